What follows belongs to an exercise in optimizing a design on an open flow for small area; a production flow would make more cautious choices. At most, simulation tests tie the RTL to the original design; equivalence was not proved. The runs stand in the order in which they began. Some may have run side by side, so a run need not build on the results above it, and the first need not be the original design. Some runs may be left out. An edit can pass the tests and still lose a function that they never use. The RTL of runs 11 and 12 was laid out without a check of its function. No activity file was given, so power comes from the tool's default toggle rates.

File: run.sh
#!/bin/bash
# synth_recipe.tcl (not shown) runs the flow's synth.tcl, then flattens the netlist and writes it again
# the make line also repeats each setting of config.mk as NAME=value (left out here)
make -C /OpenROAD-flow-scripts/flow DESIGN_CONFIG=/design/flow/config.mk WORK_HOME=/design/flow/orfs CLKGATE_MAP_FILE= SYNTH_SCRIPT=/design/flow/synth_recipe.tcl finish
File: config.mk
export PLATFORM = sky130hd
export DESIGN_NAME = safety_monitor
export DESIGN_NICKNAME = safety_monitor
export VERILOG_FILES = /design/flow/design.v
export SDC_FILE = /design/flow/constraint.sdc
export NUM_CORES = 4
export LEC_CHECK = 0
export CAP_MARGIN = 20
export CORE_MARGIN = 2
export CORE_UTILIZATION = 40
export PLACE_DENSITY = 0.6
export SLEW_MARGIN = 20
File: constraint.sdc
create_clock -name core_clock -period 5.0 [get_ports {clk}]
set_input_delay 1.0000 -clock core_clock [delete_from_list [all_inputs] [get_ports {clk}]]
set_output_delay 1.0000 -clock core_clock [all_outputs]
set_load 0.01 [all_outputs]
File: design.v
module reset_generator #(
    parameter [31:0] RESET_DELAY = 32'h00000010
)(
    input  rstn,
    input  clk,
    output reset_n
);
   reg  in_d1;
   reg  in_d2;
   reg  in_d3;
   reg  out_n;
   reg [5:0] div;
   wire clk_d2_en  = (div[0] == 1'b0);
   wire clk_d64_en = (div == 6'b011111);
   reg reset_delay;
   reg [31:0] count;
   assign reset_n = out_n & reset_delay;
   always @(posedge clk or negedge rstn) begin
      if(!rstn) begin
         div <= 6'd0;
      end else begin
         div <= div + 6'd1;
      end
   end
   always @(posedge clk or negedge rstn) begin
      if(!rstn) begin
         in_d1 <= 1'b0;
         in_d2 <= 1'b0;
         in_d3 <= 1'b0;
      end else if (clk_d2_en) begin
         in_d1 <= rstn;        
         in_d2 <= in_d1;        
         in_d3 <= in_d2;        
      end
   end
   always @(posedge clk or negedge rstn) begin
      if(!rstn) begin
         out_n <= 1'b0;
      end else if (clk_d2_en && in_d2 == in_d3) begin
         out_n <= in_d3;
      end
   end
   always @(posedge clk or negedge rstn) begin
      if(!rstn) begin
         count <= 0;
         reset_delay <= 0;
      end else if (clk_d64_en) begin
		         if (!reset_delay) begin
					 if (count > RESET_DELAY) begin
						 count <= 0;
						 reset_delay <= 1;
					 end else count <= count + 1;
				 end
      end
   end
endmodule
module reset_laser #(
    parameter [31:0] LASER_DELAY = 32'h00002000
)(
    input  rstn,
    input  clk,
    output reg laser_ready
);
   reg [31:0] count;
   always @(posedge clk or negedge rstn) begin
      if(!rstn) begin
         count <= 0;
         laser_ready <= 0;
      end else begin
		         if (!laser_ready) begin
					 if (count > LASER_DELAY) begin
						 count <= 0;
						 laser_ready <= 1;
					 end else count <= count + 1;
				 end
      end
   end
endmodule
module synchronizer( 
    input  rstn,
    input  srstn,
    input  clk,
    input  din,
    output reg dount
);
reg din_d;
always @(posedge clk or negedge rstn) begin
      if(!rstn) begin
         din_d <= 0;
         dount <= 0;
      end else if (!srstn) begin
         din_d <= 0;
         dount <= 0;
      end else begin
		           din_d <= din;
		           dount <= din_d;
			   end
   end
endmodule
module logic_check( 
    input           rstn,
    input           clk,
    input           clear_fail,
    input           laser_pulse_in,
    input           laser_ready,
    input [31:0]    pulse_width_lower_limit,
    input [31:0]    pulse_width_upper_limit,
    input [31:0]    rate_lower_limit,
    output reg      pulse_lower_limit_fail,
    output reg      pulse_upper_limit_fail,
    output reg      rate_lower_limit_fail,
    output reg      edge_detect_1st,
    output reg      edge_detect_2nd,
    output          width_limit_window,
    output reg      pulse_check,
    output reg      period_check,
    output reg      pulse_limit_check
);
parameter   IDLE         = 0,
            WIDTH_CHECK  = 1,
            RATE_CHECK   = 2, 
      CHECK_LOWER_WINDOW = 3, 
      CHECK_UPPER_WINDOW = 4, 
            DONE         = 5;
reg [3:0]  state,window_state,edge_detect_state;
reg        laser_pulse_d1,laser_pulse_d2,laser_pulse_d3,laser_pulse_d4,laser_pulse_d5;
reg [31:0] count,window_count;
reg pulse_width_limit_window;
reg [3:0] edge_count;
reg [31:0] pulse_width_lower_limit_d,pulse_width_upper_limit_d;
reg [15:0] clk_count;
wire pulse_en;
reg laser_pulse;
reg clear_fail_d1,clear_fail_d2,clear_fail_d3,clear_fail_d4,clear_fail_all;
assign width_limit_window = pulse_width_limit_window;
assign pulse_en = (clk_count[2:0] == 3'd3);
always @(posedge clk or negedge rstn) begin
      if (!rstn) begin
           clk_count <= 0;
      end else begin
                  clk_count <= clk_count + 1;
               end
end
always @(posedge clk or negedge rstn) begin
      if (!rstn) begin
           clear_fail_d1 <= 0;
           clear_fail_d2 <= 0;
           clear_fail_d3 <= 0;
           clear_fail_d4 <= 0;
      end else begin
                  clear_fail_d1 <= clear_fail;
                  clear_fail_d2 <= clear_fail_d1;
                  clear_fail_d3 <= clear_fail_d2;
				  clear_fail_d4 <= clear_fail_d3 | clear_fail_d2 | clear_fail_d1 | clear_fail;
               end
end
always @(posedge clk,negedge rstn)
begin
    if (!rstn) begin
        laser_pulse <= 0;     
    end else if (pulse_en) begin
                laser_pulse <= laser_pulse_in & laser_ready;
              end
end
always @(posedge clk,negedge rstn)
begin
    if (!rstn) begin
        laser_pulse_d1 <= 0;     
        edge_detect_1st <= 0;    
        edge_detect_2nd <= 0;   
        edge_count <= 0;   
        edge_detect_state <= IDLE;
    end else if (pulse_en) begin
                laser_pulse_d1 <= laser_pulse;
                case(edge_detect_state)
                     IDLE : begin
						         edge_detect_2nd <= 0;
								 if (!laser_pulse_d1 & laser_pulse) begin
									 edge_detect_1st <= 1; 
									 edge_detect_state <= DONE;
								 end
                            end
                     DONE : begin
						         edge_detect_1st <= 0; 
                                 if (laser_pulse_d1 & !laser_pulse) begin
									 edge_detect_2nd <= 1;
									 edge_detect_state <= IDLE;
								 end
                            end
                endcase
            end
end
always @(posedge clk,negedge rstn)
begin
    if (!rstn) begin
        count <= 0;  
        pulse_lower_limit_fail <= 0;
        pulse_upper_limit_fail <= 0;
        rate_lower_limit_fail <= 0;
        pulse_check <= 0;
        period_check <= 0;
		pulse_limit_check <= 0;
		clear_fail_all <= 0;
        state <= IDLE;
    end else if (pulse_en) begin
                clear_fail_all <= clear_fail_d4;		
                case(state)
                     IDLE : begin
                                if (edge_detect_1st) begin
                                     count <= count + 2;
                                     state <= WIDTH_CHECK;
							    end else count <= 0;
                            end
               WIDTH_CHECK: begin
				   				pulse_check <= 1;
				                period_check <= 0;
				                count <= count + 1;
                                if (count > 32'h2f5) pulse_limit_check <= 1;     
                                if (!laser_pulse_d1) begin
									pulse_limit_check <= 0; 
                                    if (count > pulse_width_upper_limit) begin     
                                        pulse_upper_limit_fail <= 1;
                                        state <= DONE;
                                    end else begin
												if (count < pulse_width_lower_limit) begin     
													pulse_lower_limit_fail <= 1;
													state <= DONE;
												end else state <= RATE_CHECK;
											 end
                                end  
                            end
               RATE_CHECK: begin
				                pulse_check <= 0;
				                period_check <= 1;
								pulse_limit_check <= 0;
								if (count == 32'h013123) pulse_limit_check <= 1;     
                                if (laser_pulse_d1) begin
									pulse_limit_check <= 0; 
                                    if (count < rate_lower_limit) begin              
                                        rate_lower_limit_fail <= 1;
                                        state <= DONE;
                                    end else begin
									             count <= 1;
									             state <= WIDTH_CHECK;
										     end
                                end else begin
											if (count > rate_lower_limit) begin
												count <= 0;
												state <= IDLE;
											end else count <= count + 1;
										 end
                            end
                     DONE : begin
                                if (pulse_lower_limit_fail | pulse_upper_limit_fail | rate_lower_limit_fail) begin
                                    if (clear_fail_all) begin
                                        count <= 0;
                                        pulse_lower_limit_fail <= 0;
                                        pulse_upper_limit_fail <= 0;
                                        rate_lower_limit_fail <= 0;
                                        state <= IDLE;
                                    end
                                end 
                            end
                endcase
            end
end
always @(posedge clk,negedge rstn)
begin
    if (!rstn) begin
        window_count <= 0;
        pulse_width_lower_limit_d <= 0;
        pulse_width_upper_limit_d <= 0;
        pulse_width_limit_window <= 0;
        window_state <= IDLE;
    end else if (pulse_en) begin
		        pulse_width_lower_limit_d <= pulse_width_lower_limit;
		        pulse_width_upper_limit_d <= pulse_width_upper_limit;
                case(window_state)
                     IDLE : begin
                                if (edge_detect_1st) begin
                                    window_count <= window_count + 1;
                                    window_state <= CHECK_LOWER_WINDOW;
                                end
                            end
        CHECK_LOWER_WINDOW: begin
                                window_count <= window_count + 1;
                                if (window_count == pulse_width_lower_limit_d) begin
									pulse_width_limit_window <= 1;
                                    window_state <= CHECK_UPPER_WINDOW;
                                end 
                            end
        CHECK_UPPER_WINDOW: begin
                                if (window_count == pulse_width_upper_limit_d) begin
                                    window_count <= 0;
                                    pulse_width_limit_window <= 0;
                                    window_state <= IDLE;
                                end else begin
                                              window_count <= window_count + 1;
                                         end
                            end
                endcase
            end
end
endmodule
module limit_check( 
    input        rstn,
    input        clk,
    input        clear_fail,
    input        laser_pulse,
    input        laser_ready,
    input [31:0] pulse_width_lower_limit,
    input [31:0] pulse_width_upper_limit,
    input [31:0] rate_lower_limit,	
    output       pulse_lower_limit_fail,
    output       pulse_upper_limit_fail,
    output       rate_lower_limit_fail,
    output       width_limit_window,
	output       edge_detect_1st,
    output       edge_detect_2nd,
	output       pulse_check,
    output       period_check,
    output       pulse_limit_check
);
logic_check logic_check( 
    .rstn                     (rstn),
    .clk                      (clk),
    .clear_fail               (clear_fail),
    .laser_pulse_in           (laser_pulse),
    .laser_ready              (laser_ready),
    .pulse_width_lower_limit  (pulse_width_lower_limit),
    .pulse_width_upper_limit  (pulse_width_upper_limit),
    .rate_lower_limit         (rate_lower_limit),
    .pulse_lower_limit_fail   (pulse_lower_limit_fail),
    .pulse_upper_limit_fail   (pulse_upper_limit_fail),
    .rate_lower_limit_fail    (rate_lower_limit_fail),
    .width_limit_window       (width_limit_window),
    .edge_detect_1st          (edge_detect_1st),
    .edge_detect_2nd          (edge_detect_2nd),
    .pulse_check              (pulse_check),
    .period_check             (period_check),
    .pulse_limit_check        (pulse_limit_check)
);
endmodule
module adc_control( 
    input              rstn,
    input              srstn,
    input              clk,
    input              laser_pulse,
    input              clear_peak_power,
    input              adc_sdo,
    output             adc_sck,
    output reg         adc_convert,
	output reg         adc_data_valid,
    output reg [15:0] adc_data_value,
    output reg [15:0] peak_power_value,
    output reg [15:0] cw_power_value,
    output reg         start_timer,
	output             laser_pulse_delay
) ;
parameter   CONVERT_DELAY = 16'd3000;
parameter   SAMPLE = 16'd10;
parameter   INIT        = 4'd0,
            IDLE        = 4'd1,
            CONVERT     = 4'd2, 
            SCK_HIGH    = 4'd3, 
            SCK_LOW     = 4'd4, 
            CAPTURE     = 4'd5,
            SEND_HIBYTE = 4'd6,
            WAIT        = 4'd7,
            SEND_LOBYTE = 4'd8,
            REPEAT      = 4'd9,
            DONE        = 4'd10,
            PWRUP       = 4'd11;
reg [3:0] state,capture_state;
reg [7:0] convert_count;
reg [7:0] count;
reg [11:0] voltage_data;
reg [11:0] current_data;
reg [15:0] adc_voltage_data_temp,adc_voltage_data_temp_d;
reg [3:0] sck_count;
reg [3:0] index;
reg [7:0] cycle_count;
reg [15:0] wait_timer,sample_count;
reg [15:0] adc_data_value_old;
reg [15:0] adc_data_value_final;
reg [15:0] power_up_count;
reg data_ready;
reg adc_sck_temp;
reg adc_data_valid_temp,adc_data_valid_temp_d;
reg laser_pulse_d1,laser_pulse_d2,laser_pulse_d3,laser_pulse_d4,laser_pulse_d5;
assign adc_sck = adc_sck_temp & data_ready;
assign laser_pulse_delay = laser_pulse_d2;
always @(posedge clk,negedge rstn)
begin
    if (!rstn) begin
        adc_convert <= 0;     
        convert_count <= 0; 
        sample_count <= 0;		
        data_ready <= 0;     
        adc_sck_temp <= 0;     
        sck_count <= 0;     
        cycle_count <= 0;     
        wait_timer <= 0;     
        start_timer <= 0;     
        laser_pulse_d1 <= 0;     
        laser_pulse_d2 <= 0;     
        laser_pulse_d3 <= 0;     
        laser_pulse_d4 <= 0;     
        laser_pulse_d5 <= 0;     
        power_up_count <= 0;     
        state <= PWRUP;     
    end else if (!srstn) begin
        adc_convert <= 0;     
        convert_count <= 0; 
        sample_count <= 0;		
        data_ready <= 0;     
        adc_sck_temp <= 0;     
        sck_count <= 0;     
        cycle_count <= 0;     
        wait_timer <= 0;     
        start_timer <= 0;     
        laser_pulse_d1 <= 0;     
        laser_pulse_d2 <= 0;     
        laser_pulse_d3 <= 0;     
        laser_pulse_d4 <= 0;     
        laser_pulse_d5 <= 0;     
        power_up_count <= 0;     
        state <= PWRUP;     
    end else begin
		      laser_pulse_d1 <= laser_pulse;
		      laser_pulse_d2 <= laser_pulse_d1;
		      laser_pulse_d3 <= laser_pulse_d2;
		      laser_pulse_d4 <= laser_pulse_d3;
		      laser_pulse_d5 <= laser_pulse_d4;
                    case (state)
                          PWRUP : begin
									if (power_up_count > 16'hfff0) begin
										power_up_count <= 0;
									    state <= INIT;
								    end else power_up_count <= power_up_count + 1;
                                 end
                          INIT : begin
                                    data_ready <= 0;
									if (!laser_pulse_d5 && laser_pulse) begin
										wait_timer <= 0;
										start_timer <= 1;
									    state <= IDLE;
								    end
                                 end
                          IDLE : begin
									if (wait_timer > CONVERT_DELAY) begin
											wait_timer <= 0;
											start_timer <= 0; 
											adc_convert <= 0;
											state <= CONVERT;
									end else begin
											        wait_timer <= wait_timer + 1;
												    adc_convert <= 1;
											 end
                                 end
                       CONVERT : begin
                                    if (convert_count > 20) begin
                                        adc_convert <= 0;
                                        convert_count <= 0;
                                        data_ready <= 1;
                                        state <= SCK_HIGH;
                                    end else convert_count <= convert_count + 1;                                       
                                 end
                      SCK_HIGH : begin
                                    adc_sck_temp <= 1;
                                    state <= SCK_LOW;
                                 end
                       SCK_LOW : begin
                                    adc_sck_temp <= 0;
                                    if (sck_count > 12) data_ready <= 0;
                                    if (sck_count > 13) adc_convert <= 1;
                                    if (sck_count > 14) begin
                                        sck_count <= 0;
									    state <= REPEAT;
                                    end else begin
                                                sck_count <= sck_count + 1;
                                                state <= SCK_HIGH;
                                             end
                                 end
                        REPEAT : begin
									if (sample_count > SAMPLE) begin
										sample_count <= 0;
										state <= DONE;
									end else begin
										        sample_count <= sample_count + 1;
											    state <= CONVERT;
										 end
                                 end
                          DONE : begin
									if (laser_pulse_d2 && !laser_pulse_d1) state <= INIT;
                                 end
                    endcase
        end
end
always @(posedge clk,negedge rstn)
begin
    if (!rstn) begin
        index <= 13;     
        count <= 0;     
        adc_data_valid_temp <= 0; 
        adc_voltage_data_temp <= 0;    
        voltage_data <= 0;     
        capture_state <= IDLE;
    end else if (!srstn) begin
        index <= 13;     
        count <= 0;     
        adc_data_valid_temp <= 0; 
        adc_voltage_data_temp <= 0;    
        voltage_data <= 0;     
        capture_state <= IDLE;
    end else if (adc_sck_temp) begin
                case(capture_state)
                        IDLE : begin
                                    adc_data_valid_temp <= 0;
                                    adc_voltage_data_temp <= 0;
                                    if (data_ready) capture_state <= CAPTURE;
                               end
                     CAPTURE : begin  
                                    if (index < 12) voltage_data[index] <= adc_sdo;    
                                    if (count > 12) begin
                                        index <= 13;
                                        count <= 0;
                                        capture_state <= DONE;
                                    end else begin
                                                index <= index - 1;
                                                count <= count + 1;
                                             end
                              end
                       DONE : begin  
                                    adc_data_valid_temp <= 1;
                                    adc_voltage_data_temp <= {4'h0,voltage_data};
                                    capture_state <= IDLE;
                              end
                endcase
            end
end
always @(posedge clk,negedge rstn)
begin
    if (!rstn) begin
        peak_power_value <= 0;
		cw_power_value <= 0;
        adc_data_valid_temp_d <= 0;     
        adc_voltage_data_temp_d <= 0;     
        adc_data_value_final <= 16'h0;     
        adc_data_value_old <= 16'h0;     
        adc_data_value <= 16'h0;     
        adc_data_valid <= 0;     
    end else if (!srstn) begin
        peak_power_value <= 0;
		cw_power_value <= 0;
        adc_data_valid_temp_d <= 0;     
        adc_voltage_data_temp_d <= 0;     
        adc_data_value_final <= 16'h0;     
        adc_data_value_old <= 16'h0;     
        adc_data_value <= 16'h0;     
        adc_data_valid <= 0;     
    end else begin
				 adc_data_valid_temp_d <= adc_data_valid_temp;
				 adc_voltage_data_temp_d <= adc_voltage_data_temp;
				 if (clear_peak_power) peak_power_value <= 0;
				 if (laser_pulse) peak_power_value <= adc_data_value_final;
				 if (!adc_data_valid_temp_d & adc_data_valid_temp) begin
				     adc_data_valid <= 1;
					 adc_data_value <= adc_voltage_data_temp;
					 adc_data_value_old <= adc_voltage_data_temp;
					 adc_data_value_final <= (adc_voltage_data_temp + adc_data_value_old)/2;
				 end else begin
								adc_data_value <= 0;
								adc_data_valid <= 0;
						  end
             end
end
endmodule
module power_peak_check( 
    input         rstn,
    input         srstn,
    input         clk,
    input         laser_pulse,
    input         clear_power_fail,
    input          adc_data_valid,
    input [15:0]  adc_data_value,
    input [15:0]  adc_data_old_value,
    input [15:0]  peak_power_value,
    input [15:0]  cw_power_value,
    input [15:0]  cw_current_limit,
    input [15:0]  drive_current_limit,
    output reg    cw_current_limit_fail,
    output reg    power_peak_current_limit_fail
);
parameter   IDLE  = 0,
            CHECK = 1, 
            DONE  = 2;
reg [3:0] state;
reg [15:0] adc_data_d1;
reg [15:0] peak_power_value_d1,peak_power_value_d2;
reg [15:0] cw_power_value_d1,cw_power_value_d2;
reg [15:0] cw_current_limit_d1,cw_current_limit_d2;
reg [15:0] drive_current_limit_d1,drive_current_limit_d2;
reg adc_data_valid_d1;
reg laser_pulse_d1;
always @(posedge clk,negedge rstn)
begin
    if (!rstn) begin
        drive_current_limit_d1 <= 0;     
        drive_current_limit_d2 <= 0;     
        cw_current_limit_d1 <= 0;     
        cw_current_limit_d2 <= 0;     
        cw_power_value_d1 <= 0;     
        cw_power_value_d2 <= 0;     
        peak_power_value_d1 <= 0;     
        peak_power_value_d2 <= 0;     
        adc_data_valid_d1 <= 0;     
        adc_data_d1 <= 0;     
        laser_pulse_d1 <= 0;     
        cw_current_limit_fail <= 0;     
        power_peak_current_limit_fail <= 0;     
	    state <= IDLE;
    end else if (!srstn) begin
        drive_current_limit_d1 <= 0;     
        drive_current_limit_d2 <= 0;     
        cw_current_limit_d1 <= 0;     
        cw_current_limit_d2 <= 0;     
        cw_power_value_d1 <= 0;     
        cw_power_value_d2 <= 0;     
        peak_power_value_d1 <= 0;     
        peak_power_value_d2 <= 0;     
        adc_data_valid_d1 <= 0;     
        adc_data_d1 <= 0;     
        laser_pulse_d1 <= 0;     
        cw_current_limit_fail <= 0;     
        power_peak_current_limit_fail <= 0;     
	    state <= IDLE;
    end else begin
                laser_pulse_d1 <= laser_pulse;
                drive_current_limit_d1 <= drive_current_limit;
                drive_current_limit_d2 <= drive_current_limit_d1;
                cw_current_limit_d1 <= cw_current_limit;
                cw_current_limit_d2 <= cw_current_limit_d1;
                peak_power_value_d1 <= peak_power_value;
                peak_power_value_d2 <= peak_power_value_d1;
                cw_power_value_d1 <= cw_power_value;
                cw_power_value_d2 <= cw_power_value_d1;
                adc_data_valid_d1 <= adc_data_valid;
                adc_data_d1 <= adc_data_old_value;
				case (state)
						IDLE : begin
									if (!laser_pulse_d1 & laser_pulse) state <= CHECK;
							   end
				   	   CHECK : begin
									if (peak_power_value > drive_current_limit_d1) begin
										state <= DONE;
										power_peak_current_limit_fail <= 1;
									end
							   end
						DONE : begin
									if (clear_power_fail) begin
										state <= IDLE;
										cw_current_limit_fail <= 0;
										power_peak_current_limit_fail <= 0;
									end
							   end
				endcase
            end
end
endmodule
module power_peak_check_top( 
    input            rstn,
    input            srstn,
    input            clk,
    input            laser_pulse,
    input            clear_power_fail,
    input            clear_peak_power,
    input            adc_sdo,
    output           adc_sck,
    output           adc_convert,
    input [15:0]    cw_current_limit,
    input [15:0]    drive_current_limit,
    output           adc_data_valid,
    output [15:0]   adc_data_value,
    output [15:0]   peak_power_value,
    output [15:0]   cw_power_value,
    output           cw_current_limit_fail,
    output           power_peak_current_limit_fail,
    output           start_timer,
	output           laser_pulse_delay
);
adc_control adc_control( 
    .rstn      			(rstn),
    .srstn      			(srstn),
    .clk       			(clk),
    .laser_pulse 		(laser_pulse),
    .clear_peak_power 	(clear_peak_power),
    .adc_sdo 			(adc_sdo),
    .adc_sck 			(adc_sck),
    .adc_convert 		(adc_convert),
    .adc_data_valid 	(adc_data_valid),
    .adc_data_value 	(adc_data_value),
    .peak_power_value   (peak_power_value), 
    .cw_power_value     (cw_power_value),
    .start_timer        (start_timer),
    .laser_pulse_delay  (laser_pulse_delay)
);
power_peak_check power_peak_check( 
    .rstn      						(rstn),
    .srstn      						(srstn),
    .clk       						(clk),
    .laser_pulse 		            (laser_pulse),
    .clear_power_fail 	            (clear_power_fail),
    .adc_data_valid 				(adc_data_valid),
    .adc_data_value 				(adc_data_value),
    .adc_data_old_value 			(16'h0),
    .peak_power_value              (peak_power_value), 
    .cw_power_value                (cw_power_value), 
    .cw_current_limit 		        (cw_current_limit),
    .cw_current_limit_fail     	    (cw_current_limit_fail),
    .drive_current_limit 		    (drive_current_limit),
    .power_peak_current_limit_fail 	(power_peak_current_limit_fail)
);
endmodule
module safety_monitor (
    input         clk,
    input         rstn,                          
    input         laser_pulse,                   
    input         adc_sdo,                       
    input  [31:0] pulse_width_lower_limit,       
    input  [31:0] pulse_width_upper_limit,
    input  [31:0] rate_lower_limit,
    input  [15:0] drive_current_limit,
    input  [2:0]  dynamic_control,               
    output        ta_shutdown,
    output        pulse_lower_limit_fail,
    output        pulse_upper_limit_fail,
    output        rate_lower_limit_fail,
    output        power_peak_current_limit_fail,
    output        adc_sck,
    output        adc_convert,
    output        start_timer,
    output        adc_data_valid,
    output [15:0] adc_data_value,
    output [15:0] peak_power_value
);
wire reset_n;
wire laser_ready;
wire buf_laser_pulse;
wire clear_fail       = dynamic_control[0];
wire clear_power_fail = dynamic_control[1] | dynamic_control[0];
wire clear_peak_power = dynamic_control[2];
assign ta_shutdown = pulse_lower_limit_fail | pulse_upper_limit_fail | rate_lower_limit_fail | power_peak_current_limit_fail;
reset_generator reset_generator (
    .rstn      (rstn),
    .clk       (clk),
    .reset_n   (reset_n)
);
reset_laser reset_laser (
    .rstn          (rstn),
    .clk           (clk),
    .laser_ready   (laser_ready)
);
synchronizer synchronizer (
    .rstn      (rstn),
    .srstn     (reset_n),
    .clk       (clk),
    .din       (laser_pulse),
    .dount     (buf_laser_pulse)
);
limit_check limit_check (
    .rstn                               (rstn),
    .clk                                (clk),
    .clear_fail                         (clear_fail),
    .laser_pulse                        (buf_laser_pulse),
    .laser_ready                        (laser_ready),
    .pulse_width_lower_limit            (pulse_width_lower_limit),
    .pulse_width_upper_limit            (pulse_width_upper_limit),
    .rate_lower_limit                   (rate_lower_limit),
    .pulse_lower_limit_fail             (pulse_lower_limit_fail),
    .pulse_upper_limit_fail             (pulse_upper_limit_fail),
    .rate_lower_limit_fail              (rate_lower_limit_fail),
    .width_limit_window                 (),
    .edge_detect_1st                    (),
    .edge_detect_2nd                    (),
    .pulse_check                        (),
    .period_check                       (),
    .pulse_limit_check                  ()
);
power_peak_check_top power_peak_check_top (
    .rstn                           (rstn),
    .srstn                          (reset_n),
    .clk                            (clk),
    .laser_pulse                    (buf_laser_pulse),
    .clear_power_fail               (clear_power_fail),
    .clear_peak_power               (clear_peak_power),
    .adc_sdo                        (adc_sdo),
    .adc_sck                        (adc_sck),
    .adc_convert                    (adc_convert),
    .adc_data_valid                 (adc_data_valid),
    .adc_data_value                 (adc_data_value),
    .peak_power_value               (peak_power_value),
    .cw_power_value                 (),
    .cw_current_limit               (16'h0),
    .cw_current_limit_fail          (),
    .drive_current_limit            (drive_current_limit),
    .power_peak_current_limit_fail  (power_peak_current_limit_fail),
    .start_timer                    (start_timer),
    .laser_pulse_delay              ()
);
endmodule
==> flow_summary_export.csv, run 1 <==
group,metric,value,unit
outcome,status,"finished clean",
synthesis,synthAdderAreaFrac,10.6,%
placement,gp_congestion,0.915,
synthesis,yosysWarningCount,6,
sta,slew_headroom,31.2,%
sta,finalCritPeriodShare,72.0,%
finish,fillers,4024,
sta,max_freq,0.278,GHz
detailed_routing,wl,45100,um
sta,grt_setup_unrepaired,"false",
sta,setup_violations,0,
worst_setup_path,crit-reg2reg-launch,"limit_check.logic_check.count[0]",
clock_tree,insertion_delay,0.55,ns
clock_tree,clkSinkCount,310,
detailed_routing,dr.pass1.iters,6,
worst_setup_path,reg2reg_slack,1.69,ns
sta,hold_viol,0,
worst_setup_path,critPathArrivalTime,4.00,ns
placement,portBuffers,151,
grt,grt_pass1_wl,73000,um
detailed_routing,wl_per_cell,17.2,um
power,clockPowerShare,50.8,%
synthesis,synthXorXnorAreaFrac,1.35,%
synthesis,synth_area,17500,um^2
die,die-height,213,um
worst_setup_path,crit_path_end_kind,"flip-flop",
worst_setup_path,worst-path-max-fanout,11,
sta,drv_slew,0,
power,sequentialPowerShare,45.0,%
die,core-area,43200,um^2
clock_tree,post-cts-setup-buffers,0,
clock_tree,htreeDepth,2,
detailed_routing,drtAntennaViolNets,0,
detailed_routing,via_count,14200,
synthesis,synthMuxAreaShare,0.436,%
finish,num-nets-final,2282,
finish,layout_commonest_cell,"dfrtp_1",
detailed_routing,drc,0,
worst_setup_path,r2r_end,"limit_check.logic_check.count[23]",
power,leakage,9.90,nW
grt,grt_overflow,0,
sta,worst_pin_slew,1.03,ns
placement,dp_hpwl,32700,um
worst_hold_path,min_to,"limit_check.logic_check.clear_fail_d2",
die,rows,76,
clock_tree,clk_pin_slew,0.06,ns
clock_tree,cts-hold-fix-buffers,0,
synthesis,synth_top_family_by_area,"simple AND/OR/NAND/NOR gates",
finish,drive_gt1_share,6.27,%
worst_hold_path,hold_path.startpoint,"limit_check.logic_check.clear_fail_d1",
finish,diodes,0,
power,vdd_ir_drop_max,0.230,mV
finish,fin_area,20800,um^2
synthesis,synth_edf_count,0,
sta,timing.final.crit_period,3.60,ns
grt,grt_use_total,20.1,%
detailed_routing,viasPerCell,5.41,
die,start_util,40.5,%
flow_run,maxCapViolCount,0,
clock_tree,cts_tree,"built",
die,die_x,213,um
finish,layout_common_cells,"dfrtp_1, inv_1, nor2_1",
grt,grt_pass1_vias,13900,
finish,syn_to_final_growth,19.0,%
synthesis,synthSimpleGateAreaFrac,18.9,%
die,die_area,45400,um^2
clock_tree,numCtsBuffers,37,
synthesis,synth_compound_area_share,18.5,%
clock_tree,cts_buffer_depth,3,
worst_hold_path,hold_depth,0,
worst_setup_path,worst-setup-path-type,"input pin to flip-flop",
synthesis,ys_ff_latch,310,
worst_setup_path,critPathLaunchType,"input pin",
synthesis,postSynthAreaPerCell,9.34,um^2
grt,antenna_found_initial,1,
synthesis,synth_ff_type,"dfrtp_1",
worst_hold_path,hold_path_class,"flip-flop to flip-flop",
power,internal-power,4.39,mW
die,ios,160,
worst_setup_path,worstRegToRegCells,10,
synthesis,ys_types,96,
power,power_switching,1.20,mW
sta,tns,0,ns
detailed_routing,drt_iter0_drc,773,
clock_tree,ctsResizeCount,0,
power,combPwrFrac,4.2,%
worst_setup_path,worst_ep_required_time,5.40,ns
power,sw_frac_of_total,21.4,%
sta,skew,0.0159,ns
clock_tree,cts.root.buffer_cell,"clkbuf_16",
synthesis,async_flop_share,100,%
grt,grt_max_degree,96,
power,power.density,268,nW/um^2
synthesis,synth_cells,1874,
placement,detailed_place.area,19500,um^2
synthesis,ys_seq_area_share,44.4,%
==> cell families after synthesis <==
| group | Yosys count |
|---|---|
| and+or+nand+nor | 641 |
| AOI/OAI and AO/OA | 501 |
| DFF | 310 |
| buffers and inverters | 239 |
| adders and majority gates | 148 |
| xor gates and xnor gates | 27 |
| muxes | 7 |
| other | 1 |
==> per-layer routing <==
layer / vias up / track usage [%] / part of all wire, % / routed length (um)
met5: - / 0 / 0.042 / 19
met1: 6882 / 26.4 / 45 / 20300
met4: 2 / 8.19 / 3.6 / 1640
met2: 307 / 33.1 / 47 / 21000
met3: 85 / 3.13 / 4.7 / 2110
li1: 6951 / - / - / -
==> registers in the layout, summed over array words and instances, names as in the netlist, 12 cells and up, named ones only <==
name,cells
power_peak_check_top.adc_control.adc_data_value_old,12
reset_laser.count,32
power_peak_check_top.adc_control.peak_power_value,12
power_peak_check_top.adc_control.adc_voltage_data_temp,12
power_peak_check_top.adc_control.adc_data_value,12
power_peak_check_top.adc_control.adc_data_value_final,12
power_peak_check_top.power_peak_check.drive_current_limit_d1,16
limit_check.logic_check.count,32
power_peak_check_top.adc_control.voltage_data,12
power_peak_check_top.adc_control.power_up_count,16
power_peak_check_top.adc_control.sample_count,16
reset_generator.count,32
power_peak_check_top.adc_control.wait_timer,16
==> through the flow <==
| step | hold slack, ns | setup WS [ns] | power [mW] | util (%) | std cells |
|---|---|---|---|---|---|
| after floorplan | 0.346 | 1.85 | 2.63 | - | 1881 |
| after global placement | 0.353 | 0.920 | 2.79 | 45.3 | 2561 |
| after detailed placement | 0.373 | 0.857 | 2.80 | 45.3 | 2561 |
| after CTS | 0.386 | 1.44 | 5.66 | 48.2 | 2628 |
| after global routing | 0.397 | 1.22 | 5.79 | 48.2 | 2628 |
| final | 0.380 | 1.40 | 5.59 | 48.2 | 2628 |
==> area by class of cell <==
| class | instances | area, um^2 | share of cell area, % |
|---|---|---|---|
| Clock buffer | 51 | 1070 | 5.14 |
| Clock inverter | 16 | 218 | 1.05 |
| Inverter | 168 | 631 | 3.03 |
| Multi-Input combinational cell | 1332 | 8760 | 42.0 |
| Sequential cell | 310 | 7770 | 37.3 |
| Tap cell | 585 | 732 | 3.51 |
| Timing Repair Buffer | 166 | 1650 | 7.94 |
==> synth_stat cells (4+ instances only) <==
| master | n | area, um^2 |
|---|---|---|
| nand4_1 | 41 | 257 |
| nand3_1 | 62 | 310 |
| ha_1 | 147 | 1840 |
| nand2_1 | 121 | 454 |
| a22oi_1 | 12 | 90.1 |
| dfrtp_1 | 303 | 7580 |
| nand2b_1 | 20 | 125 |
| buf_4 | 11 | 82.6 |
| clkbuf_8 | 5 | 68.8 |
| a31oi_1 | 33 | 206 |
| nor3_2 | 4 | 40.0 |
| nor3_1 | 32 | 160 |
| xnor2_1 | 12 | 105 |
| o211ai_1 | 8 | 60.1 |
| o221ai_1 | 4 | 35.0 |
| nand3b_1 | 5 | 37.5 |
| nor4_1 | 27 | 169 |
| o21ai_1 | 13 | 65.1 |
| xor2_1 | 15 | 131 |
| nor2b_1 | 21 | 131 |
| o31ai_1 | 13 | 97.6 |
| inv_1 | 167 | 627 |
| a22o_1 | 27 | 236 |
| clkbuf_1 | 46 | 173 |
| and3_1 | 69 | 432 |
| a21o_1 | 33 | 248 |
| a21oi_1 | 131 | 656 |
| o21ai_0 | 140 | 701 |
| a211oi_1 | 8 | 60.1 |
| dfstp_2 | 7 | 184 |
| a311oi_2 | 4 | 60.1 |
| or4_1 | 4 | 30.0 |
| mux2_2 | 5 | 56.3 |
| and4_1 | 6 | 52.6 |
| and2_1 | 50 | 313 |
| o22ai_1 | 9 | 56.3 |
| a41oi_1 | 7 | 61.3 |
| o41ai_1 | 4 | 35.0 |
| nor2_1 | 156 | 586 |
| o21a_1 | 10 | 75.1 |
==> worst max path at each step <==
stage	to	from	slack (ns)
after global routing	limit_check.logic_check.count[9]	rate_lower_limit[27]	1.22
final	limit_check.logic_check.count[23]	rate_lower_limit[27]	1.40
after floorplan	limit_check.logic_check.count[6]	rate_lower_limit[30]	1.85
after detailed placement	limit_check.logic_check.count[23]	rate_lower_limit[27]	0.86
after CTS	limit_check.logic_check.count[19]	rate_lower_limit[27]	1.44
after global placement	limit_check.logic_check.count[23]	rate_lower_limit[25]	0.92
==> worst max-delay path, cell delays in order <==
cell and delay [ns]:
clkdlybuf4s50_1 0.46, inv_1 0.04, ha_1 0.30, nand4_1 0.22, nor4_1 0.59, nand2b_1 0.11, a31o_2 0.25, a31oi_4 0.16
nand2_1 0.18, nor2_2 0.57, nor3b_2 0.10
==> power by group through the flow <==
stage	Combinational [mW]	Clock (mW)	Sequential (mW)
after floorplan	0.0668	0	2.56
after detailed placement	0.237	0	2.56
after CTS	0.239	2.91	2.51
after global routing	0.264	3.02	2.51
final	0.233	2.84	2.52
after global placement	0.233	0	2.56
==> run 2, diff against run 1 <==
==> design.v (replaced) <==
module safety_monitor (
    input         clk,
    input         rstn,                          
    input         laser_pulse,                   
    input         adc_sdo,                       
    input  [31:0] pulse_width_lower_limit,
    input  [31:0] pulse_width_upper_limit,
    input  [31:0] rate_lower_limit,
    input  [15:0] drive_current_limit,
    input  [2:0]  dynamic_control,               
    output        ta_shutdown,
    output        pulse_lower_limit_fail,
    output        pulse_upper_limit_fail,
    output        rate_lower_limit_fail,
    output        power_peak_current_limit_fail,
    output        adc_sck,
    output        adc_convert,
    output        start_timer,
    output        adc_data_valid,
    output [15:0] adc_data_value,
    output [15:0] peak_power_value
);
reg  [2:0] tc;
wire       tick = (tc == 3'd3);
always @(posedge clk or negedge rstn) begin
    if (!rstn) tc <= 3'd0;
    else       tc <= tc + 3'd1;
end
reg din_d, lp0, lp1, lp2, lp3, lp4, lp5;
always @(posedge clk or negedge rstn) begin
    if (!rstn) begin
        din_d <= 1'b0;
        lp0   <= 1'b0;
        lp1   <= 1'b0;
        lp2   <= 1'b0;
        lp3   <= 1'b0;
        lp4   <= 1'b0;
        lp5   <= 1'b0;
    end else begin
        din_d <= laser_pulse;
        lp0   <= din_d;
        lp1   <= lp0;
        lp2   <= lp1;
        lp3   <= lp2;
        lp4   <= lp3;
        lp5   <= lp4;
    end
end
localparam [2:0] S_PWRUP = 3'd0,
                 S_INIT  = 3'd1,
                 S_IDLE  = 3'd2,
                 S_CONV  = 3'd3,
                 S_SCK   = 3'd4,
                 S_REP   = 3'd5,
                 S_DONE  = 3'd6;
reg  [2:0]  state;
reg  [13:0] p;
reg  [3:0]  sample_count;
reg         convert_r;
reg         valid_r;
reg  [11:0] sr;            
reg  [11:0] old;           
reg  [11:0] final_v;       
reg  [11:0] peak;
wire pwrup       = (state == S_PWRUP);
wire laser_ready = !(pwrup && p[13:10] == 4'd0);
wire sck_low     = (state == S_SCK) && p[0];
always @(posedge clk or negedge rstn) begin
    if (!rstn) begin
        state        <= S_PWRUP;
        p            <= 14'd0;
        sample_count <= 4'd0;
        convert_r    <= 1'b0;
        valid_r      <= 1'b0;
    end else begin
        valid_r <= 1'b0;
        case (state)
            S_PWRUP: begin
                if (p == 14'd8330 && tc == 3'd1) begin
                    p     <= 14'd0;
                    state <= S_INIT;
                end else if (tc == 3'd7) p <= p + 14'd1;
            end
            S_INIT: begin
                if (!lp5 && lp0) state <= S_IDLE;
            end
            S_IDLE: begin
                if (p == 14'd3001) begin
                    p         <= 14'd0;
                    convert_r <= 1'b0;
                    state     <= S_CONV;
                end else begin
                    p         <= p + 14'd1;
                    convert_r <= 1'b1;
                end
            end
            S_CONV: begin
                if (p[4:0] == 5'd21) begin
                    p         <= 14'd0;
                    convert_r <= 1'b0;
                    state     <= S_SCK;
                end else p <= p + 14'd1;
            end
            S_SCK: begin
                if (p[4:0] == 5'd29) convert_r <= 1'b1;
                if (p[4:0] == 5'd31) begin
                    p     <= 14'd0;
                    state <= S_REP;
                end else p <= p + 14'd1;
            end
            S_REP: begin
                valid_r <= 1'b1;
                if (sample_count == 4'd11) begin
                    sample_count <= 4'd0;
                    state        <= S_DONE;
                end else begin
                    sample_count <= sample_count + 4'd1;
                    state        <= S_CONV;
                end
            end
            S_DONE: begin
                if (lp2 && !lp1) state <= S_INIT;
            end
            default: state <= S_PWRUP;
        endcase
    end
end
always @(posedge clk) begin
    if (sck_low && p[4:1] != 4'd15) sr <= {sr[10:0], adc_sdo};
end
always @(posedge clk or negedge rstn) begin
    if (!rstn) begin
        old     <= 12'd0;
        final_v <= 12'd0;
    end else if (state == S_REP) begin
        old     <= sr;
        final_v <= ({1'b0, sr} + {1'b0, old}) >> 1;
    end
end
wire [11:0] peak_next = lp0 ? final_v : (dynamic_control[2] ? 12'd0 : peak);
always @(posedge clk or negedge rstn) begin
    if (!rstn) peak <= 12'd0;
    else       peak <= peak_next;
end
assign adc_sck          = sck_low && (p[4:1] <= 4'd13);
assign adc_convert      = convert_r;
assign start_timer      = (state == S_IDLE);
assign adc_data_valid   = valid_r;
assign adc_data_value   = {4'd0, old & {12{valid_r}}};
assign peak_power_value = {4'd0, peak};
reg pchk, pfail, gt_r;
always @(posedge clk or negedge rstn) begin
    if (!rstn) begin
        pchk  <= 1'b0;
        pfail <= 1'b0;
        gt_r  <= 1'b0;
    end else begin
        gt_r <= ({4'd0, peak_next} > drive_current_limit);
        if (pfail) begin
            if (dynamic_control[1] | dynamic_control[0]) pfail <= 1'b0;
        end else if (pchk) begin
            if (gt_r) begin
                pfail <= 1'b1;
                pchk  <= 1'b0;
            end
        end else if (!lp1 && lp0) pchk <= 1'b1;
    end
end
assign power_peak_current_limit_fail = pfail;
reg        acc, cfa;
reg        lpt, lpt_d, e1;
reg [1:0]  mode;
reg        f_lo, f_up, f_rate;
localparam [1:0] M_IDLE = 2'd0, M_WIDTH = 2'd1, M_RATE = 2'd2;
wire any_fail = f_lo | f_up | f_rate;
reg [31:0] cn;
reg        rot_carry, rot_clr;
wire       cnt_load  = (mode == M_IDLE) || (mode == M_RATE && lpt_d);
wire       clr_eff   = tick ? cnt_load : rot_clr;
wire [1:0] add_eff   = tick ? ((mode == M_IDLE) ? 2'd2 : 2'd1) : {1'b0, rot_carry};
wire [4:0] slice_sum = {1'b0, (clr_eff ? 4'd0 : ~cn[3:0])} + {3'd0, add_eff};
always @(posedge clk) begin
    cn        <= {~slice_sum[3:0], cn[31:4]};
    rot_carry <= slice_sum[4];
    rot_clr   <= clr_eff;
end
function automatic le_chain(input [31:0] an, input [31:0] b, input cin);
    integer i;
    reg c;
    begin
        c = cin;
        for (i = 0; i < 32; i = i + 1)
            c = (an[i] & b[i]) | (an[i] & c) | (b[i] & c);
        le_chain = c;
    end
endfunction
wire count_gt_up = !le_chain(cn, pulse_width_upper_limit, 1'b1);
wire count_lt_lo =  le_chain(cn, pulse_width_lower_limit, 1'b0);
wire rate_c      =  le_chain(cn, rate_lower_limit, !lpt_d);   
always @(posedge clk or negedge rstn) begin
    if (!rstn) begin
        lpt    <= 1'b0;
        lpt_d  <= 1'b0;
        e1     <= 1'b0;
        mode   <= M_IDLE;
        f_lo   <= 1'b0;
        f_up   <= 1'b0;
        f_rate <= 1'b0;
    end else if (tick) begin
        lpt   <= lp0 & laser_ready;
        lpt_d <= lpt;
        e1    <= !lpt_d & lpt;
        if (any_fail) begin
            if (cfa) begin
                f_lo   <= 1'b0;
                f_up   <= 1'b0;
                f_rate <= 1'b0;
                mode   <= M_IDLE;
            end
        end else begin
            case (mode)
                M_IDLE: if (e1) mode <= M_WIDTH;
                M_WIDTH: begin
                    if (!lpt_d) begin
                        if (count_gt_up)      f_up <= 1'b1;
                        else if (count_lt_lo) f_lo <= 1'b1;
                        else                  mode <= M_RATE;
                    end
                end
                default: begin
                    if (lpt_d) begin
                        if (rate_c) f_rate <= 1'b1;
                        else        mode   <= M_WIDTH;
                    end else if (!rate_c) mode <= M_IDLE;
                end
            endcase
        end
    end
end
always @(posedge clk) begin
    acc <= dynamic_control[0] | (acc & (tc != 3'd7));
    if (tick) cfa <= acc;
end
assign pulse_lower_limit_fail = f_lo;
assign pulse_upper_limit_fail = f_up;
assign rate_lower_limit_fail  = f_rate;
assign ta_shutdown = f_lo | f_up | f_rate | pfail;
endmodule
==> flow/run.sh (new file) <==
#!/bin/bash
# The standard ORFS layout (standard.sh), with smaller port buffers, a clock
# tree of small buffers without dummy loads, and power recovery (downsizing)
# after global routing. ORFS keeps each step's log under orfs/logs/; the
# make output goes to flow.log.
set -euo pipefail
bash standard.sh \
  "BUFFER_PORTS_ARGS=-buffer_cell sky130_fd_sc_hd__buf_1" \
  "CTS_ARGS=-sink_clustering_enable -repair_clock_nets -dont_use_dummy_load -buf_list sky130_fd_sc_hd__clkbuf_8 -root_buf sky130_fd_sc_hd__clkbuf_8 -sink_clustering_size 30 -sink_clustering_max_diameter 60" \
  RECOVER_POWER=100 \
  finish > flow.log 2>&1
==> standard.sh (new file) <==
#!/bin/bash
# synth_recipe.tcl (not shown) runs the flow's synth.tcl, then flattens the netlist and writes it again
# the make line also repeats each setting of config.mk as NAME=value (left out here)
make -C /OpenROAD-flow-scripts/flow DESIGN_CONFIG=/design/flow/config.mk WORK_HOME=/design/flow/orfs CLKGATE_MAP_FILE= SYNTH_SCRIPT=/design/flow/synth_recipe.tcl "${@:-finish}"
removed: run.sh
==> run 2 against run 1 <==
  * Die area down 59%
  * Sequential share of layout area up 1.4 points
  * Clock power fell by 78%
  * Non-clock buffer count fell by 12
  * Via count shrank 56%
  * Count of clock-buffer cells in the layout shrank 34
  * Largest power group is now registers
  * The layout now fails its checks (max-capacitance violations, max-slew violations)
  * Fmax grew 14%
  * Worst setup slack gained 0.44 ns
==> flow_summary_export.csv, run 2 <==
group,metric,value,unit
die,rows,48,
clock_tree,clkSinkCount,128,
synthesis,synth_area_leaders,"dfrtp_1, dfxtp_1, ha_1",
synthesis,synthXorXnorAreaFrac,1.74,%
outcome,status,"failed layout checks",
clock_tree,cts-hold-fix-buffers,0,
finish,drive_gt1_share,3.81,%
die,core-area,17200,um^2
synthesis,postSynthAreaPerCell,9.09,um^2
power,leakage,3.36,nW
synthesis,synth_ff_type,"dfrtp_1",
finish,largest_register_ffs,32,
die,ios,160,
worst_setup_path,worst-path-max-fanout,15,
worst_setup_path,r2r_end,"p[13]",
finish,layout_common_cells,"buf_1, nand2_1, dfrtp_1",
synthesis,synthSimpleGateAreaFrac,19.1,%
worst_setup_path,worstRegToRegCells,10,
worst_setup_path,reg2reg_slack,1.84,ns
worst_setup_path,crit_path_end_kind,"flip-flop",
finish,fillers,1719,
clock_tree,post-cts-setup-buffers,0,
synthesis,synthMuxAreaShare,0.604,%
grt,grt_pass1_wl,28500,um
power,p_total,1.80,mW
synthesis,async_flop_share,62.5,%
detailed_routing,wl,18000,um
synthesis,synth_top_area_share,28.4,%
detailed_routing,viasPerCell,5.47,
sta,skew,0.0262,ns
sta,grt_setup_unrepaired,"false",
clock_tree,ctsResizeCount,0,
synthesis,ys_types,79,
synthesis,ys_ff_latch,128,
worst_hold_path,hold_path_class,"flip-flop to flip-flop",
detailed_routing,dr.pass1.iters,5,
clock_tree,cts.root.buffer_cell,"clkbuf_8",
sta,slew_headroom,-81.9,%
synthesis,yosysTopAreaCell,"dfrtp_1",
grt,grt_max_degree,51,
flow_run,maxCapViolCount,2,
detailed_routing,drtAntennaViolNets,0,
sta,finalCritPeriodShare,63.2,%
die,die_x,137,um
placement,dp_hpwl,13700,um
outcome,so.violations,"max-capacitance violations, max-slew violations",
power,vdd_ir_drop_max,0.179,mV
placement,detailed_place.area,7770,um^2
synthesis,synth_commonest_cells,"nand2_1, dfrtp_1, o21ai_0, nor2_1",
detailed_routing,wl_per_cell,15.8,um
worst_hold_path,min_to,"lp5",
grt,grt_use_total,19.4,%
sta,tns,0,ns
sta,max_freq,0.316,GHz
die,start_util,40.9,%
finish,num-nets-final,1076,
finish,diodes,0,
sta,worst_pin_slew,2.73,ns
synthesis,synth_compound_area_share,22.2,%
worst_hold_path,hold_depth,0,
placement,portBuffers,151,
finish,regMostFlops,"cn",
detailed_routing,via_count,6258,
detailed_routing,drc,0,
finish,fin_area,7990,um^2
sta,drv_slew,67,
sta,whs,0.350,ns
worst_setup_path,crit-reg2reg-launch,"p[0]",
synthesis,synth_area,7040,um^2
clock_tree,clk_pin_slew,0.07,ns
clock_tree,cts_tree,"built",
worst_hold_path,hold_path.startpoint,"lp4",
finish,multi_input_area,3660,um^2
clock_tree,htreeDepth,4,
die,die-height,137,um
power,power.density,225,nW/um^2
synthesis,synth_most_common_cell,"nand2_1",
synthesis,synth_edf_count,13,
worst_setup_path,critPathLaunchType,"flip-flop",
synthesis,yosysWarningCount,1,
sta,hold_viol,0,
finish,regArea,3090,um^2
clock_tree,insertion_delay,0.43,ns
die,die_area,18700,um^2
sta,setup_violations,0,
synthesis,synth_cells,775,
worst_setup_path,critPathArrivalTime,3.45,ns
grt,grt_pass1_vias,5803,
synthesis,synthAdderAreaFrac,8.07,%
finish,syn_to_final_growth,13.5,%
worst_setup_path,worst_ep_required_time,5.29,ns
synthesis,synth_top_family_by_area,"compound AO/OA/AOI/OAI gates",
worst_setup_path,worst-setup-path-type,"flip-flop to flip-flop",
grt,antenna_found_initial,0,
synthesis,ys_seq_area_share,43.9,%
clock_tree,cts_buffer_depth,2,
finish,top_regs,"cn: 32 flops, p: 14 flops",
finish,layout_commonest_cell,"buf_1",
sta,timing.final.crit_period,3.16,ns
detailed_routing,drt_iter0_drc,390,
grt,grt_overflow,0,
placement,gp_congestion,0.883,
clock_tree,numCtsBuffers,17,
==> run 2: cell count changes in the layout (fill, tap and decap cells not counted), moves of 42 or more <==
cell,change
a21oi_1,-99
and3_1,-60
buf_1,+150
clkdlybuf4s50_1,-150
dfrtp_1,-223
ha_1,-113
inv_1,-132
nand3_1,-42
nor2_1,-99
o21ai_0,-80
==> run 2: critical path, stage by stage, from the launching register on <==
cell     delay, ns
dfrtp_1       0.45
inv_1         0.07
ha_1          0.20
nor4b_1       0.14
nand4_1       0.16
a31oi_1       0.11
o21ai_0       1.19
nor3_1        0.28
nand4_1       0.21
xor2_1        0.16
nor2_1        0.05
==> run 2: cells by family after synthesis <==
kind of cell,Yosys count
simple gates,277
compound gates,235
flops,128
buf+inv,70
fa+ha+maj,46
xor+xnor,14
mux,4
other cells,1
==> run 2: stage by stage <==
stage / setup WS [ns] / util, % / cells
after floorplan: 2.31 / - / 782
after global placement: 1.91 / 45.1 / 1127
after detailed placement: 1.89 / 45.1 / 1127
after CTS: 2.22 / 46.5 / 1144
after global routing: 1.36 / 46.4 / 1144
final: 1.84 / 46.4 / 1144
==> run 2: per-layer routing <==
metal / global-route usage, % / vias up / wire length, um
met4: 5.32 / 0 / 225
met5: 0 / - / 0
met3: 4.33 / 21 / 880
li1: - / 3118 / -
met2: 30.6 / 166 / 8360
met1: 26.8 / 2953 / 8580
==> run 2: power by group <==
| group | total, mW | leakage [nW] | switching [mW] | internal, mW |
|---|---|---|---|---|
| Clock | 0.637 | 0.122 | 0.339 | 0.298 |
| Combinational | 0.110 | 1.76 | 0.0667 | 0.0430 |
| Sequential | 1.05 | 1.48 | 0.00374 | 1.05 |
| Total | 1.80 | 3.36 | 0.410 | 1.39 |
==> run 2: cell type report <==
cell class	instances	area share, %
flip-flops and latches	128	38.7
well taps	225	3.52
inverters	36	1.69
repair buffers	154	7.33
multi-input cells	584	45.8
clock buffers	17	2.93
==> run 2: how the worst max path moves through the flow <==
stage                              from     endpoint  slack, ns  depth (start not counted)
finish                             p[0]        p[13]       1.84                         10
global route                       rstn       old[8]       1.36                          2
CTS                                f_up  ta_shutdown       2.22                          3
detailed placement  rate_lower_limit[8]      mode[0]       1.89                          9
global placement    rate_lower_limit[8]      mode[0]       1.91                          9
floorplan           rate_lower_limit[8]      mode[0]       2.31                          8
==> run 3, diff against run 2 <==
==> flow/run.sh (replaced) <==
#!/bin/bash
# The standard ORFS layout (standard.sh), with smaller port buffers and a
# clock tree of small buffers without dummy loads. ORFS keeps each step's
# log under orfs/logs/; the make output goes to flow.log.
set -euo pipefail
bash standard.sh \
  "BUFFER_PORTS_ARGS=-buffer_cell sky130_fd_sc_hd__buf_1" \
  "CTS_ARGS=-sink_clustering_enable -repair_clock_nets -dont_use_dummy_load -buf_list sky130_fd_sc_hd__clkbuf_8 -root_buf sky130_fd_sc_hd__clkbuf_8 -sink_clustering_size 30 -sink_clustering_max_diameter 60" \
  finish > flow.log 2>&1
==> run 3 against run 2 <==
  * First-iteration DRC count rose by 3.3%
  * Hold slack barely moved
  * Flip-flop and latch count did not move
  * Count of clock-buffer cells in the layout did not move
  * Now clean on timing, DRC and antenna
  * Area after synthesis did not move
  * Power barely moved
  * Worst setup slack improved by 0.42 ns
  * Global-route usage did not move
  * Non-clock buffer count did not move
  * Combinational power barely moved
==> flow_summary_export.csv, run 3 <==
group,metric,value,unit
outcome,status,"finished clean",
synthesis,synth_ff_type,"dfrtp_1",
grt,grt_use_total,19.4,%
sta,max_freq,0.365,GHz
worst_setup_path,r2r_end,"gt_r",
placement,portBuffers,151,
detailed_routing,drtAntennaViolNets,0,
worst_hold_path,hold_path_class,"flip-flop to flip-flop",
power,leakage,3.38,nW
placement,gp_congestion,0.883,
placement,detailed_place.area,7770,um^2
worst_setup_path,worst-path-max-fanout,18,
grt,grt_overflow,0,
sta,worst_slack,2.26,ns
grt,top_usage_layer,"met2",
synthesis,yosysWarningCount,1,
worst_setup_path,worstRegToRegCells,10,
synthesis,synth_area,7040,um^2
worst_setup_path,reg2reg_slack,2.26,ns
detailed_routing,via_count,6225,
clock_tree,cts-hold-fix-buffers,0,
grt,grt_pass1_vias,5803,
sta,worst_pin_slew,0.945,ns
flow_run,maxCapViolCount,0,
clock_tree,insertion_delay,0.43,ns
worst_hold_path,hold_depth,0,
finish,fillers,1714,
finish,drive_gt1_share,4.46,%
worst_setup_path,critPathArrivalTime,3.06,ns
power,p_total,1.80,mW
clock_tree,post-cts-setup-buffers,0,
synthesis,ys_types,79,
sta,slew_headroom,36.6,%
detailed_routing,wl_per_cell,15.7,um
finish,fin_area,8010,um^2
sta,grt_setup_unrepaired,"false",
worst_setup_path,crit_path_end_kind,"flip-flop",
synthesis,synth_edf_count,13,
die,rows,48,
synthesis,async_flop_share,62.5,%
worst_hold_path,hold_path.startpoint,"lp4",
synthesis,synth_compound_area_share,22.2,%
finish,top_regs,"cn: 32 flops, p: 14 flops",
detailed_routing,viasPerCell,5.44,
grt,met2_usage,30.6,%
grt,grt_pass1_wl,28500,um
synthesis,synthMuxAreaShare,0.604,%
finish,layout_commonest_cell,"buf_1",
synthesis,postSynthAreaPerCell,9.09,um^2
synthesis,synth_top_family_by_area,"compound AO/OA/AOI/OAI gates",
sta,whs,0.350,ns
sta,drv_slew,0,
grt,grt_use_met3,4.33,%
sta,skew,0.0246,ns
finish,syn_to_final_growth,13.7,%
sta,timing.final.crit_period,2.74,ns
placement,dp_hpwl,13700,um
die,die-height,137,um
clock_tree,cts.root.buffer_cell,"clkbuf_8",
placement,dp_slack,1.89,ns
grt,grt_max_degree,51,
synthesis,synth_most_common_cell,"nand2_1",
grt,antenna_found_initial,0,
finish,regMostFlops,"cn",
synthesis,synth_top_area_share,28.4,%
worst_setup_path,worst-setup-path-type,"flip-flop to flip-flop",
finish,layout_common_cells,"buf_1, nand2_1, dfrtp_1",
synthesis,synth_cells,775,
worst_setup_path,worst_ep_required_time,5.32,ns
synthesis,synthAdderAreaFrac,8.07,%
finish,diodes,0,
detailed_routing,drt_iter0_drc,403,
clock_tree,ctsResizeCount,0,
finish,num-nets-final,1076,
die,ios,160,
synthesis,ys_seq_area_share,43.9,%
power,power.density,225,nW/um^2
clock_tree,cts_tree,"built",
worst_hold_path,min_to,"lp5",
detailed_routing,wl,18000,um
die,start_util,40.9,%
die,die_area,18700,um^2
die,core-area,17200,um^2
power,vdd_ir_drop_max,0.177,mV
worst_setup_path,critPathLaunchType,"flip-flop",
sta,setup_violations,0,
synthesis,synth_commonest_cells,"nand2_1, dfrtp_1, o21ai_0, nor2_1",
grt,grt_util_met1,26.8,%
synthesis,synthXorXnorAreaFrac,1.74,%
detailed_routing,drc,0,
sta,tns,0,ns
sta,finalCritPeriodShare,54.8,%
synthesis,ys_ff_latch,128,
die,die_x,137,um
worst_setup_path,crit-reg2reg-launch,"lp0",
clock_tree,htreeDepth,4,
clock_tree,clk_pin_slew,0.07,ns
synthesis,synthSimpleGateAreaFrac,19.1,%
detailed_routing,dr.pass1.iters,5,
sta,hold_viol,0,
clock_tree,numCtsBuffers,17,
clock_tree,cts_buffer_depth,2,
synthesis,synth_area_leaders,"dfrtp_1, dfxtp_1, ha_1",
finish,largest_register_ffs,32,
clock_tree,clkSinkCount,128,
synthesis,yosysTopAreaCell,"dfrtp_1",
==> run 3: how the worst max path moves through the flow <==
stage / from / end
after global placement: rate_lower_limit[8] / mode[0]
after global routing: lp0 / gt_r
final: lp0 / gt_r
after detailed placement: rate_lower_limit[8] / mode[0]
after floorplan: rate_lower_limit[8] / mode[0]
after CTS: f_up / ta_shutdown
==> run 3: layer usage <==
metal / vias up / wire length [um]
met3: 12 / 867
met1: 2946 / 8550
met4: 0 / 175
met5: - / 0
met2: 148 / 8420
li1: 3119 / -
==> run 3: final cells by class <==
type / instances / area (um^2) / area share, %
Multi-Input combinational cell: 584 / 3670 / 45.9
Sequential cell: 128 / 3090 / 38.6
Timing Repair Buffer: 154 / 593 / 7.41
Tap cell: 225 / 282 / 3.52
Clock buffer: 17 / 234 / 2.92
Inverter: 36 / 135 / 1.69
==> run 3: stage by stage <==
stage               utilization (%)  instances
floorplan                         -        782
global placement               45.1       1127
global route                   46.5       1144
CTS                            46.5       1144
detailed placement             45.1       1127
finish                         46.5       1144
==> run 3: report_power, final <==
group | switching [mW] | leakage, nW | total, mW | internal, mW
registers | 0.00372 | 1.48 | 1.05 | 1.05
logic | 0.0665 | 1.78 | 0.110 | 0.0435
clock network | 0.339 | 0.122 | 0.637 | 0.298
total | 0.409 | 3.38 | 1.80 | 1.39
==> run 3: cell families after synthesis <==
group,count (synthesis)
simple gates,277
compound gates,235
flops,128
buf+inv,70
fa+ha+maj,46
xor+xnor,14
mux,4
other cells,1
==> run 3: worst max-delay path, stage by stage (launching register included) <==
cell      delay (ns)
dfrtp_1         0.62
nor2_1          0.70
a22o_1          0.25
ha_1            0.24
o21ai_0         0.08
nand2b_1        0.07
a21oi_1         0.13
o21ai_0         0.10
nand4_1         0.10
a31oi_1         0.09
o31a_1          0.24
==> run 4, diff against run 3 <==
==> flow/run.sh (replaced) <==
#!/bin/bash
# Layout flow: the standard ORFS flow (standard.sh) with
#  - the standard synthesis, whose combinational logic is then re-mapped by
#    ABC for area (flip-flops untouched, see reopt.ys.in),
#  - buf_1 port buffers,
#  - a clock tree of clkbuf_8 without dummy loads.
# Each tool's output goes to its own log here; ORFS also keeps per-step logs
# under orfs/logs/.
set -euo pipefail
LIB=$FLOW_HOME/platforms/sky130hd/lib/sky130_fd_sc_hd__tt_025C_1v80.lib
R=orfs/results/sky130hd/safety_monitor/base
ARGS=(
  "BUFFER_PORTS_ARGS=-buffer_cell sky130_fd_sc_hd__buf_1"
  "CTS_ARGS=-sink_clustering_enable -repair_clock_nets -dont_use_dummy_load -buf_list sky130_fd_sc_hd__clkbuf_8 -root_buf sky130_fd_sc_hd__clkbuf_8 -sink_clustering_size 30 -sink_clustering_max_diameter 60"
)
bash standard.sh "${ARGS[@]}" synth > synth.log 2>&1
cp $R/1_2_yosys.v 1_2_yosys.standard.v
python3 flow/libcomb.py $LIB comb_models.v > libcomb.log 2>&1
sed -e "s#@LIB@#$LIB#g" -e "s#@IN@#1_2_yosys.standard.v#" -e "s#@OUT@#$R/1_2_yosys.v#" \
    -e "s#@TOP@#$FLOW_TOP#" flow/reopt.ys.in > reopt.ys
yosys -c reopt.ys > reopt.log 2>&1 || yosys -s reopt.ys > reopt.log 2>&1
rm -f $R/1_synth.odb $R/1_synth.sdc
bash standard.sh "${ARGS[@]}" finish > flow.log 2>&1
==> flow/area.abc (new file) <==
strash
&get -n
&st
&deepsyn -T 20
&dch -f
&nf -a -R 1000
&put
==> flow/libcomb.py (new file) <==
#!/usr/bin/env python3
# Write Verilog models of the combinational cells of a liberty file (one
# output pin with a "function"), for yosys to flatten and re-map.
import re, sys
txt = open(sys.argv[1]).read()
out = open(sys.argv[2], 'w')
def conv(f):
    f = f.strip().strip('"')
    f = f.replace('!', '~').replace('*', '&').replace('+', '|')
    # implicit AND by whitespace between operands: "A B" -> "A & B"
    f = re.sub(r'([A-Za-z0-9_\)])\s+(?=[A-Za-z0-9_\(~])', r'\1 & ', f)
    return f
n = 0
for m in re.finditer(r'\n\s*cell\s*\(\s*"?([\w]+)"?\s*\)\s*\{', txt):
    name = m.group(1)
    start = m.end()
    # find end of the cell group by brace matching
    depth = 1; i = start
    while depth:
        c = txt[i]
        if c == '{': depth += 1
        elif c == '}': depth -= 1
        i += 1
    body = txt[start:i]
    if re.search(r'\b(ff|latch|statetable)\s*\(', body): continue
    pins = []
    for pm in re.finditer(r'\n\s*pin\s*\(\s*"?(\w+)"?\s*\)\s*\{', body):
        ps = pm.end(); d = 1; j = ps
        while d:
            c = body[j]
            if c == '{': d += 1
            elif c == '}': d -= 1
            j += 1
        pb = body[ps:j]
        dm = re.search(r'direction\s*:\s*"?(\w+)"?', pb)
        fm = re.search(r'\n\s*function\s*:\s*"([^"]*)"', pb)
        pins.append((pm.group(1), dm.group(1) if dm else None, fm.group(1) if fm else None))
    outs = [p for p in pins if p[1] == 'output']
    ins = [p for p in pins if p[1] == 'input']
    if not outs or any(o[2] is None for o in outs) or not ins: continue
    out.write('module %s(%s);\n' % (name, ', '.join([p[0] for p in ins] + [o[0] for o in outs])))
    for p in ins: out.write('  input %s;\n' % p[0])
    for o in outs: out.write('  output %s;\n  assign %s = %s;\n' % (o[0], o[0], conv(o[2])))
    out.write('endmodule\n')
    n += 1
sys.stderr.write('%d combinational cells\n' % n)
==> flow/reopt.ys.in (new file) <==
# Re-map the combinational logic of the standard synthesis for area. The
# flip-flop instances are left as they are (liberty cells read as black
# boxes); the combinational cells are read as their liberty functions.
read_liberty -lib @LIB@
read_verilog -overwrite comb_models.v
read_verilog @IN@
hierarchy -top @TOP@
flatten
opt -purge
techmap
opt -fast
abc -liberty @LIB@ -dont_use *probe* -dont_use *lpflow* -script flow/area.abc
opt_clean -purge
hilomap -singleton -hicell sky130_fd_sc_hd__conb_1 HI -locell sky130_fd_sc_hd__conb_1 LO
splitnets
opt_clean -purge
tee -o reopt_stat.txt stat -liberty @LIB@
write_verilog -noattr -noexpr -nohex -nodec @OUT@
==> run 4 against run 3 <==
  * Still clean
  * Flip-flop and latch count unchanged
  * Combinational power down 22%
  * First-iteration DRC count down 12%
  * Design area down 14%
  * Count of clock-buffer cells in the layout unchanged
  * Clock skew down 0.0060 ns
  * Critical path depth up 22
  * Fmax down 41%
  * Largest cell class is now registers
==> flow_summary_export.csv, run 4 <==
group,metric,value,unit
placement,dp_slack,-0.314,ns
synthesis,synth_area,5760,um^2
sta,worst_slack,0.373,ns
die,die_area,15400,um^2
detailed_routing,wl,15500,um
clock_tree,insertion_delay,0.44,ns
sta,drv_slew,0,
sta,slew_headroom,34.5,%
detailed_routing,dr.pass1.iters,5,
sta,skew,0.0186,ns
grt,antenna_found_initial,0,
finish,syn_to_final_growth,19.8,%
worst_setup_path,worst_ep_required_time,5.37,ns
grt,grt_max_degree,81,
sta,worst_pin_slew,0.979,ns
power,vdd_ir_drop_max,0.242,mV
finish,top_regs,"cn: 32 flops, p: 14 flops",
finish,layout_commonest_cell,"buf_1",
finish,drive_gt1_share,3.92,%
synthesis,postSynthAreaPerCell,9.46,um^2
grt,grt_pass1_vias,5121,
clock_tree,cts_tree,"built",
grt,grt_pass1_wl,24100,um
worst_setup_path,reg2reg_slack,0.55,ns
clock_tree,clk_pin_slew,0.06,ns
die,core-area,14000,um^2
synthesis,yosysWarningCount,1,
power,leakage,2.73,nW
detailed_routing,viasPerCell,5.61,
die,die_x,124,um
placement,dp_hpwl,11200,um
clock_tree,clkSinkCount,128,
synthesis,synth_cells,609,
sta,finalCritPeriodShare,92.5,%
worst_hold_path,hold_path_class,"flip-flop to flip-flop",
power,p_total,1.77,mW
flow_run,maxCapViolCount,0,
grt,grt_use_total,20.2,%
clock_tree,cts-hold-fix-buffers,0,
grt,grt_overflow,0,
clock_tree,htreeDepth,4,
finish,regMostFlops,"cn",
outcome,status,"finished clean",
worst_setup_path,cpMostUsedCell,"a21oi_1",
clock_tree,cts.root.buffer_cell,"clkbuf_8",
die,rows,43,
worst_setup_path,critPathLaunchType,"input pin",
sta,hold_viol,0,
placement,gp_congestion,0.839,
worst_setup_path,worst_path_max_delay_cell,"maj3_2",
finish,num-nets-final,911,
worst_setup_path,crit_path_end_kind,"flip-flop",
die,start_util,41.2,%
clock_tree,cts_buffer_depth,2,
sta,max_freq,0.216,GHz
worst_setup_path,worst-setup-path-type,"input pin to flip-flop",
detailed_routing,via_count,5438,
finish,largest_register_ffs,32,
placement,portBuffers,151,
clock_tree,numCtsBuffers,17,
detailed_routing,drt_iter0_drc,355,
worst_setup_path,worst-path-max-fanout,4,
detailed_routing,wl_per_cell,16.0,um
worst_setup_path,critPathArrivalTime,5.00,ns
die,die-height,124,um
detailed_routing,drc,0,
worst_setup_path,critPathMaxStageDelay,0.35,ns
finish,layout_common_cells,"buf_1, nor2_1, dfrtp_1",
finish,diodes,0,
die,ios,160,
sta,setup_violations,0,
power,power.density,256,nW/um^2
sta,timing.final.crit_period,4.63,ns
detailed_routing,drtAntennaViolNets,0,
[run 4: where the power goes]
group	leakage [nW]	switching, mW	internal, mW
combinational	1.13	0.0528	0.0329
clock	0.122	0.331	0.298
sequential	1.48	0.00380	1.05
total	2.73	0.387	1.38
[run 4: final timing paths]
kind,cells after the start,to,startpoint
max reg2reg,31,mode[0],cn[1]
min,0,lp0,din_d
max in group asynchronous,1,sample_count[3],rstn
min in group asynchronous,1,final_v[2],rstn
min reg2reg,0,lp0,din_d
max,32,mode[0],pulse_width_upper_limit[2]
[run 4: repair_timing]
item / in CTS / in global routing
resized for setup: 0 / 18
setup buffers: 0 / 1
setup endpoints to repair: 0 / 5
[run 4: layer usage]
| layer | vias to the layer above | part of all wire, % | global-route usage, % |
|---|---|---|---|
| li1 | 2633 | - | - |
| met1 | 2579 | 43 | 24.5 |
| met2 | 201 | 46 | 33.5 |
| met3 | 25 | 9.3 | 6.73 |
| met4 | 0 | 1.8 | 7.58 |
| met5 | - | 0 | 0 |
[run 4: metrics by stage]
| step | hold WS [ns] | instances | utilization, % | TNS (ns) | cell area [um^2] |
|---|---|---|---|---|---|
| after floorplan | 0.331 | 616 | - | 0 | 5790 |
| after global placement | 0.333 | 952 | 47.3 | -0.195 | 6620 |
| after detailed placement | 0.336 | 952 | 47.3 | -0.658 | 6620 |
| after CTS | 0.352 | 969 | 49.0 | 0 | 6860 |
| after global routing | 0.354 | 970 | 49.3 | -0.00859 | 6900 |
| final | 0.350 | 970 | 49.3 | 0 | 6900 |
[run 4: critical path, delay by kind of cell]
kind                       cells  cell delay [ns]
AOI/OAI and AO/OA             27             3.37
adders and majority gates      1             0.35
buffers and inverters          1             0.09
and+or+nand+nor                3             0.20
[run 4: final cells by class]
| cell class | instances | area [um^2] |
|---|---|---|
| fill | 1372 | 7090 |
| sequential | 128 | 3090 |
| multi-input combinational | 468 | 2660 |
| tap | 180 | 225 |
| clock buffer | 17 | 234 |
| timing repair buffer | 157 | 619 |
| inverter | 20 | 75.1 |
==> run 5, diff against run 4 <==
--- a/flow/run.sh
+++ b/flow/run.sh
@@ -18,6 +18,6 @@
 python3 flow/libcomb.py $LIB comb_models.v > libcomb.log 2>&1
 sed -e "s#@LIB@#$LIB#g" -e "s#@IN@#1_2_yosys.standard.v#" -e "s#@OUT@#$R/1_2_yosys.v#" \
     -e "s#@TOP@#$FLOW_TOP#" flow/reopt.ys.in > reopt.ys
-yosys -c reopt.ys > reopt.log 2>&1 || yosys -s reopt.ys > reopt.log 2>&1
+yosys -s reopt.ys > reopt.log 2>&1
 rm -f $R/1_synth.odb $R/1_synth.sdc
 bash standard.sh "${ARGS[@]}" finish > flow.log 2>&1
==> run 5 against run 4 <==
  * Critical endpoint unchanged
  * First-iteration DRC count unchanged
  * Fmax unchanged
  * Die area unchanged
  * Still clean
  * Clock power about the same
  * Largest cell class unchanged
==> flow_summary_export.csv, run 5 <==
group,metric,value,unit
outcome,status,"finished clean",
finish,top_regs,"cn: 32 flops, p: 14 flops",
die,die-height,124,um
detailed_routing,wl_per_cell,16.0,um
clock_tree,cts-hold-fix-buffers,0,
finish,diodes,0,
detailed_routing,dr.pass1.iters,5,
worst_setup_path,worst-path-max-fanout,4,
clock_tree,cts.root.buffer_cell,"clkbuf_8",
worst_setup_path,worst_ep_required_time,5.37,ns
finish,regMostFlops,"cn",
sta,drv_slew,0,
sta,slew_headroom,34.5,%
power,leakage,2.73,nW
placement,portBuffers,151,
detailed_routing,drt_iter0_drc,355,
die,die_area,15400,um^2
synthesis,synth_cells,609,
detailed_routing,wl,15500,um
grt,grt_pass1_vias,5121,
worst_setup_path,worst-setup-path-type,"input pin to flip-flop",
finish,syn_to_final_growth,19.8,%
detailed_routing,drc,0,
clock_tree,cts_tree,"built",
grt,grt_use_total,20.2,%
sta,max_freq,0.216,GHz
sta,finalCritPeriodShare,92.5,%
grt,grt_max_degree,81,
sta,setup_violations,0,
finish,num-nets-final,911,
placement,dp_hpwl,11200,um
finish,largest_register_ffs,32,
worst_setup_path,critPathArrivalTime,5.00,ns
finish,fin_util,49.3,%
finish,drive_gt1_share,3.92,%
clock_tree,clkSinkCount,128,
detailed_routing,viasPerCell,5.61,
clock_tree,clk_pin_slew,0.06,ns
clock_tree,htreeDepth,4,
sta,skew,0.0186,ns
synthesis,synth_area,5760,um^2
die,core-area,14000,um^2
finish,layout_commonest_cell,"buf_1",
synthesis,postSynthAreaPerCell,9.46,um^2
grt,antenna_found_initial,0,
finish,layout_common_cells,"buf_1, nor2_1, dfrtp_1",
worst_setup_path,critPathLaunchType,"input pin",
clock_tree,cts_buffer_depth,2,
sta,hold_viol,0,
worst_setup_path,critPathMaxStageDelay,0.35,ns
clock_tree,numCtsBuffers,17,
sta,whs,0.350,ns
worst_setup_path,worst_path_max_delay_cell,"maj3_2",
finish,fillers,1372,
die,rows,43,
synthesis,yosysWarningCount,1,
power,p_total,1.77,mW
sta,worst_pin_slew,0.979,ns
detailed_routing,drtAntennaViolNets,0,
die,start_util,41.2,%
clock_tree,insertion_delay,0.44,ns
placement,gp_congestion,0.839,
sta,timing.final.crit_period,4.63,ns
grt,grt_pass1_wl,24100,um
worst_hold_path,hold_path_class,"flip-flop to flip-flop",
flow_run,maxCapViolCount,0,
worst_setup_path,crit_path_end_kind,"flip-flop",
power,vdd_ir_drop_max,0.242,mV
detailed_routing,via_count,5438,
die,ios,160,
worst_setup_path,cpMostUsedCell,"a21oi_1",
grt,grt_overflow,0,
power,power.density,256,nW/um^2
die,die_x,124,um
## run 5: what timing repair did
item / 4_1_cts / 5_1_grt
resized for setup: 0 / 18
setup buffers: 0 / 1
endpoints found under the setup margin: 0 / 5
## run 5: where the power goes
part	internal, mW	total (mW)	switching, mW	leakage (nW)
Combinational	0.0329	0.0857	0.0528	1.13
Clock	0.298	0.629	0.331	0.122
Sequential	1.05	1.05	0.00380	1.48
## run 5: layer usage
| layer | global-route usage, % | share of wire, % |
|---|---|---|
| met3 | 6.73 | 9.3 |
| met2 | 33.5 | 46 |
| met5 | 0 | 0 |
| met1 | 24.5 | 43 |
| met4 | 7.58 | 1.8 |
## run 5: layout make-up
type / instances / area [um^2] / area share [%]
timing repair buffer: 157 / 619 / 8.97
tap: 180 / 225 / 3.26
inverter: 20 / 75.1 / 1.09
sequential: 128 / 3090 / 44.8
multi-input combinational: 468 / 2660 / 38.5
clock buffer: 17 / 234 / 3.39
## run 5: path summary, 6_finish.rpt
kind / start / end / slack (ns) / depth (start not counted)
setup / recovery: pulse_width_upper_limit[2] / mode[0] / 0.37 / 32
hold / removal: din_d / lp0 / 0.35 / 0
setup reg to reg: cn[1] / mode[0] / 0.55 / 31
hold reg to reg: din_d / lp0 / 0.35 / 0
max in group asynchronous: rstn / sample_count[3] / 3.90 / 1
min in group asynchronous: rstn / final_v[2] / 0.59 / 1
## run 5: critical path, delay by kind of cell
family,cells,cell delay [ns]
AOI/OAI and AO/OA,27,3.37
adders and majority gates,1,0.35
and+or+nand+nor,3,0.20
buffers and inverters,1,0.09
## run 5: through the flow
| step | TNS, ns | std cells | cell area (um^2) | setup slack (ns) |
|---|---|---|---|---|
| 2_1_floorplan | 0 | 616 | 5790 | 0.548 |
| 3_3_place_gp | -0.195 | 952 | 6620 | -0.171 |
| 3_5_place_dp | -0.658 | 952 | 6620 | -0.314 |
| 4_1_cts | 0 | 969 | 6860 | 0.158 |
| 5_1_grt | -0.00859 | 970 | 6900 | -0.00859 |
| 6_report | 0 | 970 | 6900 | 0.373 |
==> run 6, diff against run 5 <==
--- a/design.v
+++ b/design.v
@@ -27,24 +27,14 @@
     else       tc <= tc + 3'd1;
 end
 reg din_d, lp0, lp1, lp2, lp3, lp4, lp5;
-always @(posedge clk or negedge rstn) begin
-    if (!rstn) begin
-        din_d <= 1'b0;
-        lp0   <= 1'b0;
-        lp1   <= 1'b0;
-        lp2   <= 1'b0;
-        lp3   <= 1'b0;
-        lp4   <= 1'b0;
-        lp5   <= 1'b0;
-    end else begin
-        din_d <= laser_pulse;
-        lp0   <= din_d;
-        lp1   <= lp0;
-        lp2   <= lp1;
-        lp3   <= lp2;
-        lp4   <= lp3;
-        lp5   <= lp4;
-    end
+always @(posedge clk) begin
+    din_d <= laser_pulse;
+    lp0   <= din_d;
+    lp1   <= lp0;
+    lp2   <= lp1;
+    lp3   <= lp2;
+    lp4   <= lp3;
+    lp5   <= lp4;
 end
 localparam [2:0] S_PWRUP = 3'd0,
                  S_INIT  = 3'd1,
@@ -54,8 +44,7 @@
                  S_REP   = 3'd5,
                  S_DONE  = 3'd6;
 reg  [2:0]  state;
-reg  [13:0] p;
-reg  [3:0]  sample_count;
+reg  [13:0] p;             
 reg         convert_r;
 reg         valid_r;
 reg  [11:0] sr;            
@@ -69,7 +58,6 @@
     if (!rstn) begin
         state        <= S_PWRUP;
         p            <= 14'd0;
-        sample_count <= 4'd0;
         convert_r    <= 1'b0;
         valid_r      <= 1'b0;
     end else begin
@@ -96,26 +84,24 @@
             end
             S_CONV: begin
                 if (p[4:0] == 5'd21) begin
-                    p         <= 14'd0;
+                    p[4:0]    <= 5'd0;
                     convert_r <= 1'b0;
                     state     <= S_SCK;
-                end else p <= p + 14'd1;
+                end else p[4:0] <= p[4:0] + 5'd1;
             end
             S_SCK: begin
                 if (p[4:0] == 5'd29) convert_r <= 1'b1;
-                if (p[4:0] == 5'd31) begin
-                    p     <= 14'd0;
-                    state <= S_REP;
-                end else p <= p + 14'd1;
+                p[4:0] <= p[4:0] + 5'd1;
+                if (p[4:0] == 5'd31) state <= S_REP;
             end
             S_REP: begin
                 valid_r <= 1'b1;
-                if (sample_count == 4'd11) begin
-                    sample_count <= 4'd0;
-                    state        <= S_DONE;
+                if (p[8:5] == 4'd11) begin
+                    p     <= 14'd0;
+                    state <= S_DONE;
                 end else begin
-                    sample_count <= sample_count + 4'd1;
-                    state        <= S_CONV;
+                    p[8:5] <= p[8:5] + 4'd1;
+                    state  <= S_CONV;
                 end
             end
             S_DONE: begin
@@ -168,16 +154,19 @@
 end
 assign power_peak_current_limit_fail = pfail;
 reg        acc, cfa;
-reg        lpt, lpt_d, e1;
+reg        lpt, lpt_d;
 reg [1:0]  mode;
 reg        f_lo, f_up, f_rate;
-localparam [1:0] M_IDLE = 2'd0, M_WIDTH = 2'd1, M_RATE = 2'd2;
+localparam [1:0] M_IDLE = 2'd0, M_WIDTH = 2'd1, M_RATE = 2'd2, M_ARMED = 2'd3;
 wire any_fail = f_lo | f_up | f_rate;
+wire rise     = !lpt_d & lpt;
+wire idle     = (mode == M_IDLE) || (mode == M_ARMED);
+wire [1:0] idle_next = rise ? M_ARMED : M_IDLE;
 reg [31:0] cn;
 reg        rot_carry, rot_clr;
-wire       cnt_load  = (mode == M_IDLE) || (mode == M_RATE && lpt_d);
+wire       cnt_load  = idle || (mode == M_RATE && lpt_d);
 wire       clr_eff   = tick ? cnt_load : rot_clr;
-wire [1:0] add_eff   = tick ? ((mode == M_IDLE) ? 2'd2 : 2'd1) : {1'b0, rot_carry};
+wire [1:0] add_eff   = tick ? (idle ? 2'd2 : 2'd1) : {1'b0, rot_carry};
 wire [4:0] slice_sum = {1'b0, (clr_eff ? 4'd0 : ~cn[3:0])} + {3'd0, add_eff};
 always @(posedge clk) begin
     cn        <= {~slice_sum[3:0], cn[31:4]};
@@ -201,7 +190,6 @@
     if (!rstn) begin
         lpt    <= 1'b0;
         lpt_d  <= 1'b0;
-        e1     <= 1'b0;
         mode   <= M_IDLE;
         f_lo   <= 1'b0;
         f_up   <= 1'b0;
@@ -209,17 +197,17 @@
     end else if (tick) begin
         lpt   <= lp0 & laser_ready;
         lpt_d <= lpt;
-        e1    <= !lpt_d & lpt;
         if (any_fail) begin
             if (cfa) begin
                 f_lo   <= 1'b0;
                 f_up   <= 1'b0;
                 f_rate <= 1'b0;
-                mode   <= M_IDLE;
+                mode   <= idle_next;
             end
         end else begin
             case (mode)
-                M_IDLE: if (e1) mode <= M_WIDTH;
+                M_IDLE:  mode <= idle_next;
+                M_ARMED: mode <= M_WIDTH;
                 M_WIDTH: begin
                     if (!lpt_d) begin
                         if (count_gt_up)      f_up <= 1'b1;
@@ -227,11 +215,11 @@
                         else                  mode <= M_RATE;
                     end
                 end
-                default: begin
+                M_RATE: begin
                     if (lpt_d) begin
                         if (rate_c) f_rate <= 1'b1;
                         else        mode   <= M_WIDTH;
-                    end else if (!rate_c) mode <= M_IDLE;
+                    end else if (!rate_c) mode <= idle_next;
                 end
             endcase
         end
--- a/flow/run.sh
+++ b/flow/run.sh
@@ -11,7 +11,7 @@
 R=orfs/results/sky130hd/safety_monitor/base
 ARGS=(
   "BUFFER_PORTS_ARGS=-buffer_cell sky130_fd_sc_hd__buf_1"
-  "CTS_ARGS=-sink_clustering_enable -repair_clock_nets -dont_use_dummy_load -buf_list sky130_fd_sc_hd__clkbuf_8 -root_buf sky130_fd_sc_hd__clkbuf_8 -sink_clustering_size 30 -sink_clustering_max_diameter 60"
+  "CTS_ARGS=-sink_clustering_enable -repair_clock_nets -dont_use_dummy_load -buf_list sky130_fd_sc_hd__clkbuf_8 -root_buf sky130_fd_sc_hd__clkbuf_8 -sink_clustering_size 40 -sink_clustering_max_diameter 200"
 )
 bash standard.sh "${ARGS[@]}" synth > synth.log 2>&1
 cp $R/1_2_yosys.v 1_2_yosys.standard.v
==> run 6 against run 5 <==
  * Still clean
  * Worst setup slack got worse by 0.16 ns
  * Power shrank 2.9%
  * Critical path depth decreased by 4
  * Largest power group unchanged
  * Highest routed layer unchanged
==> flow_summary_export.csv, run 6 <==
group,metric,value,unit
detailed_routing,wl_per_cell,16.2,um
power,combPwrFrac,5.0,%
worst_setup_path,critical_path_buf_inv_count,1,
power,p_total,1.71,mW
sta,whs,0.326,ns
worst_setup_path,worst-setup-path-type,"input pin to flip-flop",
placement,dp_slack,-0.282,ns
detailed_routing,viasPerCell,5.63,
clock_tree,cts_buffer_depth,2,
synthesis,synth_cells,596,
clock_tree,cts_tree,"built",
clock_tree,clkSinkCount,123,
worst_setup_path,critPathArrivalTime,5.09,ns
sta,worst_slack,0.208,ns
power,vdd_ir_drop_max,0.139,mV
clock_tree,cts.root.buffer_cell,"clkbuf_8",
sta,hold_viol,0,
sta,finalCritPeriodShare,95.8,%
finish,num-nets-final,899,
worst_hold_path,hold_depth,0,
grt,grt_pass1_wl,24300,um
power,leakage,2.64,nW
worst_setup_path,worstRegToRegCells,27,
grt,grt_pass1_vias,5043,
clock_tree,numCtsBuffers,17,
placement,gp_congestion,0.842,
worst_hold_path,hold_path_class,"flip-flop to flip-flop",
placement,dp_hpwl,11400,um
sta,slew_headroom,41.8,%
die,core-area,13800,um^2
detailed_routing,drc,0,
worst_setup_path,worst-path-max-fanout,2,
finish,layout_commonest_cell,"buf_1",
worst_setup_path,worst_path_max_delay_cell,"maj3_1",
finish,diodes,0,
worst_setup_path,reg2reg_slack,0.47,ns
die,die_area,15000,um^2
worst_setup_path,crit-reg2reg-launch,"cn[1]",
grt,grt_use_total,21.0,%
detailed_routing,drt-met1-wl,7050,um
worst_setup_path,critPathMaxStageDelay,0.41,ns
detailed_routing,dr.pass1.iters,6,
finish,drive_gt1_share,4.50,%
sta,max_freq,0.209,GHz
sta,skew,0.0228,ns
flow_run,maxCapViolCount,0,
finish,top_regs,"cn: 32 flops, p: 14 flops",
outcome,status,"finished clean",
detailed_routing,via_count,5397,
sta,timing.final.crit_period,4.79,ns
clock_tree,cts-hold-fix-buffers,0,
worst_hold_path,min_to,"lp0",
detailed_routing,wl,15500,um
sta,tns,0,ns
sta,setup_violations,0,
finish,syn_to_final_growth,20.9,%
power,sw_frac_of_total,22.0,%
sta,drv_slew,0,
placement,detailed_place.area,6480,um^2
placement,portBuffers,151,
die,ios,160,
clock_tree,clk_pin_slew,0.06,ns
finish,largest_register_ffs,32,
die,die-height,122,um
power,sequentialPowerShare,58.9,%
grt,antenna_found_initial,0,
finish,final_cell_count_no_fill,958,
detailed_routing,dr_wl_met3,1200,um
die,rows,43,
detailed_routing,met2_length,7130,um
detailed_routing,drtAntennaViolNets,0,
detailed_routing,top_layer,"met4",
grt,grt_overflow,0,
worst_setup_path,critPathTopFamily,"compound AO/OA/AOI/OAI gates",
clock_tree,htreeDepth,4,
worst_setup_path,worst_ep_required_time,5.30,ns
power,clockPowerShare,36.1,%
power,internal-power,1.34,mW
worst_setup_path,critPathLaunchType,"input pin",
placement,placed_cells,940,
finish,regMostFlops,"cn",
sta,worst_pin_slew,0.872,ns
clock_tree,insertion_delay,0.43,ns
synthesis,yosysWarningCount,1,
finish,fin_util,49.2,%
die,die_x,122,um
power,power.density,253,nW/um^2
worst_hold_path,hold_path.startpoint,"din_d",
worst_setup_path,r2r_end,"mode[1]",
worst_setup_path,crit_path_end_kind,"flip-flop",
grt,grt_max_degree,39,
power,power_switching,0.378,mW
synthesis,postSynthAreaPerCell,9.41,um^2
finish,layout_common_cells,"buf_1, nor2_1, dfrtp_1",
sta,grt_setup_unrepaired,"true",
detailed_routing,drt_iter0_drc,322,
finish,fin_area,6780,um^2
die,start_util,40.7,%
synthesis,synth_area,5610,um^2
-- run 6: power by group through the flow --
| stage | sequential (mW) | combinational (mW) | clock, mW |
|---|---|---|---|
| floorplan | 1.03 | 0.0182 | 0 |
| global placement | 1.03 | 0.0796 | 0 |
| detailed placement | 1.03 | 0.0820 | 0 |
| CTS | 1.01 | 0.0825 | 0.644 |
| global route | 1.01 | 0.0949 | 0.687 |
| finish | 1.01 | 0.0850 | 0.619 |
-- run 6: cell type report --
| type | instances | area (um^2) |
|---|---|---|
| Clock buffer | 17 | 234 |
| Sequential cell | 123 | 2930 |
| Tap cell | 180 | 225 |
| Timing Repair Buffer | 158 | 621 |
| Multi-Input combinational cell | 461 | 2690 |
| Inverter | 19 | 71.3 |
| Fill cell | 1365 | 7000 |
-- run 6: how the worst max path moves through the flow --
stage,from,endpoint,cells past startpoint
after floorplan,rate_lower_limit[0],mode[0],32
after global placement,rate_lower_limit[0],mode[0],33
after detailed placement,rate_lower_limit[0],mode[0],33
after CTS,rate_lower_limit[0],mode[0],33
after global routing,rate_lower_limit[0],mode[1],33
final,pulse_width_upper_limit[1],mode[1],28
-- run 6: worst reg2reg max path: cells and delay by family (launching register included) --
kind	cells	cell delay, ns
flops	1	0.38
compound gates	22	3.22
fa+ha+maj	1	0.41
simple gates	4	0.43
-- run 6: routing by layer --
| metal | vias up | GRT usage (%) |
|---|---|---|
| li1 | 2606 | - |
| met1 | 2560 | 27.2 |
| met2 | 218 | 34.0 |
| met3 | 13 | 5.48 |
| met4 | 0 | 7.26 |
| met5 | - | 0 |
-- run 6: repair_timing --
action | 4_1_cts | 5_1_grt
hold endpoints to repair | 0 | 0
setup buffers | 0 | 1
gates resized for setup | 0 | 23
endpoints found under the setup margin | 0 | 4
==> run 7, diff against run 6 <==
--- a/flow/run.sh
+++ b/flow/run.sh
@@ -11,7 +11,7 @@
 R=orfs/results/sky130hd/safety_monitor/base
 ARGS=(
   "BUFFER_PORTS_ARGS=-buffer_cell sky130_fd_sc_hd__buf_1"
-  "CTS_ARGS=-sink_clustering_enable -repair_clock_nets -dont_use_dummy_load -buf_list sky130_fd_sc_hd__clkbuf_8 -root_buf sky130_fd_sc_hd__clkbuf_8 -sink_clustering_size 40 -sink_clustering_max_diameter 200"
+  "CTS_ARGS=-sink_clustering_enable -repair_clock_nets -dont_use_dummy_load -buf_list sky130_fd_sc_hd__clkbuf_4 -root_buf sky130_fd_sc_hd__clkbuf_4 -sink_clustering_size 40 -sink_clustering_max_diameter 200"
 )
 bash standard.sh "${ARGS[@]}" synth > synth.log 2>&1
 cp $R/1_2_yosys.v 1_2_yosys.standard.v
==> run 7 against run 6 <==
  * Fmax increased by 4.5%
  * Wire length decreased by 3.6%
  * Critical endpoint is now mode[0]
  * Die area increased by 0.61%
  * Area after synthesis increased by 0.62%
  * Via count about the same
  * Global-route usage decreased by 1.2 points
  * Count of clock-buffer cells in the layout unchanged
  * Critical path type unchanged
==> flow_summary_export.csv, run 7 <==
group,metric,value,unit
sta,worst_pin_slew,0.922,ns
worst_setup_path,worst-setup-path-type,"input pin to flip-flop",
sta,worst_slack,0.415,ns
finish,largest_register_ffs,32,
clock_tree,cts.root.buffer_cell,"clkbuf_4",
detailed_routing,viasPerCell,5.70,
clock_tree,insertion_delay,0.52,ns
detailed_routing,drt_iter0_drc,469,
clock_tree,htreeDepth,4,
finish,layout_common_cells,"buf_1, nor2_1, dfrtp_1",
clock_tree,cts_tree,"built",
outcome,status,"finished clean",
detailed_routing,dr.pass1.iters,5,
detailed_routing,drtAntennaViolNets,0,
worst_setup_path,reg2reg_slack,0.56,ns
placement,dp_hpwl,10900,um
die,ios,160,
placement,portBuffers,151,
worst_setup_path,worstRegToRegCells,24,
power,vdd_ir_drop_max,0.112,mV
synthesis,postSynthAreaPerCell,9.61,um^2
worst_setup_path,cpMostUsedCell,"a221oi_1",
worst_hold_path,min_to,"lp0",
worst_setup_path,worst-path-max-fanout,3,
worst_setup_path,r2r_end,"mode[0]",
detailed_routing,via_count,5401,
worst_setup_path,critical_path_buf_inv_count,1,
placement,dp_slack,-0.0418,ns
die,die-height,123,um
grt,antenna_found_initial,2,
die,die_area,15100,um^2
sta,hold_viol,0,
worst_setup_path,crit_path_end_kind,"flip-flop",
finish,drive_gt1_share,3.00,%
sta,finalCritPeriodShare,91.7,%
finish,regMostFlops,"cn",
grt,grt_pass1_wl,23200,um
finish,fillers,1372,
clock_tree,cts_buffer_depth,2,
grt,grt_use_total,19.7,%
sta,setup_violations,0,
synthesis,yosysWarningCount,1,
sta,drv_slew,0,
power,leakage,2.59,nW
worst_hold_path,hold_depth,0,
clock_tree,cts-hold-fix-buffers,0,
worst_setup_path,critPathArrivalTime,4.98,ns
synthesis,synth_cells,587,
clock_tree,numCtsBuffers,17,
die,start_util,40.8,%
grt,grt_pass1_vias,4986,
worst_setup_path,crit-reg2reg-launch,"cn[1]",
grt,grt_max_degree,55,
finish,top_regs,"cn: 32 flops, p: 14 flops",
finish,syn_to_final_growth,17.5,%
sta,max_freq,0.218,GHz
finish,final_cell_count_no_fill,947,
sta,skew,0.0319,ns
finish,num-nets-final,887,
worst_setup_path,worst_ep_required_time,5.40,ns
grt,grt_overflow,0,
die,rows,43,
power,power.density,233,nW/um^2
detailed_routing,wl,15000,um
sta,grt_setup_unrepaired,"false",
sta,timing.final.crit_period,4.58,ns
clock_tree,clkSinkCount,123,
synthesis,synth_area,5640,um^2
worst_setup_path,critPathTopFamily,"compound AO/OA/AOI/OAI gates",
worst_setup_path,critPathLaunchType,"input pin",
worst_hold_path,hold_path.startpoint,"din_d",
worst_setup_path,critPathMaxStageDelay,0.37,ns
worst_hold_path,hold_path_class,"flip-flop to flip-flop",
finish,layout_commonest_cell,"buf_1",
placement,gp_congestion,0.836,
placement,placed_cells,929,
worst_setup_path,worst_path_max_delay_cell,"a222oi_1",
detailed_routing,drc,0,
sta,slew_headroom,38.4,%
flow_run,maxCapViolCount,0,
sta,tns,0,ns
clock_tree,clk_pin_slew,0.09,ns
die,core-area,13800,um^2
detailed_routing,wl_per_cell,15.8,um
die,die_x,123,um
==> run 7: cell types whose count changed in the layout (fill, tap and decap cells not counted), sizes merged, moves of 3 or more <==
cell and change:
a211o +3, a21oi -5, a41oi +3, buf -3, nand2 -7, nand3 +4, nand4 -3, nor2 -6
nor3 +4, o21a +3, o21ai -8
==> run 7: metrics by stage <==
step | utilization (%) | total power [mW] | instance area [um^2] | hold slack (ns)
floorplan | - | 1.05 | 5670 | 0.310
global placement | 46.9 | 1.11 | 6490 | 0.311
detailed placement | 46.9 | 1.11 | 6490 | 0.312
CTS | 47.9 | 1.57 | 6620 | 0.333
global route | 47.9 | 1.62 | 6620 | 0.337
finish | 47.9 | 1.55 | 6630 | 0.332
==> run 7: what timing repair did <==
action / CTS / global route
resized for setup: 0 / 2
endpoints found under the setup margin: 0 / 2
buffers inserted: 0 / 0
==> run 7: worst max-delay path by stage <==
| stage | from | to | slack, ns | depth (start not counted) |
|---|---|---|---|---|
| after floorplan | pulse_width_lower_limit[1] | mode[0] | 0.56 | 24 |
| after global routing | pulse_width_lower_limit[1] | mode[0] | 0.01 | 25 |
| final | pulse_width_lower_limit[1] | mode[0] | 0.42 | 25 |
| after global placement | pulse_width_lower_limit[1] | mode[0] | -0.01 | 25 |
| after detailed placement | pulse_width_lower_limit[1] | mode[0] | -0.04 | 25 |
| after CTS | pulse_width_lower_limit[1] | mode[0] | 0.53 | 25 |
==> run 7: power by group <==
| part | internal, mW | switching [mW] |
|---|---|---|
| clock | 0.155 | 0.301 |
| sequential | 1.01 | 0.00349 |
| combinational | 0.0325 | 0.0490 |
| total | 1.19 | 0.354 |
==> run 7: cell type report <==
cell class | instances | area [um^2] | share of cell area, %
well taps | 180 | 225 | 3.40
clock buffers | 17 | 128 | 1.93
repair buffers | 155 | 598 | 9.03
inverters | 17 | 63.8 | 0.963
diodes | 1 | 2.50 | 0.0378
multi-input cells | 454 | 2680 | 40.4
flip-flops and latches | 123 | 2930 | 44.3
==> run 7: routing by layer <==
metal	GRT usage (%)	wire length, um	vias up
met5	0	16	-
met4	7.76	285	2
met3	5.99	1310	30
met2	31.9	6890	234
met1	24.6	6490	2545
li1	-	-	2590
==> run 8, diff against run 7 <==
--- a/flow/run.sh
+++ b/flow/run.sh
@@ -3,7 +3,7 @@
 #  - the standard synthesis, whose combinational logic is then re-mapped by
 #    ABC for area (flip-flops untouched, see reopt.ys.in),
 #  - buf_1 port buffers,
-#  - a clock tree of clkbuf_8 without dummy loads.
+#  - a clock tree of clkbuf_4 without dummy loads.
 # Each tool's output goes to its own log here; ORFS also keeps per-step logs
 # under orfs/logs/.
 set -euo pipefail
==> run 8 against run 7 <==
  * Still clean
  * Clock power about the same
  * Sequential share of layout area is 0.24 points lower
  * Via count grew 0.61%
  * Largest cell class unchanged
==> flow_summary_export.csv, run 8 <==
group,metric,value,unit
detailed_routing,via_count,5434,
finish,regMostFlops,"cn",
synthesis,postSynthAreaPerCell,9.41,um^2
worst_hold_path,min_to,"lp0",
flow_run,maxCapViolCount,0,
power,power.density,233,nW/um^2
placement,portBuffers,151,
worst_setup_path,reg2reg_slack,0.47,ns
die,start_util,40.7,%
finish,regArea,2930,um^2
worst_setup_path,crit-reg2reg-launch,"cn[0]",
placement,dp_slack,-0.282,ns
clock_tree,insertion_delay,0.54,ns
sta,finalCritPeriodShare,94.2,%
power,vdd_ir_drop_max,0.143,mV
die,core-area,13800,um^2
grt,antenna_found_initial,1,
detailed_routing,drc,0,
grt,grt_pass1_wl,24300,um
worst_setup_path,cpMostUsedCell,"o21ai_0",
finish,top_regs,"cn: 32 flops, p: 14 flops",
clock_tree,numCtsBuffers,17,
clock_tree,cts.root.buffer_cell,"clkbuf_4",
worst_setup_path,cp-startpoint,"pulse_width_upper_limit[1]",
clock_tree,cts-hold-fix-buffers,0,
clock_tree,clkSinkCount,123,
detailed_routing,dr.pass1.iters,4,
worst_setup_path,critPathLaunchType,"input pin",
detailed_routing,drt_iter0_drc,341,
finish,drive_gt1_share,4.37,%
placement,placed_cells,940,
synthesis,synth_area,5610,um^2
worst_setup_path,r2r_end,"mode[1]",
finish,syn_to_final_growth,18.9,%
outcome,status,"finished clean",
power,leakage,2.60,nW
sta,max_freq,0.212,GHz
synthesis,synth_cells,596,
die,ios,160,
finish,largest_register_ffs,32,
finish,layout_commonest_cell,"buf_1",
finish,fillers,1377,
detailed_routing,wl_per_cell,16.3,um
worst_setup_path,critPathMaxStageDelay,0.41,ns
sta,hold_viol,0,
power,p_total,1.55,mW
worst_setup_path,critPathArrivalTime,5.10,ns
grt,grt_use_total,21.0,%
synthesis,yosysWarningCount,1,
grt,grt_overflow,0,
worst_setup_path,worst_ep_required_time,5.39,ns
finish,multi_input_area,2680,um^2
sta,worst_pin_slew,0.872,ns
sta,skew,0.0437,ns
grt,grt_max_degree,39,
worst_setup_path,worst-path-max-fanout,2,
sta,timing.final.crit_period,4.71,ns
worst_setup_path,worst_path_max_delay_cell,"maj3_1",
finish,final_cell_count_no_fill,959,
finish,num-nets-final,899,
die,die_area,15000,um^2
worst_hold_path,hold_path.startpoint,"din_d",
clock_tree,cts_buffer_depth,2,
sta,whs,0.334,ns
detailed_routing,wl,15600,um
sta,drv_slew,0,
sta,worst_slack,0.290,ns
sta,setup_violations,0,
detailed_routing,viasPerCell,5.67,
die,die-height,122,um
clock_tree,clk_pin_slew,0.09,ns
detailed_routing,drtAntennaViolNets,0,
worst_setup_path,crit_path_end_kind,"flip-flop",
grt,grt_pass1_vias,5030,
worst_hold_path,hold_path_class,"flip-flop to flip-flop",
placement,dp_hpwl,11400,um
clock_tree,htreeDepth,4,
worst_setup_path,worst-setup-path-type,"input pin to flip-flop",
clock_tree,cts_tree,"built",
placement,gp_congestion,0.842,
sta,slew_headroom,41.9,%
die,rows,43,
worst_setup_path,worstRegToRegCells,32,
finish,layout_common_cells,"buf_1, nor2_1, dfrtp_1",
die,die_x,122,um
worst_hold_path,hold_depth,0,
run 8: where the power goes:
group          leakage [nW]  internal [mW]  switching (mW)
combinational          1.13         0.0321          0.0529
clock                0.0782          0.155           0.304
sequential             1.39           1.01         0.00348
total                  2.60           1.19           0.361
run 8: cell type report:
cell class                 count  area share [%]
inverter                      19            1.07
timing repair buffer         158            9.31
clock buffer                  17            1.91
sequential                   123            44.0
multi-input combinational    461            40.3
antenna                        1          0.0375
tap                          180            3.38
run 8: worst max-delay path, delay by kind of cell:
family / cells / cell delay [ns]
adders and majority gates: 1 / 0.41
and+or+nand+nor: 4 / 0.43
buffers and inverters: 1 / 0.10
AOI/OAI and AO/OA: 22 / 3.17
run 8: through the flow:
step	cell area, um^2	utilization [%]	setup TNS, ns
floorplan	5630	-	0
global placement	6480	47.0	-0.465
detailed placement	6480	47.0	-0.630
CTS	6600	47.9	0
global route	6670	48.4	-0.0386
finish	6670	48.4	0
run 8: how the worst max path moves through the flow:
stage,cells after the start,endpoint
floorplan,32,mode[0]
global placement,33,mode[0]
detailed placement,33,mode[0]
CTS,33,mode[0]
global route,33,mode[1]
finish,28,mode[1]
run 8: routing by layer:
| metal | global-route usage [%] | vias to the layer above | part of all wire (%) |
|---|---|---|---|
| li1 | - | 2612 | - |
| met1 | 27.1 | 2596 | 45 |
| met2 | 33.9 | 213 | 46 |
| met3 | 5.62 | 13 | 7.6 |
| met4 | 7.47 | 0 | 1.2 |
| met5 | 0 | - | 0 |
run 8: repair_timing:
action | in CTS | in global routing
gates resized for setup | 0 | 18
buffers inserted | 0 | 1
setup endpoints to repair | 0 | 4
==> run 9, diff against run 8 <==
--- a/design.v
+++ b/design.v
@@ -28,8 +28,6 @@
 end
 reg din_d, lp0, lp1, lp2, lp3, lp4, lp5;
 always @(posedge clk) begin
-    din_d <= laser_pulse;
-    lp0   <= din_d;
     lp1   <= lp0;
     lp2   <= lp1;
     lp3   <= lp2;
@@ -54,6 +52,16 @@
 wire pwrup       = (state == S_PWRUP);
 wire laser_ready = !(pwrup && p[13:10] == 4'd0);
 wire sck_low     = (state == S_SCK) && p[0];
+wire early_startup = pwrup && (p[13:2] == 12'd0);
+always @(posedge clk or negedge rstn) begin
+    if (!rstn) begin
+        din_d <= 1'b0;
+        lp0   <= 1'b0;
+    end else begin
+        din_d <= laser_pulse & !early_startup;
+        lp0   <= din_d;
+    end
+end
 always @(posedge clk or negedge rstn) begin
     if (!rstn) begin
         state        <= S_PWRUP;
@@ -112,13 +120,10 @@
     end
 end
 always @(posedge clk) begin
-    if (sck_low && p[4:1] != 4'd15) sr <= {sr[10:0], adc_sdo};
-end
-always @(posedge clk or negedge rstn) begin
-    if (!rstn) begin
-        old     <= 12'd0;
-        final_v <= 12'd0;
-    end else if (state == S_REP) begin
+    if (pwrup || (sck_low && p[4:1] != 4'd15)) sr <= {sr[10:0], adc_sdo & !pwrup};
+end
+always @(posedge clk) begin
+    if (pwrup || state == S_REP) begin
         old     <= sr;
         final_v <= ({1'b0, sr} + {1'b0, old}) >> 1;
     end
@@ -135,13 +140,12 @@
 assign adc_data_value   = {4'd0, old & {12{valid_r}}};
 assign peak_power_value = {4'd0, peak};
 reg pchk, pfail, gt_r;
+always @(posedge clk) gt_r <= ({4'd0, peak_next} > drive_current_limit);
 always @(posedge clk or negedge rstn) begin
     if (!rstn) begin
         pchk  <= 1'b0;
         pfail <= 1'b0;
-        gt_r  <= 1'b0;
     end else begin
-        gt_r <= ({4'd0, peak_next} > drive_current_limit);
         if (pfail) begin
             if (dynamic_control[1] | dynamic_control[0]) pfail <= 1'b0;
         end else if (pchk) begin
==> run 9 against run 8 <==
  * Register-to-register slack got worse by 0.09 ns
  * Critical path type unchanged
  * Combinational power increased by 2%
  * Critical endpoint is now mode[0]
  * Worst setup slack got worse by 0.086 ns
  * Power increased by 0.90%
  * Largest cell class unchanged
  * Clock skew increased by 0.0051 ns
  * Flip-flop and latch count unchanged
  * Cell count decreased by 4.6%
  * Die area decreased by 1.3%
  * Wire length decreased by 3.5%
  * Still clean
==> flow_summary_export.csv, run 9 <==
group,metric,value,unit
clock_tree,clk_pin_slew,0.10,ns
finish,syn_to_final_growth,19.9,%
finish,regArea,3060,um^2
worst_setup_path,crit_path_end_kind,"flip-flop",
detailed_routing,drt_iter0_drc,288,
finish,fin_area,6640,um^2
power,power_switching,0.348,mW
power,leakage,2.56,nW
power,sequentialPowerShare,65.7,%
detailed_routing,drtAntennaViolNets,0,
finish,drive_gt1_share,6.38,%
sta,max_freq,0.209,GHz
worst_setup_path,worst_ep_required_time,5.43,ns
placement,detailed_place.area,6420,um^2
worst_setup_path,cpMostUsedCell,"o21ai_1",
die,die_x,122,um
finish,largest_register_ffs,32,
synthesis,synth_area,5530,um^2
finish,layout_commonest_cell,"buf_1",
worst_setup_path,critPathLaunchType,"input pin",
grt,grt_max_degree,46,
grt,grt_use_total,20.2,%
finish,fillers,1312,
clock_tree,numCtsBuffers,17,
sta,slew_headroom,42.3,%
sta,whs,0.338,ns
die,die-height,122,um
worst_setup_path,critPathMaxStageDelay,0.28,ns
sta,worst_slack,0.205,ns
power,power.density,236,nW/um^2
detailed_routing,viasPerCell,5.58,
clock_tree,htreeDepth,4,
finish,layout_common_cells,"buf_1, nand2_1, dfrtp_1",
power,p_total,1.57,mW
synthesis,synth_cells,553,
clock_tree,cts_buffer_depth,2,
sta,hold_viol,0,
die,ios,160,
detailed_routing,drc,0,
synthesis,postSynthAreaPerCell,10.0,um^2
detailed_routing,dr.pass1.iters,6,
sta,timing.final.crit_period,4.80,ns
clock_tree,clkSinkCount,123,
sta,grt_setup_unrepaired,"true",
power,vdd_ir_drop_max,0.163,mV
power,sw_frac_of_total,22.2,%
worst_hold_path,hold_path_class,"flip-flop to flip-flop",
worst_setup_path,worst_path_max_delay_cell,"a221o_1",
worst_setup_path,critPathArrivalTime,5.22,ns
power,clockPowerShare,28.8,%
detailed_routing,wl_per_cell,16.4,um
placement,dp_hpwl,11200,um
finish,top_regs,"cn: 32 flops, p: 14 flops",
sta,setup_violations,0,
grt,grt_pass1_vias,4805,
detailed_routing,wl,15000,um
flow_run,maxCapViolCount,0,
placement,gp_congestion,0.854,
detailed_routing,via_count,5104,
finish,num-nets-final,858,
sta,tns,0,ns
finish,multi_input_area,2510,um^2
sta,drv_slew,0,
placement,portBuffers,151,
grt,grt_overflow,0,
outcome,status,"finished clean",
finish,regMostFlops,"cn",
clock_tree,insertion_delay,0.52,ns
synthesis,yosysWarningCount,1,
power,internal-power,1.22,mW
die,rows,42,
sta,finalCritPeriodShare,95.9,%
placement,dp_slack,-0.611,ns
sta,worst_pin_slew,0.844,ns
worst_setup_path,worst-path-max-fanout,3,
clock_tree,cts_tree,"built",
die,core-area,13400,um^2
die,start_util,41.3,%
die,die_area,14800,um^2
sta,skew,0.0488,ns
grt,grt_pass1_wl,23200,um
power,combPwrFrac,5.5,%
clock_tree,cts.root.buffer_cell,"clkbuf_4",
grt,antenna_found_initial,1,
worst_setup_path,worst-setup-path-type,"input pin to flip-flop",
run 9: metal layers:
metal  track usage, %  wire length [um]
met4             6.11               212
met3             5.99              1150
met2             35.0              7300
met1             24.4              6370
met5                0                 0
run 9: critical path: cells and delay by family:
family / cells / cell delay, ns
buffers and inverters: 1 / 0.10
AND/OR/NAND/NOR: 3 / 0.21
AO/OA/AOI/OAI: 32 / 3.92
run 9: power groups by stage:
stage | clock network, mW | logic [mW] | registers (mW)
5_1_grt | 0.516 | 0.0956 | 1.03
4_1_cts | 0.475 | 0.0825 | 1.03
3_3_place_gp | 0 | 0.0792 | 1.05
6_report | 0.451 | 0.0864 | 1.03
3_5_place_dp | 0 | 0.0821 | 1.05
2_1_floorplan | 0 | 0.0196 | 1.05
run 9: repair_timing:
item                                    in CTS  in global routing
resized for setup                            1                 38
pin swaps                                    0                 17
endpoints found under the setup margin       2                  4
buffers inserted                             0                  0
hold buffers                                 0                  0
run 9: final timing paths:
| path | from | to | slack, ns | cells after the start |
|---|---|---|---|---|
| max in group asynchronous | rstn | peak[11] | 3.99 | 2 |
| max | rate_lower_limit[0] | mode[0] | 0.20 | 36 |
| min reg2reg | lp3 | lp4 | 0.34 | 0 |
| max reg2reg | cn[2] | mode[0] | 0.38 | 33 |
| min | lp3 | lp4 | 0.34 | 0 |
| min in group asynchronous | rstn | peak[2] | 0.56 | 2 |
run 9: area by class of cell:
type,instances,area share (%)
inverter,17,0.962
tap,176,3.32
multi-input combinational,420,37.8
antenna,2,0.0754
sequential,123,46.1
clock buffer,17,1.92
timing repair buffer,160,9.75
run 9: stage by stage:
stage,util (%),cells
6_report,49.5,915
5_1_grt,49.5,913
4_1_cts,48.8,913
3_5_place_dp,47.9,896
3_3_place_gp,47.9,896
2_1_floorplan,-,560
==> run 10, diff against run 9 <==
--- a/design.v
+++ b/design.v
@@ -119,13 +119,27 @@
         endcase
     end
 end
+function automatic [11:0] avg12(input [11:0] x, input [11:0] y);
+    integer i;
+    reg c;
+    reg [12:0] sum;
+    begin
+        c = 1'b0;
+        for (i = 0; i < 12; i = i + 1) begin
+            sum[i] = x[i] ^ y[i] ^ c;
+            c = (x[i] & y[i]) | (x[i] & c) | (y[i] & c);
+        end
+        sum[12] = c;
+        avg12 = sum[12:1];
+    end
+endfunction
 always @(posedge clk) begin
     if (pwrup || (sck_low && p[4:1] != 4'd15)) sr <= {sr[10:0], adc_sdo & !pwrup};
 end
 always @(posedge clk) begin
     if (pwrup || state == S_REP) begin
         old     <= sr;
-        final_v <= ({1'b0, sr} + {1'b0, old}) >> 1;
+        final_v <= avg12(sr, old);
     end
 end
 wire [11:0] peak_next = lp0 ? final_v : (dynamic_control[2] ? 12'd0 : peak);
==> flow/run.sh (replaced) <==
#!/bin/bash
# Layout flow: the standard ORFS flow (standard.sh) with
#  - the standard synthesis, whose combinational logic is then re-mapped by
#    ABC for area (flip-flops untouched, see reopt.ys.in); four ABC scripts
#    (flow/area*.abc) are tried and the smallest netlist that meets timing
#    after layout is kept,
#  - buf_1 port buffers,
#  - a clock tree of clkbuf_4 without dummy loads.
# Each tool's output goes to its own log here; ORFS also keeps per-step logs
# under orfs/logs/.
set -euo pipefail
LIB=$FLOW_HOME/platforms/sky130hd/lib/sky130_fd_sc_hd__tt_025C_1v80.lib
R=orfs/results/sky130hd/safety_monitor/base
ARGS=(
  "SETUP_SLACK_MARGIN=0.15"
  "BUFFER_PORTS_ARGS=-buffer_cell sky130_fd_sc_hd__buf_1"
  "CTS_ARGS=-sink_clustering_enable -repair_clock_nets -dont_use_dummy_load -buf_list sky130_fd_sc_hd__clkbuf_4 -root_buf sky130_fd_sc_hd__clkbuf_4 -sink_clustering_size 40 -sink_clustering_max_diameter 200"
)
bash standard.sh "${ARGS[@]}" synth > synth.log 2>&1
cp $R/1_2_yosys.v 1_2_yosys.standard.v
python3 flow/libcomb.py $LIB comb_models.v > libcomb.log 2>&1
for k in 1 2 3 4; do
  sed -e "s#@LIB@#$LIB#g" -e "s#@IN@#1_2_yosys.standard.v#" -e "s#@OUT@#reopt_$k.v#" \
      -e "s#@TOP@#$FLOW_TOP#" -e "s#@ABC@#flow/area$k.abc#" -e "s#@STAT@#reopt_stat_$k.txt#" \
      flow/reopt.ys.in > reopt_$k.ys
  yosys -s reopt_$k.ys > reopt_$k.log 2>&1 &
done
wait
# candidates, smallest first; if the layout of one misses timing, the next
# one is laid out
cands=$(for k in 1 2 3 4; do echo "$(grep 'Chip area' reopt_stat_$k.txt | awk '{print $NF}') $k"; done | sort -g | awk '{print $2}')
n=0
for k in $cands; do
  n=$((n + 1))
  echo "laying out reopt_$k.v" >> reopt_choice.log
  cp reopt_$k.v $R/1_2_yosys.v
  rm -f $R/1_synth.* $R/2_* $R/3_* $R/4_* $R/5_* $R/6_*
  bash standard.sh "${ARGS[@]}" finish > flow_$n.log 2>&1
  ws=$(python3 -c "import json; print(json.load(open('orfs/logs/sky130hd/safety_monitor/base/6_report.json'))['finish__timing__setup__ws'])")
  echo "reopt_$k.v: setup slack $ws" >> reopt_choice.log
  if python3 -c "import sys; sys.exit(0 if float('$ws') >= 0.15 else 1)"; then break; fi
  if [ $n -ge 3 ]; then break; fi
done
==> flow/area1.abc (new file) <==
strash
&get -n
&st
&syn3
&dch -f
&nf -a -R 1000
&put
==> flow/area2.abc (new file) <==
strash
&get -n
&st
&deepsyn -T 30 -S 1
&dch -f
&nf -a -R 1000
&put
==> flow/area3.abc (new file) <==
strash
&get -n
&st
&deepsyn -T 30 -S 2
&dch -f
&nf -a -R 1000
&put
==> flow/area4.abc (new file) <==
strash
&get -n
&st
&deepsyn -T 30 -S 3
&dch -f
&nf -a -R 1000
&put
--- a/flow/reopt.ys.in
+++ b/flow/reopt.ys.in
@@ -9,10 +9,10 @@
 opt -purge
 techmap
 opt -fast
-abc -liberty @LIB@ -dont_use *probe* -dont_use *lpflow* -script flow/area.abc
+abc -liberty @LIB@ -dont_use *probe* -dont_use *lpflow* -script @ABC@
 opt_clean -purge
 hilomap -singleton -hicell sky130_fd_sc_hd__conb_1 HI -locell sky130_fd_sc_hd__conb_1 LO
 splitnets
 opt_clean -purge
-tee -o reopt_stat.txt stat -liberty @LIB@
+tee -o @STAT@ stat -liberty @LIB@
 write_verilog -noattr -noexpr -nohex -nodec @OUT@
removed: flow/area.abc
==> run 10 against run 9 <==
  * Clock power is 2% lower
  * Sequential share of layout area is 0.76 points higher
  * Global-route usage is 1.3 points lower
  * Sequential power hardly changed
  * Non-clock buffer count is 6 lower
  * Worst setup slack worse by 0.039 ns
  * Critical endpoint is now mode[1]
  * Still clean
  * Largest cell class unchanged
  * Combinational power is 9.7% lower
  * Synthesized cell count is 2.5% lower
  * Register-to-register slack worse by 0.07 ns
  * Critical path type unchanged
  * Critical path depth is 5 lower
  * Flip-flop and latch count stayed put
  * Cell count is 2.3% lower
==> flow_summary_export.csv, run 10 <==
group,metric,value,unit
finish,top_regs,"cn: 32 flops, p: 14 flops",
detailed_routing,viasPerCell,5.56,
synthesis,synth_cells,539,
power,leakage,2.48,nW
worst_setup_path,worst_path_max_delay_cell,"a222oi_1",
clock_tree,clkSinkCount,123,
worst_setup_path,cpMostUsedCell,"o21ai_1",
clock_tree,clk_pin_slew,0.08,ns
sta,hold_viol,0,
worst_setup_path,crit_path_end_kind,"flip-flop",
grt,grt_max_degree,46,
worst_setup_path,worst-setup-path-type,"input pin to flip-flop",
grt,grt_pass1_wl,21700,um
grt,grt_use_total,18.9,%
finish,largest_register_ffs,32,
finish,regMostFlops,"cn",
power,power.density,238,nW/um^2
clock_tree,numCtsBuffers,17,
sta,max_freq,0.207,GHz
detailed_routing,wl_per_cell,15.6,um
grt,antenna_found_initial,0,
worst_hold_path,hold_path_class,"flip-flop to flip-flop",
die,start_util,41.3,%
grt,grt_pass1_vias,4577,
clock_tree,cts_buffer_depth,2,
power,vdd_ir_drop_max,0.166,mV
detailed_routing,drc,0,
worst_setup_path,critPathMaxStageDelay,0.33,ns
sta,worst_pin_slew,0.876,ns
placement,detailed_place.area,6380,um^2
die,die_area,14800,um^2
sta,grt_setup_unrepaired,"true",
die,ios,160,
detailed_routing,drt_iter0_drc,434,
outcome,status,"finished clean",
placement,dp_slack,-0.451,ns
finish,num-nets-final,838,
sta,worst_slack,0.165,ns
grt,grt_overflow,0,
worst_setup_path,critPathLaunchType,"input pin",
finish,drive_gt1_share,4.04,%
power,p_total,1.55,mW
sta,finalCritPeriodShare,96.7,%
die,die-height,121,um
worst_setup_path,critPathTopFamily,"compound AO/OA/AOI/OAI gates",
finish,syn_to_final_growth,18.2,%
synthesis,yosysWarningCount,1,
sta,drv_slew,0,
clock_tree,cts_tree,"built",
detailed_routing,wl,13900,um
finish,fin_area,6520,um^2
die,rows,42,
detailed_routing,drtAntennaViolNets,0,
finish,fin_util,48.9,%
sta,skew,0.0167,ns
placement,gp_congestion,0.915,
finish,fillers,1308,
clock_tree,insertion_delay,0.50,ns
clock_tree,htreeDepth,4,
die,core-area,13300,um^2
flow_run,maxCapViolCount,0,
placement,portBuffers,151,
sta,slew_headroom,41.2,%
detailed_routing,via_count,4968,
worst_setup_path,worst-path-max-fanout,3,
worst_setup_path,critPathArrivalTime,5.26,ns
synthesis,synth_area,5520,um^2
clock_tree,cts.root.buffer_cell,"clkbuf_4",
synthesis,postSynthAreaPerCell,10.2,um^2
worst_setup_path,worst_ep_required_time,5.42,ns
worst_setup_path,critical_path_buf_inv_count,1,
finish,layout_commonest_cell,"buf_1",
finish,layout_common_cells,"buf_1, dfrtp_1, a21oi_1",
sta,setup_violations,0,
sta,timing.final.crit_period,4.83,ns
sta,tns,0,ns
detailed_routing,dr.pass1.iters,5,
clock_tree,post-cts-setup-buffers,0,
die,die_x,121,um
placement,dp_hpwl,10400,um
[run 10: metrics by stage]
stage	cells	hold slack [ns]
6_report	894	0.333
5_1_grt	893	0.360
2_1_floorplan	546	0.310
3_5_place_dp	876	0.315
3_3_place_gp	876	0.314
4_1_cts	893	0.338
[run 10: worst paths after layout]
kind                                       startpoint  endpoint  slack [ns]  cells past startpoint
hold / removal                                    lp3       lp4        0.33                      0
max in group asynchronous                        rstn   peak[5]        3.99                      2
setup / recovery           pulse_width_upper_limit[1]   mode[1]        0.17                     31
hold reg to reg                                   lp3       lp4        0.33                      0
setup reg to reg                                cn[3]   mode[1]        0.31                     30
min in group asynchronous                        rstn       lpt        0.59                      2
[run 10: area by class of cell]
type,instances,area (um^2),area share (%)
diodes,1,2.50,0.0384
repair buffers,154,591,9.06
inverters,28,105,1.61
flip-flops and latches,123,3060,46.9
multi-input cells,395,2420,37.1
well taps,176,220,3.38
clock buffers,17,128,1.96
[run 10: power breakdown]
group	internal [mW]	switching (mW)	leakage (nW)
registers	1.03	0.00346	1.39
clock network	0.155	0.288	0.0782
logic	0.0323	0.0457	1.01
total	1.22	0.337	2.48
[run 10: layer usage]
metal  GRT usage (%)  routed length, um
met4            6.75                190
met2            30.1               6660
met3            5.31                981
met5               0                  0
met1            24.7               6100
[run 10: repair_timing]
action | in CTS | in global routing
pin swaps | 1 | 6
hold endpoints to repair | 0 | 0
gates resized for setup | 0 | 5
hold buffers | 0 | 0
gates cloned | 0 | 0
setup endpoints to repair | 2 | 4
==> run 11, diff against run 10 <==
--- a/design.v
+++ b/design.v
@@ -35,12 +35,12 @@
     lp5   <= lp4;
 end
 localparam [2:0] S_PWRUP = 3'd0,
-                 S_INIT  = 3'd1,
-                 S_IDLE  = 3'd2,
-                 S_CONV  = 3'd3,
-                 S_SCK   = 3'd4,
-                 S_REP   = 3'd5,
-                 S_DONE  = 3'd6;
+                 S_INIT = 3'd3,
+                 S_IDLE = 3'd6,
+                 S_CONV = 3'd4,
+                 S_SCK = 3'd7,
+                 S_REP = 3'd5,
+                 S_DONE = 3'd1;
 reg  [2:0]  state;
 reg  [13:0] p;             
 reg         convert_r;
==> run 11 against run 10 <==
  * Count of clock-buffer cells in the layout stayed put
  * First-iteration DRC count is 34% lower
  * Critical path depth is 19 lower
  * Hold slack better by 0.0061 ns
  * Synthesized cell count is 3.3% lower
  * Worst setup slack better by 0.10 ns
  * Design area is 0.84% higher
  * Sequential share of layout area is 0.39 points lower
  * Wire length is 2.5% higher
  * Core utilization is 0.41 points higher
  * Critical endpoint is now final_v[11]
  * Largest power group unchanged
==> flow_summary_export.csv, run 11 <==
group,metric,value,unit
power,combPwrFrac,5.2,%
detailed_routing,viasPerCell,5.64,
power,clockPowerShare,29.1,%
power,p_total,1.57,mW
synthesis,postSynthAreaPerCell,10.6,um^2
power,sw_frac_of_total,22.4,%
synthesis,synth_cells,521,
synthesis,synth_area,5510,um^2
finish,num-nets-final,827,
clock_tree,clk_pin_slew,0.11,ns
clock_tree,cts.root.buffer_cell,"clkbuf_4",
power,power.density,239,nW/um^2
worst_setup_path,critPathArrivalTime,5.02,ns
clock_tree,clkSinkCount,123,
clock_tree,insertion_delay,0.53,ns
detailed_routing,wl,14300,um
clock_tree,cts_tree,"built",
worst_setup_path,worst_ep_required_time,5.29,ns
grt,grt_use_total,19.7,%
worst_setup_path,crit_path_end_kind,"flip-flop",
finish,top_regs,"cn: 32 flops, p: 14 flops",
worst_hold_path,hold_path.startpoint,"lp3",
worst_setup_path,critPathTopFamily,"adder cells",
placement,gp_congestion,0.844,
worst_setup_path,worstRegToRegCells,12,
detailed_routing,drc,0,
grt,grt_pass1_vias,4775,
grt,antenna_found_initial,1,
worst_hold_path,hold_path_class,"flip-flop to flip-flop",
sta,max_freq,0.211,GHz
sta,skew,0.0362,ns
grt,grt_util_met1,23.8,%
power,vdd_ir_drop_max,0.191,mV
finish,drive_gt1_share,5.38,%
finish,fillers,1317,
outcome,status,"finished clean",
worst_setup_path,worst-setup-path-type,"flip-flop to flip-flop",
placement,detailed_place.area,6360,um^2
worst_setup_path,critPathLaunchType,"flip-flop",
worst_setup_path,critPathMaxStageDelay,0.42,ns
power,sequentialPowerShare,65.8,%
synthesis,yosysWarningCount,1,
die,ios,160,
worst_setup_path,worst_path_max_delay_cell,"edfxtp_1",
finish,layout_common_cells,"buf_1, dfrtp_1, dfxtp_1",
grt,met2_usage,33.0,%
worst_setup_path,r2r_end,"final_v[11]",
placement,dp_hpwl,10500,um
grt,top_usage_layer,"met2",
worst_setup_path,critical_path_buf_inv_count,0,
finish,regMostFlops,"cn",
flow_run,maxCapViolCount,0,
clock_tree,cts-hold-fix-buffers,0,
die,die-height,121,um
placement,portBuffers,151,
finish,multi_input_area,2460,um^2
finish,fin_area,6580,um^2
sta,setup_violations,0,
sta,grt_setup_unrepaired,"false",
worst_hold_path,min_to,"lp4",
grt,grt_max_degree,46,
die,die_area,14700,um^2
detailed_routing,wl_per_cell,16.2,um
detailed_routing,dr.pass1.iters,5,
power,leakage,2.49,nW
die,start_util,41.3,%
detailed_routing,via_count,4973,
worst_setup_path,cpMostUsedCell,"maj3_1",
finish,syn_to_final_growth,19.3,%
grt,grt_use_met3,7.19,%
sta,tns,0,ns
sta,timing.final.crit_period,4.73,ns
power,power_switching,0.352,mW
finish,diodes,0,
worst_setup_path,crit_chain,"nor2_1, o21ai_1, maj3_1, maj3_1, maj3_1, maj3_1, maj3_1, maj3_2, maj3_2, maj3_1, maj3_1, maj3_1",
grt,grt_overflow,0,
worst_setup_path,crit-reg2reg-launch,"sr[1]",
grt,grt_pass1_wl,22600,um
finish,regArea,3060,um^2
clock_tree,cts_buffer_depth,2,
detailed_routing,drt_iter0_drc,288,
finish,largest_register_ffs,32,
power,internal-power,1.22,mW
die,rows,42,
sta,hold_viol,0,
sta,slew_headroom,45.9,%
finish,fin_util,49.3,%
sta,drv_slew,0,
die,die_x,121,um
finish,layout_commonest_cell,"buf_1",
worst_setup_path,reg2reg_slack,0.27,ns
clock_tree,numCtsBuffers,17,
die,core-area,13300,um^2
clock_tree,htreeDepth,4,
sta,finalCritPeriodShare,94.7,%
detailed_routing,drtAntennaViolNets,0,
worst_setup_path,worst-path-max-fanout,3,
sta,worst_pin_slew,0.806,ns
worst_hold_path,hold_depth,0,
==> run 11: cell types whose count changed in the layout (fill, tap and decap cells not counted), moves of 5 or more <==
| cell | before | now |
|---|---|---|
| a221oi_1 | 12 | 7 |
| a21oi_1 | 43 | 29 |
| o21ai_0 | 28 | 33 |
| xnor2_1 | 20 | 26 |
| o21ai_1 | 12 | 7 |
| buf_4 | 3 | 10 |
| nor2_1 | 39 | 34 |
| clkinv_1 | 28 | 18 |
| and3_1 | 9 | 4 |
| nor3_1 | 11 | 5 |
==> run 11: per-stage QoR <==
step,std cells,hold WS (ns),setup WS (ns)
2_1_floorplan,528,0.310,0.210
3_3_place_gp,859,0.313,0.0504
3_5_place_dp,859,0.316,0.0109
4_1_cts,879,0.342,0.173
5_1_grt,882,0.348,0.110
6_report,882,0.339,0.267
==> run 11: power groups by stage <==
| stage | logic, mW | clock network, mW | registers (mW) |
|---|---|---|---|
| final | 0.0808 | 0.456 | 1.03 |
| after global routing | 0.0901 | 0.516 | 1.03 |
| after CTS | 0.0791 | 0.472 | 1.03 |
| after detailed placement | 0.0785 | 0 | 1.05 |
| after global placement | 0.0763 | 0 | 1.05 |
| after floorplan | 0.0196 | 0 | 1.05 |
==> run 11: routing by layer <==
metal	wire length (um)	share of wire [%]
met5	11	0.077
met4	266	1.9
met3	1180	8.2
met2	6720	47
met1	6110	43
==> run 11: final cells by class <==
type | instances | share of cell area, %
Tap cell | 176 | 3.35
Timing Repair Buffer | 161 | 9.78
Multi-Input combinational cell | 387 | 37.4
Inverter | 18 | 1.03
Sequential cell | 123 | 46.5
Clock buffer | 17 | 1.94
==> run 11: how the worst max path moves through the flow <==
stage / end / start / depth (start not counted)
final: final_v[11] / sr[1] / 12
after global routing: mode[1] / pulse_width_upper_limit[1] / 25
after CTS: final_v[11] / sr[1] / 12
after detailed placement: mode[1] / pulse_width_lower_limit[1] / 28
after global placement: mode[1] / rate_lower_limit[0] / 29
after floorplan: final_v[11] / sr[1] / 12
==> run 11: what timing repair did <==
item                                    in CTS  in global routing
buffers inserted                             3                  3
pin swaps                                    0                  5
endpoints found under the setup margin       1                  4
resized for setup                            2                 14
==> run 12, diff against run 11 <==
--- a/flow/run.sh
+++ b/flow/run.sh
@@ -12,7 +12,7 @@
 LIB=$FLOW_HOME/platforms/sky130hd/lib/sky130_fd_sc_hd__tt_025C_1v80.lib
 R=orfs/results/sky130hd/safety_monitor/base
 ARGS=(
-  "SETUP_SLACK_MARGIN=0.15"
+  "SETUP_SLACK_MARGIN=0.0"
   "BUFFER_PORTS_ARGS=-buffer_cell sky130_fd_sc_hd__buf_1"
   "CTS_ARGS=-sink_clustering_enable -repair_clock_nets -dont_use_dummy_load -buf_list sky130_fd_sc_hd__clkbuf_4 -root_buf sky130_fd_sc_hd__clkbuf_4 -sink_clustering_size 40 -sink_clustering_max_diameter 200"
 )
@@ -38,6 +38,6 @@
   bash standard.sh "${ARGS[@]}" finish > flow_$n.log 2>&1
   ws=$(python3 -c "import json; print(json.load(open('orfs/logs/sky130hd/safety_monitor/base/6_report.json'))['finish__timing__setup__ws'])")
   echo "reopt_$k.v: setup slack $ws" >> reopt_choice.log
-  if python3 -c "import sys; sys.exit(0 if float('$ws') >= 0.15 else 1)"; then break; fi
+  if python3 -c "import sys; sys.exit(0 if float('$ws') >= 0.13 else 1)"; then break; fi
   if [ $n -ge 3 ]; then break; fi
 done
==> run 12 against run 11 <==
  * Critical path depth grew 17
  * Sequential power is essentially flat
  * Register-to-register slack gained 0.23 ns
  * Global-route usage shrank 0.39 points
  * Largest power group unchanged
==> flow_summary_export.csv, run 12 <==
group,metric,value,unit
finish,largest_register_ffs,32,
finish,top_regs,"cn: 32 flops, p: 14 flops",
power,sw_frac_of_total,22.5,%
clock_tree,cts.root.buffer_cell,"clkbuf_4",
clock_tree,cts_buffer_depth,2,
detailed_routing,viasPerCell,5.65,
sta,drv_slew,0,
worst_setup_path,worst_path_max_delay_cell,"mux2_1",
clock_tree,cts_tree,"built",
power,p_total,1.57,mW
placement,gp_congestion,0.852,
worst_hold_path,hold_path_class,"flip-flop to flip-flop",
finish,fillers,1284,
placement,portBuffers,151,
worst_setup_path,critical_path_buf_inv_count,1,
sta,hold_viol,0,
finish,multi_input_area,2460,um^2
finish,fin_util,49.3,%
sta,max_freq,0.215,GHz
grt,grt_overflow,0,
die,die-height,122,um
finish,regArea,3060,um^2
sta,finalCritPeriodShare,92.9,%
finish,num-nets-final,841,
worst_setup_path,critPathMaxStageDelay,0.31,ns
finish,regMostFlops,"cn",
synthesis,synth_cells,534,
clock_tree,clk_pin_slew,0.11,ns
detailed_routing,drc,0,
grt,grt_pass1_vias,4631,
detailed_routing,drtAntennaViolNets,0,
grt,grt_pass1_wl,22300,um
power,combPwrFrac,5.1,%
power,internal-power,1.22,mW
finish,fin_area,6590,um^2
worst_setup_path,critPathTopFamily,"compound AO/OA/AOI/OAI gates",
flow_run,maxCapViolCount,0,
worst_setup_path,critPathLaunchType,"input pin",
synthesis,synth_area,5530,um^2
finish,syn_to_final_growth,19.1,%
worst_setup_path,critPathArrivalTime,5.04,ns
detailed_routing,wl_per_cell,16.0,um
detailed_routing,wl,14300,um
clock_tree,insertion_delay,0.52,ns
sta,slew_headroom,46.5,%
grt,antenna_found_initial,2,
power,power_switching,0.354,mW
sta,setup_violations,0,
clock_tree,clkSinkCount,123,
sta,timing.final.crit_period,4.64,ns
sta,tns,0,ns
finish,drive_gt1_share,5.00,%
detailed_routing,drt_iter0_drc,363,
power,leakage,2.50,nW
die,core-area,13300,um^2
finish,layout_common_cells,"buf_1, a21oi_1, dfrtp_1",
clock_tree,htreeDepth,4,
sta,skew,0.0439,ns
worst_setup_path,worst-setup-path-type,"input pin to flip-flop",
grt,grt_use_total,19.3,%
power,power.density,239,nW/um^2
detailed_routing,dr.pass1.iters,5,
worst_setup_path,worst-path-max-fanout,2,
sta,worst_pin_slew,0.799,ns
synthesis,postSynthAreaPerCell,10.4,um^2
synthesis,yosysWarningCount,1,
placement,dp_hpwl,10400,um
clock_tree,numCtsBuffers,17,
detailed_routing,via_count,5071,
placement,detailed_place.area,6410,um^2
finish,layout_commonest_cell,"buf_1",
sta,whs,0.338,ns
power,vdd_ir_drop_max,0.145,mV
worst_setup_path,crit_path_end_kind,"flip-flop",
finish,final_cell_count_no_fill,897,
outcome,status,"finished clean",
grt,grt_max_degree,46,
die,die_area,14800,um^2
power,sequentialPowerShare,65.7,%
sta,worst_slack,0.356,ns
die,start_util,41.4,%
power,clockPowerShare,29.2,%
die,ios,160,
placement,dp_slack,-0.406,ns
placement,placed_cells,877,
worst_setup_path,worst_ep_required_time,5.39,ns
die,rows,42,
die,die_x,122,um
## run 12: cell count changes in the layout (fill, tap and decap cells not counted), moves of 3 or more
cell      previous run  this run
a222oi_1             5         0
nand3_1              9         4
a221o_1              1         4
nor3b_1              2         5
xnor2_1             26        17
a221oi_1             7        11
nor3_1               5         8
and3_1               4         8
a22oi_1             40        35
maj3_1               8         4
nand2b_1             5        10
a21oi_1             29        49
## run 12: final cells by class
cell class	count	share of cell area [%]
Inverter	16	0.912
Tap cell	176	3.34
Antenna cell	1	0.0380
Multi-Input combinational cell	402	37.4
Clock buffer	17	1.94
Timing Repair Buffer	162	9.88
Sequential cell	123	46.5
## run 12: worst reg2reg max path, delay by kind of cell, from the launching register on
kind	cells	cell delay [ns]
flip-flops	1	0.45
AND/OR/NAND/NOR	1	0.13
multiplexers	1	0.33
AO/OA/AOI/OAI	26	3.48
## run 12: final timing paths
path / startpoint / slack (ns) / end / depth (start not counted)
max: pulse_width_lower_limit[1] / 0.36 / mode[0] / 29
min: lp3 / 0.34 / lp4 / 0
max reg2reg: cn[1] / 0.50 / mode[0] / 28
min reg2reg: lp3 / 0.34 / lp4 / 0
max in group asynchronous: rstn / 3.97 / p[11] / 2
min in group asynchronous: rstn / 0.57 / mode[1] / 2
## run 12: per-layer routing
layer  vias to the layer above  wire (um)  global-route usage, %
li1                       2447          -                      -
met1                      2380       6490                   25.5
met2                       220       6580                   30.7
met3                        22       1010                   4.73
met4                         2        244                   7.76
met5                         -         13                      0
## run 12: power by group through the flow
stage               clock (mW)  sequential, mW  combinational (mW)
floorplan                    0            1.05              0.0192
global placement             0            1.05              0.0771
detailed placement           0            1.05              0.0789
CTS                      0.478            1.03              0.0795
global route             0.517            1.03              0.0892
finish                   0.458            1.03              0.0809
## run 12: timing repair
action | 4_1_cts | 5_1_grt
setup buffers | 0 | 2
setup endpoints to repair | 0 | 3
resized for setup | 0 | 16
hold buffers | 0 | 0
==> run 13, diff against run 12 <==
--- a/design.v
+++ b/design.v
@@ -72,7 +72,7 @@
         valid_r <= 1'b0;
         case (state)
             S_PWRUP: begin
-                if (p == 14'd8330 && tc == 3'd1) begin
+                if ((p & 14'd8330) == 14'd8330 && tc == 3'd1) begin
                     p     <= 14'd0;
                     state <= S_INIT;
                 end else if (tc == 3'd7) p <= p + 14'd1;
@@ -81,7 +81,7 @@
                 if (!lp5 && lp0) state <= S_IDLE;
             end
             S_IDLE: begin
-                if (p == 14'd3001) begin
+                if ((p & 14'd3001) == 14'd3001) begin
                     p         <= 14'd0;
                     convert_r <= 1'b0;
                     state     <= S_CONV;
@@ -91,26 +91,23 @@
                 end
             end
             S_CONV: begin
-                if (p[4:0] == 5'd21) begin
+                if ((p[4:0] & 5'd21) == 5'd21) begin
                     p[4:0]    <= 5'd0;
                     convert_r <= 1'b0;
                     state     <= S_SCK;
-                end else p[4:0] <= p[4:0] + 5'd1;
+                end else p <= p + 14'd1;
             end
             S_SCK: begin
-                if (p[4:0] == 5'd29) convert_r <= 1'b1;
-                p[4:0] <= p[4:0] + 5'd1;
+                if ((p[4:0] & 5'd29) == 5'd29) convert_r <= 1'b1;
+                p <= p + 14'd1;
                 if (p[4:0] == 5'd31) state <= S_REP;
             end
             S_REP: begin
                 valid_r <= 1'b1;
-                if (p[8:5] == 4'd11) begin
+                if (p[8:7] == 2'b11) begin
                     p     <= 14'd0;
                     state <= S_DONE;
-                end else begin
-                    p[8:5] <= p[8:5] + 4'd1;
-                    state  <= S_CONV;
-                end
+                end else state <= S_CONV;
             end
             S_DONE: begin
                 if (lp2 && !lp1) state <= S_INIT;
@@ -171,7 +168,7 @@
     end
 end
 assign power_peak_current_limit_fail = pfail;
-reg        acc, cfa;
+reg        acc;
 reg        lpt, lpt_d;
 reg [1:0]  mode;
 reg        f_lo, f_up, f_rate;
@@ -216,37 +213,40 @@
         lpt   <= lp0 & laser_ready;
         lpt_d <= lpt;
         if (any_fail) begin
-            if (cfa) begin
+            if (mode[0]) begin
                 f_lo   <= 1'b0;
                 f_up   <= 1'b0;
                 f_rate <= 1'b0;
                 mode   <= idle_next;
-            end
+            end else mode <= {1'b0, acc};
         end else begin
             case (mode)
                 M_IDLE:  mode <= idle_next;
                 M_ARMED: mode <= M_WIDTH;
                 M_WIDTH: begin
                     if (!lpt_d) begin
-                        if (count_gt_up)      f_up <= 1'b1;
-                        else if (count_lt_lo) f_lo <= 1'b1;
-                        else                  mode <= M_RATE;
+                        if (count_gt_up) begin
+                            f_up <= 1'b1;
+                            mode <= {1'b0, acc};
+                        end else if (count_lt_lo) begin
+                            f_lo <= 1'b1;
+                            mode <= {1'b0, acc};
+                        end else mode <= M_RATE;
                     end
                 end
                 M_RATE: begin
                     if (lpt_d) begin
-                        if (rate_c) f_rate <= 1'b1;
-                        else        mode   <= M_WIDTH;
+                        if (rate_c) begin
+                            f_rate <= 1'b1;
+                            mode   <= {1'b0, acc};
+                        end else mode <= M_WIDTH;
                     end else if (!rate_c) mode <= idle_next;
                 end
             endcase
         end
     end
 end
-always @(posedge clk) begin
-    acc <= dynamic_control[0] | (acc & (tc != 3'd7));
-    if (tick) cfa <= acc;
-end
+always @(posedge clk) acc <= dynamic_control[0] | (acc & (tc != 3'd7));
 assign pulse_lower_limit_fail = f_lo;
 assign pulse_upper_limit_fail = f_up;
 assign rate_lower_limit_fail  = f_rate;
--- a/flow/run.sh
+++ b/flow/run.sh
@@ -12,7 +12,7 @@
 LIB=$FLOW_HOME/platforms/sky130hd/lib/sky130_fd_sc_hd__tt_025C_1v80.lib
 R=orfs/results/sky130hd/safety_monitor/base
 ARGS=(
-  "SETUP_SLACK_MARGIN=0.0"
+  "SETUP_SLACK_MARGIN=0.15"
   "BUFFER_PORTS_ARGS=-buffer_cell sky130_fd_sc_hd__buf_1"
   "CTS_ARGS=-sink_clustering_enable -repair_clock_nets -dont_use_dummy_load -buf_list sky130_fd_sc_hd__clkbuf_4 -root_buf sky130_fd_sc_hd__clkbuf_4 -sink_clustering_size 40 -sink_clustering_max_diameter 200"
 )
@@ -38,6 +38,6 @@
   bash standard.sh "${ARGS[@]}" finish > flow_$n.log 2>&1
   ws=$(python3 -c "import json; print(json.load(open('orfs/logs/sky130hd/safety_monitor/base/6_report.json'))['finish__timing__setup__ws'])")
   echo "reopt_$k.v: setup slack $ws" >> reopt_choice.log
-  if python3 -c "import sys; sys.exit(0 if float('$ws') >= 0.13 else 1)"; then break; fi
+  if python3 -c "import sys; sys.exit(0 if float('$ws') >= 0.15 else 1)"; then break; fi
   if [ $n -ge 3 ]; then break; fi
 done
==> run 13 against run 12 <==
  * Core utilization down 0.20 points
  * Register-to-register slack got worse by 0.17 ns
  * Design area is 1.2% lower
  * Fmax decreased by 0.61%
  * Hold slack better by 0.0030 ns
  * Clock power hardly changed
==> flow_summary_export.csv, run 13 <==
group,metric,value,unit
outcome,status,"finished clean",
synthesis,postSynthAreaPerCell,10.4,um^2
detailed_routing,drtAntennaViolNets,0,
finish,top_regs,"cn: 32 flops, p: 14 flops",
die,die_x,120,um
clock_tree,insertion_delay,0.52,ns
sta,hold_viol,0,
detailed_routing,wl_per_cell,16.2,um
worst_setup_path,worst-setup-path-type,"flip-flop to flip-flop",
power,power.density,240,nW/um^2
finish,final_cell_count_no_fill,882,
detailed_routing,wl,14300,um
grt,grt_pass1_vias,4780,
detailed_routing,via_count,4925,
worst_setup_path,cp-startpoint,"old[1]",
worst_hold_path,hold_path_class,"flip-flop to flip-flop",
sta,worst_slack,0.327,ns
die,ios,160,
die,start_util,40.9,%
power,vdd_ir_drop_max,0.121,mV
finish,layout_common_cells,"buf_1, dfrtp_1, nor2_1, a22oi_1, a21oi_1",
sta,grt_setup_unrepaired,"true",
worst_setup_path,crit_path_end_kind,"flip-flop",
sta,finalCritPeriodShare,93.5,%
worst_setup_path,critPathLaunchType,"flip-flop",
die,core-area,13200,um^2
die,rows,42,
worst_setup_path,worst-path-max-fanout,3,
placement,gp_congestion,0.880,
synthesis,synth_area,5420,um^2
finish,drive_gt1_share,6.94,%
sta,timing.final.crit_period,4.67,ns
grt,grt_overflow,0,
detailed_routing,drt_iter0_drc,292,
synthesis,yosysWarningCount,1,
grt,grt_pass1_wl,22800,um
sta,setup_violations,0,
clock_tree,cts_tree,"built",
sta,drv_slew,0,
sta,slew_headroom,50.1,%
finish,diodes,0,
worst_setup_path,worstRegToRegCells,12,
placement,placed_cells,862,
sta,tns,0,ns
finish,fillers,1259,
clock_tree,clk_pin_slew,0.11,ns
clock_tree,cts.root.buffer_cell,"clkbuf_4",
finish,layout_commonest_cell,"buf_1",
worst_setup_path,r2r_end,"final_v[11]",
clock_tree,numCtsBuffers,17,
worst_setup_path,crit-reg2reg-launch,"old[1]",
synthesis,synth_cells,520,
detailed_routing,dr.pass1.iters,5,
clock_tree,htreeDepth,4,
flow_run,maxCapViolCount,0,
power,leakage,2.47,nW
grt,grt_max_degree,46,
finish,largest_register_ffs,32,
finish,num-nets-final,827,
die,die_area,14500,um^2
die,die-height,120,um
sta,max_freq,0.214,GHz
sta,whs,0.341,ns
sta,worst_pin_slew,0.748,ns
detailed_routing,drc,0,
clock_tree,cts-hold-fix-buffers,0,
clock_tree,clkSinkCount,122,
placement,dp_slack,-0.197,ns
worst_setup_path,critPathCapture,"final_v[11]",
worst_setup_path,reg2reg_slack,0.33,ns
worst_setup_path,critPathArrivalTime,4.91,ns
placement,dp_hpwl,10600,um
grt,grt_use_total,19.9,%
clock_tree,cts_buffer_depth,2,
grt,antenna_found_initial,0,
power,p_total,1.56,mW
detailed_routing,viasPerCell,5.58,
finish,syn_to_final_growth,20.0,%
worst_setup_path,worst_ep_required_time,5.23,ns
sta,skew,0.0346,ns
placement,portBuffers,151,
finish,regMostFlops,"cn",
-- run 13: repair_timing --
item	in CTS	in global routing
pin swaps	1	13
gates resized for setup	3	23
setup endpoints to repair	1	5
buffers inserted	2	1
-- run 13: how the worst min path moves through the flow --
| stage | cells after the start | slack [ns] | endpoint | from |
|---|---|---|---|---|
| floorplan | 0 | 0.31 | lp4 | lp3 |
| global placement | 0 | 0.31 | lp4 | lp3 |
| detailed placement | 0 | 0.31 | lp5 | lp4 |
| CTS | 0 | 0.34 | lp5 | lp4 |
| global route | 0 | 0.35 | lp5 | lp4 |
| finish | 0 | 0.34 | lp5 | lp4 |
-- run 13: per-layer routing --
layer,global-route usage [%],wire length (um)
met4,7.12,217
met1,24.1,6130
met2,33.7,6900
met3,5.90,1060
met5,0,0
-- run 13: through the flow --
step | utilization, % | cell area (um^2)
floorplan | - | 5460
CTS | 48.7 | 6450
detailed placement | 47.6 | 6310
finish | 49.1 | 6510
global route | 49.1 | 6510
global placement | 47.6 | 6310
-- run 13: worst max-delay path, cell delays in order, from the launching register on --
cell and delay (ns):
edfxtp_1 0.46, xor2_2 0.24, a21oi_2 0.09, maj3_1 0.40
maj3_2 0.35, maj3_2 0.34, maj3_2 0.34, maj3_2 0.34
maj3_2 0.34, maj3_1 0.40, maj3_2 0.34, maj3_1 0.39
maj3_1 0.36
-- run 13: layout make-up --
type | instances | area, um^2 | share of cell area [%]
tap | 176 | 220 | 3.38
inverter | 17 | 63.8 | 0.981
clock buffer | 17 | 128 | 1.96
sequential | 122 | 3030 | 46.6
multi-input combinational | 388 | 2410 | 37.1
timing repair buffer | 162 | 652 | 10.0
-- run 13: power breakdown --
part	switching, mW	internal, mW
registers	0.00144	1.02
logic	0.0510	0.0337
clock network	0.300	0.155
==> run 14, diff against run 13 <==
--- a/flow/run.sh
+++ b/flow/run.sh
@@ -13,6 +13,7 @@
 R=orfs/results/sky130hd/safety_monitor/base
 ARGS=(
   "SETUP_SLACK_MARGIN=0.15"
+  "SKIP_REPAIR_TIE_FANOUT=1"
   "BUFFER_PORTS_ARGS=-buffer_cell sky130_fd_sc_hd__buf_1"
   "CTS_ARGS=-sink_clustering_enable -repair_clock_nets -dont_use_dummy_load -buf_list sky130_fd_sc_hd__clkbuf_4 -root_buf sky130_fd_sc_hd__clkbuf_4 -sink_clustering_size 40 -sink_clustering_max_diameter 200"
 )
==> run 14 against run 13 <==
  * Cell count down 1.5%
  * Still clean
  * Critical path type unchanged
  * First-iteration DRC count rose by 20%
  * Power shrank 0.70%
  * Design area shrank 0.94%
  * Wire length down 3.2%
  * Highest routed layer unchanged
  * Non-clock buffer count fell by 3
==> flow_summary_export.csv, run 14 <==
group,metric,value,unit
sta,worst_pin_slew,0.664,ns
clock_tree,cts_tree,"built",
finish,largest_register_ffs,32,
placement,dp_hpwl,10300,um
detailed_routing,drc,0,
clock_tree,insertion_delay,0.51,ns
detailed_routing,dr.pass1.iters,4,
sta,slew_headroom,55.3,%
clock_tree,cts_buffer_depth,2,
grt,grt_pass1_vias,4589,
clock_tree,clk_pin_slew,0.11,ns
worst_setup_path,worst-setup-path-type,"flip-flop to flip-flop",
placement,gp_congestion,0.885,
sta,drv_slew,0,
sta,setup_violations,0,
clock_tree,numCtsBuffers,17,
sta,finalCritPeriodShare,93.5,%
placement,placed_cells,849,
synthesis,yosysWarningCount,1,
clock_tree,cts-hold-fix-buffers,0,
finish,regMostFlops,"cn",
worst_setup_path,crit_chain,"xor2_2, a21oi_2, maj3_1, maj3_2, maj3_1, maj3_1, maj3_2, maj3_2, maj3_2, maj3_2, maj3_1, maj3_1",
finish,syn_to_final_growth,18.7,%
worst_setup_path,critPathLaunchType,"flip-flop",
synthesis,synth_cells,516,
worst_setup_path,crit_path_end_kind,"flip-flop",
die,die_area,14500,um^2
power,p_total,1.55,mW
sta,grt_setup_unrepaired,"true",
die,core-area,13200,um^2
worst_setup_path,worst-path-max-fanout,3,
worst_setup_path,critPathMaxStageDelay,0.47,ns
detailed_routing,wl_per_cell,15.9,um
worst_setup_path,cp-startpoint,"sr[1]",
finish,final_cell_count_no_fill,869,
worst_hold_path,hold_path_class,"flip-flop to flip-flop",
detailed_routing,via_count,4883,
grt,grt_pass1_wl,22000,um
grt,grt_overflow,0,
detailed_routing,drtAntennaViolNets,0,
finish,fillers,1303,
detailed_routing,viasPerCell,5.62,
worst_setup_path,crit-reg2reg-launch,"sr[1]",
power,vdd_ir_drop_max,0.183,mV
die,ios,160,
grt,antenna_found_initial,1,
finish,layout_commonest_cell,"buf_1",
power,power.density,241,nW/um^2
die,die_x,121,um
die,rows,42,
worst_setup_path,worstRegToRegCells,12,
worst_setup_path,worst_ep_required_time,5.26,ns
sta,hold_viol,0,
worst_setup_path,reg2reg_slack,0.33,ns
clock_tree,htreeDepth,4,
worst_setup_path,critPathArrivalTime,4.94,ns
worst_hold_path,hold_path.startpoint,"lp4",
finish,top_regs,"cn: 32 flops, p: 14 flops",
clock_tree,cts.root.buffer_cell,"clkbuf_4",
placement,portBuffers,151,
flow_run,maxCapViolCount,0,
grt,grt_max_degree,46,
outcome,status,"finished clean",
finish,drive_gt1_share,5.35,%
worst_setup_path,r2r_end,"final_v[11]",
sta,max_freq,0.214,GHz
die,die-height,121,um
sta,timing.final.crit_period,4.67,ns
power,leakage,2.40,nW
synthesis,synth_area,5430,um^2
detailed_routing,drt_iter0_drc,349,
worst_setup_path,worst_path_max_delay_cell,"edfxtp_1",
grt,grt_use_total,19.1,%
clock_tree,clkSinkCount,122,
detailed_routing,wl,13900,um
sta,skew,0.0376,ns
finish,num-nets-final,813,
synthesis,postSynthAreaPerCell,10.5,um^2
worst_setup_path,critPathCapture,"final_v[11]",
die,start_util,41.0,%
finish,layout_common_cells,"buf_1, dfrtp_1, dfxtp_1",
run 14: critical path, delay by kind of cell (launching register included):
| kind | cells | cell delay, ns |
|---|---|---|
| adders and majority gates | 10 | 3.69 |
| DFF | 1 | 0.47 |
| xor gates and xnor gates | 1 | 0.19 |
| AOI/OAI and AO/OA | 1 | 0.09 |
run 14: worst min path at each step:
stage | endpoint | slack (ns) | depth (start not counted)
floorplan | lp4 | 0.31 | 0
global placement | lp4 | 0.31 | 0
detailed placement | lp5 | 0.32 | 0
CTS | lp5 | 0.34 | 0
global route | lp4 | 0.35 | 0
finish | lp5 | 0.34 | 0
run 14: report_power, final:
part | leakage [nW] | total [mW] | switching (mW) | internal, mW
registers | 1.38 | 1.02 | 0.00352 | 1.02
clock network | 0.0782 | 0.448 | 0.293 | 0.155
logic | 0.941 | 0.0794 | 0.0465 | 0.0329
run 14: repair_timing:
action,in CTS,in global routing
resized for setup,3,13
pin swaps,1,6
buffers inserted,1,1
setup endpoints to repair,1,4
run 14: stage by stage:
stage | TNS (ns) | hold WS [ns] | utilization [%] | worst slack (ns) | cell area, um^2
after floorplan | 0 | 0.310 | - | 0.209 | 5440
final | 0 | 0.338 | 48.7 | 0.327 | 6440
after global routing | 0 | 0.353 | 48.7 | 0.103 | 6440
after global placement | -0.130 | 0.315 | 47.4 | -0.130 | 6270
after detailed placement | -0.251 | 0.320 | 47.4 | -0.210 | 6270
after CTS | 0 | 0.340 | 48.4 | 0.168 | 6410
run 14: final cells by class:
class	instances	area [um^2]	share of cell area, %
flip-flops and latches	122	3030	47.0
multi-input cells	377	2370	36.8
repair buffers	159	628	9.75
well taps	176	220	3.42
clock buffers	17	128	1.98
inverters	17	63.8	0.990
diodes	1	2.50	0.0388
run 14: layer usage:
| metal | up-vias | wire length, um | track usage, % |
|---|---|---|---|
| li1 | 2362 | - | - |
| met1 | 2315 | 6080 | 24.8 |
| met2 | 182 | 6580 | 31.0 |
| met3 | 24 | 912 | 4.67 |
| met4 | 0 | 279 | 7.41 |
| met5 | - | 0 | 0 |
==> run 15, diff against run 14 <==
--- a/flow/run.sh
+++ b/flow/run.sh
@@ -5,7 +5,8 @@
 #    (flow/area*.abc) are tried and the smallest netlist that meets timing
 #    after layout is kept,
 #  - buf_1 port buffers,
-#  - a clock tree of clkbuf_4 without dummy loads.
+#  - a clock tree of clkbuf_4 without dummy loads,
+#  - one tie cell for all constant outputs (no tie fanout repair).
 # Each tool's output goes to its own log here; ORFS also keeps per-step logs
 # under orfs/logs/.
 set -euo pipefail
==> run 15 against run 14 <==
  * Critical path depth rose by 20
  * Still clean on timing, DRC and antenna
  * Worst setup slack got worse by 0.051 ns
  * Critical path type is now input pin to flip-flop
  * First-iteration DRC count down 10%
  * Hold slack worse by 0.0031 ns
  * Largest power group unchanged
  * Highest routed layer unchanged
  * Design area up 0.52%
==> flow_summary_export.csv, run 15 <==
group,metric,value,unit
placement,portBuffers,151,
sta,slew_headroom,49.3,%
grt,grt_pass1_vias,4455,
finish,fillers,1303,
detailed_routing,drc,0,
die,die_area,14500,um^2
placement,dp_hpwl,9840,um
worst_setup_path,critPathLaunchType,"input pin",
worst_setup_path,critPathArrivalTime,5.13,ns
sta,grt_setup_unrepaired,"true",
sta,worst_pin_slew,0.760,ns
detailed_routing,drtAntennaViolNets,0,
finish,diodes,0,
clock_tree,cts_buffer_depth,2,
sta,max_freq,0.212,GHz
synthesis,synth_area,5420,um^2
clock_tree,cts.root.buffer_cell,"clkbuf_4",
die,die-height,120,um
worst_setup_path,worst-path-max-fanout,2,
finish,drive_gt1_share,5.92,%
worst_setup_path,worst-setup-path-type,"input pin to flip-flop",
die,rows,42,
worst_setup_path,critPathTopFamily,"compound AO/OA/AOI/OAI gates",
sta,skew,0.0240,ns
worst_setup_path,worst_ep_required_time,5.41,ns
finish,fin_util,48.9,%
worst_setup_path,critPathMaxStageDelay,0.26,ns
clock_tree,cts_tree,"built",
detailed_routing,via_count,4872,
clock_tree,numCtsBuffers,17,
detailed_routing,drt_iter0_drc,314,
finish,layout_commonest_cell,"buf_1",
power,leakage,2.44,nW
finish,num-nets-final,813,
detailed_routing,dr.pass1.iters,7,
worst_setup_path,cpMostUsedCell,"a21oi_1",
synthesis,postSynthAreaPerCell,10.5,um^2
worst_setup_path,critical_path_buf_inv_count,1,
die,ios,160,
sta,setup_violations,0,
sta,finalCritPeriodShare,94.5,%
die,die_x,120,um
synthesis,yosysWarningCount,1,
clock_tree,clk_pin_slew,0.08,ns
die,start_util,40.9,%
placement,gp_congestion,0.848,
grt,grt_overflow,0,
die,core-area,13200,um^2
clock_tree,insertion_delay,0.49,ns
detailed_routing,met2_length,6230,um
placement,dp_slack,-0.397,ns
finish,regArea,3030,um^2
sta,hold_viol,0,
grt,antenna_found_initial,0,
clock_tree,htreeDepth,4,
power,power.density,239,nW/um^2
detailed_routing,viasPerCell,5.61,
detailed_routing,dr_wl_met3,872,um
worst_setup_path,crit_path_end_kind,"flip-flop",
outcome,status,"finished clean",
grt,grt_max_degree,46,
finish,largest_register_ffs,32,
detailed_routing,top_layer,"met4",
sta,timing.final.crit_period,4.72,ns
worst_setup_path,worst_path_max_delay_cell,"a221o_1",
clock_tree,clkSinkCount,122,
detailed_routing,drt-met1-wl,6020,um
finish,regMostFlops,"cn",
sta,worst_slack,0.276,ns
grt,grt_use_total,18.0,%
finish,syn_to_final_growth,19.5,%
finish,top_regs,"cn: 32 flops, p: 14 flops",
sta,drv_slew,0,
detailed_routing,wl,13300,um
detailed_routing,wl_per_cell,15.3,um
power,vdd_ir_drop_max,0.142,mV
grt,grt_pass1_wl,21000,um
finish,layout_common_cells,"buf_1, dfrtp_1, dfxtp_1",
synthesis,synth_cells,516,
worst_hold_path,hold_path_class,"flip-flop to flip-flop",
finish,multi_input_area,2410,um^2
flow_run,maxCapViolCount,0,
==> run 15: path summary, 6_finish.rpt <==
| check | endpoint | from | slack [ns] | depth (start not counted) |
|---|---|---|---|---|
| max | mode[0] | pulse_width_upper_limit[2] | 0.28 | 32 |
| min reg2reg | lp4 | lp3 | 0.33 | 0 |
| max in group asynchronous | mode[0] | rstn | 3.98 | 2 |
| max reg2reg | mode[0] | cn[2] | 0.44 | 31 |
| min in group asynchronous | peak[9] | rstn | 0.59 | 2 |
| min | lp4 | lp3 | 0.33 | 0 |
==> run 15: power by group <==
group | switching [mW] | internal (mW)
clock | 0.281 | 0.155
sequential | 0.00390 | 1.02
combinational | 0.0508 | 0.0352
total | 0.336 | 1.21
==> run 15: layout make-up <==
type                       instances  area share (%)
multi-input combinational        376            37.2
tap                              176            3.40
sequential                       122            46.7
clock buffer                      17            1.97
timing repair buffer             159            9.69
inverter                          18            1.04
==> run 15: repair_timing <==
| action | in CTS | in global routing |
|---|---|---|
| buffers inserted | 0 | 0 |
| endpoints found under the hold margin | 0 | 0 |
| hold buffers | 0 | 0 |
| resized for setup | 2 | 29 |
| setup endpoints to repair | 1 | 2 |
| pin swaps | 0 | 22 |
==> run 15: metal layers <==
metal | up-vias | global-route usage [%]
met4 | 0 | 5.81
met2 | 171 | 28.0
met3 | 14 | 5.75
li1 | 2363 | -
met5 | - | 0
met1 | 2324 | 23.8
==> run 15: stage by stage <==
stage	cell area [um^2]	instances	hold slack [ns]	power (mW)	setup TNS [ns]
floorplan	5420	516	0.310	1.07	0
global placement	6270	851	0.314	1.12	-0.321
detailed placement	6270	851	0.315	1.13	-0.397
CTS	6400	868	0.333	1.56	0
global route	6480	868	0.345	1.62	0
finish	6480	868	0.334	1.55	0
==> run 16, diff against run 15 <==
--- a/flow/run.sh
+++ b/flow/run.sh
@@ -16,7 +16,7 @@
   "SETUP_SLACK_MARGIN=0.15"
   "SKIP_REPAIR_TIE_FANOUT=1"
   "BUFFER_PORTS_ARGS=-buffer_cell sky130_fd_sc_hd__buf_1"
-  "CTS_ARGS=-sink_clustering_enable -repair_clock_nets -dont_use_dummy_load -buf_list sky130_fd_sc_hd__clkbuf_4 -root_buf sky130_fd_sc_hd__clkbuf_4 -sink_clustering_size 40 -sink_clustering_max_diameter 200"
+  "CTS_ARGS=-sink_clustering_enable -repair_clock_nets -dont_use_dummy_load -buf_list sky130_fd_sc_hd__clkbuf_4 -root_buf sky130_fd_sc_hd__clkbuf_4 -sink_clustering_size 40 -sink_clustering_max_diameter 200 -sink_buffer_max_cap_derate 1.0"
 )
 bash standard.sh "${ARGS[@]}" synth > synth.log 2>&1
 cp $R/1_2_yosys.v 1_2_yosys.standard.v
==> run 16 against run 15 <==
  * Clock skew rose by 0.014 ns
  * Design area fell by 0.52%
  * Sequential power barely moved
  * Largest cell class unchanged
  * Area after synthesis rose by 0.12%
  * Critical path type is now flip-flop to flip-flop
  * Core utilization fell by 0.26 points
  * Power rose by 0.25%
  * Fmax rose by 1.1%
  * Critical endpoint is now final_v[11]
  * Global-route usage rose by 1.2 points
  * Cell count rose by 0.12%
  * Combinational power fell by 7.7%
  * Worst setup slack improved by 0.051 ns
==> flow_summary_export.csv, run 16 <==
group,metric,value,unit
grt,grt_pass1_vias,4589,
placement,portBuffers,151,
die,die-height,121,um
die,die_x,121,um
outcome,status,"finished clean",
power,sequentialPowerShare,66.0,%
finish,regMostFlops,"cn",
synthesis,synth_area,5430,um^2
detailed_routing,wl_per_cell,15.9,um
power,leakage,2.40,nW
clock_tree,cts_buffer_depth,2,
worst_setup_path,worst-setup-path-type,"flip-flop to flip-flop",
worst_hold_path,hold_depth,0,
finish,syn_to_final_growth,18.7,%
detailed_routing,drc,0,
sta,finalCritPeriodShare,93.5,%
grt,grt_overflow,0,
power,power.density,241,nW/um^2
finish,fin_util,48.7,%
power,p_total,1.55,mW
detailed_routing,viasPerCell,5.62,
die,ios,160,
worst_setup_path,worstRegToRegCells,12,
power,internal-power,1.21,mW
clock_tree,htreeDepth,4,
clock_tree,numCtsBuffers,17,
placement,detailed_place.area,6270,um^2
detailed_routing,via_count,4883,
sta,hold_viol,0,
synthesis,postSynthAreaPerCell,10.5,um^2
sta,setup_violations,0,
worst_setup_path,crit_path_end_kind,"flip-flop",
grt,grt_max_degree,46,
power,combPwrFrac,5.1,%
placement,dp_hpwl,10300,um
detailed_routing,wl,13900,um
worst_setup_path,crit-reg2reg-launch,"sr[1]",
worst_setup_path,reg2reg_slack,0.33,ns
finish,fin_area,6440,um^2
worst_setup_path,critPathArrivalTime,4.94,ns
grt,antenna_found_initial,1,
detailed_routing,drt_iter0_drc,349,
placement,placed_cells,849,
detailed_routing,dr.pass1.iters,4,
power,clockPowerShare,28.9,%
finish,top_regs,"cn: 32 flops, p: 14 flops",
sta,drv_slew,0,
finish,layout_commonest_cell,"buf_1",
finish,largest_register_ffs,32,
die,core-area,13200,um^2
sta,skew,0.0376,ns
clock_tree,insertion_delay,0.51,ns
finish,final_cell_count_no_fill,869,
worst_setup_path,worst-path-max-fanout,3,
sta,worst_slack,0.327,ns
sta,max_freq,0.214,GHz
sta,slew_headroom,55.3,%
die,rows,42,
sta,worst_pin_slew,0.664,ns
finish,fillers,1303,
clock_tree,cts-hold-fix-buffers,0,
sta,tns,0,ns
placement,gp_congestion,0.885,
finish,num-nets-final,813,
clock_tree,clk_pin_slew,0.11,ns
sta,timing.final.crit_period,4.67,ns
placement,dp_slack,-0.210,ns
grt,grt_use_total,19.1,%
worst_hold_path,min_to,"lp5",
clock_tree,clkSinkCount,122,
finish,layout_common_cells,"buf_1, dfrtp_1, dfxtp_1",
power,power_switching,0.343,mW
detailed_routing,drtAntennaViolNets,0,
clock_tree,cts.root.buffer_cell,"clkbuf_4",
power,sw_frac_of_total,22.1,%
worst_hold_path,hold_path_class,"flip-flop to flip-flop",
power,vdd_ir_drop_max,0.183,mV
die,start_util,41.0,%
worst_setup_path,worst_ep_required_time,5.26,ns
clock_tree,cts_tree,"built",
grt,grt_pass1_wl,22000,um
synthesis,synth_cells,516,
worst_setup_path,critPathLaunchType,"flip-flop",
sta,grt_setup_unrepaired,"true",
finish,drive_gt1_share,5.35,%
worst_hold_path,hold_path.startpoint,"lp4",
worst_setup_path,r2r_end,"final_v[11]",
flow_run,maxCapViolCount,0,
synthesis,yosysWarningCount,1,
sta,whs,0.338,ns
die,die_area,14500,um^2
==> run 16: layout make-up <==
type | count | area (um^2) | share of cell area [%]
Tap cell | 176 | 220 | 3.42
Antenna cell | 1 | 2.50 | 0.0388
Multi-Input combinational cell | 377 | 2370 | 36.8
Sequential cell | 122 | 3030 | 47.0
Inverter | 17 | 63.8 | 0.990
Timing Repair Buffer | 159 | 628 | 9.75
Clock buffer | 17 | 128 | 1.98
==> run 16: worst max-delay path by stage <==
stage | to | startpoint | slack [ns] | depth (start not counted)
after floorplan | final_v[11] | old[1] | 0.21 | 12
after global placement | mode[0] | pulse_width_upper_limit[2] | -0.13 | 33
after detailed placement | mode[0] | pulse_width_upper_limit[2] | -0.21 | 33
after CTS | final_v[11] | sr[1] | 0.17 | 12
after global routing | mode[0] | rate_lower_limit[0] | 0.10 | 28
final | final_v[11] | sr[1] | 0.33 | 12
==> run 16: power groups by stage <==
stage	combinational [mW]	sequential [mW]	clock (mW)
6_report	0.0794	1.02	0.448
5_1_grt	0.0885	1.02	0.512
4_1_cts	0.0787	1.02	0.468
3_5_place_dp	0.0779	1.05	0
3_3_place_gp	0.0758	1.04	0
2_1_floorplan	0.0197	1.04	0
==> run 16: per-layer routing <==
layer	wire length (um)	track usage [%]	vias up
met5	0	0	-
met4	279	7.41	0
met3	912	4.67	24
met2	6580	31.0	182
met1	6080	24.8	2315
li1	-	-	2362
==> run 16: repair_timing <==
item | CTS | global route
buffers inserted | 1 | 1
setup endpoints to repair | 1 | 4
gates resized for setup | 3 | 13
endpoints found under the hold margin | 0 | 0
pin swaps | 1 | 6
==> run 16: critical path, cell delays in order, from the launching register on <==
cell and delay [ns]:
edfxtp_1 0.47, xor2_2 0.19, a21oi_2 0.09, maj3_1 0.40, maj3_2 0.35, maj3_1 0.40, maj3_1 0.41, maj3_2 0.35
maj3_2 0.34, maj3_2 0.34, maj3_2 0.33, maj3_1 0.39, maj3_1 0.38
==> run 17, diff against run 16 <==
--- a/flow/run.sh
+++ b/flow/run.sh
@@ -16,7 +16,7 @@
   "SETUP_SLACK_MARGIN=0.15"
   "SKIP_REPAIR_TIE_FANOUT=1"
   "BUFFER_PORTS_ARGS=-buffer_cell sky130_fd_sc_hd__buf_1"
-  "CTS_ARGS=-sink_clustering_enable -repair_clock_nets -dont_use_dummy_load -buf_list sky130_fd_sc_hd__clkbuf_4 -root_buf sky130_fd_sc_hd__clkbuf_4 -sink_clustering_size 40 -sink_clustering_max_diameter 200 -sink_buffer_max_cap_derate 1.0"
+  "CTS_ARGS=-repair_clock_nets -dont_use_dummy_load -buf_list sky130_fd_sc_hd__clkbuf_4 -root_buf sky130_fd_sc_hd__clkbuf_4 -sink_clustering_size 40 -sink_clustering_max_diameter 200"
 )
 bash standard.sh "${ARGS[@]}" synth > synth.log 2>&1
 cp $R/1_2_yosys.v 1_2_yosys.standard.v
==> run 17 against run 16 <==
  * Wire length rose by 4.0%
  * Via count hardly changed
  * Still clean
  * Design area up 0.19%
  * Count of clock-buffer cells in the layout unchanged
  * Fmax fell by 0.33%
  * Synthesized cell count is 0.78% higher
  * Highest routed layer unchanged
  * Largest power group unchanged
==> flow_summary_export.csv, run 17 <==
group,metric,value,unit
outcome,status,"finished clean",
sta,slew_headroom,55.9,%
detailed_routing,drc,0,
worst_setup_path,critPathArrivalTime,4.97,ns
sta,tns,0,ns
grt,grt_pass1_wl,22800,um
finish,num-nets-final,820,
die,die_area,14500,um^2
die,die-height,120,um
worst_setup_path,critPathMaxStageDelay,0.45,ns
detailed_routing,viasPerCell,5.58,
power,power.density,241,nW/um^2
grt,grt_pass1_vias,4757,
grt,antenna_found_initial,0,
detailed_routing,drt_iter0_drc,284,
worst_setup_path,crit_path_end_kind,"flip-flop",
placement,portBuffers,151,
worst_setup_path,worst_ep_required_time,5.28,ns
finish,regArea,3030,um^2
detailed_routing,drtAntennaViolNets,0,
worst_setup_path,critPathLaunchType,"flip-flop",
clock_tree,clk_pin_slew,0.11,ns
flow_run,maxCapViolCount,0,
worst_hold_path,hold_path_class,"flip-flop to flip-flop",
die,start_util,40.9,%
finish,diodes,0,
synthesis,yosysWarningCount,1,
sta,whs,0.327,ns
detailed_routing,via_count,4879,
clock_tree,cts_tree,"built",
detailed_routing,dr.pass1.iters,5,
sta,setup_violations,0,
sta,skew,0.0432,ns
finish,multi_input_area,2360,um^2
sta,max_freq,0.213,GHz
die,core-area,13200,um^2
sta,drv_slew,0,
synthesis,synth_area,5420,um^2
finish,syn_to_final_growth,19.1,%
synthesis,synth_cells,520,
clock_tree,cts_buffer_depth,2,
grt,grt_max_degree,46,
finish,drive_gt1_share,6.15,%
power,vdd_ir_drop_max,0.146,mV
clock_tree,cts-hold-fix-buffers,0,
finish,fillers,1273,
placement,gp_congestion,0.912,
finish,layout_commonest_cell,"buf_1",
sta,timing.final.crit_period,4.69,ns
clock_tree,clkSinkCount,122,
die,rows,42,
placement,dp_hpwl,10700,um
clock_tree,numCtsBuffers,17,
grt,grt_overflow,0,
finish,regMostFlops,"cn",
sta,finalCritPeriodShare,93.8,%
sta,grt_setup_unrepaired,"true",
finish,layout_common_cells,"buf_1, dfrtp_1, nor2_1, a22oi_1",
sta,worst_pin_slew,0.662,ns
die,ios,160,
synthesis,postSynthAreaPerCell,10.4,um^2
worst_setup_path,critPathTopFamily,"adder cells",
clock_tree,insertion_delay,0.52,ns
die,die_x,120,um
power,leakage,2.44,nW
worst_setup_path,worst-setup-path-type,"flip-flop to flip-flop",
worst_setup_path,crit_chain,"xor2_2, a21oi_2, maj3_1, maj3_1, maj3_2, maj3_1, maj3_2, maj3_2, maj3_2, maj3_2, maj3_1, maj3_1",
worst_setup_path,critical_path_buf_inv_count,0,
detailed_routing,wl,14400,um
worst_setup_path,worst-path-max-fanout,3,
detailed_routing,wl_per_cell,16.5,um
power,p_total,1.56,mW
worst_setup_path,worst_path_max_delay_cell,"edfxtp_1",
clock_tree,htreeDepth,4,
grt,grt_use_total,20.0,%
finish,largest_register_ffs,32,
clock_tree,cts.root.buffer_cell,"clkbuf_4",
finish,top_regs,"cn: 32 flops, p: 14 flops",
sta,hold_viol,0,
[run 17: cell count changes in the layout (fill, tap and decap cells not counted), sizes merged, moves of 3 or more]
| cell | before | now |
|---|---|---|
| o22ai | 39 | 36 |
| a211oi | 1 | 5 |
| o21ai | 46 | 41 |
| a22oi | 36 | 40 |
| nor3 | 13 | 10 |
| nor2 | 34 | 40 |
| a21oi | 32 | 42 |
| buf | 158 | 161 |
[run 17: area by class of cell]
class	count	area share (%)
clock buffers	17	1.98
inverters	17	0.988
repair buffers	162	10.1
well taps	176	3.41
multi-input cells	381	36.6
flip-flops and latches	122	46.9
[run 17: timing repair]
action | CTS | global route
setup buffers | 1 | 2
gates resized for setup | 3 | 13
setup endpoints to repair | 1 | 3
pin swaps | 1 | 10
[run 17: per-layer routing]
metal	GRT usage, %	share of wire, %
met5	0	0
met3	7.64	7.8
met2	33.8	48
met4	6.47	1.3
met1	23.5	43
[run 17: where the power goes]
part           internal, mW  total [mW]  leakage (nW)  switching, mW
clock                 0.155       0.450        0.0782          0.295
sequential             1.02        1.02          1.38        0.00137
combinational        0.0337      0.0850         0.982         0.0513
[run 17: final timing paths]
check / depth (start not counted) / slack, ns / from / endpoint
worst max-delay path: 12 / 0.31 / old[1] / final_v[11]
worst min-delay path: 0 / 0.33 / lp3 / lp4
worst max register to register: 12 / 0.31 / old[1] / final_v[11]
worst min register to register: 0 / 0.33 / lp3 / lp4
max in group asynchronous: 2 / 3.98 / rstn / mode[0]
min in group asynchronous: 2 / 0.56 / rstn / p[4]
[run 17: stage by stage]
step | util (%) | setup WS, ns | cells | area [um^2]
6_report | 48.8 | 0.311 | 875 | 6460
5_1_grt | 48.8 | 0.143 | 875 | 6460
4_1_cts | 48.5 | 0.212 | 873 | 6420
3_5_place_dp | 47.4 | -0.155 | 855 | 6280
3_3_place_gp | 47.4 | -0.0674 | 855 | 6280
2_1_floorplan | - | 0.210 | 520 | 5430
==> run 18, diff against run 17 <==
--- a/flow/run.sh
+++ b/flow/run.sh
@@ -16,7 +16,7 @@
   "SETUP_SLACK_MARGIN=0.15"
   "SKIP_REPAIR_TIE_FANOUT=1"
   "BUFFER_PORTS_ARGS=-buffer_cell sky130_fd_sc_hd__buf_1"
-  "CTS_ARGS=-repair_clock_nets -dont_use_dummy_load -buf_list sky130_fd_sc_hd__clkbuf_4 -root_buf sky130_fd_sc_hd__clkbuf_4 -sink_clustering_size 40 -sink_clustering_max_diameter 200"
+  "CTS_ARGS=-sink_clustering_enable -repair_clock_nets -dont_use_dummy_load -buf_list sky130_fd_sc_hd__clkbuf_4 -root_buf sky130_fd_sc_hd__clkbuf_4 -sink_clustering_size 40 -sink_clustering_max_diameter 200 -sink_clustering_levels 1"
 )
 bash standard.sh "${ARGS[@]}" synth > synth.log 2>&1
 cp $R/1_2_yosys.v 1_2_yosys.standard.v
==> run 18 against run 17 <==
  * Worst setup slack improved by 0.14 ns
  * Combinational power rose by 75%
  * Flip-flop and latch count did not move
  * Register-to-register slack improved by 0.23 ns
  * Cell count fell by 0.34%
  * Sequential power rose by 4%
  * Design area fell by 0.14%
  * Largest power group unchanged
  * Core utilization fell by 0.066 points
  * Still clean on timing, DRC and antenna
==> flow_summary_export.csv, run 18 <==
group,metric,value,unit
finish,drive_gt1_share,5.60,%
grt,antenna_found_initial,0,
sta,skew,0.0316,ns
finish,layout_commonest_cell,"buf_1",
placement,dp_slack,-0.345,ns
die,die_x,120,um
sta,setup_violations,0,
finish,diodes,0,
die,ios,160,
placement,dp_hpwl,10800,um
worst_setup_path,crit_path_end_kind,"flip-flop",
worst_setup_path,worst_path_max_delay_cell,"or3_4",
grt,grt_overflow,0,
die,rows,42,
worst_hold_path,min_to,"lp5",
worst_setup_path,critPathLaunchType,"input pin",
clock_tree,clk_pin_slew,0.09,ns
synthesis,postSynthAreaPerCell,10.4,um^2
worst_setup_path,critPathArrivalTime,4.95,ns
finish,fin_util,48.7,%
placement,placed_cells,854,
detailed_routing,drtAntennaViolNets,0,
clock_tree,cts_buffer_depth,2,
clock_tree,insertion_delay,0.52,ns
sta,timing.final.crit_period,4.55,ns
sta,worst_slack,0.446,ns
sta,finalCritPeriodShare,91.1,%
power,leakage,2.41,nW
flow_run,maxCapViolCount,0,
clock_tree,htreeDepth,4,
grt,grt_use_total,19.8,%
die,die-height,120,um
clock_tree,numCtsBuffers,17,
placement,gp_congestion,0.845,
worst_hold_path,hold_depth,0,
die,start_util,40.9,%
worst_setup_path,worst-path-max-fanout,2,
synthesis,synth_area,5410,um^2
finish,layout_common_cells,"buf_1, dfrtp_1, a21oi_1",
sta,slew_headroom,55.3,%
finish,largest_register_ffs,32,
detailed_routing,drt_iter0_drc,368,
sta,worst_pin_slew,0.665,ns
sta,drv_slew,0,
worst_setup_path,r2r_end,"mode[0]",
worst_setup_path,reg2reg_slack,0.54,ns
grt,grt_max_degree,46,
finish,top_regs,"cn: 32 flops, p: 14 flops",
detailed_routing,wl,14500,um
die,core-area,13200,um^2
die,die_area,14500,um^2
worst_setup_path,worst_ep_required_time,5.40,ns
finish,num-nets-final,817,
worst_hold_path,hold_path.startpoint,"lp4",
sta,whs,0.338,ns
grt,grt_pass1_wl,22600,um
clock_tree,cts-hold-fix-buffers,0,
synthesis,synth_cells,520,
worst_setup_path,critPathMaxStageDelay,0.40,ns
outcome,status,"finished clean",
sta,grt_setup_unrepaired,"false",
detailed_routing,viasPerCell,5.76,
synthesis,yosysWarningCount,1,
detailed_routing,via_count,5024,
power,power.density,257,nW/um^2
worst_setup_path,worst-setup-path-type,"input pin to flip-flop",
power,vdd_ir_drop_max,0.187,mV
clock_tree,clkSinkCount,122,
finish,syn_to_final_growth,19.1,%
sta,hold_viol,0,
finish,regMostFlops,"cn",
grt,grt_pass1_vias,4765,
worst_setup_path,crit-reg2reg-launch,"cn[2]",
detailed_routing,dr.pass1.iters,7,
power,p_total,1.66,mW
worst_setup_path,worstRegToRegCells,29,
clock_tree,cts_tree,"built",
clock_tree,cts.root.buffer_cell,"clkbuf_4",
detailed_routing,wl_per_cell,16.6,um
worst_setup_path,cpMostUsedCell,"a21oi_1",
worst_hold_path,hold_path_class,"flip-flop to flip-flop",
detailed_routing,drc,0,
sta,max_freq,0.220,GHz
placement,portBuffers,151,
finish,final_cell_count_no_fill,872,
==> run 18: timing repair <==
action | in CTS | in global routing
gates resized for setup | 0 | 20
pin swaps | 0 | 15
setup buffers | 1 | 0
endpoints found under the setup margin | 1 | 3
==> run 18: report_power, final <==
part           internal [mW]  leakage, nW  switching, mW
Clock                  0.155       0.0782          0.296
Combinational         0.0620        0.953         0.0868
Sequential              1.03         1.38         0.0220
Total                   1.25         2.41          0.405
==> run 18: worst max-delay path by stage <==
stage	depth (start not counted)	end	start	slack, ns
2_1_floorplan	27	mode[0]	rate_lower_limit[0]	0.34
3_3_place_gp	28	mode[1]	rate_lower_limit[0]	-0.24
3_5_place_dp	28	mode[1]	rate_lower_limit[0]	-0.35
4_1_cts	28	mode[1]	rate_lower_limit[0]	0.20
5_1_grt	30	mode[0]	pulse_width_upper_limit[1]	0.15
6_report	30	mode[0]	pulse_width_upper_limit[2]	0.45
==> run 18: metal layers <==
layer  GRT usage (%)  wire [um]
met5               0          0
met4            7.05        233
met3            5.90       1050
met2            33.1       6860
met1            24.4       6350
==> run 18: metrics by stage <==
step	cell area, um^2	TNS [ns]
detailed placement	6250	-0.969
floorplan	5410	0
global placement	6250	-0.611
global route	6450	0
CTS	6390	0
finish	6450	0
==> run 18: final cells by class <==
type                            instances  area (um^2)
Multi-Input combinational cell        380         2380
Fill cell                            1316         6790
Sequential cell                       122         3030
Inverter                               18         67.6
Clock buffer                           17          128
Tap cell                              176          220
Timing Repair Buffer                  159          628
==> run 18: critical path, delay by kind of cell <==
family	cells	cell delay, ns
compound gates	26	3.19
buf+inv	1	0.11
simple gates	3	0.69

[separate check: timing with driven ports]
In the flow no input, the clock included, has a driving cell. The finished layouts below were timed again as built, in two steps.
Step 1 sets driving cells, clkbuf_16 on the clock port and buf_2 on the other inputs (assumed; they add their load-dependent delay and slew).
Step 2 adds t to the input delays and takes it off the output delays; t is the mean of the earliest and latest rising clock arrival at the registers after step 1. Input paths then give back, and output paths get back, about the clock's delay inside the block.
a / b / c = ideal / step 1 / step 2; a / b = the first two.
| run | t (ns) | setup slack, ns | worst register clock-pin slew, ns |
|---|---|---|---|
| run 1 | 0.589 | 1.400 / 1.425 / 0.836 | 0.06 / 0.06 |
| run 2 | 0.456 | 1.839 / 1.839 / 1.508 | 0.08 / 0.08 |
| run 3 | 0.453 | 2.262 / 2.226 / 1.889 | 0.07 / 0.07 |
| run 4 | 0.464 | 0.373 / 0.385 / -0.079 | 0.07 / 0.07 |
| run 5 | 0.464 | 0.373 / 0.385 / -0.079 | 0.07 / 0.07 |
| run 6 | 0.459 | 0.208 / 0.225 / -0.234 | 0.08 / 0.08 |
| run 7 | 0.542 | 0.415 / 0.430 / -0.112 | 0.11 / 0.11 |
| run 8 | 0.551 | 0.290 / 0.305 / -0.246 | 0.12 / 0.12 |
| run 9 | 0.534 | 0.205 / 0.201 / -0.333 | 0.12 / 0.12 |
| run 10 | 0.524 | 0.165 / 0.176 / -0.347 | 0.09 / 0.09 |
| run 11 | 0.539 | 0.267 / 0.267 / 0.055 | 0.11 / 0.11 |
| run 12 | 0.528 | 0.356 / 0.364 / -0.164 | 0.11 / 0.11 |
| run 13 | 0.534 | 0.327 / 0.327 / -0.009 | 0.11 / 0.11 |
| run 14 | 0.526 | 0.327 / 0.327 / -0.158 | 0.11 / 0.11 |
| run 15 | 0.514 | 0.276 / 0.284 / -0.230 | 0.10 / 0.10 |
| run 16 | 0.526 | 0.327 / 0.327 / -0.158 | 0.11 / 0.11 |
| run 17 | 0.537 | 0.311 / 0.311 / -0.086 | 0.11 / 0.11 |
| run 18 | 0.532 | 0.446 / 0.457 / -0.075 | 0.11 / 0.11 |
With both steps, setup timing fails in 14 of these runs, where it was met with ideal ports. The setup slack of run 1, which loses most, moves by +0.025 ns with the drivers and by -0.564 ns with both steps. Setup slack includes reset recovery checks.
